This design comes from an exercise in tuning for small area and a short achievable clock period on the open sky130 flow, not from production work. RTL that was checked went through simulation tests only; none was proved equivalent to the original. Runs are listed by start time; runs that overlapped did not see each other's results, and the first one shown may already differ from the original design. Some runs may be left out. An edit can pass the tests and still lose a function that they never use. For runs 3, 4, 6, 8 and 9, only the layout was checked, not whether the RTL still works. No activity file was given, so power comes from the tool's default toggle rates.

==> flow/design.v <==
module CRC32_D64(
    data_in,
    crc_last,
    crc_out
);
input   [63:0]  data_in;
input   [31:0]  crc_last;
output  [31:0]  crc_out;
wire    [63:0]  d;
wire    [31:0]  c;
wire    [31:0]  newcrc;
assign     d = data_in;
assign     c = crc_last;
assign    newcrc[0] = d[63] ^ d[61] ^ d[60] ^ d[58] ^ d[55] ^ d[54] ^ d[53] ^ d[50] ^ d[48] ^ d[47] ^ d[45] ^ d[44] ^ d[37] ^ d[34] ^ d[32] ^ d[31] ^ d[30] ^ d[29] ^ d[28] ^ d[26] ^ d[25] ^ d[24] ^ d[16] ^ d[12] ^ d[10] ^ d[9] ^ d[6] ^ d[0] ^ c[0] ^ c[2] ^ c[5] ^ c[12] ^ c[13] ^ c[15] ^ c[16] ^ c[18] ^ c[21] ^ c[22] ^ c[23] ^ c[26] ^ c[28] ^ c[29] ^ c[31];
assign    newcrc[1] = d[63] ^ d[62] ^ d[60] ^ d[59] ^ d[58] ^ d[56] ^ d[53] ^ d[51] ^ d[50] ^ d[49] ^ d[47] ^ d[46] ^ d[44] ^ d[38] ^ d[37] ^ d[35] ^ d[34] ^ d[33] ^ d[28] ^ d[27] ^ d[24] ^ d[17] ^ d[16] ^ d[13] ^ d[12] ^ d[11] ^ d[9] ^ d[7] ^ d[6] ^ d[1] ^ d[0] ^ c[1] ^ c[2] ^ c[3] ^ c[5] ^ c[6] ^ c[12] ^ c[14] ^ c[15] ^ c[17] ^ c[18] ^ c[19] ^ c[21] ^ c[24] ^ c[26] ^ c[27] ^ c[28] ^ c[30] ^ c[31];
assign    newcrc[2] = d[59] ^ d[58] ^ d[57] ^ d[55] ^ d[53] ^ d[52] ^ d[51] ^ d[44] ^ d[39] ^ d[38] ^ d[37] ^ d[36] ^ d[35] ^ d[32] ^ d[31] ^ d[30] ^ d[26] ^ d[24] ^ d[18] ^ d[17] ^ d[16] ^ d[14] ^ d[13] ^ d[9] ^ d[8] ^ d[7] ^ d[6] ^ d[2] ^ d[1] ^ d[0] ^ c[0] ^ c[3] ^ c[4] ^ c[5] ^ c[6] ^ c[7] ^ c[12] ^ c[19] ^ c[20] ^ c[21] ^ c[23] ^ c[25] ^ c[26] ^ c[27];
assign    newcrc[3] = d[60] ^ d[59] ^ d[58] ^ d[56] ^ d[54] ^ d[53] ^ d[52] ^ d[45] ^ d[40] ^ d[39] ^ d[38] ^ d[37] ^ d[36] ^ d[33] ^ d[32] ^ d[31] ^ d[27] ^ d[25] ^ d[19] ^ d[18] ^ d[17] ^ d[15] ^ d[14] ^ d[10] ^ d[9] ^ d[8] ^ d[7] ^ d[3] ^ d[2] ^ d[1] ^ c[0] ^ c[1] ^ c[4] ^ c[5] ^ c[6] ^ c[7] ^ c[8] ^ c[13] ^ c[20] ^ c[21] ^ c[22] ^ c[24] ^ c[26] ^ c[27] ^ c[28];
assign    newcrc[4] = d[63] ^ d[59] ^ d[58] ^ d[57] ^ d[50] ^ d[48] ^ d[47] ^ d[46] ^ d[45] ^ d[44] ^ d[41] ^ d[40] ^ d[39] ^ d[38] ^ d[33] ^ d[31] ^ d[30] ^ d[29] ^ d[25] ^ d[24] ^ d[20] ^ d[19] ^ d[18] ^ d[15] ^ d[12] ^ d[11] ^ d[8] ^ d[6] ^ d[4] ^ d[3] ^ d[2] ^ d[0] ^ c[1] ^ c[6] ^ c[7] ^ c[8] ^ c[9] ^ c[12] ^ c[13] ^ c[14] ^ c[15] ^ c[16] ^ c[18] ^ c[25] ^ c[26] ^ c[27] ^ c[31];
assign    newcrc[5] = d[63] ^ d[61] ^ d[59] ^ d[55] ^ d[54] ^ d[53] ^ d[51] ^ d[50] ^ d[49] ^ d[46] ^ d[44] ^ d[42] ^ d[41] ^ d[40] ^ d[39] ^ d[37] ^ d[29] ^ d[28] ^ d[24] ^ d[21] ^ d[20] ^ d[19] ^ d[13] ^ d[10] ^ d[7] ^ d[6] ^ d[5] ^ d[4] ^ d[3] ^ d[1] ^ d[0] ^ c[5] ^ c[7] ^ c[8] ^ c[9] ^ c[10] ^ c[12] ^ c[14] ^ c[17] ^ c[18] ^ c[19] ^ c[21] ^ c[22] ^ c[23] ^ c[27] ^ c[29] ^ c[31];
assign    newcrc[6] = d[62] ^ d[60] ^ d[56] ^ d[55] ^ d[54] ^ d[52] ^ d[51] ^ d[50] ^ d[47] ^ d[45] ^ d[43] ^ d[42] ^ d[41] ^ d[40] ^ d[38] ^ d[30] ^ d[29] ^ d[25] ^ d[22] ^ d[21] ^ d[20] ^ d[14] ^ d[11] ^ d[8] ^ d[7] ^ d[6] ^ d[5] ^ d[4] ^ d[2] ^ d[1] ^ c[6] ^ c[8] ^ c[9] ^ c[10] ^ c[11] ^ c[13] ^ c[15] ^ c[18] ^ c[19] ^ c[20] ^ c[22] ^ c[23] ^ c[24] ^ c[28] ^ c[30];
assign    newcrc[7] = d[60] ^ d[58] ^ d[57] ^ d[56] ^ d[54] ^ d[52] ^ d[51] ^ d[50] ^ d[47] ^ d[46] ^ d[45] ^ d[43] ^ d[42] ^ d[41] ^ d[39] ^ d[37] ^ d[34] ^ d[32] ^ d[29] ^ d[28] ^ d[25] ^ d[24] ^ d[23] ^ d[22] ^ d[21] ^ d[16] ^ d[15] ^ d[10] ^ d[8] ^ d[7] ^ d[5] ^ d[3] ^ d[2] ^ d[0] ^ c[0] ^ c[2] ^ c[5] ^ c[7] ^ c[9] ^ c[10] ^ c[11] ^ c[13] ^ c[14] ^ c[15] ^ c[18] ^ c[19] ^ c[20] ^ c[22] ^ c[24] ^ c[25] ^ c[26] ^ c[28];
assign    newcrc[8] = d[63] ^ d[60] ^ d[59] ^ d[57] ^ d[54] ^ d[52] ^ d[51] ^ d[50] ^ d[46] ^ d[45] ^ d[43] ^ d[42] ^ d[40] ^ d[38] ^ d[37] ^ d[35] ^ d[34] ^ d[33] ^ d[32] ^ d[31] ^ d[28] ^ d[23] ^ d[22] ^ d[17] ^ d[12] ^ d[11] ^ d[10] ^ d[8] ^ d[4] ^ d[3] ^ d[1] ^ d[0] ^ c[0] ^ c[1] ^ c[2] ^ c[3] ^ c[5] ^ c[6] ^ c[8] ^ c[10] ^ c[11] ^ c[13] ^ c[14] ^ c[18] ^ c[19] ^ c[20] ^ c[22] ^ c[25] ^ c[27] ^ c[28] ^ c[31];
assign    newcrc[9] = d[61] ^ d[60] ^ d[58] ^ d[55] ^ d[53] ^ d[52] ^ d[51] ^ d[47] ^ d[46] ^ d[44] ^ d[43] ^ d[41] ^ d[39] ^ d[38] ^ d[36] ^ d[35] ^ d[34] ^ d[33] ^ d[32] ^ d[29] ^ d[24] ^ d[23] ^ d[18] ^ d[13] ^ d[12] ^ d[11] ^ d[9] ^ d[5] ^ d[4] ^ d[2] ^ d[1] ^ c[0] ^ c[1] ^ c[2] ^ c[3] ^ c[4] ^ c[6] ^ c[7] ^ c[9] ^ c[11] ^ c[12] ^ c[14] ^ c[15] ^ c[19] ^ c[20] ^ c[21] ^ c[23] ^ c[26] ^ c[28] ^ c[29];
assign    newcrc[10] = d[63] ^ d[62] ^ d[60] ^ d[59] ^ d[58] ^ d[56] ^ d[55] ^ d[52] ^ d[50] ^ d[42] ^ d[40] ^ d[39] ^ d[36] ^ d[35] ^ d[33] ^ d[32] ^ d[31] ^ d[29] ^ d[28] ^ d[26] ^ d[19] ^ d[16] ^ d[14] ^ d[13] ^ d[9] ^ d[5] ^ d[3] ^ d[2] ^ d[0] ^ c[0] ^ c[1] ^ c[3] ^ c[4] ^ c[7] ^ c[8] ^ c[10] ^ c[18] ^ c[20] ^ c[23] ^ c[24] ^ c[26] ^ c[27] ^ c[28] ^ c[30] ^ c[31];
assign    newcrc[11] = d[59] ^ d[58] ^ d[57] ^ d[56] ^ d[55] ^ d[54] ^ d[51] ^ d[50] ^ d[48] ^ d[47] ^ d[45] ^ d[44] ^ d[43] ^ d[41] ^ d[40] ^ d[36] ^ d[33] ^ d[31] ^ d[28] ^ d[27] ^ d[26] ^ d[25] ^ d[24] ^ d[20] ^ d[17] ^ d[16] ^ d[15] ^ d[14] ^ d[12] ^ d[9] ^ d[4] ^ d[3] ^ d[1] ^ d[0] ^ c[1] ^ c[4] ^ c[8] ^ c[9] ^ c[11] ^ c[12] ^ c[13] ^ c[15] ^ c[16] ^ c[18] ^ c[19] ^ c[22] ^ c[23] ^ c[24] ^ c[25] ^ c[26] ^ c[27];
assign    newcrc[12] = d[63] ^ d[61] ^ d[59] ^ d[57] ^ d[56] ^ d[54] ^ d[53] ^ d[52] ^ d[51] ^ d[50] ^ d[49] ^ d[47] ^ d[46] ^ d[42] ^ d[41] ^ d[31] ^ d[30] ^ d[27] ^ d[24] ^ d[21] ^ d[18] ^ d[17] ^ d[15] ^ d[13] ^ d[12] ^ d[9] ^ d[6] ^ d[5] ^ d[4] ^ d[2] ^ d[1] ^ d[0] ^ c[9] ^ c[10] ^ c[14] ^ c[15] ^ c[17] ^ c[18] ^ c[19] ^ c[20] ^ c[21] ^ c[22] ^ c[24] ^ c[25] ^ c[27] ^ c[29] ^ c[31];
assign    newcrc[13] = d[62] ^ d[60] ^ d[58] ^ d[57] ^ d[55] ^ d[54] ^ d[53] ^ d[52] ^ d[51] ^ d[50] ^ d[48] ^ d[47] ^ d[43] ^ d[42] ^ d[32] ^ d[31] ^ d[28] ^ d[25] ^ d[22] ^ d[19] ^ d[18] ^ d[16] ^ d[14] ^ d[13] ^ d[10] ^ d[7] ^ d[6] ^ d[5] ^ d[3] ^ d[2] ^ d[1] ^ c[0] ^ c[10] ^ c[11] ^ c[15] ^ c[16] ^ c[18] ^ c[19] ^ c[20] ^ c[21] ^ c[22] ^ c[23] ^ c[25] ^ c[26] ^ c[28] ^ c[30];
assign    newcrc[14] = d[63] ^ d[61] ^ d[59] ^ d[58] ^ d[56] ^ d[55] ^ d[54] ^ d[53] ^ d[52] ^ d[51] ^ d[49] ^ d[48] ^ d[44] ^ d[43] ^ d[33] ^ d[32] ^ d[29] ^ d[26] ^ d[23] ^ d[20] ^ d[19] ^ d[17] ^ d[15] ^ d[14] ^ d[11] ^ d[8] ^ d[7] ^ d[6] ^ d[4] ^ d[3] ^ d[2] ^ c[0] ^ c[1] ^ c[11] ^ c[12] ^ c[16] ^ c[17] ^ c[19] ^ c[20] ^ c[21] ^ c[22] ^ c[23] ^ c[24] ^ c[26] ^ c[27] ^ c[29] ^ c[31];
assign    newcrc[15] = d[62] ^ d[60] ^ d[59] ^ d[57] ^ d[56] ^ d[55] ^ d[54] ^ d[53] ^ d[52] ^ d[50] ^ d[49] ^ d[45] ^ d[44] ^ d[34] ^ d[33] ^ d[30] ^ d[27] ^ d[24] ^ d[21] ^ d[20] ^ d[18] ^ d[16] ^ d[15] ^ d[12] ^ d[9] ^ d[8] ^ d[7] ^ d[5] ^ d[4] ^ d[3] ^ c[1] ^ c[2] ^ c[12] ^ c[13] ^ c[17] ^ c[18] ^ c[20] ^ c[21] ^ c[22] ^ c[23] ^ c[24] ^ c[25] ^ c[27] ^ c[28] ^ c[30];
assign    newcrc[16] = d[57] ^ d[56] ^ d[51] ^ d[48] ^ d[47] ^ d[46] ^ d[44] ^ d[37] ^ d[35] ^ d[32] ^ d[30] ^ d[29] ^ d[26] ^ d[24] ^ d[22] ^ d[21] ^ d[19] ^ d[17] ^ d[13] ^ d[12] ^ d[8] ^ d[5] ^ d[4] ^ d[0] ^ c[0] ^ c[3] ^ c[5] ^ c[12] ^ c[14] ^ c[15] ^ c[16] ^ c[19] ^ c[24] ^ c[25];
assign    newcrc[17] = d[58] ^ d[57] ^ d[52] ^ d[49] ^ d[48] ^ d[47] ^ d[45] ^ d[38] ^ d[36] ^ d[33] ^ d[31] ^ d[30] ^ d[27] ^ d[25] ^ d[23] ^ d[22] ^ d[20] ^ d[18] ^ d[14] ^ d[13] ^ d[9] ^ d[6] ^ d[5] ^ d[1] ^ c[1] ^ c[4] ^ c[6] ^ c[13] ^ c[15] ^ c[16] ^ c[17] ^ c[20] ^ c[25] ^ c[26];
assign    newcrc[18] = d[59] ^ d[58] ^ d[53] ^ d[50] ^ d[49] ^ d[48] ^ d[46] ^ d[39] ^ d[37] ^ d[34] ^ d[32] ^ d[31] ^ d[28] ^ d[26] ^ d[24] ^ d[23] ^ d[21] ^ d[19] ^ d[15] ^ d[14] ^ d[10] ^ d[7] ^ d[6] ^ d[2] ^ c[0] ^ c[2] ^ c[5] ^ c[7] ^ c[14] ^ c[16] ^ c[17] ^ c[18] ^ c[21] ^ c[26] ^ c[27];
assign    newcrc[19] = d[60] ^ d[59] ^ d[54] ^ d[51] ^ d[50] ^ d[49] ^ d[47] ^ d[40] ^ d[38] ^ d[35] ^ d[33] ^ d[32] ^ d[29] ^ d[27] ^ d[25] ^ d[24] ^ d[22] ^ d[20] ^ d[16] ^ d[15] ^ d[11] ^ d[8] ^ d[7] ^ d[3] ^ c[0] ^ c[1] ^ c[3] ^ c[6] ^ c[8] ^ c[15] ^ c[17] ^ c[18] ^ c[19] ^ c[22] ^ c[27] ^ c[28];
assign    newcrc[20] = d[61] ^ d[60] ^ d[55] ^ d[52] ^ d[51] ^ d[50] ^ d[48] ^ d[41] ^ d[39] ^ d[36] ^ d[34] ^ d[33] ^ d[30] ^ d[28] ^ d[26] ^ d[25] ^ d[23] ^ d[21] ^ d[17] ^ d[16] ^ d[12] ^ d[9] ^ d[8] ^ d[4] ^ c[1] ^ c[2] ^ c[4] ^ c[7] ^ c[9] ^ c[16] ^ c[18] ^ c[19] ^ c[20] ^ c[23] ^ c[28] ^ c[29];
assign    newcrc[21] = d[62] ^ d[61] ^ d[56] ^ d[53] ^ d[52] ^ d[51] ^ d[49] ^ d[42] ^ d[40] ^ d[37] ^ d[35] ^ d[34] ^ d[31] ^ d[29] ^ d[27] ^ d[26] ^ d[24] ^ d[22] ^ d[18] ^ d[17] ^ d[13] ^ d[10] ^ d[9] ^ d[5] ^ c[2] ^ c[3] ^ c[5] ^ c[8] ^ c[10] ^ c[17] ^ c[19] ^ c[20] ^ c[21] ^ c[24] ^ c[29] ^ c[30];
assign    newcrc[22] = d[62] ^ d[61] ^ d[60] ^ d[58] ^ d[57] ^ d[55] ^ d[52] ^ d[48] ^ d[47] ^ d[45] ^ d[44] ^ d[43] ^ d[41] ^ d[38] ^ d[37] ^ d[36] ^ d[35] ^ d[34] ^ d[31] ^ d[29] ^ d[27] ^ d[26] ^ d[24] ^ d[23] ^ d[19] ^ d[18] ^ d[16] ^ d[14] ^ d[12] ^ d[11] ^ d[9] ^ d[0] ^ c[2] ^ c[3] ^ c[4] ^ c[5] ^ c[6] ^ c[9] ^ c[11] ^ c[12] ^ c[13] ^ c[15] ^ c[16] ^ c[20] ^ c[23] ^ c[25] ^ c[26] ^ c[28] ^ c[29] ^ c[30];
assign    newcrc[23] = d[62] ^ d[60] ^ d[59] ^ d[56] ^ d[55] ^ d[54] ^ d[50] ^ d[49] ^ d[47] ^ d[46] ^ d[42] ^ d[39] ^ d[38] ^ d[36] ^ d[35] ^ d[34] ^ d[31] ^ d[29] ^ d[27] ^ d[26] ^ d[20] ^ d[19] ^ d[17] ^ d[16] ^ d[15] ^ d[13] ^ d[9] ^ d[6] ^ d[1] ^ d[0] ^ c[2] ^ c[3] ^ c[4] ^ c[6] ^ c[7] ^ c[10] ^ c[14] ^ c[15] ^ c[17] ^ c[18] ^ c[22] ^ c[23] ^ c[24] ^ c[27] ^ c[28] ^ c[30];
assign    newcrc[24] = d[63] ^ d[61] ^ d[60] ^ d[57] ^ d[56] ^ d[55] ^ d[51] ^ d[50] ^ d[48] ^ d[47] ^ d[43] ^ d[40] ^ d[39] ^ d[37] ^ d[36] ^ d[35] ^ d[32] ^ d[30] ^ d[28] ^ d[27] ^ d[21] ^ d[20] ^ d[18] ^ d[17] ^ d[16] ^ d[14] ^ d[10] ^ d[7] ^ d[2] ^ d[1] ^ c[0] ^ c[3] ^ c[4] ^ c[5] ^ c[7] ^ c[8] ^ c[11] ^ c[15] ^ c[16] ^ c[18] ^ c[19] ^ c[23] ^ c[24] ^ c[25] ^ c[28] ^ c[29] ^ c[31];
assign    newcrc[25] = d[62] ^ d[61] ^ d[58] ^ d[57] ^ d[56] ^ d[52] ^ d[51] ^ d[49] ^ d[48] ^ d[44] ^ d[41] ^ d[40] ^ d[38] ^ d[37] ^ d[36] ^ d[33] ^ d[31] ^ d[29] ^ d[28] ^ d[22] ^ d[21] ^ d[19] ^ d[18] ^ d[17] ^ d[15] ^ d[11] ^ d[8] ^ d[3] ^ d[2] ^ c[1] ^ c[4] ^ c[5] ^ c[6] ^ c[8] ^ c[9] ^ c[12] ^ c[16] ^ c[17] ^ c[19] ^ c[20] ^ c[24] ^ c[25] ^ c[26] ^ c[29] ^ c[30];
assign    newcrc[26] = d[62] ^ d[61] ^ d[60] ^ d[59] ^ d[57] ^ d[55] ^ d[54] ^ d[52] ^ d[49] ^ d[48] ^ d[47] ^ d[44] ^ d[42] ^ d[41] ^ d[39] ^ d[38] ^ d[31] ^ d[28] ^ d[26] ^ d[25] ^ d[24] ^ d[23] ^ d[22] ^ d[20] ^ d[19] ^ d[18] ^ d[10] ^ d[6] ^ d[4] ^ d[3] ^ d[0] ^ c[6] ^ c[7] ^ c[9] ^ c[10] ^ c[12] ^ c[15] ^ c[16] ^ c[17] ^ c[20] ^ c[22] ^ c[23] ^ c[25] ^ c[27] ^ c[28] ^ c[29] ^ c[30];
assign    newcrc[27] = d[63] ^ d[62] ^ d[61] ^ d[60] ^ d[58] ^ d[56] ^ d[55] ^ d[53] ^ d[50] ^ d[49] ^ d[48] ^ d[45] ^ d[43] ^ d[42] ^ d[40] ^ d[39] ^ d[32] ^ d[29] ^ d[27] ^ d[26] ^ d[25] ^ d[24] ^ d[23] ^ d[21] ^ d[20] ^ d[19] ^ d[11] ^ d[7] ^ d[5] ^ d[4] ^ d[1] ^ c[0] ^ c[7] ^ c[8] ^ c[10] ^ c[11] ^ c[13] ^ c[16] ^ c[17] ^ c[18] ^ c[21] ^ c[23] ^ c[24] ^ c[26] ^ c[28] ^ c[29] ^ c[30] ^ c[31];
assign    newcrc[28] = d[63] ^ d[62] ^ d[61] ^ d[59] ^ d[57] ^ d[56] ^ d[54] ^ d[51] ^ d[50] ^ d[49] ^ d[46] ^ d[44] ^ d[43] ^ d[41] ^ d[40] ^ d[33] ^ d[30] ^ d[28] ^ d[27] ^ d[26] ^ d[25] ^ d[24] ^ d[22] ^ d[21] ^ d[20] ^ d[12] ^ d[8] ^ d[6] ^ d[5] ^ d[2] ^ c[1] ^ c[8] ^ c[9] ^ c[11] ^ c[12] ^ c[14] ^ c[17] ^ c[18] ^ c[19] ^ c[22] ^ c[24] ^ c[25] ^ c[27] ^ c[29] ^ c[30] ^ c[31];
assign    newcrc[29] = d[63] ^ d[62] ^ d[60] ^ d[58] ^ d[57] ^ d[55] ^ d[52] ^ d[51] ^ d[50] ^ d[47] ^ d[45] ^ d[44] ^ d[42] ^ d[41] ^ d[34] ^ d[31] ^ d[29] ^ d[28] ^ d[27] ^ d[26] ^ d[25] ^ d[23] ^ d[22] ^ d[21] ^ d[13] ^ d[9] ^ d[7] ^ d[6] ^ d[3] ^ c[2] ^ c[9] ^ c[10] ^ c[12] ^ c[13] ^ c[15] ^ c[18] ^ c[19] ^ c[20] ^ c[23] ^ c[25] ^ c[26] ^ c[28] ^ c[30] ^ c[31];
assign    newcrc[30] = d[63] ^ d[61] ^ d[59] ^ d[58] ^ d[56] ^ d[53] ^ d[52] ^ d[51] ^ d[48] ^ d[46] ^ d[45] ^ d[43] ^ d[42] ^ d[35] ^ d[32] ^ d[30] ^ d[29] ^ d[28] ^ d[27] ^ d[26] ^ d[24] ^ d[23] ^ d[22] ^ d[14] ^ d[10] ^ d[8] ^ d[7] ^ d[4] ^ c[0] ^ c[3] ^ c[10] ^ c[11] ^ c[13] ^ c[14] ^ c[16] ^ c[19] ^ c[20] ^ c[21] ^ c[24] ^ c[26] ^ c[27] ^ c[29] ^ c[31];
assign    newcrc[31] = d[62] ^ d[60] ^ d[59] ^ d[57] ^ d[54] ^ d[53] ^ d[52] ^ d[49] ^ d[47] ^ d[46] ^ d[44] ^ d[43] ^ d[36] ^ d[33] ^ d[31] ^ d[30] ^ d[29] ^ d[28] ^ d[27] ^ d[25] ^ d[24] ^ d[23] ^ d[15] ^ d[11] ^ d[9] ^ d[8] ^ d[5] ^ c[1] ^ c[4] ^ c[11] ^ c[12] ^ c[14] ^ c[15] ^ c[17] ^ c[20] ^ c[21] ^ c[22] ^ c[25] ^ c[27] ^ c[28] ^ c[30];
assign crc_out = newcrc;
endmodule
module crc32_64bit_gen(
  input 			     clk			  , 	 
	input 			     reset_n		,	   
	input [63:0] 	   data		    ,	   
	input 			     datavalid	,	   
	output[31:0] 	   checksum	  ,	   
	output reg			     crcvalid		     
);
wire [31:0] nextCRC32_D64 	;
wire [63:0] data_tmp		    ;
reg [31:0] 	crc_result		  ;
reg  [31:0] checksum_tmp 	  ;
assign data_tmp = {data[56],data[57],data[58],data[59],data[60],data[61],data[62],data[63],
                   data[48],data[49],data[50],data[51],data[52],data[53],data[54],data[55],
                   data[40],data[41],data[42],data[43],data[44],data[45],data[46],data[47],
                   data[32],data[33],data[34],data[35],data[36],data[37],data[38],data[39],
                   data[24],data[25],data[26],data[27],data[28],data[29],data[30],data[31],
                   data[16],data[17],data[18],data[19],data[20],data[21],data[22],data[23],
                   data[8],data[9],data[10],data[11],data[12],data[13],data[14],data[15],
                   data[0],data[1],data[2],data[3],data[4],data[5],data[6],data[7]
                   };
always @ (posedge clk or negedge reset_n)
begin
    if (~reset_n) begin
        checksum_tmp <= 32'b0;
        crcvalid <= 1'b0;
    end
    else if(datavalid) begin
    	crcvalid <= 1'b1;
    	checksum_tmp <= nextCRC32_D64;
    end
    else begin
    	checksum_tmp <= 32'b0;
        crcvalid <= 1'b0;
    end
end
assign checksum = ~{checksum_tmp[24],checksum_tmp[25],checksum_tmp[26],checksum_tmp[27],checksum_tmp[28],checksum_tmp[29],checksum_tmp[30],checksum_tmp[31],
                    checksum_tmp[16],checksum_tmp[17],checksum_tmp[18],checksum_tmp[19],checksum_tmp[20],checksum_tmp[21],checksum_tmp[22],checksum_tmp[23],
                    checksum_tmp[8],checksum_tmp[9],checksum_tmp[10],checksum_tmp[11],checksum_tmp[12],checksum_tmp[13],checksum_tmp[14],checksum_tmp[15],
                    checksum_tmp[0],checksum_tmp[1],checksum_tmp[2],checksum_tmp[3],checksum_tmp[4],checksum_tmp[5],checksum_tmp[6],checksum_tmp[7]};
always @ (posedge clk or negedge reset_n)
begin
    if (~reset_n)
        crc_result <= 32'hffffffff;
    else if(datavalid)
        crc_result <= 32'hffffffff;
    else if(datavalid)
        crc_result <= nextCRC32_D64;
end
CRC32_D64  CRC32_D64_u  (.data_in(data_tmp[63:00]),.crc_last(crc_result),.crc_out(nextCRC32_D64 ));   
endmodule
`timescale 1ns / 1ps
module MINGA_TOP(
	input 			sys_clk		,		 
	input 			rst_n 		,		 
	input [31:0] 	e 			,		 
	input 			e_valid		,		 
	input 			e_query		,		 
	output reg 		out_valid	,		 
	output reg[31:0]out_id 		,		 
	output reg[15:0]out_count			 
    );
	parameter LENGTH = 32 ;
	localparam AW = 5 ;
	wire[31:0] hash							;	 
	wire 	   hash_valid 					;	 
	wire[31:0] random_num 					;	 
	reg [15:0] timer 						;	 
	reg [15:0] counter_array [0:LENGTH-1]	;
	reg [31:0] ID_array [0:LENGTH-1]		;
	reg [31:0] e_reg 						;
	reg 	   query_reg 					;
	reg 	   valid_1 						;
	reg 	   query_1 						;
	reg [31:0] e_reg_1 						;
	reg [AW-1:0] addr_1 					;
	reg [16:0] counter_1 					;	 
	reg [31:0] random_num_reg 				;
	reg 	   valid_2 						;
	reg 	   query_2 						;
	reg [31:0] e_reg_2 						;
	reg [AW-1:0] addr_2 					;
	reg [15:0] counter_2 					;
	reg [63:0] multi_result_1				;
	reg [63:0] multi_result_2				;
	reg [63:0] multi_result_3				;
	reg [63:0] multi_result_4				;
	reg 	   valid_3 						;
	reg 	   query_3 						;
	reg [31:0] e_reg_3 						;
	reg [AW-1:0] addr_3 					;
	reg [15:0] counter_3 					;
	reg 	   replace_3 					;
	integer i ;
	wire [AW-1:0] addr_0 = query_reg ? e_reg[AW-1:0] : hash[AW-1:0] ;
	wire [15:0]   counter_rd = counter_array[addr_0] ;
	wire [16:0]   counter_inc = {1'b0, counter_rd} + 17'b1 ;
	wire [63:0]   multi_sum = {multi_result_1[39:0], 24'b0} + {multi_result_2[47:0], 16'b0}
	                        + {multi_result_3[55:0], 8'b0} + multi_result_4 ;
	wire [31:0]   id_rd = ID_array[addr_3] ;
	always @ (posedge sys_clk or negedge rst_n) begin
	    if (~rst_n) begin
	        timer 			<= 16'b0;
	        e_reg 			<= 32'b0;
	        query_reg 		<= 1'b0;
	    end
	    else begin
	    	timer 			<= timer + 16'b1;
	    	e_reg 			<= e;
	    	query_reg 		<= e_query;
	    end
	end
	always @ (posedge sys_clk or negedge rst_n) begin
	    if (~rst_n) begin
	        for (i = 0; i < LENGTH; i = i + 1)
	        	counter_array[i] <= 16'b0;
	        valid_1 		<= 1'b0;
	        query_1 		<= 1'b0;
	        e_reg_1 		<= 32'b0;
	        addr_1 			<= {AW{1'b0}};
	        counter_1 		<= 17'b0;
	        random_num_reg 	<= 32'b0;
	    end
	    else begin
	    	if (hash_valid == 1'b1 && query_reg == 1'b0)
	    		counter_array[addr_0] <= counter_inc[15:0];
	    	valid_1 		<= hash_valid;
	    	query_1 		<= query_reg;
	    	e_reg_1 		<= e_reg;
	    	addr_1 			<= addr_0;
	    	counter_1 		<= query_reg ? {1'b0, counter_rd} : counter_inc;
	    	random_num_reg 	<= random_num;
	    end
	end
	always @(posedge sys_clk or negedge rst_n) begin
		if(~rst_n) begin
			valid_2 		<= 1'b0;
			query_2 		<= 1'b0;
			e_reg_2 		<= 32'b0;
			addr_2 			<= {AW{1'b0}};
			counter_2 		<= 16'b0;
			multi_result_1 	<= 64'b0;
			multi_result_2 	<= 64'b0;
			multi_result_3 	<= 64'b0;
			multi_result_4 	<= 64'b0;
		end
		else begin
			valid_2 		<= valid_1;
			query_2 		<= query_1;
			e_reg_2 		<= e_reg_1;
			addr_2 			<= addr_1;
			counter_2 		<= counter_1[15:0];
			if (valid_1 == 1'b1) begin
				multi_result_1 <= random_num_reg[31:16] * counter_1[16:8];
				multi_result_2 <= random_num_reg[31:16] * counter_1[7:0];
				multi_result_3 <= random_num_reg[15:0] * counter_1[16:8];
				multi_result_4 <= random_num_reg[15:0] * counter_1[7:0];
			end
		end
	end
	always @(posedge sys_clk or negedge rst_n) begin
		if(~rst_n) begin
			valid_3 		<= 1'b0;
			query_3 		<= 1'b0;
			e_reg_3 		<= 32'b0;
			addr_3 			<= {AW{1'b0}};
			counter_3 		<= 16'b0;
			replace_3 		<= 1'b0;
		end
		else begin
			valid_3 		<= valid_2;
			query_3 		<= query_2;
			e_reg_3 		<= e_reg_2;
			addr_3 			<= addr_2;
			counter_3 		<= counter_2;
			replace_3 		<= (multi_sum[63:32] == 32'b0);
		end
	end
	always @(posedge sys_clk or negedge rst_n) begin
		if(~rst_n) begin
			for (i = 0; i < LENGTH; i = i + 1)
				ID_array[i] <= 32'b0;
			out_valid 		<= 1'b0;
			out_id 			<= 32'b0;
			out_count 		<= 16'b0;
		end
		else begin
			out_valid 		<= valid_3;
			out_count 		<= counter_3;
			if (valid_3 == 1'b1 && query_3 == 1'b0 && replace_3 == 1'b1) begin
				ID_array[addr_3] <= e_reg_3;
				out_id 			<= e_reg_3;
			end
			else begin
				out_id 			<= id_rd;
			end
		end
	end
	crc32_64bit_gen random_num_gen(
    .clk		(sys_clk			), 	 
	.reset_n	(rst_n 				),	 
	.data		({48'b0, timer}		),	 
	.datavalid	(e_valid			),	 
	.checksum	(random_num			),
	.crcvalid	(					)
	);
	crc32_64bit_gen hash_gen(
    .clk		(sys_clk			), 	 
	.reset_n	(rst_n 				),	 
	.data		({32'b0, e}			),	 
	.datavalid	(e_valid			),	 
	.checksum	(hash				),
	.crcvalid	(hash_valid			)
	);
endmodule
==> flow/run.sh <==
#!/bin/bash
# synth_recipe.tcl (not shown) runs the flow's synth.tcl, then flattens the netlist and writes it again
# the make line also repeats each setting of config.mk as NAME=value (left out here)
make -C /OpenROAD-flow-scripts/flow DESIGN_CONFIG=/design/flow/config.mk WORK_HOME=/design/flow/orfs CLKGATE_MAP_FILE= SYNTH_SCRIPT=/design/flow/synth_recipe.tcl finish
==> flow/config.mk <==
export PLATFORM = sky130hd
export DESIGN_NAME = MINGA_TOP
export DESIGN_NICKNAME = MINGA_TOP
export VERILOG_FILES = /design/flow/design.v
export SDC_FILE = /design/flow/constraint.sdc
export NUM_CORES = 4
export LEC_CHECK = 0
export CAP_MARGIN = 20
export CORE_MARGIN = 2
export CORE_UTILIZATION = 45
export PLACE_DENSITY = 0.6
export SLEW_MARGIN = 20
==> flow/constraint.sdc <==
create_clock -name core_clock -period 5.5 [get_ports {sys_clk}]
set_input_delay 1.1000 -clock core_clock [delete_from_list [all_inputs] [get_ports {sys_clk}]]
set_output_delay 1.1000 -clock core_clock [all_outputs]
set_load 0.01 [all_outputs]
==> summary.txt, run 1 <==
status - finished clean
switching share of power - 0.417
Top Registers - ID_array: 1024 flops, counter_array: 512 flops
share of layout cells above drive strength 1 - 0.240
clock power share - 0.198
leakage power - 53.4 nW
Die X - 474 um
Critical Path Max Stage Delay - 0.50 ns
delay-heaviest family, CP - adder cells
post-synthesis xor/xnor area fraction - 0.0243
Post-synth ARST share - 1.00
Power Total - 74.9 mW
via count of the first global-routing pass - 72965
CP Cell Sequence - buf_12 > buf_4 > and2_1 > fa_1 > inv_1 > fa_1 > fa_1 > inv_1 > fa_1 > ha_1 > or3_1 > o21ai_0 > a311o_1 > nand3_2 > nand2_2 > o21ai_1 > or4_4 > a31oi_4 > xnor2_1 > mux2_2
Rel. slew slack - 0.203
max reg flops - 1024
DR vias - 72245
Syn-to-layout area delta - 14.4%
Startpoint Class - register
DRT Pass-1 Iters - 6
Placement Rows - 172
global-route met3 utilization - 0.0598
total track usage - 0.297
Synth Area in Adders - 0.105
die height - 474 um
CTS root buffer - clkbuf_16
Worst Skew - 0.0570 ns
Max Cap Viol - 0
commonest non-fill, non-tap cells in the layout - dfrtp_1 (1954), mux2_2 (1130), nand2_1 (707)
Finish-stage setup viols - 0
Int Power - 43.7 mW
final worst path period share - 0.970
Post-CTS Hold Fix Bufs - 0
slowest CP cell - fa_1
DRC Markers - 0
Synth Net Count - 9330
Worst Tran Pin Value - 1.16 ns
clock buffer count from CTS - 209
Hold Vio Cnt, Final - 0
Post-Route Setup TNS - 0 ns
sequential share of power - 0.237
Mapped Cells - 8684
full die area - 225000 sq um
H-tree levels - 4
CP endpoint kind - register
Synth Area in Compound Gates - 0.117
Hold WC Path Type - input port to asynchronous set/reset pin
Max Freq - 187 MHz
Clock Path Buffers - 3
Post-DP HPWL - 215000 um
CP max FO - 15
EDFF count, synth - 0
Sink Count - 1961
initial antenna violation count - 15
crit path kind - register to register
final setup margin - 0.164 ns
Ports - 85
clock-pin slew on the worst setup and hold paths - 0.07 ns
min cycle time layout - 5.34 ns
CP arrival - 6.08 ns
CP required - 6.24 ns
synthesized area - 99500 sq um
worst vdd rail ir drop - 0.973 mV
power per cell area - 658 nW/um^2
Distinct cells, synth - 90
First DRT Iteration DRCs - 7267
CTS tree - yes
number of routed nets with antenna violations - 0
sequential area share after synthesis - 0.493
Layout Nets - 9434
syn_area_per_cell - 11.5 sq um
cell mode on critical path - fa_1
WL final - 334000 um
placer congestion estimate - 0.902
gr busiest metal - met2
combinational share of power - 0.565
mux cell area share after synthesis - 0.130
commonest non-fill, non-tap cell in the layout - dfrtp_1
WP buf/inv - 4
largest family of logic cells by synthesized area - multiplexers
Seq cells post-synth - 1961
critical path depth - 20
Ys Warns - 4
met1 GRT Util - 0.401
largest reg by FF count - ID_array
Simple-Gate Fraction of Synth Area - 0.0867
clk latency of the worst-skew pair - 0.90 ns
largest net degree at the start of global routing - 150
max-slew violations - 0
Psw - 31.2 mW
Main synth FF type - dfrtp_1
initial core utilization - 0.453
Via density - 6.06
worst-case reg-to-reg path depth - 20
Placement Setup Slack - -0.0102 ns
first-pass GRT wire length - 495000 um
WL per Instance - 28.0 um
I/O Buffers - 84
core box area - 220000 sq um
GR Layer Usage met2 - 0.469
total gr overflow - 0
[metrics by stage]
step | util | hold WS (ns) | cells | area [sq um]
floorplan | - | 0.331 | 8684 | 99500
global placement | 0.483 | 0.331 | 11526 | 106000
detailed placement | 0.484 | 0.335 | 11529 | 106000
CTS | 0.517 | 0.264 | 11921 | 114000
global route | 0.518 | 0.294 | 11927 | 114000
finish | 0.518 | 0.277 | 11930 | 114000
[final cells by class]
cell class | instances | area, sq um
sequential | 1961 | 49100
timing repair buffer | 575 | 5260
inverter | 448 | 1680
multi-input combinational | 5593 | 46800
clock buffer | 305 | 6060
fill | 19049 | 106000
antenna | 3 | 7.51
tap | 2958 | 3700
clock inverter | 87 | 1190
[kinds of logic after synthesis]
family,after synthesis
AOI/OAI and AO/OA,1714
muxes,1149
adders and majority gates,610
xor gates and xnor gates,275
and+or+nand+nor,1845
buffers and inverters,1130
DFF,1961
[routing by layer]
metal,vias up,share of wire
met5,-,0.000054
met4,4,0.046
met3,859,0.085
met2,3338,0.46
met1,37460,0.41
li1,30584,-
[Yosys cell counts, types with 195 or more instances]
library cell | number | area (sq um)
inv_1 | 447 | 1680
a221oi_1 | 195 | 1710
mux2_2 | 1130 | 12700
a21oi_1 | 386 | 1930
clkbuf_1 | 534 | 2000
and2_1 | 255 | 1600
nor2_1 | 377 | 1420
a22oi_1 | 218 | 1640
fa_1 | 375 | 7510
nand2_1 | 725 | 2720
dfrtp_1 | 1961 | 49100
ha_1 | 235 | 2940
xnor2_1 | 208 | 1820
o21ai_0 | 314 | 1570
[worst paths after layout]
check / from / slack, ns / endpoint
max: counter_1[12] / 0.16 / multi_result_1[23]
min: rst_n / 0.28 / out_id[26]
max reg2reg: counter_1[12] / 0.16 / multi_result_1[23]
min reg2reg: counter_2[7] / 0.34 / counter_3[7]
max in group asynchronous: rst_n / 3.77 / ID_array[29][12]
min in group core_clock: counter_2[7] / 0.34 / counter_3[7]
[what timing repair did]
action / in CTS / in global routing
pin swaps: 0 / 12
gates cloned: 0 / 0
hold endpoints to repair: 0 / 0
resized for setup: 3 / 47
setup buffers: 0 / 4
setup endpoints to repair: 4 / 21
[power groups by stage]
stage	logic, mW	registers, mW	clock network, mW
floorplan	27.4	17.4	0
global placement	40.0	17.9	0
detailed placement	40.6	18.0	0
CTS	41.1	17.7	15.0
global route	47.2	18.0	15.6
finish	42.3	17.7	14.8
==> run 2, diff against run 1 <==
==> flow/design.v (replaced) <==
module MINGA_TOP(
	input 			sys_clk		,
	input 			rst_n 		,
	input [31:0] 	e 			,
	input 			e_valid		,
	input 			e_query		,
	output reg 		out_valid	,
	output reg[31:0]out_id 		,
	output reg[15:0]out_count
    );
	localparam LENGTH = 32 ;
	reg [15:0] counter_array [0:LENGTH-1] ;
	reg [31:0] ID_array [0:LENGTH-1] ;
	reg [LENGTH-1:0] cnt_valid ;
	integer j ;
	wire [4:0] hash5 = {
			^(e & 32'h5170e371) ^ 1'b0,
			^(e & 32'hc73899ba) ^ 1'b0,
			^(e & 32'h8c1c24df) ^ 1'b1,
			^(e & 32'h460e926f) ^ 1'b0,
			^(e & 32'hcc87a1b5) ^ 1'b1
		};
	reg        v0, ins0 ;
	reg [4:0]  idx0 ;
	reg [31:0] e0 ;
	always @(posedge sys_clk or negedge rst_n)
		if (~rst_n) v0 <= 1'b0;
		else        v0 <= e_valid;
	always @(posedge sys_clk) begin
		ins0 <= ~e_query;
		idx0 <= e_query ? e[4:0] : hash5;
		e0   <= e;
	end
	reg [15:0] tc ;
	always @(posedge sys_clk or negedge rst_n)
		if (~rst_n) tc <= 16'hffff;
		else        tc <= tc + 16'd1;
	wire [31:0] rnd = {
			^(tc & 16'h2261) ^ 1'b0,
			^(tc & 16'h9130) ^ 1'b1,
			^(tc & 16'h209a) ^ 1'b1,
			^(tc & 16'h104d) ^ 1'b0,
			^(tc & 16'h8826) ^ 1'b1,
			^(tc & 16'h4413) ^ 1'b0,
			^(tc & 16'ha209) ^ 1'b0,
			^(tc & 16'hd104) ^ 1'b1,
			^(tc & 16'h8c8c) ^ 1'b1,
			^(tc & 16'h4646) ^ 1'b1,
			^(tc & 16'h2323) ^ 1'b0,
			^(tc & 16'h9111) ^ 1'b1,
			^(tc & 16'hc808) ^ 1'b1,
			^(tc & 16'h6404) ^ 1'b1,
			^(tc & 16'h5a80) ^ 1'b1,
			^(tc & 16'h45c2) ^ 1'b1,
			^(tc & 16'hb8d8) ^ 1'b0,
			^(tc & 16'h5c6c) ^ 1'b0,
			^(tc & 16'h46b4) ^ 1'b1,
			^(tc & 16'h4bd8) ^ 1'b0,
			^(tc & 16'h4dee) ^ 1'b0,
			^(tc & 16'h2677) ^ 1'b0,
			^(tc & 16'h933b) ^ 1'b1,
			^(tc & 16'hc91d) ^ 1'b0,
			^(tc & 16'h6882) ^ 1'b0,
			^(tc & 16'h5cc3) ^ 1'b1,
			^(tc & 16'hc6e3) ^ 1'b1,
			^(tc & 16'he371) ^ 1'b0,
			^(tc & 16'h99ba) ^ 1'b0,
			^(tc & 16'h24df) ^ 1'b1,
			^(tc & 16'h926f) ^ 1'b0,
			^(tc & 16'ha1b5) ^ 1'b1
		};
	reg        v1, ins1, tch1 ;
	reg [4:0]  idx1 ;
	reg [31:0] e1, r1 ;
	reg [15:0] cnt_x ;
	wire [LENGTH-1:0] oh0 = 32'd1 << idx0 ;
	reg  [15:0] rd_cnt ;
	reg         rd_tch ;
	always @(*) begin
		rd_cnt = 16'd0;
		rd_tch = 1'b0;
		for (j = 0; j < LENGTH; j = j + 1) begin
			rd_cnt = rd_cnt | (counter_array[j] & {16{oh0[j] & cnt_valid[j]}});
			rd_tch = rd_tch | (oh0[j] & cnt_valid[j]);
		end
	end
	wire        byp1 = v1 & (idx1 == idx0) ;
	wire [15:0] inc_rd = rd_cnt + {15'd0, ins0} ;
	wire [15:0] inc_x  = cnt_x  + {15'd0, ins0} ;
	always @(posedge sys_clk or negedge rst_n)
		if (~rst_n) v1 <= 1'b0;
		else        v1 <= v0;
	always @(posedge sys_clk) begin
		ins1  <= v0 & ins0;
		idx1  <= idx0;
		e1    <= e0;
		r1    <= rnd;
		cnt_x <= byp1 ? inc_x : inc_rd;
		tch1  <= (byp1 ? tch1 : rd_tch) | ins0;
	end
	always @(posedge sys_clk)
		for (j = 0; j < LENGTH; j = j + 1)
			if (ins1 && idx1 == j) counter_array[j] <= cnt_x;
	always @(posedge sys_clk or negedge rst_n)
		if (~rst_n) cnt_valid <= {LENGTH{1'b0}};
		else for (j = 0; j < LENGTH; j = j + 1)
			if (ins1 && idx1 == j) cnt_valid[j] <= 1'b1;
	wire [15:0] c = cnt_x ;
	wire        c16 = (cnt_x == 16'd0) ;
	wire [31:0] rsuf ;	 
	genvar g ;
	generate for (g = 0; g < 32; g = g + 1) begin : suf
		assign rsuf[g] = |r1[31:g];
	end endgenerate
	reg big ;
	always @(*) begin
		big = c16 & rsuf[16];
		for (j = 1; j < 16; j = j + 1)
			big = big | (c[j] & rsuf[32-j]);
	end
	wire pp_0_0 = c[0] & r1[0];
	wire pp_0_1 = c[0] & r1[1];
	wire pp_0_2 = c[0] & r1[2];
	wire pp_0_3 = c[0] & r1[3];
	wire pp_0_4 = c[0] & r1[4];
	wire pp_0_5 = c[0] & r1[5];
	wire pp_0_6 = c[0] & r1[6];
	wire pp_0_7 = c[0] & r1[7];
	wire pp_0_8 = c[0] & r1[8];
	wire pp_0_9 = c[0] & r1[9];
	wire pp_0_10 = c[0] & r1[10];
	wire pp_0_11 = c[0] & r1[11];
	wire pp_0_12 = c[0] & r1[12];
	wire pp_0_13 = c[0] & r1[13];
	wire pp_0_14 = c[0] & r1[14];
	wire pp_0_15 = c[0] & r1[15];
	wire pp_0_16 = c[0] & r1[16];
	wire pp_0_17 = c[0] & r1[17];
	wire pp_0_18 = c[0] & r1[18];
	wire pp_0_19 = c[0] & r1[19];
	wire pp_0_20 = c[0] & r1[20];
	wire pp_0_21 = c[0] & r1[21];
	wire pp_0_22 = c[0] & r1[22];
	wire pp_0_23 = c[0] & r1[23];
	wire pp_0_24 = c[0] & r1[24];
	wire pp_0_25 = c[0] & r1[25];
	wire pp_0_26 = c[0] & r1[26];
	wire pp_0_27 = c[0] & r1[27];
	wire pp_0_28 = c[0] & r1[28];
	wire pp_0_29 = c[0] & r1[29];
	wire pp_0_30 = c[0] & r1[30];
	wire pp_0_31 = c[0] & r1[31];
	wire pp_1_0 = c[1] & r1[0];
	wire pp_1_1 = c[1] & r1[1];
	wire pp_1_2 = c[1] & r1[2];
	wire pp_1_3 = c[1] & r1[3];
	wire pp_1_4 = c[1] & r1[4];
	wire pp_1_5 = c[1] & r1[5];
	wire pp_1_6 = c[1] & r1[6];
	wire pp_1_7 = c[1] & r1[7];
	wire pp_1_8 = c[1] & r1[8];
	wire pp_1_9 = c[1] & r1[9];
	wire pp_1_10 = c[1] & r1[10];
	wire pp_1_11 = c[1] & r1[11];
	wire pp_1_12 = c[1] & r1[12];
	wire pp_1_13 = c[1] & r1[13];
	wire pp_1_14 = c[1] & r1[14];
	wire pp_1_15 = c[1] & r1[15];
	wire pp_1_16 = c[1] & r1[16];
	wire pp_1_17 = c[1] & r1[17];
	wire pp_1_18 = c[1] & r1[18];
	wire pp_1_19 = c[1] & r1[19];
	wire pp_1_20 = c[1] & r1[20];
	wire pp_1_21 = c[1] & r1[21];
	wire pp_1_22 = c[1] & r1[22];
	wire pp_1_23 = c[1] & r1[23];
	wire pp_1_24 = c[1] & r1[24];
	wire pp_1_25 = c[1] & r1[25];
	wire pp_1_26 = c[1] & r1[26];
	wire pp_1_27 = c[1] & r1[27];
	wire pp_1_28 = c[1] & r1[28];
	wire pp_1_29 = c[1] & r1[29];
	wire pp_1_30 = c[1] & r1[30];
	wire pp_2_0 = c[2] & r1[0];
	wire pp_2_1 = c[2] & r1[1];
	wire pp_2_2 = c[2] & r1[2];
	wire pp_2_3 = c[2] & r1[3];
	wire pp_2_4 = c[2] & r1[4];
	wire pp_2_5 = c[2] & r1[5];
	wire pp_2_6 = c[2] & r1[6];
	wire pp_2_7 = c[2] & r1[7];
	wire pp_2_8 = c[2] & r1[8];
	wire pp_2_9 = c[2] & r1[9];
	wire pp_2_10 = c[2] & r1[10];
	wire pp_2_11 = c[2] & r1[11];
	wire pp_2_12 = c[2] & r1[12];
	wire pp_2_13 = c[2] & r1[13];
	wire pp_2_14 = c[2] & r1[14];
	wire pp_2_15 = c[2] & r1[15];
	wire pp_2_16 = c[2] & r1[16];
	wire pp_2_17 = c[2] & r1[17];
	wire pp_2_18 = c[2] & r1[18];
	wire pp_2_19 = c[2] & r1[19];
	wire pp_2_20 = c[2] & r1[20];
	wire pp_2_21 = c[2] & r1[21];
	wire pp_2_22 = c[2] & r1[22];
	wire pp_2_23 = c[2] & r1[23];
	wire pp_2_24 = c[2] & r1[24];
	wire pp_2_25 = c[2] & r1[25];
	wire pp_2_26 = c[2] & r1[26];
	wire pp_2_27 = c[2] & r1[27];
	wire pp_2_28 = c[2] & r1[28];
	wire pp_2_29 = c[2] & r1[29];
	wire pp_3_0 = c[3] & r1[0];
	wire pp_3_1 = c[3] & r1[1];
	wire pp_3_2 = c[3] & r1[2];
	wire pp_3_3 = c[3] & r1[3];
	wire pp_3_4 = c[3] & r1[4];
	wire pp_3_5 = c[3] & r1[5];
	wire pp_3_6 = c[3] & r1[6];
	wire pp_3_7 = c[3] & r1[7];
	wire pp_3_8 = c[3] & r1[8];
	wire pp_3_9 = c[3] & r1[9];
	wire pp_3_10 = c[3] & r1[10];
	wire pp_3_11 = c[3] & r1[11];
	wire pp_3_12 = c[3] & r1[12];
	wire pp_3_13 = c[3] & r1[13];
	wire pp_3_14 = c[3] & r1[14];
	wire pp_3_15 = c[3] & r1[15];
	wire pp_3_16 = c[3] & r1[16];
	wire pp_3_17 = c[3] & r1[17];
	wire pp_3_18 = c[3] & r1[18];
	wire pp_3_19 = c[3] & r1[19];
	wire pp_3_20 = c[3] & r1[20];
	wire pp_3_21 = c[3] & r1[21];
	wire pp_3_22 = c[3] & r1[22];
	wire pp_3_23 = c[3] & r1[23];
	wire pp_3_24 = c[3] & r1[24];
	wire pp_3_25 = c[3] & r1[25];
	wire pp_3_26 = c[3] & r1[26];
	wire pp_3_27 = c[3] & r1[27];
	wire pp_3_28 = c[3] & r1[28];
	wire pp_4_0 = c[4] & r1[0];
	wire pp_4_1 = c[4] & r1[1];
	wire pp_4_2 = c[4] & r1[2];
	wire pp_4_3 = c[4] & r1[3];
	wire pp_4_4 = c[4] & r1[4];
	wire pp_4_5 = c[4] & r1[5];
	wire pp_4_6 = c[4] & r1[6];
	wire pp_4_7 = c[4] & r1[7];
	wire pp_4_8 = c[4] & r1[8];
	wire pp_4_9 = c[4] & r1[9];
	wire pp_4_10 = c[4] & r1[10];
	wire pp_4_11 = c[4] & r1[11];
	wire pp_4_12 = c[4] & r1[12];
	wire pp_4_13 = c[4] & r1[13];
	wire pp_4_14 = c[4] & r1[14];
	wire pp_4_15 = c[4] & r1[15];
	wire pp_4_16 = c[4] & r1[16];
	wire pp_4_17 = c[4] & r1[17];
	wire pp_4_18 = c[4] & r1[18];
	wire pp_4_19 = c[4] & r1[19];
	wire pp_4_20 = c[4] & r1[20];
	wire pp_4_21 = c[4] & r1[21];
	wire pp_4_22 = c[4] & r1[22];
	wire pp_4_23 = c[4] & r1[23];
	wire pp_4_24 = c[4] & r1[24];
	wire pp_4_25 = c[4] & r1[25];
	wire pp_4_26 = c[4] & r1[26];
	wire pp_4_27 = c[4] & r1[27];
	wire pp_5_0 = c[5] & r1[0];
	wire pp_5_1 = c[5] & r1[1];
	wire pp_5_2 = c[5] & r1[2];
	wire pp_5_3 = c[5] & r1[3];
	wire pp_5_4 = c[5] & r1[4];
	wire pp_5_5 = c[5] & r1[5];
	wire pp_5_6 = c[5] & r1[6];
	wire pp_5_7 = c[5] & r1[7];
	wire pp_5_8 = c[5] & r1[8];
	wire pp_5_9 = c[5] & r1[9];
	wire pp_5_10 = c[5] & r1[10];
	wire pp_5_11 = c[5] & r1[11];
	wire pp_5_12 = c[5] & r1[12];
	wire pp_5_13 = c[5] & r1[13];
	wire pp_5_14 = c[5] & r1[14];
	wire pp_5_15 = c[5] & r1[15];
	wire pp_5_16 = c[5] & r1[16];
	wire pp_5_17 = c[5] & r1[17];
	wire pp_5_18 = c[5] & r1[18];
	wire pp_5_19 = c[5] & r1[19];
	wire pp_5_20 = c[5] & r1[20];
	wire pp_5_21 = c[5] & r1[21];
	wire pp_5_22 = c[5] & r1[22];
	wire pp_5_23 = c[5] & r1[23];
	wire pp_5_24 = c[5] & r1[24];
	wire pp_5_25 = c[5] & r1[25];
	wire pp_5_26 = c[5] & r1[26];
	wire pp_6_0 = c[6] & r1[0];
	wire pp_6_1 = c[6] & r1[1];
	wire pp_6_2 = c[6] & r1[2];
	wire pp_6_3 = c[6] & r1[3];
	wire pp_6_4 = c[6] & r1[4];
	wire pp_6_5 = c[6] & r1[5];
	wire pp_6_6 = c[6] & r1[6];
	wire pp_6_7 = c[6] & r1[7];
	wire pp_6_8 = c[6] & r1[8];
	wire pp_6_9 = c[6] & r1[9];
	wire pp_6_10 = c[6] & r1[10];
	wire pp_6_11 = c[6] & r1[11];
	wire pp_6_12 = c[6] & r1[12];
	wire pp_6_13 = c[6] & r1[13];
	wire pp_6_14 = c[6] & r1[14];
	wire pp_6_15 = c[6] & r1[15];
	wire pp_6_16 = c[6] & r1[16];
	wire pp_6_17 = c[6] & r1[17];
	wire pp_6_18 = c[6] & r1[18];
	wire pp_6_19 = c[6] & r1[19];
	wire pp_6_20 = c[6] & r1[20];
	wire pp_6_21 = c[6] & r1[21];
	wire pp_6_22 = c[6] & r1[22];
	wire pp_6_23 = c[6] & r1[23];
	wire pp_6_24 = c[6] & r1[24];
	wire pp_6_25 = c[6] & r1[25];
	wire pp_7_0 = c[7] & r1[0];
	wire pp_7_1 = c[7] & r1[1];
	wire pp_7_2 = c[7] & r1[2];
	wire pp_7_3 = c[7] & r1[3];
	wire pp_7_4 = c[7] & r1[4];
	wire pp_7_5 = c[7] & r1[5];
	wire pp_7_6 = c[7] & r1[6];
	wire pp_7_7 = c[7] & r1[7];
	wire pp_7_8 = c[7] & r1[8];
	wire pp_7_9 = c[7] & r1[9];
	wire pp_7_10 = c[7] & r1[10];
	wire pp_7_11 = c[7] & r1[11];
	wire pp_7_12 = c[7] & r1[12];
	wire pp_7_13 = c[7] & r1[13];
	wire pp_7_14 = c[7] & r1[14];
	wire pp_7_15 = c[7] & r1[15];
	wire pp_7_16 = c[7] & r1[16];
	wire pp_7_17 = c[7] & r1[17];
	wire pp_7_18 = c[7] & r1[18];
	wire pp_7_19 = c[7] & r1[19];
	wire pp_7_20 = c[7] & r1[20];
	wire pp_7_21 = c[7] & r1[21];
	wire pp_7_22 = c[7] & r1[22];
	wire pp_7_23 = c[7] & r1[23];
	wire pp_7_24 = c[7] & r1[24];
	wire pp_8_0 = c[8] & r1[0];
	wire pp_8_1 = c[8] & r1[1];
	wire pp_8_2 = c[8] & r1[2];
	wire pp_8_3 = c[8] & r1[3];
	wire pp_8_4 = c[8] & r1[4];
	wire pp_8_5 = c[8] & r1[5];
	wire pp_8_6 = c[8] & r1[6];
	wire pp_8_7 = c[8] & r1[7];
	wire pp_8_8 = c[8] & r1[8];
	wire pp_8_9 = c[8] & r1[9];
	wire pp_8_10 = c[8] & r1[10];
	wire pp_8_11 = c[8] & r1[11];
	wire pp_8_12 = c[8] & r1[12];
	wire pp_8_13 = c[8] & r1[13];
	wire pp_8_14 = c[8] & r1[14];
	wire pp_8_15 = c[8] & r1[15];
	wire pp_8_16 = c[8] & r1[16];
	wire pp_8_17 = c[8] & r1[17];
	wire pp_8_18 = c[8] & r1[18];
	wire pp_8_19 = c[8] & r1[19];
	wire pp_8_20 = c[8] & r1[20];
	wire pp_8_21 = c[8] & r1[21];
	wire pp_8_22 = c[8] & r1[22];
	wire pp_8_23 = c[8] & r1[23];
	wire pp_9_0 = c[9] & r1[0];
	wire pp_9_1 = c[9] & r1[1];
	wire pp_9_2 = c[9] & r1[2];
	wire pp_9_3 = c[9] & r1[3];
	wire pp_9_4 = c[9] & r1[4];
	wire pp_9_5 = c[9] & r1[5];
	wire pp_9_6 = c[9] & r1[6];
	wire pp_9_7 = c[9] & r1[7];
	wire pp_9_8 = c[9] & r1[8];
	wire pp_9_9 = c[9] & r1[9];
	wire pp_9_10 = c[9] & r1[10];
	wire pp_9_11 = c[9] & r1[11];
	wire pp_9_12 = c[9] & r1[12];
	wire pp_9_13 = c[9] & r1[13];
	wire pp_9_14 = c[9] & r1[14];
	wire pp_9_15 = c[9] & r1[15];
	wire pp_9_16 = c[9] & r1[16];
	wire pp_9_17 = c[9] & r1[17];
	wire pp_9_18 = c[9] & r1[18];
	wire pp_9_19 = c[9] & r1[19];
	wire pp_9_20 = c[9] & r1[20];
	wire pp_9_21 = c[9] & r1[21];
	wire pp_9_22 = c[9] & r1[22];
	wire pp_10_0 = c[10] & r1[0];
	wire pp_10_1 = c[10] & r1[1];
	wire pp_10_2 = c[10] & r1[2];
	wire pp_10_3 = c[10] & r1[3];
	wire pp_10_4 = c[10] & r1[4];
	wire pp_10_5 = c[10] & r1[5];
	wire pp_10_6 = c[10] & r1[6];
	wire pp_10_7 = c[10] & r1[7];
	wire pp_10_8 = c[10] & r1[8];
	wire pp_10_9 = c[10] & r1[9];
	wire pp_10_10 = c[10] & r1[10];
	wire pp_10_11 = c[10] & r1[11];
	wire pp_10_12 = c[10] & r1[12];
	wire pp_10_13 = c[10] & r1[13];
	wire pp_10_14 = c[10] & r1[14];
	wire pp_10_15 = c[10] & r1[15];
	wire pp_10_16 = c[10] & r1[16];
	wire pp_10_17 = c[10] & r1[17];
	wire pp_10_18 = c[10] & r1[18];
	wire pp_10_19 = c[10] & r1[19];
	wire pp_10_20 = c[10] & r1[20];
	wire pp_10_21 = c[10] & r1[21];
	wire pp_11_0 = c[11] & r1[0];
	wire pp_11_1 = c[11] & r1[1];
	wire pp_11_2 = c[11] & r1[2];
	wire pp_11_3 = c[11] & r1[3];
	wire pp_11_4 = c[11] & r1[4];
	wire pp_11_5 = c[11] & r1[5];
	wire pp_11_6 = c[11] & r1[6];
	wire pp_11_7 = c[11] & r1[7];
	wire pp_11_8 = c[11] & r1[8];
	wire pp_11_9 = c[11] & r1[9];
	wire pp_11_10 = c[11] & r1[10];
	wire pp_11_11 = c[11] & r1[11];
	wire pp_11_12 = c[11] & r1[12];
	wire pp_11_13 = c[11] & r1[13];
	wire pp_11_14 = c[11] & r1[14];
	wire pp_11_15 = c[11] & r1[15];
	wire pp_11_16 = c[11] & r1[16];
	wire pp_11_17 = c[11] & r1[17];
	wire pp_11_18 = c[11] & r1[18];
	wire pp_11_19 = c[11] & r1[19];
	wire pp_11_20 = c[11] & r1[20];
	wire pp_12_0 = c[12] & r1[0];
	wire pp_12_1 = c[12] & r1[1];
	wire pp_12_2 = c[12] & r1[2];
	wire pp_12_3 = c[12] & r1[3];
	wire pp_12_4 = c[12] & r1[4];
	wire pp_12_5 = c[12] & r1[5];
	wire pp_12_6 = c[12] & r1[6];
	wire pp_12_7 = c[12] & r1[7];
	wire pp_12_8 = c[12] & r1[8];
	wire pp_12_9 = c[12] & r1[9];
	wire pp_12_10 = c[12] & r1[10];
	wire pp_12_11 = c[12] & r1[11];
	wire pp_12_12 = c[12] & r1[12];
	wire pp_12_13 = c[12] & r1[13];
	wire pp_12_14 = c[12] & r1[14];
	wire pp_12_15 = c[12] & r1[15];
	wire pp_12_16 = c[12] & r1[16];
	wire pp_12_17 = c[12] & r1[17];
	wire pp_12_18 = c[12] & r1[18];
	wire pp_12_19 = c[12] & r1[19];
	wire pp_13_0 = c[13] & r1[0];
	wire pp_13_1 = c[13] & r1[1];
	wire pp_13_2 = c[13] & r1[2];
	wire pp_13_3 = c[13] & r1[3];
	wire pp_13_4 = c[13] & r1[4];
	wire pp_13_5 = c[13] & r1[5];
	wire pp_13_6 = c[13] & r1[6];
	wire pp_13_7 = c[13] & r1[7];
	wire pp_13_8 = c[13] & r1[8];
	wire pp_13_9 = c[13] & r1[9];
	wire pp_13_10 = c[13] & r1[10];
	wire pp_13_11 = c[13] & r1[11];
	wire pp_13_12 = c[13] & r1[12];
	wire pp_13_13 = c[13] & r1[13];
	wire pp_13_14 = c[13] & r1[14];
	wire pp_13_15 = c[13] & r1[15];
	wire pp_13_16 = c[13] & r1[16];
	wire pp_13_17 = c[13] & r1[17];
	wire pp_13_18 = c[13] & r1[18];
	wire pp_14_0 = c[14] & r1[0];
	wire pp_14_1 = c[14] & r1[1];
	wire pp_14_2 = c[14] & r1[2];
	wire pp_14_3 = c[14] & r1[3];
	wire pp_14_4 = c[14] & r1[4];
	wire pp_14_5 = c[14] & r1[5];
	wire pp_14_6 = c[14] & r1[6];
	wire pp_14_7 = c[14] & r1[7];
	wire pp_14_8 = c[14] & r1[8];
	wire pp_14_9 = c[14] & r1[9];
	wire pp_14_10 = c[14] & r1[10];
	wire pp_14_11 = c[14] & r1[11];
	wire pp_14_12 = c[14] & r1[12];
	wire pp_14_13 = c[14] & r1[13];
	wire pp_14_14 = c[14] & r1[14];
	wire pp_14_15 = c[14] & r1[15];
	wire pp_14_16 = c[14] & r1[16];
	wire pp_14_17 = c[14] & r1[17];
	wire pp_15_0 = c[15] & r1[0];
	wire pp_15_1 = c[15] & r1[1];
	wire pp_15_2 = c[15] & r1[2];
	wire pp_15_3 = c[15] & r1[3];
	wire pp_15_4 = c[15] & r1[4];
	wire pp_15_5 = c[15] & r1[5];
	wire pp_15_6 = c[15] & r1[6];
	wire pp_15_7 = c[15] & r1[7];
	wire pp_15_8 = c[15] & r1[8];
	wire pp_15_9 = c[15] & r1[9];
	wire pp_15_10 = c[15] & r1[10];
	wire pp_15_11 = c[15] & r1[11];
	wire pp_15_12 = c[15] & r1[12];
	wire pp_15_13 = c[15] & r1[13];
	wire pp_15_14 = c[15] & r1[14];
	wire pp_15_15 = c[15] & r1[15];
	wire pp_15_16 = c[15] & r1[16];
	wire n1 = pp_0_13 ^ pp_1_12;
	wire n2 = pp_0_13 & pp_1_12;
	wire n3 = pp_0_14 ^ pp_1_13 ^ pp_2_12;
	wire n4 = (pp_0_14 & pp_1_13) | (pp_0_14 & pp_2_12) | (pp_1_13 & pp_2_12);
	wire n5 = pp_3_11 ^ pp_4_10;
	wire n6 = pp_3_11 & pp_4_10;
	wire n7 = pp_0_15 ^ pp_1_14 ^ pp_2_13;
	wire n8 = (pp_0_15 & pp_1_14) | (pp_0_15 & pp_2_13) | (pp_1_14 & pp_2_13);
	wire n9 = pp_3_12 ^ pp_4_11 ^ pp_5_10;
	wire n10 = (pp_3_12 & pp_4_11) | (pp_3_12 & pp_5_10) | (pp_4_11 & pp_5_10);
	wire n11 = pp_6_9 ^ pp_7_8;
	wire n12 = pp_6_9 & pp_7_8;
	wire n13 = pp_0_16 ^ pp_1_15 ^ pp_2_14;
	wire n14 = (pp_0_16 & pp_1_15) | (pp_0_16 & pp_2_14) | (pp_1_15 & pp_2_14);
	wire n15 = pp_3_13 ^ pp_4_12 ^ pp_5_11;
	wire n16 = (pp_3_13 & pp_4_12) | (pp_3_13 & pp_5_11) | (pp_4_12 & pp_5_11);
	wire n17 = pp_6_10 ^ pp_7_9 ^ pp_8_8;
	wire n18 = (pp_6_10 & pp_7_9) | (pp_6_10 & pp_8_8) | (pp_7_9 & pp_8_8);
	wire n19 = pp_0_17 ^ pp_1_16 ^ pp_2_15;
	wire n20 = (pp_0_17 & pp_1_16) | (pp_0_17 & pp_2_15) | (pp_1_16 & pp_2_15);
	wire n21 = pp_3_14 ^ pp_4_13 ^ pp_5_12;
	wire n22 = (pp_3_14 & pp_4_13) | (pp_3_14 & pp_5_12) | (pp_4_13 & pp_5_12);
	wire n23 = pp_6_11 ^ pp_7_10 ^ pp_8_9;
	wire n24 = (pp_6_11 & pp_7_10) | (pp_6_11 & pp_8_9) | (pp_7_10 & pp_8_9);
	wire n25 = pp_0_18 ^ pp_1_17 ^ pp_2_16;
	wire n26 = (pp_0_18 & pp_1_17) | (pp_0_18 & pp_2_16) | (pp_1_17 & pp_2_16);
	wire n27 = pp_3_15 ^ pp_4_14 ^ pp_5_13;
	wire n28 = (pp_3_15 & pp_4_14) | (pp_3_15 & pp_5_13) | (pp_4_14 & pp_5_13);
	wire n29 = pp_6_12 ^ pp_7_11 ^ pp_8_10;
	wire n30 = (pp_6_12 & pp_7_11) | (pp_6_12 & pp_8_10) | (pp_7_11 & pp_8_10);
	wire n31 = pp_0_19 ^ pp_1_18 ^ pp_2_17;
	wire n32 = (pp_0_19 & pp_1_18) | (pp_0_19 & pp_2_17) | (pp_1_18 & pp_2_17);
	wire n33 = pp_3_16 ^ pp_4_15 ^ pp_5_14;
	wire n34 = (pp_3_16 & pp_4_15) | (pp_3_16 & pp_5_14) | (pp_4_15 & pp_5_14);
	wire n35 = pp_6_13 ^ pp_7_12 ^ pp_8_11;
	wire n36 = (pp_6_13 & pp_7_12) | (pp_6_13 & pp_8_11) | (pp_7_12 & pp_8_11);
	wire n37 = pp_0_20 ^ pp_1_19 ^ pp_2_18;
	wire n38 = (pp_0_20 & pp_1_19) | (pp_0_20 & pp_2_18) | (pp_1_19 & pp_2_18);
	wire n39 = pp_3_17 ^ pp_4_16 ^ pp_5_15;
	wire n40 = (pp_3_17 & pp_4_16) | (pp_3_17 & pp_5_15) | (pp_4_16 & pp_5_15);
	wire n41 = pp_6_14 ^ pp_7_13 ^ pp_8_12;
	wire n42 = (pp_6_14 & pp_7_13) | (pp_6_14 & pp_8_12) | (pp_7_13 & pp_8_12);
	wire n43 = pp_0_21 ^ pp_1_20 ^ pp_2_19;
	wire n44 = (pp_0_21 & pp_1_20) | (pp_0_21 & pp_2_19) | (pp_1_20 & pp_2_19);
	wire n45 = pp_3_18 ^ pp_4_17 ^ pp_5_16;
	wire n46 = (pp_3_18 & pp_4_17) | (pp_3_18 & pp_5_16) | (pp_4_17 & pp_5_16);
	wire n47 = pp_6_15 ^ pp_7_14 ^ pp_8_13;
	wire n48 = (pp_6_15 & pp_7_14) | (pp_6_15 & pp_8_13) | (pp_7_14 & pp_8_13);
	wire n49 = pp_0_22 ^ pp_1_21 ^ pp_2_20;
	wire n50 = (pp_0_22 & pp_1_21) | (pp_0_22 & pp_2_20) | (pp_1_21 & pp_2_20);
	wire n51 = pp_3_19 ^ pp_4_18 ^ pp_5_17;
	wire n52 = (pp_3_19 & pp_4_18) | (pp_3_19 & pp_5_17) | (pp_4_18 & pp_5_17);
	wire n53 = pp_6_16 ^ pp_7_15 ^ pp_8_14;
	wire n54 = (pp_6_16 & pp_7_15) | (pp_6_16 & pp_8_14) | (pp_7_15 & pp_8_14);
	wire n55 = pp_0_23 ^ pp_1_22 ^ pp_2_21;
	wire n56 = (pp_0_23 & pp_1_22) | (pp_0_23 & pp_2_21) | (pp_1_22 & pp_2_21);
	wire n57 = pp_3_20 ^ pp_4_19 ^ pp_5_18;
	wire n58 = (pp_3_20 & pp_4_19) | (pp_3_20 & pp_5_18) | (pp_4_19 & pp_5_18);
	wire n59 = pp_6_17 ^ pp_7_16 ^ pp_8_15;
	wire n60 = (pp_6_17 & pp_7_16) | (pp_6_17 & pp_8_15) | (pp_7_16 & pp_8_15);
	wire n61 = pp_0_24 ^ pp_1_23 ^ pp_2_22;
	wire n62 = (pp_0_24 & pp_1_23) | (pp_0_24 & pp_2_22) | (pp_1_23 & pp_2_22);
	wire n63 = pp_3_21 ^ pp_4_20 ^ pp_5_19;
	wire n64 = (pp_3_21 & pp_4_20) | (pp_3_21 & pp_5_19) | (pp_4_20 & pp_5_19);
	wire n65 = pp_6_18 ^ pp_7_17 ^ pp_8_16;
	wire n66 = (pp_6_18 & pp_7_17) | (pp_6_18 & pp_8_16) | (pp_7_17 & pp_8_16);
	wire n67 = pp_0_25 ^ pp_1_24 ^ pp_2_23;
	wire n68 = (pp_0_25 & pp_1_24) | (pp_0_25 & pp_2_23) | (pp_1_24 & pp_2_23);
	wire n69 = pp_3_22 ^ pp_4_21 ^ pp_5_20;
	wire n70 = (pp_3_22 & pp_4_21) | (pp_3_22 & pp_5_20) | (pp_4_21 & pp_5_20);
	wire n71 = pp_6_19 ^ pp_7_18 ^ pp_8_17;
	wire n72 = (pp_6_19 & pp_7_18) | (pp_6_19 & pp_8_17) | (pp_7_18 & pp_8_17);
	wire n73 = pp_0_26 ^ pp_1_25 ^ pp_2_24;
	wire n74 = (pp_0_26 & pp_1_25) | (pp_0_26 & pp_2_24) | (pp_1_25 & pp_2_24);
	wire n75 = pp_3_23 ^ pp_4_22 ^ pp_5_21;
	wire n76 = (pp_3_23 & pp_4_22) | (pp_3_23 & pp_5_21) | (pp_4_22 & pp_5_21);
	wire n77 = pp_6_20 ^ pp_7_19 ^ pp_8_18;
	wire n78 = (pp_6_20 & pp_7_19) | (pp_6_20 & pp_8_18) | (pp_7_19 & pp_8_18);
	wire n79 = pp_0_27 ^ pp_1_26 ^ pp_2_25;
	wire n80 = (pp_0_27 & pp_1_26) | (pp_0_27 & pp_2_25) | (pp_1_26 & pp_2_25);
	wire n81 = pp_3_24 ^ pp_4_23 ^ pp_5_22;
	wire n82 = (pp_3_24 & pp_4_23) | (pp_3_24 & pp_5_22) | (pp_4_23 & pp_5_22);
	wire n83 = pp_6_21 ^ pp_7_20 ^ pp_8_19;
	wire n84 = (pp_6_21 & pp_7_20) | (pp_6_21 & pp_8_19) | (pp_7_20 & pp_8_19);
	wire n85 = pp_0_28 ^ pp_1_27 ^ pp_2_26;
	wire n86 = (pp_0_28 & pp_1_27) | (pp_0_28 & pp_2_26) | (pp_1_27 & pp_2_26);
	wire n87 = pp_3_25 ^ pp_4_24 ^ pp_5_23;
	wire n88 = (pp_3_25 & pp_4_24) | (pp_3_25 & pp_5_23) | (pp_4_24 & pp_5_23);
	wire n89 = pp_6_22 ^ pp_7_21 ^ pp_8_20;
	wire n90 = (pp_6_22 & pp_7_21) | (pp_6_22 & pp_8_20) | (pp_7_21 & pp_8_20);
	wire n91 = pp_0_29 ^ pp_1_28 ^ pp_2_27;
	wire n92 = (pp_0_29 & pp_1_28) | (pp_0_29 & pp_2_27) | (pp_1_28 & pp_2_27);
	wire n93 = pp_3_26 ^ pp_4_25 ^ pp_5_24;
	wire n94 = (pp_3_26 & pp_4_25) | (pp_3_26 & pp_5_24) | (pp_4_25 & pp_5_24);
	wire n95 = pp_6_23 ^ pp_7_22 ^ pp_8_21;
	wire n96 = (pp_6_23 & pp_7_22) | (pp_6_23 & pp_8_21) | (pp_7_22 & pp_8_21);
	wire n97 = pp_0_30 ^ pp_1_29 ^ pp_2_28;
	wire n98 = (pp_0_30 & pp_1_29) | (pp_0_30 & pp_2_28) | (pp_1_29 & pp_2_28);
	wire n99 = pp_3_27 ^ pp_4_26 ^ pp_5_25;
	wire n100 = (pp_3_27 & pp_4_26) | (pp_3_27 & pp_5_25) | (pp_4_26 & pp_5_25);
	wire n101 = pp_6_24 ^ pp_7_23 ^ pp_8_22;
	wire n102 = (pp_6_24 & pp_7_23) | (pp_6_24 & pp_8_22) | (pp_7_23 & pp_8_22);
	wire n103 = pp_0_31 ^ pp_1_30 ^ pp_2_29;
	wire n104 = (pp_0_31 & pp_1_30) | (pp_0_31 & pp_2_29) | (pp_1_30 & pp_2_29);
	wire n105 = pp_3_28 ^ pp_4_27 ^ pp_5_26;
	wire n106 = (pp_3_28 & pp_4_27) | (pp_3_28 & pp_5_26) | (pp_4_27 & pp_5_26);
	wire n107 = pp_6_25 ^ pp_7_24 ^ pp_8_23;
	wire n108 = (pp_6_25 & pp_7_24) | (pp_6_25 & pp_8_23) | (pp_7_24 & pp_8_23);
	wire n109 = pp_0_9 ^ pp_1_8;
	wire n110 = pp_0_9 & pp_1_8;
	wire n111 = pp_0_10 ^ pp_1_9 ^ pp_2_8;
	wire n112 = (pp_0_10 & pp_1_9) | (pp_0_10 & pp_2_8) | (pp_1_9 & pp_2_8);
	wire n113 = pp_3_7 ^ pp_4_6;
	wire n114 = pp_3_7 & pp_4_6;
	wire n115 = pp_0_11 ^ pp_1_10 ^ pp_2_9;
	wire n116 = (pp_0_11 & pp_1_10) | (pp_0_11 & pp_2_9) | (pp_1_10 & pp_2_9);
	wire n117 = pp_3_8 ^ pp_4_7 ^ pp_5_6;
	wire n118 = (pp_3_8 & pp_4_7) | (pp_3_8 & pp_5_6) | (pp_4_7 & pp_5_6);
	wire n119 = pp_6_5 ^ pp_7_4;
	wire n120 = pp_6_5 & pp_7_4;
	wire n121 = pp_0_12 ^ pp_1_11 ^ pp_2_10;
	wire n122 = (pp_0_12 & pp_1_11) | (pp_0_12 & pp_2_10) | (pp_1_11 & pp_2_10);
	wire n123 = pp_3_9 ^ pp_4_8 ^ pp_5_7;
	wire n124 = (pp_3_9 & pp_4_8) | (pp_3_9 & pp_5_7) | (pp_4_8 & pp_5_7);
	wire n125 = pp_6_6 ^ pp_7_5 ^ pp_8_4;
	wire n126 = (pp_6_6 & pp_7_5) | (pp_6_6 & pp_8_4) | (pp_7_5 & pp_8_4);
	wire n127 = pp_9_3 ^ pp_10_2;
	wire n128 = pp_9_3 & pp_10_2;
	wire n129 = pp_2_11 ^ pp_3_10 ^ pp_4_9;
	wire n130 = (pp_2_11 & pp_3_10) | (pp_2_11 & pp_4_9) | (pp_3_10 & pp_4_9);
	wire n131 = pp_5_8 ^ pp_6_7 ^ pp_7_6;
	wire n132 = (pp_5_8 & pp_6_7) | (pp_5_8 & pp_7_6) | (pp_6_7 & pp_7_6);
	wire n133 = pp_8_5 ^ pp_9_4 ^ pp_10_3;
	wire n134 = (pp_8_5 & pp_9_4) | (pp_8_5 & pp_10_3) | (pp_9_4 & pp_10_3);
	wire n135 = pp_11_2 ^ pp_12_1 ^ pp_13_0;
	wire n136 = (pp_11_2 & pp_12_1) | (pp_11_2 & pp_13_0) | (pp_12_1 & pp_13_0);
	wire n137 = pp_5_9 ^ pp_6_8 ^ pp_7_7;
	wire n138 = (pp_5_9 & pp_6_8) | (pp_5_9 & pp_7_7) | (pp_6_8 & pp_7_7);
	wire n139 = pp_8_6 ^ pp_9_5 ^ pp_10_4;
	wire n140 = (pp_8_6 & pp_9_5) | (pp_8_6 & pp_10_4) | (pp_9_5 & pp_10_4);
	wire n141 = pp_11_3 ^ pp_12_2 ^ pp_13_1;
	wire n142 = (pp_11_3 & pp_12_2) | (pp_11_3 & pp_13_1) | (pp_12_2 & pp_13_1);
	wire n143 = pp_14_0 ^ n3 ^ n5;
	wire n144 = (pp_14_0 & n3) | (pp_14_0 & n5) | (n3 & n5);
	wire n145 = pp_8_7 ^ pp_9_6 ^ pp_10_5;
	wire n146 = (pp_8_7 & pp_9_6) | (pp_8_7 & pp_10_5) | (pp_9_6 & pp_10_5);
	wire n147 = pp_11_4 ^ pp_12_3 ^ pp_13_2;
	wire n148 = (pp_11_4 & pp_12_3) | (pp_11_4 & pp_13_2) | (pp_12_3 & pp_13_2);
	wire n149 = pp_14_1 ^ pp_15_0 ^ n7;
	wire n150 = (pp_14_1 & pp_15_0) | (pp_14_1 & n7) | (pp_15_0 & n7);
	wire n151 = n9 ^ n11 ^ n4;
	wire n152 = (n9 & n11) | (n9 & n4) | (n11 & n4);
	wire n153 = pp_9_7 ^ pp_10_6 ^ pp_11_5;
	wire n154 = (pp_9_7 & pp_10_6) | (pp_9_7 & pp_11_5) | (pp_10_6 & pp_11_5);
	wire n155 = pp_12_4 ^ pp_13_3 ^ pp_14_2;
	wire n156 = (pp_12_4 & pp_13_3) | (pp_12_4 & pp_14_2) | (pp_13_3 & pp_14_2);
	wire n157 = pp_15_1 ^ n13 ^ n15;
	wire n158 = (pp_15_1 & n13) | (pp_15_1 & n15) | (n13 & n15);
	wire n159 = n17 ^ n8 ^ n10;
	wire n160 = (n17 & n8) | (n17 & n10) | (n8 & n10);
	wire n161 = pp_9_8 ^ pp_10_7 ^ pp_11_6;
	wire n162 = (pp_9_8 & pp_10_7) | (pp_9_8 & pp_11_6) | (pp_10_7 & pp_11_6);
	wire n163 = pp_12_5 ^ pp_13_4 ^ pp_14_3;
	wire n164 = (pp_12_5 & pp_13_4) | (pp_12_5 & pp_14_3) | (pp_13_4 & pp_14_3);
	wire n165 = pp_15_2 ^ n19 ^ n21;
	wire n166 = (pp_15_2 & n19) | (pp_15_2 & n21) | (n19 & n21);
	wire n167 = n23 ^ n14 ^ n16;
	wire n168 = (n23 & n14) | (n23 & n16) | (n14 & n16);
	wire n169 = pp_9_9 ^ pp_10_8 ^ pp_11_7;
	wire n170 = (pp_9_9 & pp_10_8) | (pp_9_9 & pp_11_7) | (pp_10_8 & pp_11_7);
	wire n171 = pp_12_6 ^ pp_13_5 ^ pp_14_4;
	wire n172 = (pp_12_6 & pp_13_5) | (pp_12_6 & pp_14_4) | (pp_13_5 & pp_14_4);
	wire n173 = pp_15_3 ^ n25 ^ n27;
	wire n174 = (pp_15_3 & n25) | (pp_15_3 & n27) | (n25 & n27);
	wire n175 = n29 ^ n20 ^ n22;
	wire n176 = (n29 & n20) | (n29 & n22) | (n20 & n22);
	wire n177 = pp_9_10 ^ pp_10_9 ^ pp_11_8;
	wire n178 = (pp_9_10 & pp_10_9) | (pp_9_10 & pp_11_8) | (pp_10_9 & pp_11_8);
	wire n179 = pp_12_7 ^ pp_13_6 ^ pp_14_5;
	wire n180 = (pp_12_7 & pp_13_6) | (pp_12_7 & pp_14_5) | (pp_13_6 & pp_14_5);
	wire n181 = pp_15_4 ^ n31 ^ n33;
	wire n182 = (pp_15_4 & n31) | (pp_15_4 & n33) | (n31 & n33);
	wire n183 = n35 ^ n26 ^ n28;
	wire n184 = (n35 & n26) | (n35 & n28) | (n26 & n28);
	wire n185 = pp_9_11 ^ pp_10_10 ^ pp_11_9;
	wire n186 = (pp_9_11 & pp_10_10) | (pp_9_11 & pp_11_9) | (pp_10_10 & pp_11_9);
	wire n187 = pp_12_8 ^ pp_13_7 ^ pp_14_6;
	wire n188 = (pp_12_8 & pp_13_7) | (pp_12_8 & pp_14_6) | (pp_13_7 & pp_14_6);
	wire n189 = pp_15_5 ^ n37 ^ n39;
	wire n190 = (pp_15_5 & n37) | (pp_15_5 & n39) | (n37 & n39);
	wire n191 = n41 ^ n32 ^ n34;
	wire n192 = (n41 & n32) | (n41 & n34) | (n32 & n34);
	wire n193 = pp_9_12 ^ pp_10_11 ^ pp_11_10;
	wire n194 = (pp_9_12 & pp_10_11) | (pp_9_12 & pp_11_10) | (pp_10_11 & pp_11_10);
	wire n195 = pp_12_9 ^ pp_13_8 ^ pp_14_7;
	wire n196 = (pp_12_9 & pp_13_8) | (pp_12_9 & pp_14_7) | (pp_13_8 & pp_14_7);
	wire n197 = pp_15_6 ^ n43 ^ n45;
	wire n198 = (pp_15_6 & n43) | (pp_15_6 & n45) | (n43 & n45);
	wire n199 = n47 ^ n38 ^ n40;
	wire n200 = (n47 & n38) | (n47 & n40) | (n38 & n40);
	wire n201 = pp_9_13 ^ pp_10_12 ^ pp_11_11;
	wire n202 = (pp_9_13 & pp_10_12) | (pp_9_13 & pp_11_11) | (pp_10_12 & pp_11_11);
	wire n203 = pp_12_10 ^ pp_13_9 ^ pp_14_8;
	wire n204 = (pp_12_10 & pp_13_9) | (pp_12_10 & pp_14_8) | (pp_13_9 & pp_14_8);
	wire n205 = pp_15_7 ^ n49 ^ n51;
	wire n206 = (pp_15_7 & n49) | (pp_15_7 & n51) | (n49 & n51);
	wire n207 = n53 ^ n44 ^ n46;
	wire n208 = (n53 & n44) | (n53 & n46) | (n44 & n46);
	wire n209 = pp_9_14 ^ pp_10_13 ^ pp_11_12;
	wire n210 = (pp_9_14 & pp_10_13) | (pp_9_14 & pp_11_12) | (pp_10_13 & pp_11_12);
	wire n211 = pp_12_11 ^ pp_13_10 ^ pp_14_9;
	wire n212 = (pp_12_11 & pp_13_10) | (pp_12_11 & pp_14_9) | (pp_13_10 & pp_14_9);
	wire n213 = pp_15_8 ^ n55 ^ n57;
	wire n214 = (pp_15_8 & n55) | (pp_15_8 & n57) | (n55 & n57);
	wire n215 = n59 ^ n50 ^ n52;
	wire n216 = (n59 & n50) | (n59 & n52) | (n50 & n52);
	wire n217 = pp_9_15 ^ pp_10_14 ^ pp_11_13;
	wire n218 = (pp_9_15 & pp_10_14) | (pp_9_15 & pp_11_13) | (pp_10_14 & pp_11_13);
	wire n219 = pp_12_12 ^ pp_13_11 ^ pp_14_10;
	wire n220 = (pp_12_12 & pp_13_11) | (pp_12_12 & pp_14_10) | (pp_13_11 & pp_14_10);
	wire n221 = pp_15_9 ^ n61 ^ n63;
	wire n222 = (pp_15_9 & n61) | (pp_15_9 & n63) | (n61 & n63);
	wire n223 = n65 ^ n56 ^ n58;
	wire n224 = (n65 & n56) | (n65 & n58) | (n56 & n58);
	wire n225 = pp_9_16 ^ pp_10_15 ^ pp_11_14;
	wire n226 = (pp_9_16 & pp_10_15) | (pp_9_16 & pp_11_14) | (pp_10_15 & pp_11_14);
	wire n227 = pp_12_13 ^ pp_13_12 ^ pp_14_11;
	wire n228 = (pp_12_13 & pp_13_12) | (pp_12_13 & pp_14_11) | (pp_13_12 & pp_14_11);
	wire n229 = pp_15_10 ^ n67 ^ n69;
	wire n230 = (pp_15_10 & n67) | (pp_15_10 & n69) | (n67 & n69);
	wire n231 = n71 ^ n62 ^ n64;
	wire n232 = (n71 & n62) | (n71 & n64) | (n62 & n64);
	wire n233 = pp_9_17 ^ pp_10_16 ^ pp_11_15;
	wire n234 = (pp_9_17 & pp_10_16) | (pp_9_17 & pp_11_15) | (pp_10_16 & pp_11_15);
	wire n235 = pp_12_14 ^ pp_13_13 ^ pp_14_12;
	wire n236 = (pp_12_14 & pp_13_13) | (pp_12_14 & pp_14_12) | (pp_13_13 & pp_14_12);
	wire n237 = pp_15_11 ^ n73 ^ n75;
	wire n238 = (pp_15_11 & n73) | (pp_15_11 & n75) | (n73 & n75);
	wire n239 = n77 ^ n68 ^ n70;
	wire n240 = (n77 & n68) | (n77 & n70) | (n68 & n70);
	wire n241 = pp_9_18 ^ pp_10_17 ^ pp_11_16;
	wire n242 = (pp_9_18 & pp_10_17) | (pp_9_18 & pp_11_16) | (pp_10_17 & pp_11_16);
	wire n243 = pp_12_15 ^ pp_13_14 ^ pp_14_13;
	wire n244 = (pp_12_15 & pp_13_14) | (pp_12_15 & pp_14_13) | (pp_13_14 & pp_14_13);
	wire n245 = pp_15_12 ^ n79 ^ n81;
	wire n246 = (pp_15_12 & n79) | (pp_15_12 & n81) | (n79 & n81);
	wire n247 = n83 ^ n74 ^ n76;
	wire n248 = (n83 & n74) | (n83 & n76) | (n74 & n76);
	wire n249 = pp_9_19 ^ pp_10_18 ^ pp_11_17;
	wire n250 = (pp_9_19 & pp_10_18) | (pp_9_19 & pp_11_17) | (pp_10_18 & pp_11_17);
	wire n251 = pp_12_16 ^ pp_13_15 ^ pp_14_14;
	wire n252 = (pp_12_16 & pp_13_15) | (pp_12_16 & pp_14_14) | (pp_13_15 & pp_14_14);
	wire n253 = pp_15_13 ^ n85 ^ n87;
	wire n254 = (pp_15_13 & n85) | (pp_15_13 & n87) | (n85 & n87);
	wire n255 = n89 ^ n80 ^ n82;
	wire n256 = (n89 & n80) | (n89 & n82) | (n80 & n82);
	wire n257 = pp_9_20 ^ pp_10_19 ^ pp_11_18;
	wire n258 = (pp_9_20 & pp_10_19) | (pp_9_20 & pp_11_18) | (pp_10_19 & pp_11_18);
	wire n259 = pp_12_17 ^ pp_13_16 ^ pp_14_15;
	wire n260 = (pp_12_17 & pp_13_16) | (pp_12_17 & pp_14_15) | (pp_13_16 & pp_14_15);
	wire n261 = pp_15_14 ^ n91 ^ n93;
	wire n262 = (pp_15_14 & n91) | (pp_15_14 & n93) | (n91 & n93);
	wire n263 = n95 ^ n86 ^ n88;
	wire n264 = (n95 & n86) | (n95 & n88) | (n86 & n88);
	wire n265 = pp_9_21 ^ pp_10_20 ^ pp_11_19;
	wire n266 = (pp_9_21 & pp_10_20) | (pp_9_21 & pp_11_19) | (pp_10_20 & pp_11_19);
	wire n267 = pp_12_18 ^ pp_13_17 ^ pp_14_16;
	wire n268 = (pp_12_18 & pp_13_17) | (pp_12_18 & pp_14_16) | (pp_13_17 & pp_14_16);
	wire n269 = pp_15_15 ^ n97 ^ n99;
	wire n270 = (pp_15_15 & n97) | (pp_15_15 & n99) | (n97 & n99);
	wire n271 = n101 ^ n92 ^ n94;
	wire n272 = (n101 & n92) | (n101 & n94) | (n92 & n94);
	wire n273 = pp_9_22 ^ pp_10_21 ^ pp_11_20;
	wire n274 = (pp_9_22 & pp_10_21) | (pp_9_22 & pp_11_20) | (pp_10_21 & pp_11_20);
	wire n275 = pp_12_19 ^ pp_13_18 ^ pp_14_17;
	wire n276 = (pp_12_19 & pp_13_18) | (pp_12_19 & pp_14_17) | (pp_13_18 & pp_14_17);
	wire n277 = pp_15_16 ^ n103 ^ n105;
	wire n278 = (pp_15_16 & n103) | (pp_15_16 & n105) | (n103 & n105);
	wire n279 = n107 ^ n98 ^ n100;
	wire n280 = (n107 & n98) | (n107 & n100) | (n98 & n100);
	wire n281 = pp_0_6 ^ pp_1_5;
	wire n282 = pp_0_6 & pp_1_5;
	wire n283 = pp_0_7 ^ pp_1_6 ^ pp_2_5;
	wire n284 = (pp_0_7 & pp_1_6) | (pp_0_7 & pp_2_5) | (pp_1_6 & pp_2_5);
	wire n285 = pp_3_4 ^ pp_4_3;
	wire n286 = pp_3_4 & pp_4_3;
	wire n287 = pp_0_8 ^ pp_1_7 ^ pp_2_6;
	wire n288 = (pp_0_8 & pp_1_7) | (pp_0_8 & pp_2_6) | (pp_1_7 & pp_2_6);
	wire n289 = pp_3_5 ^ pp_4_4 ^ pp_5_3;
	wire n290 = (pp_3_5 & pp_4_4) | (pp_3_5 & pp_5_3) | (pp_4_4 & pp_5_3);
	wire n291 = pp_6_2 ^ pp_7_1;
	wire n292 = pp_6_2 & pp_7_1;
	wire n293 = pp_2_7 ^ pp_3_6 ^ pp_4_5;
	wire n294 = (pp_2_7 & pp_3_6) | (pp_2_7 & pp_4_5) | (pp_3_6 & pp_4_5);
	wire n295 = pp_5_4 ^ pp_6_3 ^ pp_7_2;
	wire n296 = (pp_5_4 & pp_6_3) | (pp_5_4 & pp_7_2) | (pp_6_3 & pp_7_2);
	wire n297 = pp_8_1 ^ pp_9_0 ^ n109;
	wire n298 = (pp_8_1 & pp_9_0) | (pp_8_1 & n109) | (pp_9_0 & n109);
	wire n299 = pp_5_5 ^ pp_6_4 ^ pp_7_3;
	wire n300 = (pp_5_5 & pp_6_4) | (pp_5_5 & pp_7_3) | (pp_6_4 & pp_7_3);
	wire n301 = pp_8_2 ^ pp_9_1 ^ pp_10_0;
	wire n302 = (pp_8_2 & pp_9_1) | (pp_8_2 & pp_10_0) | (pp_9_1 & pp_10_0);
	wire n303 = n111 ^ n113 ^ n110;
	wire n304 = (n111 & n113) | (n111 & n110) | (n113 & n110);
	wire n305 = pp_8_3 ^ pp_9_2 ^ pp_10_1;
	wire n306 = (pp_8_3 & pp_9_2) | (pp_8_3 & pp_10_1) | (pp_9_2 & pp_10_1);
	wire n307 = pp_11_0 ^ n115 ^ n117;
	wire n308 = (pp_11_0 & n115) | (pp_11_0 & n117) | (n115 & n117);
	wire n309 = n119 ^ n112 ^ n114;
	wire n310 = (n119 & n112) | (n119 & n114) | (n112 & n114);
	wire n311 = pp_11_1 ^ pp_12_0 ^ n121;
	wire n312 = (pp_11_1 & pp_12_0) | (pp_11_1 & n121) | (pp_12_0 & n121);
	wire n313 = n123 ^ n125 ^ n127;
	wire n314 = (n123 & n125) | (n123 & n127) | (n125 & n127);
	wire n315 = n116 ^ n118 ^ n120;
	wire n316 = (n116 & n118) | (n116 & n120) | (n118 & n120);
	wire n317 = n1 ^ n129 ^ n131;
	wire n318 = (n1 & n129) | (n1 & n131) | (n129 & n131);
	wire n319 = n133 ^ n135 ^ n122;
	wire n320 = (n133 & n135) | (n133 & n122) | (n135 & n122);
	wire n321 = n124 ^ n126 ^ n128;
	wire n322 = (n124 & n126) | (n124 & n128) | (n126 & n128);
	wire n323 = n2 ^ n137 ^ n139;
	wire n324 = (n2 & n137) | (n2 & n139) | (n137 & n139);
	wire n325 = n141 ^ n143 ^ n130;
	wire n326 = (n141 & n143) | (n141 & n130) | (n143 & n130);
	wire n327 = n132 ^ n134 ^ n136;
	wire n328 = (n132 & n134) | (n132 & n136) | (n134 & n136);
	wire n329 = n6 ^ n145 ^ n147;
	wire n330 = (n6 & n145) | (n6 & n147) | (n145 & n147);
	wire n331 = n149 ^ n151 ^ n138;
	wire n332 = (n149 & n151) | (n149 & n138) | (n151 & n138);
	wire n333 = n140 ^ n142 ^ n144;
	wire n334 = (n140 & n142) | (n140 & n144) | (n142 & n144);
	wire n335 = n12 ^ n153 ^ n155;
	wire n336 = (n12 & n153) | (n12 & n155) | (n153 & n155);
	wire n337 = n157 ^ n159 ^ n146;
	wire n338 = (n157 & n159) | (n157 & n146) | (n159 & n146);
	wire n339 = n148 ^ n150 ^ n152;
	wire n340 = (n148 & n150) | (n148 & n152) | (n150 & n152);
	wire n341 = n18 ^ n161 ^ n163;
	wire n342 = (n18 & n161) | (n18 & n163) | (n161 & n163);
	wire n343 = n165 ^ n167 ^ n154;
	wire n344 = (n165 & n167) | (n165 & n154) | (n167 & n154);
	wire n345 = n156 ^ n158 ^ n160;
	wire n346 = (n156 & n158) | (n156 & n160) | (n158 & n160);
	wire n347 = n24 ^ n169 ^ n171;
	wire n348 = (n24 & n169) | (n24 & n171) | (n169 & n171);
	wire n349 = n173 ^ n175 ^ n162;
	wire n350 = (n173 & n175) | (n173 & n162) | (n175 & n162);
	wire n351 = n164 ^ n166 ^ n168;
	wire n352 = (n164 & n166) | (n164 & n168) | (n166 & n168);
	wire n353 = n30 ^ n177 ^ n179;
	wire n354 = (n30 & n177) | (n30 & n179) | (n177 & n179);
	wire n355 = n181 ^ n183 ^ n170;
	wire n356 = (n181 & n183) | (n181 & n170) | (n183 & n170);
	wire n357 = n172 ^ n174 ^ n176;
	wire n358 = (n172 & n174) | (n172 & n176) | (n174 & n176);
	wire n359 = n36 ^ n185 ^ n187;
	wire n360 = (n36 & n185) | (n36 & n187) | (n185 & n187);
	wire n361 = n189 ^ n191 ^ n178;
	wire n362 = (n189 & n191) | (n189 & n178) | (n191 & n178);
	wire n363 = n180 ^ n182 ^ n184;
	wire n364 = (n180 & n182) | (n180 & n184) | (n182 & n184);
	wire n365 = n42 ^ n193 ^ n195;
	wire n366 = (n42 & n193) | (n42 & n195) | (n193 & n195);
	wire n367 = n197 ^ n199 ^ n186;
	wire n368 = (n197 & n199) | (n197 & n186) | (n199 & n186);
	wire n369 = n188 ^ n190 ^ n192;
	wire n370 = (n188 & n190) | (n188 & n192) | (n190 & n192);
	wire n371 = n48 ^ n201 ^ n203;
	wire n372 = (n48 & n201) | (n48 & n203) | (n201 & n203);
	wire n373 = n205 ^ n207 ^ n194;
	wire n374 = (n205 & n207) | (n205 & n194) | (n207 & n194);
	wire n375 = n196 ^ n198 ^ n200;
	wire n376 = (n196 & n198) | (n196 & n200) | (n198 & n200);
	wire n377 = n54 ^ n209 ^ n211;
	wire n378 = (n54 & n209) | (n54 & n211) | (n209 & n211);
	wire n379 = n213 ^ n215 ^ n202;
	wire n380 = (n213 & n215) | (n213 & n202) | (n215 & n202);
	wire n381 = n204 ^ n206 ^ n208;
	wire n382 = (n204 & n206) | (n204 & n208) | (n206 & n208);
	wire n383 = n60 ^ n217 ^ n219;
	wire n384 = (n60 & n217) | (n60 & n219) | (n217 & n219);
	wire n385 = n221 ^ n223 ^ n210;
	wire n386 = (n221 & n223) | (n221 & n210) | (n223 & n210);
	wire n387 = n212 ^ n214 ^ n216;
	wire n388 = (n212 & n214) | (n212 & n216) | (n214 & n216);
	wire n389 = n66 ^ n225 ^ n227;
	wire n390 = (n66 & n225) | (n66 & n227) | (n225 & n227);
	wire n391 = n229 ^ n231 ^ n218;
	wire n392 = (n229 & n231) | (n229 & n218) | (n231 & n218);
	wire n393 = n220 ^ n222 ^ n224;
	wire n394 = (n220 & n222) | (n220 & n224) | (n222 & n224);
	wire n395 = n72 ^ n233 ^ n235;
	wire n396 = (n72 & n233) | (n72 & n235) | (n233 & n235);
	wire n397 = n237 ^ n239 ^ n226;
	wire n398 = (n237 & n239) | (n237 & n226) | (n239 & n226);
	wire n399 = n228 ^ n230 ^ n232;
	wire n400 = (n228 & n230) | (n228 & n232) | (n230 & n232);
	wire n401 = n78 ^ n241 ^ n243;
	wire n402 = (n78 & n241) | (n78 & n243) | (n241 & n243);
	wire n403 = n245 ^ n247 ^ n234;
	wire n404 = (n245 & n247) | (n245 & n234) | (n247 & n234);
	wire n405 = n236 ^ n238 ^ n240;
	wire n406 = (n236 & n238) | (n236 & n240) | (n238 & n240);
	wire n407 = n84 ^ n249 ^ n251;
	wire n408 = (n84 & n249) | (n84 & n251) | (n249 & n251);
	wire n409 = n253 ^ n255 ^ n242;
	wire n410 = (n253 & n255) | (n253 & n242) | (n255 & n242);
	wire n411 = n244 ^ n246 ^ n248;
	wire n412 = (n244 & n246) | (n244 & n248) | (n246 & n248);
	wire n413 = n90 ^ n257 ^ n259;
	wire n414 = (n90 & n257) | (n90 & n259) | (n257 & n259);
	wire n415 = n261 ^ n263 ^ n250;
	wire n416 = (n261 & n263) | (n261 & n250) | (n263 & n250);
	wire n417 = n252 ^ n254 ^ n256;
	wire n418 = (n252 & n254) | (n252 & n256) | (n254 & n256);
	wire n419 = n96 ^ n265 ^ n267;
	wire n420 = (n96 & n265) | (n96 & n267) | (n265 & n267);
	wire n421 = n269 ^ n271 ^ n258;
	wire n422 = (n269 & n271) | (n269 & n258) | (n271 & n258);
	wire n423 = n260 ^ n262 ^ n264;
	wire n424 = (n260 & n262) | (n260 & n264) | (n262 & n264);
	wire n425 = n102 ^ n273 ^ n275;
	wire n426 = (n102 & n273) | (n102 & n275) | (n273 & n275);
	wire n427 = n277 ^ n279 ^ n266;
	wire n428 = (n277 & n279) | (n277 & n266) | (n279 & n266);
	wire n429 = n268 ^ n270 ^ n272;
	wire n430 = (n268 & n270) | (n268 & n272) | (n270 & n272);
	wire n431 = pp_0_4 ^ pp_1_3;
	wire n432 = pp_0_4 & pp_1_3;
	wire n433 = pp_0_5 ^ pp_1_4 ^ pp_2_3;
	wire n434 = (pp_0_5 & pp_1_4) | (pp_0_5 & pp_2_3) | (pp_1_4 & pp_2_3);
	wire n435 = pp_3_2 ^ pp_4_1;
	wire n436 = pp_3_2 & pp_4_1;
	wire n437 = pp_2_4 ^ pp_3_3 ^ pp_4_2;
	wire n438 = (pp_2_4 & pp_3_3) | (pp_2_4 & pp_4_2) | (pp_3_3 & pp_4_2);
	wire n439 = pp_5_1 ^ pp_6_0 ^ n281;
	wire n440 = (pp_5_1 & pp_6_0) | (pp_5_1 & n281) | (pp_6_0 & n281);
	wire n441 = pp_5_2 ^ pp_6_1 ^ pp_7_0;
	wire n442 = (pp_5_2 & pp_6_1) | (pp_5_2 & pp_7_0) | (pp_6_1 & pp_7_0);
	wire n443 = n283 ^ n285 ^ n282;
	wire n444 = (n283 & n285) | (n283 & n282) | (n285 & n282);
	wire n445 = pp_8_0 ^ n287 ^ n289;
	wire n446 = (pp_8_0 & n287) | (pp_8_0 & n289) | (n287 & n289);
	wire n447 = n291 ^ n284 ^ n286;
	wire n448 = (n291 & n284) | (n291 & n286) | (n284 & n286);
	wire n449 = n293 ^ n295 ^ n297;
	wire n450 = (n293 & n295) | (n293 & n297) | (n295 & n297);
	wire n451 = n288 ^ n290 ^ n292;
	wire n452 = (n288 & n290) | (n288 & n292) | (n290 & n292);
	wire n453 = n299 ^ n301 ^ n303;
	wire n454 = (n299 & n301) | (n299 & n303) | (n301 & n303);
	wire n455 = n294 ^ n296 ^ n298;
	wire n456 = (n294 & n296) | (n294 & n298) | (n296 & n298);
	wire n457 = n305 ^ n307 ^ n309;
	wire n458 = (n305 & n307) | (n305 & n309) | (n307 & n309);
	wire n459 = n300 ^ n302 ^ n304;
	wire n460 = (n300 & n302) | (n300 & n304) | (n302 & n304);
	wire n461 = n311 ^ n313 ^ n315;
	wire n462 = (n311 & n313) | (n311 & n315) | (n313 & n315);
	wire n463 = n306 ^ n308 ^ n310;
	wire n464 = (n306 & n308) | (n306 & n310) | (n308 & n310);
	wire n465 = n317 ^ n319 ^ n321;
	wire n466 = (n317 & n319) | (n317 & n321) | (n319 & n321);
	wire n467 = n312 ^ n314 ^ n316;
	wire n468 = (n312 & n314) | (n312 & n316) | (n314 & n316);
	wire n469 = n323 ^ n325 ^ n327;
	wire n470 = (n323 & n325) | (n323 & n327) | (n325 & n327);
	wire n471 = n318 ^ n320 ^ n322;
	wire n472 = (n318 & n320) | (n318 & n322) | (n320 & n322);
	wire n473 = n329 ^ n331 ^ n333;
	wire n474 = (n329 & n331) | (n329 & n333) | (n331 & n333);
	wire n475 = n324 ^ n326 ^ n328;
	wire n476 = (n324 & n326) | (n324 & n328) | (n326 & n328);
	wire n477 = n335 ^ n337 ^ n339;
	wire n478 = (n335 & n337) | (n335 & n339) | (n337 & n339);
	wire n479 = n330 ^ n332 ^ n334;
	wire n480 = (n330 & n332) | (n330 & n334) | (n332 & n334);
	wire n481 = n341 ^ n343 ^ n345;
	wire n482 = (n341 & n343) | (n341 & n345) | (n343 & n345);
	wire n483 = n336 ^ n338 ^ n340;
	wire n484 = (n336 & n338) | (n336 & n340) | (n338 & n340);
	wire n485 = n347 ^ n349 ^ n351;
	wire n486 = (n347 & n349) | (n347 & n351) | (n349 & n351);
	wire n487 = n342 ^ n344 ^ n346;
	wire n488 = (n342 & n344) | (n342 & n346) | (n344 & n346);
	wire n489 = n353 ^ n355 ^ n357;
	wire n490 = (n353 & n355) | (n353 & n357) | (n355 & n357);
	wire n491 = n348 ^ n350 ^ n352;
	wire n492 = (n348 & n350) | (n348 & n352) | (n350 & n352);
	wire n493 = n359 ^ n361 ^ n363;
	wire n494 = (n359 & n361) | (n359 & n363) | (n361 & n363);
	wire n495 = n354 ^ n356 ^ n358;
	wire n496 = (n354 & n356) | (n354 & n358) | (n356 & n358);
	wire n497 = n365 ^ n367 ^ n369;
	wire n498 = (n365 & n367) | (n365 & n369) | (n367 & n369);
	wire n499 = n360 ^ n362 ^ n364;
	wire n500 = (n360 & n362) | (n360 & n364) | (n362 & n364);
	wire n501 = n371 ^ n373 ^ n375;
	wire n502 = (n371 & n373) | (n371 & n375) | (n373 & n375);
	wire n503 = n366 ^ n368 ^ n370;
	wire n504 = (n366 & n368) | (n366 & n370) | (n368 & n370);
	wire n505 = n377 ^ n379 ^ n381;
	wire n506 = (n377 & n379) | (n377 & n381) | (n379 & n381);
	wire n507 = n372 ^ n374 ^ n376;
	wire n508 = (n372 & n374) | (n372 & n376) | (n374 & n376);
	wire n509 = n383 ^ n385 ^ n387;
	wire n510 = (n383 & n385) | (n383 & n387) | (n385 & n387);
	wire n511 = n378 ^ n380 ^ n382;
	wire n512 = (n378 & n380) | (n378 & n382) | (n380 & n382);
	wire n513 = n389 ^ n391 ^ n393;
	wire n514 = (n389 & n391) | (n389 & n393) | (n391 & n393);
	wire n515 = n384 ^ n386 ^ n388;
	wire n516 = (n384 & n386) | (n384 & n388) | (n386 & n388);
	wire n517 = n395 ^ n397 ^ n399;
	wire n518 = (n395 & n397) | (n395 & n399) | (n397 & n399);
	wire n519 = n390 ^ n392 ^ n394;
	wire n520 = (n390 & n392) | (n390 & n394) | (n392 & n394);
	wire n521 = n401 ^ n403 ^ n405;
	wire n522 = (n401 & n403) | (n401 & n405) | (n403 & n405);
	wire n523 = n396 ^ n398 ^ n400;
	wire n524 = (n396 & n398) | (n396 & n400) | (n398 & n400);
	wire n525 = n407 ^ n409 ^ n411;
	wire n526 = (n407 & n409) | (n407 & n411) | (n409 & n411);
	wire n527 = n402 ^ n404 ^ n406;
	wire n528 = (n402 & n404) | (n402 & n406) | (n404 & n406);
	wire n529 = n413 ^ n415 ^ n417;
	wire n530 = (n413 & n415) | (n413 & n417) | (n415 & n417);
	wire n531 = n408 ^ n410 ^ n412;
	wire n532 = (n408 & n410) | (n408 & n412) | (n410 & n412);
	wire n533 = n419 ^ n421 ^ n423;
	wire n534 = (n419 & n421) | (n419 & n423) | (n421 & n423);
	wire n535 = n414 ^ n416 ^ n418;
	wire n536 = (n414 & n416) | (n414 & n418) | (n416 & n418);
	wire n537 = n425 ^ n427 ^ n429;
	wire n538 = (n425 & n427) | (n425 & n429) | (n427 & n429);
	wire n539 = n420 ^ n422 ^ n424;
	wire n540 = (n420 & n422) | (n420 & n424) | (n422 & n424);
	wire n541 = pp_0_3 ^ pp_1_2;
	wire n542 = pp_0_3 & pp_1_2;
	wire n543 = pp_2_2 ^ pp_3_1 ^ pp_4_0;
	wire n544 = (pp_2_2 & pp_3_1) | (pp_2_2 & pp_4_0) | (pp_3_1 & pp_4_0);
	wire n545 = pp_5_0 ^ n433 ^ n435;
	wire n546 = (pp_5_0 & n433) | (pp_5_0 & n435) | (n433 & n435);
	wire n547 = n437 ^ n439 ^ n434;
	wire n548 = (n437 & n439) | (n437 & n434) | (n439 & n434);
	wire n549 = n441 ^ n443 ^ n438;
	wire n550 = (n441 & n443) | (n441 & n438) | (n443 & n438);
	wire n551 = n445 ^ n447 ^ n442;
	wire n552 = (n445 & n447) | (n445 & n442) | (n447 & n442);
	wire n553 = n449 ^ n451 ^ n446;
	wire n554 = (n449 & n451) | (n449 & n446) | (n451 & n446);
	wire n555 = n453 ^ n455 ^ n450;
	wire n556 = (n453 & n455) | (n453 & n450) | (n455 & n450);
	wire n557 = n457 ^ n459 ^ n454;
	wire n558 = (n457 & n459) | (n457 & n454) | (n459 & n454);
	wire n559 = n461 ^ n463 ^ n458;
	wire n560 = (n461 & n463) | (n461 & n458) | (n463 & n458);
	wire n561 = n465 ^ n467 ^ n462;
	wire n562 = (n465 & n467) | (n465 & n462) | (n467 & n462);
	wire n563 = n469 ^ n471 ^ n466;
	wire n564 = (n469 & n471) | (n469 & n466) | (n471 & n466);
	wire n565 = n473 ^ n475 ^ n470;
	wire n566 = (n473 & n475) | (n473 & n470) | (n475 & n470);
	wire n567 = n477 ^ n479 ^ n474;
	wire n568 = (n477 & n479) | (n477 & n474) | (n479 & n474);
	wire n569 = n481 ^ n483 ^ n478;
	wire n570 = (n481 & n483) | (n481 & n478) | (n483 & n478);
	wire n571 = n485 ^ n487 ^ n482;
	wire n572 = (n485 & n487) | (n485 & n482) | (n487 & n482);
	wire n573 = n489 ^ n491 ^ n486;
	wire n574 = (n489 & n491) | (n489 & n486) | (n491 & n486);
	wire n575 = n493 ^ n495 ^ n490;
	wire n576 = (n493 & n495) | (n493 & n490) | (n495 & n490);
	wire n577 = n497 ^ n499 ^ n494;
	wire n578 = (n497 & n499) | (n497 & n494) | (n499 & n494);
	wire n579 = n501 ^ n503 ^ n498;
	wire n580 = (n501 & n503) | (n501 & n498) | (n503 & n498);
	wire n581 = n505 ^ n507 ^ n502;
	wire n582 = (n505 & n507) | (n505 & n502) | (n507 & n502);
	wire n583 = n509 ^ n511 ^ n506;
	wire n584 = (n509 & n511) | (n509 & n506) | (n511 & n506);
	wire n585 = n513 ^ n515 ^ n510;
	wire n586 = (n513 & n515) | (n513 & n510) | (n515 & n510);
	wire n587 = n517 ^ n519 ^ n514;
	wire n588 = (n517 & n519) | (n517 & n514) | (n519 & n514);
	wire n589 = n521 ^ n523 ^ n518;
	wire n590 = (n521 & n523) | (n521 & n518) | (n523 & n518);
	wire n591 = n525 ^ n527 ^ n522;
	wire n592 = (n525 & n527) | (n525 & n522) | (n527 & n522);
	wire n593 = n529 ^ n531 ^ n526;
	wire n594 = (n529 & n531) | (n529 & n526) | (n531 & n526);
	wire n595 = n533 ^ n535 ^ n530;
	wire n596 = (n533 & n535) | (n533 & n530) | (n535 & n530);
	wire n597 = n537 ^ n539 ^ n534;
	wire n598 = (n537 & n539) | (n537 & n534) | (n539 & n534);
	wire n599 = pp_0_2 ^ pp_1_1;
	wire n600 = pp_0_2 & pp_1_1;
	wire n601 = pp_2_1 ^ pp_3_0 ^ n541;
	wire n602 = (pp_2_1 & pp_3_0) | (pp_2_1 & n541) | (pp_3_0 & n541);
	wire n603 = n431 ^ n543 ^ n542;
	wire n604 = (n431 & n543) | (n431 & n542) | (n543 & n542);
	wire n605 = n432 ^ n545 ^ n544;
	wire n606 = (n432 & n545) | (n432 & n544) | (n545 & n544);
	wire n607 = n436 ^ n547 ^ n546;
	wire n608 = (n436 & n547) | (n436 & n546) | (n547 & n546);
	wire n609 = n440 ^ n549 ^ n548;
	wire n610 = (n440 & n549) | (n440 & n548) | (n549 & n548);
	wire n611 = n444 ^ n551 ^ n550;
	wire n612 = (n444 & n551) | (n444 & n550) | (n551 & n550);
	wire n613 = n448 ^ n553 ^ n552;
	wire n614 = (n448 & n553) | (n448 & n552) | (n553 & n552);
	wire n615 = n452 ^ n555 ^ n554;
	wire n616 = (n452 & n555) | (n452 & n554) | (n555 & n554);
	wire n617 = n456 ^ n557 ^ n556;
	wire n618 = (n456 & n557) | (n456 & n556) | (n557 & n556);
	wire n619 = n460 ^ n559 ^ n558;
	wire n620 = (n460 & n559) | (n460 & n558) | (n559 & n558);
	wire n621 = n464 ^ n561 ^ n560;
	wire n622 = (n464 & n561) | (n464 & n560) | (n561 & n560);
	wire n623 = n468 ^ n563 ^ n562;
	wire n624 = (n468 & n563) | (n468 & n562) | (n563 & n562);
	wire n625 = n472 ^ n565 ^ n564;
	wire n626 = (n472 & n565) | (n472 & n564) | (n565 & n564);
	wire n627 = n476 ^ n567 ^ n566;
	wire n628 = (n476 & n567) | (n476 & n566) | (n567 & n566);
	wire n629 = n480 ^ n569 ^ n568;
	wire n630 = (n480 & n569) | (n480 & n568) | (n569 & n568);
	wire n631 = n484 ^ n571 ^ n570;
	wire n632 = (n484 & n571) | (n484 & n570) | (n571 & n570);
	wire n633 = n488 ^ n573 ^ n572;
	wire n634 = (n488 & n573) | (n488 & n572) | (n573 & n572);
	wire n635 = n492 ^ n575 ^ n574;
	wire n636 = (n492 & n575) | (n492 & n574) | (n575 & n574);
	wire n637 = n496 ^ n577 ^ n576;
	wire n638 = (n496 & n577) | (n496 & n576) | (n577 & n576);
	wire n639 = n500 ^ n579 ^ n578;
	wire n640 = (n500 & n579) | (n500 & n578) | (n579 & n578);
	wire n641 = n504 ^ n581 ^ n580;
	wire n642 = (n504 & n581) | (n504 & n580) | (n581 & n580);
	wire n643 = n508 ^ n583 ^ n582;
	wire n644 = (n508 & n583) | (n508 & n582) | (n583 & n582);
	wire n645 = n512 ^ n585 ^ n584;
	wire n646 = (n512 & n585) | (n512 & n584) | (n585 & n584);
	wire n647 = n516 ^ n587 ^ n586;
	wire n648 = (n516 & n587) | (n516 & n586) | (n587 & n586);
	wire n649 = n520 ^ n589 ^ n588;
	wire n650 = (n520 & n589) | (n520 & n588) | (n589 & n588);
	wire n651 = n524 ^ n591 ^ n590;
	wire n652 = (n524 & n591) | (n524 & n590) | (n591 & n590);
	wire n653 = n528 ^ n593 ^ n592;
	wire n654 = (n528 & n593) | (n528 & n592) | (n593 & n592);
	wire n655 = n532 ^ n595 ^ n594;
	wire n656 = (n532 & n595) | (n532 & n594) | (n595 & n594);
	wire n657 = n536 ^ n597 ^ n596;
	wire n658 = (n536 & n597) | (n536 & n596) | (n597 & n596);
	wire [31:0] csa_a = {n657, n655, n653, n651, n649, n647, n645, n643, n641, n639, n637, n635, n633, n631, n629, n627, n625, n623, n621, n619, n617, n615, n613, n611, n609, n607, n605, n603, n601, pp_2_0, pp_0_1, pp_0_0};
	wire [31:0] csa_b = {n656, n654, n652, n650, n648, n646, n644, n642, n640, n638, n636, n634, n632, n630, n628, n626, n624, n622, n620, n618, n616, n614, n612, n610, n608, n606, n604, n602, n600, n599, pp_1_0, 1'b0};
	wire csa_k = n104 | n106 | n108 | n274 | n276 | n278 | n280 | n426 | n428 | n430 | n538 | n540 | n598 | n658;
	reg        v2, ins2, tch2, big2, k2 ;
	reg [4:0]  idx2 ;
	reg [31:0] e2, sa, sb ;
	reg [15:0] cnt2 ;
	always @(posedge sys_clk or negedge rst_n)
		if (~rst_n) v2 <= 1'b0;
		else        v2 <= v1;
	always @(posedge sys_clk) begin
		ins2 <= ins1;
		tch2 <= tch1;
		idx2 <= idx1;
		e2   <= e1;
		cnt2 <= cnt_x;
		big2 <= big;
		k2   <= csa_k;
		sa   <= csa_a;
		sb   <= csa_b;
	end
	wire [32:0] ssum = {1'b0, sa} + {1'b0, sb} ;
	wire replace = ins2 & ~big2 & ~k2 & ~ssum[32] ;
	wire [LENGTH-1:0] oh2 = 32'd1 << idx2 ;
	reg [31:0] rd_id ;
	always @(*) begin
		rd_id = 32'd0;
		for (j = 0; j < LENGTH; j = j + 1)
			rd_id = rd_id | (ID_array[j] & {32{oh2[j]}});
	end
	always @(posedge sys_clk)
		for (j = 0; j < LENGTH; j = j + 1)
			if (replace && idx2 == j) ID_array[j] <= e2;
	always @(posedge sys_clk or negedge rst_n)
		if (~rst_n) out_valid <= 1'b0;
		else        out_valid <= v2;
	always @(posedge sys_clk) begin
		out_count <= cnt2;
		out_id    <= replace ? e2 : (rd_id & {32{tch2}});
	end
endmodule
==> summary.txt, run 2 <==
total track usage - 0.299 (+0.00112)
WP buf/inv - 3 (-1)
top cells by count, synth - edfxtp_1 (1536), and2_1 (352), fa_1 (315)
delay-heaviest family, CP - adder cells
CP endpoint kind - register
core box area - 172000 sq um (-22%)
Finish-stage setup viols - 0 (unchanged)
Top Registers - ID_array: 1024 flops, counter_array: 512 flops
power per cell area - 515 nW/um^2 (-22%)
Ys Warns - 3 (-1)
commonest non-fill, non-tap cell in the layout - edfxtp_1
post-route insts no fill - 7764 (-35%)
cell mode on critical path - fa_1
largest net degree at the start of global routing - 65 (-57%)
Placement Rows - 152 (-12%)
Worst Tran Pin Value - 1.28 ns (+0.112 ns)
Post-Route Setup TNS - 0 ns (unchanged)
placer congestion estimate - 0.953 (+5.6%)
RSZ-0062 raised after global routing - false
Startpoint Class - register
clock-pin slew on the worst setup and hold paths - 0.06 ns (about the same)
First DRT Iteration DRCs - 7046 (-3.0%)
Sink Count - 1880 (-4.1%)
flop-to-flop setup slack - 0.90 ns (+0.74 ns)
CTS root buffer - clkbuf_16
first-pass GRT wire length - 368000 um (-26%)
Yosys top cell area share - 0.592 (+0.0990)
max-slew violations - 0 (unchanged)
top-count cell post-synth - edfxtp_1
Hold Vio Cnt, Final - 0 (unchanged)
EDFF count, synth - 1536 (+1536)
WL final - 262000 um (-22%)
Clock Path Buffers - 3 (unchanged)
DRT Pass-1 Iters - 6 (unchanged)
crit path kind - register to register
DRC Markers - 0 (unchanged)
placed cells - 7410 (-36%)
worst r2r dst - sa[16]
worst vdd rail ir drop - 0.609 mV (-37%)
Main synth FF type - edfxtp_1
post-cts resize count - 0 (-3)
Ports - 85 (unchanged)
Layout Nets - 5696 (-40%)
Rel. slew slack - 0.126 (-0.0769)
largest reg by FF count - ID_array
I/O Buffers - 84 (unchanged)
WL per Instance - 33.8 um (+20%)
Critical Path Max Stage Delay - 0.61 ns (+0.11 ns)
Mapped Cells - 5100 (-41%)
CP max FO - 47 (+32)
final worst path period share - 0.836 (-0.135)
Multi-input gate area - 22800 sq um (-51%)
min cycle time layout - 4.60 ns (-0.741 ns)
Via density - 6.23 (+2.9%)
Max Cap Viol - 0 (unchanged)
commonest non-fill, non-tap cells in the layout - edfxtp_1 (1536), and2_1 (320), fa_1 (315)
max reg flops - 1024 (unchanged)
sequential cell area - 53300 sq um (+8.6%)
FF-to-FF Start - cnt_x[5]
slowest CP cell - buf_4
cell taking the most area after synthesis - edfxtp_1
initial antenna violation count - 6 (-9)
Die X - 420 um (-11%)
sequential area share after synthesis - 0.684 (+0.191)
die height - 420 um (-11%)
top cells by area, synth - edfxtp_1 (59%), fa_1 (8.1%), dfxtp_1 (7.5%)
initial core utilization - 0.454 (+0.000654)
leakage power - 30.6 nW (-43%)
CP required - 6.18 ns (-0.06 ns)
via count of the first global-routing pass - 47864 (-34%)
Post-DP HPWL - 158000 um (-26%)
Hold WC Path Type - input port to asynchronous set/reset pin
worst-case reg-to-reg path depth - 10 (-50%)
Post-CTS Setup Inserts - 0 (unchanged)
Max Freq - 218 MHz (+16%)
Syn-to-layout area delta - 14.5% (about the same)
Distinct cells, synth - 70 (-22%)
total gr overflow - 0 (unchanged)
CTS tree - yes
Power Total - 45.9 mW (-39%)
full die area - 176000 sq um (-22%)
Worst Skew - 0.0742 ns (+0.0172 ns)
CP Cell Sequence - buf_4 > and2_1 > fa_1 > fa_1 > inv_1 > fa_1 > fa_1 > fa_1 > inv_1 > fa_1
Post-synth ARST share - 0.0277 (-0.972)
clock buffer count from CTS - 186 (-11%)
synthesized area - 77900 sq um (-22%)
clk latency of the worst-skew pair - 0.88 ns (-0.02 ns)
DR vias - 48360 (-33%)
number of routed nets with antenna violations - 0 (unchanged)
syn_area_per_cell - 15.3 sq um (+33%)
status - finished clean
CP arrival - 5.28 ns (-0.80 ns)
Synth Net Count - 5508 (-41%)
share of layout cells above drive strength 1 - 0.133 (-0.108)
Post-CTS Hold Fix Bufs - 0 (unchanged)
H-tree levels - 4 (unchanged)
Seq cells post-synth - 1880 (-4.1%)
# fillers - 14040 (-26%)
## run 2: changes by cell type in the layout (fill, tap and decap cells not counted), moves of 113 or more
cell / before / now
ha_1: 232 / 57
edfxtp_1: 0 / 1536
nor3_1: 50 / 166
buf_4: 434 / 189
dfxtp_1: 0 / 273
inv_1: 446 / 273
mux2_2: 1130 / 33
nand2_1: 707 / 269
dfrtp_1: 1954 / 36
nor2_1: 339 / 41
nand3_1: 152 / 39
a21oi_1: 382 / 14
o21ai_0: 308 / 13
## run 2: layout make-up
class,instances,share of cell area
flip-flops and latches,1880,0.598
multi-input cells,2645,0.256
clock buffers,272,0.0599
well taps,2310,0.0324
repair buffers,302,0.0318
inverters,273,0.0115
clock inverters,78,0.0105
diodes,4,0.000112
## run 2: logic make-up after synthesis
family | Yosys count | synth area share
buffers and inverters | 575 | 0.0290
and+or+nand+nor | 1291 | 0.0914
muxes | 34 | 0.00495
xor gates and xnor gates | 171 | 0.0192
AOI/OAI and AO/OA | 777 | 0.0813
adders and majority gates | 372 | 0.0901
DFF | 1880 | 0.684
## run 2: per-layer routing
metal	vias to the layer above	part of all wire	track usage
met5	-	0.000042	0
li1	19512	-	-
met3	608	0.12	0.0728
met4	2	0.047	0.122
met2	3370	0.45	0.460
met1	24868	0.38	0.407
## run 2: where the power goes
part | switching [mW] | internal (mW)
combinational | 9.35 | 5.82
sequential | 1.07 | 16.7
clock | 5.65 | 7.33
## run 2: how the worst max path moves through the flow
| stage | from | endpoint | slack [ns] | cells after the start |
|---|---|---|---|---|
| floorplan | cnt_x[5] | k2 | 0.68 | 16 |
| global placement | cnt_x[5] | sa[16] | 1.00 | 10 |
| detailed placement | cnt_x[5] | sa[16] | 0.98 | 10 |
| CTS | cnt_x[5] | sa[16] | 0.93 | 10 |
| global route | cnt_x[0] | k2 | 0.75 | 12 |
| finish | cnt_x[5] | sa[16] | 0.90 | 10 |
## run 2: metrics by stage
stage | util | setup WS, ns | cell area (sq um) | hold slack [ns]
3_5_place_dp | 0.483 | 0.975 | 82900 | 0.312
2_1_floorplan | - | 0.683 | 77900 | 0.310
4_1_cts | 0.519 | 0.928 | 89200 | 0.219
3_3_place_gp | 0.483 | 1.00 | 82900 | 0.310
5_1_grt | 0.519 | 0.752 | 89200 | 0.240
6_report | 0.519 | 0.904 | 89200 | 0.239
## run 2: worst reg2reg max path, cell delays in order, from the launching register on
cell     delay [ns]
dfxtp_2        0.52
buf_4          0.61
and2_1         0.28
fa_1           0.42
fa_1           0.59
inv_1          0.06
fa_1           0.46
fa_1           0.49
fa_1           0.51
inv_1          0.06
fa_1           0.44
==> run 3, diff against run 2 <==
==> flow/design.v (replaced) <==
module MINGA_TOP(
	input 			sys_clk		,
	input 			rst_n 		,
	input [31:0] 	e 			,
	input 			e_valid		,
	input 			e_query		,
	output reg 		out_valid	,
	output reg[31:0]out_id 		,
	output reg[15:0]out_count
    );
	localparam LENGTH = 32 ;
	reg [15:0] counter_array [0:LENGTH-1] ;
	reg [31:0] ID_array [0:LENGTH-1] ;
	reg [LENGTH-1:0] cnt_valid ;
	integer j ;
	wire [4:0] hash5 = {
			^(e & 32'h5170e371) ^ 1'b0,
			^(e & 32'hc73899ba) ^ 1'b0,
			^(e & 32'h8c1c24df) ^ 1'b1,
			^(e & 32'h460e926f) ^ 1'b0,
			^(e & 32'hcc87a1b5) ^ 1'b1
		};
	reg        v0, ins0 ;
	reg [4:0]  idx0 ;
	reg [31:0] e0 ;
	always @(posedge sys_clk or negedge rst_n)
		if (~rst_n) v0 <= 1'b0;
		else        v0 <= e_valid;
	always @(posedge sys_clk) begin
		ins0 <= ~e_query;
		idx0 <= e_query ? e[4:0] : hash5;
		e0   <= e;
	end
	reg [15:0] tc ;
	always @(posedge sys_clk or negedge rst_n)
		if (~rst_n) tc <= 16'hffff;
		else        tc <= tc + 16'd1;
	wire [31:0] rnd = {
			^(tc & 16'h2261) ^ 1'b0,
			^(tc & 16'h9130) ^ 1'b1,
			^(tc & 16'h209a) ^ 1'b1,
			^(tc & 16'h104d) ^ 1'b0,
			^(tc & 16'h8826) ^ 1'b1,
			^(tc & 16'h4413) ^ 1'b0,
			^(tc & 16'ha209) ^ 1'b0,
			^(tc & 16'hd104) ^ 1'b1,
			^(tc & 16'h8c8c) ^ 1'b1,
			^(tc & 16'h4646) ^ 1'b1,
			^(tc & 16'h2323) ^ 1'b0,
			^(tc & 16'h9111) ^ 1'b1,
			^(tc & 16'hc808) ^ 1'b1,
			^(tc & 16'h6404) ^ 1'b1,
			^(tc & 16'h5a80) ^ 1'b1,
			^(tc & 16'h45c2) ^ 1'b1,
			^(tc & 16'hb8d8) ^ 1'b0,
			^(tc & 16'h5c6c) ^ 1'b0,
			^(tc & 16'h46b4) ^ 1'b1,
			^(tc & 16'h4bd8) ^ 1'b0,
			^(tc & 16'h4dee) ^ 1'b0,
			^(tc & 16'h2677) ^ 1'b0,
			^(tc & 16'h933b) ^ 1'b1,
			^(tc & 16'hc91d) ^ 1'b0,
			^(tc & 16'h6882) ^ 1'b0,
			^(tc & 16'h5cc3) ^ 1'b1,
			^(tc & 16'hc6e3) ^ 1'b1,
			^(tc & 16'he371) ^ 1'b0,
			^(tc & 16'h99ba) ^ 1'b0,
			^(tc & 16'h24df) ^ 1'b1,
			^(tc & 16'h926f) ^ 1'b0,
			^(tc & 16'ha1b5) ^ 1'b1
		};
	wire [33:0] rnd3 = {2'b00, rnd} + {1'b0, rnd, 1'b0} ;
	reg        v1, ins1, tch1 ;
	reg [4:0]  idx1 ;
	reg [31:0] e1, r1 ;
	reg [33:0] r3 ;
	reg [15:0] cnt_x ;
	wire [LENGTH-1:0] oh0 = 32'd1 << idx0 ;
	reg  [15:0] rd_cnt ;
	reg         rd_tch ;
	always @(*) begin
		rd_cnt = 16'd0;
		rd_tch = 1'b0;
		for (j = 0; j < LENGTH; j = j + 1) begin
			rd_cnt = rd_cnt | (counter_array[j] & {16{oh0[j] & cnt_valid[j]}});
			rd_tch = rd_tch | (oh0[j] & cnt_valid[j]);
		end
	end
	wire        byp1 = v1 & (idx1 == idx0) ;
	wire [15:0] inc_rd = rd_cnt + {15'd0, ins0} ;
	wire [15:0] inc_x  = cnt_x  + {15'd0, ins0} ;
	always @(posedge sys_clk or negedge rst_n)
		if (~rst_n) v1 <= 1'b0;
		else        v1 <= v0;
	always @(posedge sys_clk) begin
		ins1  <= v0 & ins0;
		idx1  <= idx0;
		e1    <= e0;
		r1    <= rnd;
		r3    <= rnd3;
		cnt_x <= byp1 ? inc_x : inc_rd;
		tch1  <= (byp1 ? tch1 : rd_tch) | ins0;
	end
	always @(posedge sys_clk)
		for (j = 0; j < LENGTH; j = j + 1)
			if (ins1 && idx1 == j) counter_array[j] <= cnt_x;
	always @(posedge sys_clk or negedge rst_n)
		if (~rst_n) cnt_valid <= {LENGTH{1'b0}};
		else for (j = 0; j < LENGTH; j = j + 1)
			if (ins1 && idx1 == j) cnt_valid[j] <= 1'b1;
	wire [15:0] c = cnt_x ;
	wire        c16 = (cnt_x == 16'd0) ;
	wire [7:0] d1, d2, d3 ;
	genvar g ;
	generate for (g = 0; g < 8; g = g + 1) begin : dig
		assign d1[g] = ~c[2*g+1] &  c[2*g];
		assign d2[g] =  c[2*g+1] & ~c[2*g];
		assign d3[g] =  c[2*g+1] &  c[2*g];
	end endgenerate
	wire d0_1 = d1[0], d0_2 = d2[0], d0_3 = d3[0];
	wire d1_1 = d1[1], d1_2 = d2[1], d1_3 = d3[1];
	wire d2_1 = d1[2], d2_2 = d2[2], d2_3 = d3[2];
	wire d3_1 = d1[3], d3_2 = d2[3], d3_3 = d3[3];
	wire d4_1 = d1[4], d4_2 = d2[4], d4_3 = d3[4];
	wire d5_1 = d1[5], d5_2 = d2[5], d5_3 = d3[5];
	wire d6_1 = d1[6], d6_2 = d2[6], d6_3 = d3[6];
	wire d7_1 = d1[7], d7_2 = d2[7], d7_3 = d3[7];
	wire [31:0] rsuf ;	 
	generate for (g = 0; g < 32; g = g + 1) begin : suf
		assign rsuf[g] = |r1[31:g];
	end endgenerate
	reg big ;
	always @(*) begin
		big = c16 & rsuf[16];
		for (j = 1; j < 16; j = j + 1)
			big = big | (c[j] & rsuf[32-j]);
	end
	wire ppn_0_0 = ~((d0_1 & r1[0]) | (d0_3 & r3[0]));
	wire ppn_0_1 = ~((d0_1 & r1[1]) | (d0_2 & r1[0]) | (d0_3 & r3[1]));
	wire ppn_0_2 = ~((d0_1 & r1[2]) | (d0_2 & r1[1]) | (d0_3 & r3[2]));
	wire ppn_0_3 = ~((d0_1 & r1[3]) | (d0_2 & r1[2]) | (d0_3 & r3[3]));
	wire ppn_0_4 = ~((d0_1 & r1[4]) | (d0_2 & r1[3]) | (d0_3 & r3[4]));
	wire ppn_0_5 = ~((d0_1 & r1[5]) | (d0_2 & r1[4]) | (d0_3 & r3[5]));
	wire ppn_0_6 = ~((d0_1 & r1[6]) | (d0_2 & r1[5]) | (d0_3 & r3[6]));
	wire ppn_0_7 = ~((d0_1 & r1[7]) | (d0_2 & r1[6]) | (d0_3 & r3[7]));
	wire ppn_0_8 = ~((d0_1 & r1[8]) | (d0_2 & r1[7]) | (d0_3 & r3[8]));
	wire ppn_0_9 = ~((d0_1 & r1[9]) | (d0_2 & r1[8]) | (d0_3 & r3[9]));
	wire ppn_0_10 = ~((d0_1 & r1[10]) | (d0_2 & r1[9]) | (d0_3 & r3[10]));
	wire ppn_0_11 = ~((d0_1 & r1[11]) | (d0_2 & r1[10]) | (d0_3 & r3[11]));
	wire ppn_0_12 = ~((d0_1 & r1[12]) | (d0_2 & r1[11]) | (d0_3 & r3[12]));
	wire ppn_0_13 = ~((d0_1 & r1[13]) | (d0_2 & r1[12]) | (d0_3 & r3[13]));
	wire ppn_0_14 = ~((d0_1 & r1[14]) | (d0_2 & r1[13]) | (d0_3 & r3[14]));
	wire ppn_0_15 = ~((d0_1 & r1[15]) | (d0_2 & r1[14]) | (d0_3 & r3[15]));
	wire ppn_0_16 = ~((d0_1 & r1[16]) | (d0_2 & r1[15]) | (d0_3 & r3[16]));
	wire ppn_0_17 = ~((d0_1 & r1[17]) | (d0_2 & r1[16]) | (d0_3 & r3[17]));
	wire ppn_0_18 = ~((d0_1 & r1[18]) | (d0_2 & r1[17]) | (d0_3 & r3[18]));
	wire ppn_0_19 = ~((d0_1 & r1[19]) | (d0_2 & r1[18]) | (d0_3 & r3[19]));
	wire ppn_0_20 = ~((d0_1 & r1[20]) | (d0_2 & r1[19]) | (d0_3 & r3[20]));
	wire ppn_0_21 = ~((d0_1 & r1[21]) | (d0_2 & r1[20]) | (d0_3 & r3[21]));
	wire ppn_0_22 = ~((d0_1 & r1[22]) | (d0_2 & r1[21]) | (d0_3 & r3[22]));
	wire ppn_0_23 = ~((d0_1 & r1[23]) | (d0_2 & r1[22]) | (d0_3 & r3[23]));
	wire ppn_0_24 = ~((d0_1 & r1[24]) | (d0_2 & r1[23]) | (d0_3 & r3[24]));
	wire ppn_0_25 = ~((d0_1 & r1[25]) | (d0_2 & r1[24]) | (d0_3 & r3[25]));
	wire ppn_0_26 = ~((d0_1 & r1[26]) | (d0_2 & r1[25]) | (d0_3 & r3[26]));
	wire ppn_0_27 = ~((d0_1 & r1[27]) | (d0_2 & r1[26]) | (d0_3 & r3[27]));
	wire ppn_0_28 = ~((d0_1 & r1[28]) | (d0_2 & r1[27]) | (d0_3 & r3[28]));
	wire ppn_0_29 = ~((d0_1 & r1[29]) | (d0_2 & r1[28]) | (d0_3 & r3[29]));
	wire ppn_0_30 = ~((d0_1 & r1[30]) | (d0_2 & r1[29]) | (d0_3 & r3[30]));
	wire ppn_0_31 = ~((d0_1 & r1[31]) | (d0_2 & r1[30]) | (d0_3 & r3[31]));
	wire ppn_0_32 = ~((d0_2 & r1[31]) | (d0_3 & r3[32]));
	wire ppn_1_2 = ~((d1_1 & r1[0]) | (d1_3 & r3[0]));
	wire ppn_1_3 = ~((d1_1 & r1[1]) | (d1_2 & r1[0]) | (d1_3 & r3[1]));
	wire ppn_1_4 = ~((d1_1 & r1[2]) | (d1_2 & r1[1]) | (d1_3 & r3[2]));
	wire ppn_1_5 = ~((d1_1 & r1[3]) | (d1_2 & r1[2]) | (d1_3 & r3[3]));
	wire ppn_1_6 = ~((d1_1 & r1[4]) | (d1_2 & r1[3]) | (d1_3 & r3[4]));
	wire ppn_1_7 = ~((d1_1 & r1[5]) | (d1_2 & r1[4]) | (d1_3 & r3[5]));
	wire ppn_1_8 = ~((d1_1 & r1[6]) | (d1_2 & r1[5]) | (d1_3 & r3[6]));
	wire ppn_1_9 = ~((d1_1 & r1[7]) | (d1_2 & r1[6]) | (d1_3 & r3[7]));
	wire ppn_1_10 = ~((d1_1 & r1[8]) | (d1_2 & r1[7]) | (d1_3 & r3[8]));
	wire ppn_1_11 = ~((d1_1 & r1[9]) | (d1_2 & r1[8]) | (d1_3 & r3[9]));
	wire ppn_1_12 = ~((d1_1 & r1[10]) | (d1_2 & r1[9]) | (d1_3 & r3[10]));
	wire ppn_1_13 = ~((d1_1 & r1[11]) | (d1_2 & r1[10]) | (d1_3 & r3[11]));
	wire ppn_1_14 = ~((d1_1 & r1[12]) | (d1_2 & r1[11]) | (d1_3 & r3[12]));
	wire ppn_1_15 = ~((d1_1 & r1[13]) | (d1_2 & r1[12]) | (d1_3 & r3[13]));
	wire ppn_1_16 = ~((d1_1 & r1[14]) | (d1_2 & r1[13]) | (d1_3 & r3[14]));
	wire ppn_1_17 = ~((d1_1 & r1[15]) | (d1_2 & r1[14]) | (d1_3 & r3[15]));
	wire ppn_1_18 = ~((d1_1 & r1[16]) | (d1_2 & r1[15]) | (d1_3 & r3[16]));
	wire ppn_1_19 = ~((d1_1 & r1[17]) | (d1_2 & r1[16]) | (d1_3 & r3[17]));
	wire ppn_1_20 = ~((d1_1 & r1[18]) | (d1_2 & r1[17]) | (d1_3 & r3[18]));
	wire ppn_1_21 = ~((d1_1 & r1[19]) | (d1_2 & r1[18]) | (d1_3 & r3[19]));
	wire ppn_1_22 = ~((d1_1 & r1[20]) | (d1_2 & r1[19]) | (d1_3 & r3[20]));
	wire ppn_1_23 = ~((d1_1 & r1[21]) | (d1_2 & r1[20]) | (d1_3 & r3[21]));
	wire ppn_1_24 = ~((d1_1 & r1[22]) | (d1_2 & r1[21]) | (d1_3 & r3[22]));
	wire ppn_1_25 = ~((d1_1 & r1[23]) | (d1_2 & r1[22]) | (d1_3 & r3[23]));
	wire ppn_1_26 = ~((d1_1 & r1[24]) | (d1_2 & r1[23]) | (d1_3 & r3[24]));
	wire ppn_1_27 = ~((d1_1 & r1[25]) | (d1_2 & r1[24]) | (d1_3 & r3[25]));
	wire ppn_1_28 = ~((d1_1 & r1[26]) | (d1_2 & r1[25]) | (d1_3 & r3[26]));
	wire ppn_1_29 = ~((d1_1 & r1[27]) | (d1_2 & r1[26]) | (d1_3 & r3[27]));
	wire ppn_1_30 = ~((d1_1 & r1[28]) | (d1_2 & r1[27]) | (d1_3 & r3[28]));
	wire ppn_1_31 = ~((d1_1 & r1[29]) | (d1_2 & r1[28]) | (d1_3 & r3[29]));
	wire ppn_1_32 = ~((d1_1 & r1[30]) | (d1_2 & r1[29]) | (d1_3 & r3[30]));
	wire ppn_2_4 = ~((d2_1 & r1[0]) | (d2_3 & r3[0]));
	wire ppn_2_5 = ~((d2_1 & r1[1]) | (d2_2 & r1[0]) | (d2_3 & r3[1]));
	wire ppn_2_6 = ~((d2_1 & r1[2]) | (d2_2 & r1[1]) | (d2_3 & r3[2]));
	wire ppn_2_7 = ~((d2_1 & r1[3]) | (d2_2 & r1[2]) | (d2_3 & r3[3]));
	wire ppn_2_8 = ~((d2_1 & r1[4]) | (d2_2 & r1[3]) | (d2_3 & r3[4]));
	wire ppn_2_9 = ~((d2_1 & r1[5]) | (d2_2 & r1[4]) | (d2_3 & r3[5]));
	wire ppn_2_10 = ~((d2_1 & r1[6]) | (d2_2 & r1[5]) | (d2_3 & r3[6]));
	wire ppn_2_11 = ~((d2_1 & r1[7]) | (d2_2 & r1[6]) | (d2_3 & r3[7]));
	wire ppn_2_12 = ~((d2_1 & r1[8]) | (d2_2 & r1[7]) | (d2_3 & r3[8]));
	wire ppn_2_13 = ~((d2_1 & r1[9]) | (d2_2 & r1[8]) | (d2_3 & r3[9]));
	wire ppn_2_14 = ~((d2_1 & r1[10]) | (d2_2 & r1[9]) | (d2_3 & r3[10]));
	wire ppn_2_15 = ~((d2_1 & r1[11]) | (d2_2 & r1[10]) | (d2_3 & r3[11]));
	wire ppn_2_16 = ~((d2_1 & r1[12]) | (d2_2 & r1[11]) | (d2_3 & r3[12]));
	wire ppn_2_17 = ~((d2_1 & r1[13]) | (d2_2 & r1[12]) | (d2_3 & r3[13]));
	wire ppn_2_18 = ~((d2_1 & r1[14]) | (d2_2 & r1[13]) | (d2_3 & r3[14]));
	wire ppn_2_19 = ~((d2_1 & r1[15]) | (d2_2 & r1[14]) | (d2_3 & r3[15]));
	wire ppn_2_20 = ~((d2_1 & r1[16]) | (d2_2 & r1[15]) | (d2_3 & r3[16]));
	wire ppn_2_21 = ~((d2_1 & r1[17]) | (d2_2 & r1[16]) | (d2_3 & r3[17]));
	wire ppn_2_22 = ~((d2_1 & r1[18]) | (d2_2 & r1[17]) | (d2_3 & r3[18]));
	wire ppn_2_23 = ~((d2_1 & r1[19]) | (d2_2 & r1[18]) | (d2_3 & r3[19]));
	wire ppn_2_24 = ~((d2_1 & r1[20]) | (d2_2 & r1[19]) | (d2_3 & r3[20]));
	wire ppn_2_25 = ~((d2_1 & r1[21]) | (d2_2 & r1[20]) | (d2_3 & r3[21]));
	wire ppn_2_26 = ~((d2_1 & r1[22]) | (d2_2 & r1[21]) | (d2_3 & r3[22]));
	wire ppn_2_27 = ~((d2_1 & r1[23]) | (d2_2 & r1[22]) | (d2_3 & r3[23]));
	wire ppn_2_28 = ~((d2_1 & r1[24]) | (d2_2 & r1[23]) | (d2_3 & r3[24]));
	wire ppn_2_29 = ~((d2_1 & r1[25]) | (d2_2 & r1[24]) | (d2_3 & r3[25]));
	wire ppn_2_30 = ~((d2_1 & r1[26]) | (d2_2 & r1[25]) | (d2_3 & r3[26]));
	wire ppn_2_31 = ~((d2_1 & r1[27]) | (d2_2 & r1[26]) | (d2_3 & r3[27]));
	wire ppn_2_32 = ~((d2_1 & r1[28]) | (d2_2 & r1[27]) | (d2_3 & r3[28]));
	wire ppn_3_6 = ~((d3_1 & r1[0]) | (d3_3 & r3[0]));
	wire ppn_3_7 = ~((d3_1 & r1[1]) | (d3_2 & r1[0]) | (d3_3 & r3[1]));
	wire ppn_3_8 = ~((d3_1 & r1[2]) | (d3_2 & r1[1]) | (d3_3 & r3[2]));
	wire ppn_3_9 = ~((d3_1 & r1[3]) | (d3_2 & r1[2]) | (d3_3 & r3[3]));
	wire ppn_3_10 = ~((d3_1 & r1[4]) | (d3_2 & r1[3]) | (d3_3 & r3[4]));
	wire ppn_3_11 = ~((d3_1 & r1[5]) | (d3_2 & r1[4]) | (d3_3 & r3[5]));
	wire ppn_3_12 = ~((d3_1 & r1[6]) | (d3_2 & r1[5]) | (d3_3 & r3[6]));
	wire ppn_3_13 = ~((d3_1 & r1[7]) | (d3_2 & r1[6]) | (d3_3 & r3[7]));
	wire ppn_3_14 = ~((d3_1 & r1[8]) | (d3_2 & r1[7]) | (d3_3 & r3[8]));
	wire ppn_3_15 = ~((d3_1 & r1[9]) | (d3_2 & r1[8]) | (d3_3 & r3[9]));
	wire ppn_3_16 = ~((d3_1 & r1[10]) | (d3_2 & r1[9]) | (d3_3 & r3[10]));
	wire ppn_3_17 = ~((d3_1 & r1[11]) | (d3_2 & r1[10]) | (d3_3 & r3[11]));
	wire ppn_3_18 = ~((d3_1 & r1[12]) | (d3_2 & r1[11]) | (d3_3 & r3[12]));
	wire ppn_3_19 = ~((d3_1 & r1[13]) | (d3_2 & r1[12]) | (d3_3 & r3[13]));
	wire ppn_3_20 = ~((d3_1 & r1[14]) | (d3_2 & r1[13]) | (d3_3 & r3[14]));
	wire ppn_3_21 = ~((d3_1 & r1[15]) | (d3_2 & r1[14]) | (d3_3 & r3[15]));
	wire ppn_3_22 = ~((d3_1 & r1[16]) | (d3_2 & r1[15]) | (d3_3 & r3[16]));
	wire ppn_3_23 = ~((d3_1 & r1[17]) | (d3_2 & r1[16]) | (d3_3 & r3[17]));
	wire ppn_3_24 = ~((d3_1 & r1[18]) | (d3_2 & r1[17]) | (d3_3 & r3[18]));
	wire ppn_3_25 = ~((d3_1 & r1[19]) | (d3_2 & r1[18]) | (d3_3 & r3[19]));
	wire ppn_3_26 = ~((d3_1 & r1[20]) | (d3_2 & r1[19]) | (d3_3 & r3[20]));
	wire ppn_3_27 = ~((d3_1 & r1[21]) | (d3_2 & r1[20]) | (d3_3 & r3[21]));
	wire ppn_3_28 = ~((d3_1 & r1[22]) | (d3_2 & r1[21]) | (d3_3 & r3[22]));
	wire ppn_3_29 = ~((d3_1 & r1[23]) | (d3_2 & r1[22]) | (d3_3 & r3[23]));
	wire ppn_3_30 = ~((d3_1 & r1[24]) | (d3_2 & r1[23]) | (d3_3 & r3[24]));
	wire ppn_3_31 = ~((d3_1 & r1[25]) | (d3_2 & r1[24]) | (d3_3 & r3[25]));
	wire ppn_3_32 = ~((d3_1 & r1[26]) | (d3_2 & r1[25]) | (d3_3 & r3[26]));
	wire ppn_4_8 = ~((d4_1 & r1[0]) | (d4_3 & r3[0]));
	wire ppn_4_9 = ~((d4_1 & r1[1]) | (d4_2 & r1[0]) | (d4_3 & r3[1]));
	wire ppn_4_10 = ~((d4_1 & r1[2]) | (d4_2 & r1[1]) | (d4_3 & r3[2]));
	wire ppn_4_11 = ~((d4_1 & r1[3]) | (d4_2 & r1[2]) | (d4_3 & r3[3]));
	wire ppn_4_12 = ~((d4_1 & r1[4]) | (d4_2 & r1[3]) | (d4_3 & r3[4]));
	wire ppn_4_13 = ~((d4_1 & r1[5]) | (d4_2 & r1[4]) | (d4_3 & r3[5]));
	wire ppn_4_14 = ~((d4_1 & r1[6]) | (d4_2 & r1[5]) | (d4_3 & r3[6]));
	wire ppn_4_15 = ~((d4_1 & r1[7]) | (d4_2 & r1[6]) | (d4_3 & r3[7]));
	wire ppn_4_16 = ~((d4_1 & r1[8]) | (d4_2 & r1[7]) | (d4_3 & r3[8]));
	wire ppn_4_17 = ~((d4_1 & r1[9]) | (d4_2 & r1[8]) | (d4_3 & r3[9]));
	wire ppn_4_18 = ~((d4_1 & r1[10]) | (d4_2 & r1[9]) | (d4_3 & r3[10]));
	wire ppn_4_19 = ~((d4_1 & r1[11]) | (d4_2 & r1[10]) | (d4_3 & r3[11]));
	wire ppn_4_20 = ~((d4_1 & r1[12]) | (d4_2 & r1[11]) | (d4_3 & r3[12]));
	wire ppn_4_21 = ~((d4_1 & r1[13]) | (d4_2 & r1[12]) | (d4_3 & r3[13]));
	wire ppn_4_22 = ~((d4_1 & r1[14]) | (d4_2 & r1[13]) | (d4_3 & r3[14]));
	wire ppn_4_23 = ~((d4_1 & r1[15]) | (d4_2 & r1[14]) | (d4_3 & r3[15]));
	wire ppn_4_24 = ~((d4_1 & r1[16]) | (d4_2 & r1[15]) | (d4_3 & r3[16]));
	wire ppn_4_25 = ~((d4_1 & r1[17]) | (d4_2 & r1[16]) | (d4_3 & r3[17]));
	wire ppn_4_26 = ~((d4_1 & r1[18]) | (d4_2 & r1[17]) | (d4_3 & r3[18]));
	wire ppn_4_27 = ~((d4_1 & r1[19]) | (d4_2 & r1[18]) | (d4_3 & r3[19]));
	wire ppn_4_28 = ~((d4_1 & r1[20]) | (d4_2 & r1[19]) | (d4_3 & r3[20]));
	wire ppn_4_29 = ~((d4_1 & r1[21]) | (d4_2 & r1[20]) | (d4_3 & r3[21]));
	wire ppn_4_30 = ~((d4_1 & r1[22]) | (d4_2 & r1[21]) | (d4_3 & r3[22]));
	wire ppn_4_31 = ~((d4_1 & r1[23]) | (d4_2 & r1[22]) | (d4_3 & r3[23]));
	wire ppn_4_32 = ~((d4_1 & r1[24]) | (d4_2 & r1[23]) | (d4_3 & r3[24]));
	wire ppn_5_10 = ~((d5_1 & r1[0]) | (d5_3 & r3[0]));
	wire ppn_5_11 = ~((d5_1 & r1[1]) | (d5_2 & r1[0]) | (d5_3 & r3[1]));
	wire ppn_5_12 = ~((d5_1 & r1[2]) | (d5_2 & r1[1]) | (d5_3 & r3[2]));
	wire ppn_5_13 = ~((d5_1 & r1[3]) | (d5_2 & r1[2]) | (d5_3 & r3[3]));
	wire ppn_5_14 = ~((d5_1 & r1[4]) | (d5_2 & r1[3]) | (d5_3 & r3[4]));
	wire ppn_5_15 = ~((d5_1 & r1[5]) | (d5_2 & r1[4]) | (d5_3 & r3[5]));
	wire ppn_5_16 = ~((d5_1 & r1[6]) | (d5_2 & r1[5]) | (d5_3 & r3[6]));
	wire ppn_5_17 = ~((d5_1 & r1[7]) | (d5_2 & r1[6]) | (d5_3 & r3[7]));
	wire ppn_5_18 = ~((d5_1 & r1[8]) | (d5_2 & r1[7]) | (d5_3 & r3[8]));
	wire ppn_5_19 = ~((d5_1 & r1[9]) | (d5_2 & r1[8]) | (d5_3 & r3[9]));
	wire ppn_5_20 = ~((d5_1 & r1[10]) | (d5_2 & r1[9]) | (d5_3 & r3[10]));
	wire ppn_5_21 = ~((d5_1 & r1[11]) | (d5_2 & r1[10]) | (d5_3 & r3[11]));
	wire ppn_5_22 = ~((d5_1 & r1[12]) | (d5_2 & r1[11]) | (d5_3 & r3[12]));
	wire ppn_5_23 = ~((d5_1 & r1[13]) | (d5_2 & r1[12]) | (d5_3 & r3[13]));
	wire ppn_5_24 = ~((d5_1 & r1[14]) | (d5_2 & r1[13]) | (d5_3 & r3[14]));
	wire ppn_5_25 = ~((d5_1 & r1[15]) | (d5_2 & r1[14]) | (d5_3 & r3[15]));
	wire ppn_5_26 = ~((d5_1 & r1[16]) | (d5_2 & r1[15]) | (d5_3 & r3[16]));
	wire ppn_5_27 = ~((d5_1 & r1[17]) | (d5_2 & r1[16]) | (d5_3 & r3[17]));
	wire ppn_5_28 = ~((d5_1 & r1[18]) | (d5_2 & r1[17]) | (d5_3 & r3[18]));
	wire ppn_5_29 = ~((d5_1 & r1[19]) | (d5_2 & r1[18]) | (d5_3 & r3[19]));
	wire ppn_5_30 = ~((d5_1 & r1[20]) | (d5_2 & r1[19]) | (d5_3 & r3[20]));
	wire ppn_5_31 = ~((d5_1 & r1[21]) | (d5_2 & r1[20]) | (d5_3 & r3[21]));
	wire ppn_5_32 = ~((d5_1 & r1[22]) | (d5_2 & r1[21]) | (d5_3 & r3[22]));
	wire ppn_6_12 = ~((d6_1 & r1[0]) | (d6_3 & r3[0]));
	wire ppn_6_13 = ~((d6_1 & r1[1]) | (d6_2 & r1[0]) | (d6_3 & r3[1]));
	wire ppn_6_14 = ~((d6_1 & r1[2]) | (d6_2 & r1[1]) | (d6_3 & r3[2]));
	wire ppn_6_15 = ~((d6_1 & r1[3]) | (d6_2 & r1[2]) | (d6_3 & r3[3]));
	wire ppn_6_16 = ~((d6_1 & r1[4]) | (d6_2 & r1[3]) | (d6_3 & r3[4]));
	wire ppn_6_17 = ~((d6_1 & r1[5]) | (d6_2 & r1[4]) | (d6_3 & r3[5]));
	wire ppn_6_18 = ~((d6_1 & r1[6]) | (d6_2 & r1[5]) | (d6_3 & r3[6]));
	wire ppn_6_19 = ~((d6_1 & r1[7]) | (d6_2 & r1[6]) | (d6_3 & r3[7]));
	wire ppn_6_20 = ~((d6_1 & r1[8]) | (d6_2 & r1[7]) | (d6_3 & r3[8]));
	wire ppn_6_21 = ~((d6_1 & r1[9]) | (d6_2 & r1[8]) | (d6_3 & r3[9]));
	wire ppn_6_22 = ~((d6_1 & r1[10]) | (d6_2 & r1[9]) | (d6_3 & r3[10]));
	wire ppn_6_23 = ~((d6_1 & r1[11]) | (d6_2 & r1[10]) | (d6_3 & r3[11]));
	wire ppn_6_24 = ~((d6_1 & r1[12]) | (d6_2 & r1[11]) | (d6_3 & r3[12]));
	wire ppn_6_25 = ~((d6_1 & r1[13]) | (d6_2 & r1[12]) | (d6_3 & r3[13]));
	wire ppn_6_26 = ~((d6_1 & r1[14]) | (d6_2 & r1[13]) | (d6_3 & r3[14]));
	wire ppn_6_27 = ~((d6_1 & r1[15]) | (d6_2 & r1[14]) | (d6_3 & r3[15]));
	wire ppn_6_28 = ~((d6_1 & r1[16]) | (d6_2 & r1[15]) | (d6_3 & r3[16]));
	wire ppn_6_29 = ~((d6_1 & r1[17]) | (d6_2 & r1[16]) | (d6_3 & r3[17]));
	wire ppn_6_30 = ~((d6_1 & r1[18]) | (d6_2 & r1[17]) | (d6_3 & r3[18]));
	wire ppn_6_31 = ~((d6_1 & r1[19]) | (d6_2 & r1[18]) | (d6_3 & r3[19]));
	wire ppn_6_32 = ~((d6_1 & r1[20]) | (d6_2 & r1[19]) | (d6_3 & r3[20]));
	wire ppn_7_14 = ~((d7_1 & r1[0]) | (d7_3 & r3[0]));
	wire ppn_7_15 = ~((d7_1 & r1[1]) | (d7_2 & r1[0]) | (d7_3 & r3[1]));
	wire ppn_7_16 = ~((d7_1 & r1[2]) | (d7_2 & r1[1]) | (d7_3 & r3[2]));
	wire ppn_7_17 = ~((d7_1 & r1[3]) | (d7_2 & r1[2]) | (d7_3 & r3[3]));
	wire ppn_7_18 = ~((d7_1 & r1[4]) | (d7_2 & r1[3]) | (d7_3 & r3[4]));
	wire ppn_7_19 = ~((d7_1 & r1[5]) | (d7_2 & r1[4]) | (d7_3 & r3[5]));
	wire ppn_7_20 = ~((d7_1 & r1[6]) | (d7_2 & r1[5]) | (d7_3 & r3[6]));
	wire ppn_7_21 = ~((d7_1 & r1[7]) | (d7_2 & r1[6]) | (d7_3 & r3[7]));
	wire ppn_7_22 = ~((d7_1 & r1[8]) | (d7_2 & r1[7]) | (d7_3 & r3[8]));
	wire ppn_7_23 = ~((d7_1 & r1[9]) | (d7_2 & r1[8]) | (d7_3 & r3[9]));
	wire ppn_7_24 = ~((d7_1 & r1[10]) | (d7_2 & r1[9]) | (d7_3 & r3[10]));
	wire ppn_7_25 = ~((d7_1 & r1[11]) | (d7_2 & r1[10]) | (d7_3 & r3[11]));
	wire ppn_7_26 = ~((d7_1 & r1[12]) | (d7_2 & r1[11]) | (d7_3 & r3[12]));
	wire ppn_7_27 = ~((d7_1 & r1[13]) | (d7_2 & r1[12]) | (d7_3 & r3[13]));
	wire ppn_7_28 = ~((d7_1 & r1[14]) | (d7_2 & r1[13]) | (d7_3 & r3[14]));
	wire ppn_7_29 = ~((d7_1 & r1[15]) | (d7_2 & r1[14]) | (d7_3 & r3[15]));
	wire ppn_7_30 = ~((d7_1 & r1[16]) | (d7_2 & r1[15]) | (d7_3 & r3[16]));
	wire ppn_7_31 = ~((d7_1 & r1[17]) | (d7_2 & r1[16]) | (d7_3 & r3[17]));
	wire ppn_7_32 = ~((d7_1 & r1[18]) | (d7_2 & r1[17]) | (d7_3 & r3[18]));
	wire n1 = ~(ppn_0_12 ^ ppn_1_12);
	wire n2 = ppn_0_12 | ppn_1_12;
	wire n3 = ppn_0_13 ^ ppn_1_13 ^ ppn_2_13;
	wire n4 = (ppn_0_13 & ppn_1_13) | (ppn_0_13 & ppn_2_13) | (ppn_1_13 & ppn_2_13);
	wire n5 = ppn_0_14 ^ ppn_1_14 ^ ppn_2_14;
	wire n6 = (ppn_0_14 & ppn_1_14) | (ppn_0_14 & ppn_2_14) | (ppn_1_14 & ppn_2_14);
	wire n7 = ~(ppn_3_14 ^ ppn_4_14);
	wire n8 = ppn_3_14 | ppn_4_14;
	wire n9 = ppn_0_15 ^ ppn_1_15 ^ ppn_2_15;
	wire n10 = (ppn_0_15 & ppn_1_15) | (ppn_0_15 & ppn_2_15) | (ppn_1_15 & ppn_2_15);
	wire n11 = ppn_3_15 ^ ppn_4_15 ^ ppn_5_15;
	wire n12 = (ppn_3_15 & ppn_4_15) | (ppn_3_15 & ppn_5_15) | (ppn_4_15 & ppn_5_15);
	wire n13 = ppn_0_16 ^ ppn_1_16 ^ ppn_2_16;
	wire n14 = (ppn_0_16 & ppn_1_16) | (ppn_0_16 & ppn_2_16) | (ppn_1_16 & ppn_2_16);
	wire n15 = ppn_3_16 ^ ppn_4_16 ^ ppn_5_16;
	wire n16 = (ppn_3_16 & ppn_4_16) | (ppn_3_16 & ppn_5_16) | (ppn_4_16 & ppn_5_16);
	wire n17 = ppn_0_17 ^ ppn_1_17 ^ ppn_2_17;
	wire n18 = (ppn_0_17 & ppn_1_17) | (ppn_0_17 & ppn_2_17) | (ppn_1_17 & ppn_2_17);
	wire n19 = ppn_3_17 ^ ppn_4_17 ^ ppn_5_17;
	wire n20 = (ppn_3_17 & ppn_4_17) | (ppn_3_17 & ppn_5_17) | (ppn_4_17 & ppn_5_17);
	wire n21 = ppn_0_18 ^ ppn_1_18 ^ ppn_2_18;
	wire n22 = (ppn_0_18 & ppn_1_18) | (ppn_0_18 & ppn_2_18) | (ppn_1_18 & ppn_2_18);
	wire n23 = ppn_3_18 ^ ppn_4_18 ^ ppn_5_18;
	wire n24 = (ppn_3_18 & ppn_4_18) | (ppn_3_18 & ppn_5_18) | (ppn_4_18 & ppn_5_18);
	wire n25 = ppn_0_19 ^ ppn_1_19 ^ ppn_2_19;
	wire n26 = (ppn_0_19 & ppn_1_19) | (ppn_0_19 & ppn_2_19) | (ppn_1_19 & ppn_2_19);
	wire n27 = ppn_3_19 ^ ppn_4_19 ^ ppn_5_19;
	wire n28 = (ppn_3_19 & ppn_4_19) | (ppn_3_19 & ppn_5_19) | (ppn_4_19 & ppn_5_19);
	wire n29 = ppn_0_20 ^ ppn_1_20 ^ ppn_2_20;
	wire n30 = (ppn_0_20 & ppn_1_20) | (ppn_0_20 & ppn_2_20) | (ppn_1_20 & ppn_2_20);
	wire n31 = ppn_3_20 ^ ppn_4_20 ^ ppn_5_20;
	wire n32 = (ppn_3_20 & ppn_4_20) | (ppn_3_20 & ppn_5_20) | (ppn_4_20 & ppn_5_20);
	wire n33 = ppn_0_21 ^ ppn_1_21 ^ ppn_2_21;
	wire n34 = (ppn_0_21 & ppn_1_21) | (ppn_0_21 & ppn_2_21) | (ppn_1_21 & ppn_2_21);
	wire n35 = ppn_3_21 ^ ppn_4_21 ^ ppn_5_21;
	wire n36 = (ppn_3_21 & ppn_4_21) | (ppn_3_21 & ppn_5_21) | (ppn_4_21 & ppn_5_21);
	wire n37 = ppn_0_22 ^ ppn_1_22 ^ ppn_2_22;
	wire n38 = (ppn_0_22 & ppn_1_22) | (ppn_0_22 & ppn_2_22) | (ppn_1_22 & ppn_2_22);
	wire n39 = ppn_3_22 ^ ppn_4_22 ^ ppn_5_22;
	wire n40 = (ppn_3_22 & ppn_4_22) | (ppn_3_22 & ppn_5_22) | (ppn_4_22 & ppn_5_22);
	wire n41 = ppn_0_23 ^ ppn_1_23 ^ ppn_2_23;
	wire n42 = (ppn_0_23 & ppn_1_23) | (ppn_0_23 & ppn_2_23) | (ppn_1_23 & ppn_2_23);
	wire n43 = ppn_3_23 ^ ppn_4_23 ^ ppn_5_23;
	wire n44 = (ppn_3_23 & ppn_4_23) | (ppn_3_23 & ppn_5_23) | (ppn_4_23 & ppn_5_23);
	wire n45 = ppn_0_24 ^ ppn_1_24 ^ ppn_2_24;
	wire n46 = (ppn_0_24 & ppn_1_24) | (ppn_0_24 & ppn_2_24) | (ppn_1_24 & ppn_2_24);
	wire n47 = ppn_3_24 ^ ppn_4_24 ^ ppn_5_24;
	wire n48 = (ppn_3_24 & ppn_4_24) | (ppn_3_24 & ppn_5_24) | (ppn_4_24 & ppn_5_24);
	wire n49 = ppn_0_25 ^ ppn_1_25 ^ ppn_2_25;
	wire n50 = (ppn_0_25 & ppn_1_25) | (ppn_0_25 & ppn_2_25) | (ppn_1_25 & ppn_2_25);
	wire n51 = ppn_3_25 ^ ppn_4_25 ^ ppn_5_25;
	wire n52 = (ppn_3_25 & ppn_4_25) | (ppn_3_25 & ppn_5_25) | (ppn_4_25 & ppn_5_25);
	wire n53 = ppn_0_26 ^ ppn_1_26 ^ ppn_2_26;
	wire n54 = (ppn_0_26 & ppn_1_26) | (ppn_0_26 & ppn_2_26) | (ppn_1_26 & ppn_2_26);
	wire n55 = ppn_3_26 ^ ppn_4_26 ^ ppn_5_26;
	wire n56 = (ppn_3_26 & ppn_4_26) | (ppn_3_26 & ppn_5_26) | (ppn_4_26 & ppn_5_26);
	wire n57 = ppn_0_27 ^ ppn_1_27 ^ ppn_2_27;
	wire n58 = (ppn_0_27 & ppn_1_27) | (ppn_0_27 & ppn_2_27) | (ppn_1_27 & ppn_2_27);
	wire n59 = ppn_3_27 ^ ppn_4_27 ^ ppn_5_27;
	wire n60 = (ppn_3_27 & ppn_4_27) | (ppn_3_27 & ppn_5_27) | (ppn_4_27 & ppn_5_27);
	wire n61 = ppn_0_28 ^ ppn_1_28 ^ ppn_2_28;
	wire n62 = (ppn_0_28 & ppn_1_28) | (ppn_0_28 & ppn_2_28) | (ppn_1_28 & ppn_2_28);
	wire n63 = ppn_3_28 ^ ppn_4_28 ^ ppn_5_28;
	wire n64 = (ppn_3_28 & ppn_4_28) | (ppn_3_28 & ppn_5_28) | (ppn_4_28 & ppn_5_28);
	wire n65 = ppn_0_29 ^ ppn_1_29 ^ ppn_2_29;
	wire n66 = (ppn_0_29 & ppn_1_29) | (ppn_0_29 & ppn_2_29) | (ppn_1_29 & ppn_2_29);
	wire n67 = ppn_3_29 ^ ppn_4_29 ^ ppn_5_29;
	wire n68 = (ppn_3_29 & ppn_4_29) | (ppn_3_29 & ppn_5_29) | (ppn_4_29 & ppn_5_29);
	wire n69 = ppn_0_30 ^ ppn_1_30 ^ ppn_2_30;
	wire n70 = (ppn_0_30 & ppn_1_30) | (ppn_0_30 & ppn_2_30) | (ppn_1_30 & ppn_2_30);
	wire n71 = ppn_3_30 ^ ppn_4_30 ^ ppn_5_30;
	wire n72 = (ppn_3_30 & ppn_4_30) | (ppn_3_30 & ppn_5_30) | (ppn_4_30 & ppn_5_30);
	wire n73 = ppn_0_31 ^ ppn_1_31 ^ ppn_2_31;
	wire n74 = (ppn_0_31 & ppn_1_31) | (ppn_0_31 & ppn_2_31) | (ppn_1_31 & ppn_2_31);
	wire n75 = ppn_3_31 ^ ppn_4_31 ^ ppn_5_31;
	wire n76 = (ppn_3_31 & ppn_4_31) | (ppn_3_31 & ppn_5_31) | (ppn_4_31 & ppn_5_31);
	wire n77 = ~(ppn_0_8 ^ ppn_1_8);
	wire n78 = ppn_0_8 | ppn_1_8;
	wire n79 = ppn_0_9 ^ ppn_1_9 ^ ppn_2_9;
	wire n80 = (ppn_0_9 & ppn_1_9) | (ppn_0_9 & ppn_2_9) | (ppn_1_9 & ppn_2_9);
	wire n81 = ppn_0_10 ^ ppn_1_10 ^ ppn_2_10;
	wire n82 = (ppn_0_10 & ppn_1_10) | (ppn_0_10 & ppn_2_10) | (ppn_1_10 & ppn_2_10);
	wire n83 = ~(ppn_3_10 ^ ppn_4_10);
	wire n84 = ppn_3_10 | ppn_4_10;
	wire n85 = ppn_0_11 ^ ppn_1_11 ^ ppn_2_11;
	wire n86 = (ppn_0_11 & ppn_1_11) | (ppn_0_11 & ppn_2_11) | (ppn_1_11 & ppn_2_11);
	wire n87 = ppn_3_11 ^ ppn_4_11 ^ ppn_5_11;
	wire n88 = (ppn_3_11 & ppn_4_11) | (ppn_3_11 & ppn_5_11) | (ppn_4_11 & ppn_5_11);
	wire n89 = ppn_2_12 ^ ppn_3_12 ^ ppn_4_12;
	wire n90 = (ppn_2_12 & ppn_3_12) | (ppn_2_12 & ppn_4_12) | (ppn_3_12 & ppn_4_12);
	wire n91 = ppn_5_12 ^ ppn_6_12 ^ n1;
	wire n92 = (ppn_5_12 & ppn_6_12) | (ppn_5_12 & n1) | (ppn_6_12 & n1);
	wire n93 = ppn_3_13 ^ ppn_4_13 ^ ppn_5_13;
	wire n94 = (ppn_3_13 & ppn_4_13) | (ppn_3_13 & ppn_5_13) | (ppn_4_13 & ppn_5_13);
	wire n95 = ppn_6_13 ^ n3 ^ n2;
	wire n96 = (ppn_6_13 & n3) | (ppn_6_13 & n2) | (n3 & n2);
	wire n97 = ppn_5_14 ^ ppn_6_14 ^ ppn_7_14;
	wire n98 = (ppn_5_14 & ppn_6_14) | (ppn_5_14 & ppn_7_14) | (ppn_6_14 & ppn_7_14);
	wire n99 = n5 ^ n7 ^ n4;
	wire n100 = (n5 & n7) | (n5 & n4) | (n7 & n4);
	wire n101 = ppn_6_15 ^ ppn_7_15 ^ n9;
	wire n102 = (ppn_6_15 & ppn_7_15) | (ppn_6_15 & n9) | (ppn_7_15 & n9);
	wire n103 = n11 ^ n6 ^ n8;
	wire n104 = (n11 & n6) | (n11 & n8) | (n6 & n8);
	wire n105 = ppn_6_16 ^ ppn_7_16 ^ n13;
	wire n106 = (ppn_6_16 & ppn_7_16) | (ppn_6_16 & n13) | (ppn_7_16 & n13);
	wire n107 = n15 ^ n10 ^ n12;
	wire n108 = (n15 & n10) | (n15 & n12) | (n10 & n12);
	wire n109 = ppn_6_17 ^ ppn_7_17 ^ n17;
	wire n110 = (ppn_6_17 & ppn_7_17) | (ppn_6_17 & n17) | (ppn_7_17 & n17);
	wire n111 = n19 ^ n14 ^ n16;
	wire n112 = (n19 & n14) | (n19 & n16) | (n14 & n16);
	wire n113 = ppn_6_18 ^ ppn_7_18 ^ n21;
	wire n114 = (ppn_6_18 & ppn_7_18) | (ppn_6_18 & n21) | (ppn_7_18 & n21);
	wire n115 = n23 ^ n18 ^ n20;
	wire n116 = (n23 & n18) | (n23 & n20) | (n18 & n20);
	wire n117 = ppn_6_19 ^ ppn_7_19 ^ n25;
	wire n118 = (ppn_6_19 & ppn_7_19) | (ppn_6_19 & n25) | (ppn_7_19 & n25);
	wire n119 = n27 ^ n22 ^ n24;
	wire n120 = (n27 & n22) | (n27 & n24) | (n22 & n24);
	wire n121 = ppn_6_20 ^ ppn_7_20 ^ n29;
	wire n122 = (ppn_6_20 & ppn_7_20) | (ppn_6_20 & n29) | (ppn_7_20 & n29);
	wire n123 = n31 ^ n26 ^ n28;
	wire n124 = (n31 & n26) | (n31 & n28) | (n26 & n28);
	wire n125 = ppn_6_21 ^ ppn_7_21 ^ n33;
	wire n126 = (ppn_6_21 & ppn_7_21) | (ppn_6_21 & n33) | (ppn_7_21 & n33);
	wire n127 = n35 ^ n30 ^ n32;
	wire n128 = (n35 & n30) | (n35 & n32) | (n30 & n32);
	wire n129 = ppn_6_22 ^ ppn_7_22 ^ n37;
	wire n130 = (ppn_6_22 & ppn_7_22) | (ppn_6_22 & n37) | (ppn_7_22 & n37);
	wire n131 = n39 ^ n34 ^ n36;
	wire n132 = (n39 & n34) | (n39 & n36) | (n34 & n36);
	wire n133 = ppn_6_23 ^ ppn_7_23 ^ n41;
	wire n134 = (ppn_6_23 & ppn_7_23) | (ppn_6_23 & n41) | (ppn_7_23 & n41);
	wire n135 = n43 ^ n38 ^ n40;
	wire n136 = (n43 & n38) | (n43 & n40) | (n38 & n40);
	wire n137 = ppn_6_24 ^ ppn_7_24 ^ n45;
	wire n138 = (ppn_6_24 & ppn_7_24) | (ppn_6_24 & n45) | (ppn_7_24 & n45);
	wire n139 = n47 ^ n42 ^ n44;
	wire n140 = (n47 & n42) | (n47 & n44) | (n42 & n44);
	wire n141 = ppn_6_25 ^ ppn_7_25 ^ n49;
	wire n142 = (ppn_6_25 & ppn_7_25) | (ppn_6_25 & n49) | (ppn_7_25 & n49);
	wire n143 = n51 ^ n46 ^ n48;
	wire n144 = (n51 & n46) | (n51 & n48) | (n46 & n48);
	wire n145 = ppn_6_26 ^ ppn_7_26 ^ n53;
	wire n146 = (ppn_6_26 & ppn_7_26) | (ppn_6_26 & n53) | (ppn_7_26 & n53);
	wire n147 = n55 ^ n50 ^ n52;
	wire n148 = (n55 & n50) | (n55 & n52) | (n50 & n52);
	wire n149 = ppn_6_27 ^ ppn_7_27 ^ n57;
	wire n150 = (ppn_6_27 & ppn_7_27) | (ppn_6_27 & n57) | (ppn_7_27 & n57);
	wire n151 = n59 ^ n54 ^ n56;
	wire n152 = (n59 & n54) | (n59 & n56) | (n54 & n56);
	wire n153 = ppn_6_28 ^ ppn_7_28 ^ n61;
	wire n154 = (ppn_6_28 & ppn_7_28) | (ppn_6_28 & n61) | (ppn_7_28 & n61);
	wire n155 = n63 ^ n58 ^ n60;
	wire n156 = (n63 & n58) | (n63 & n60) | (n58 & n60);
	wire n157 = ppn_6_29 ^ ppn_7_29 ^ n65;
	wire n158 = (ppn_6_29 & ppn_7_29) | (ppn_6_29 & n65) | (ppn_7_29 & n65);
	wire n159 = n67 ^ n62 ^ n64;
	wire n160 = (n67 & n62) | (n67 & n64) | (n62 & n64);
	wire n161 = ppn_6_30 ^ ppn_7_30 ^ n69;
	wire n162 = (ppn_6_30 & ppn_7_30) | (ppn_6_30 & n69) | (ppn_7_30 & n69);
	wire n163 = n71 ^ n66 ^ n68;
	wire n164 = (n71 & n66) | (n71 & n68) | (n66 & n68);
	wire n165 = ppn_6_31 ^ ppn_7_31 ^ n73;
	wire n166 = (ppn_6_31 & ppn_7_31) | (ppn_6_31 & n73) | (ppn_7_31 & n73);
	wire n167 = n75 ^ n70 ^ n72;
	wire n168 = (n75 & n70) | (n75 & n72) | (n70 & n72);
	reg q_ppn_0_0, q_ppn_0_1, q_ppn_0_2, q_ppn_1_2, q_ppn_0_3, q_ppn_1_3, q_ppn_0_4, q_ppn_1_4, q_ppn_2_4, q_ppn_0_5, q_ppn_1_5, q_ppn_2_5, q_ppn_0_6, q_ppn_1_6, q_ppn_2_6, q_ppn_3_6, q_ppn_0_7, q_ppn_1_7, q_ppn_2_7, q_ppn_3_7, q_ppn_2_8, q_ppn_3_8, q_ppn_4_8, q_n77, q_ppn_3_9, q_ppn_4_9, q_n79, q_n78, q_ppn_5_10, q_n81, q_n83, q_n80, q_n85, q_n87, q_n82, q_n84, q_n89, q_n91, q_n86, q_n88, q_n93, q_n95, q_n90, q_n92, q_n97, q_n99, q_n94, q_n96, q_n101, q_n103, q_n98, q_n100, q_n105, q_n107, q_n102, q_n104, q_n109, q_n111, q_n106, q_n108, q_n113, q_n115, q_n110, q_n112, q_n117, q_n119, q_n114, q_n116, q_n121, q_n123, q_n118, q_n120, q_n125, q_n127, q_n122, q_n124, q_n129, q_n131, q_n126, q_n128, q_n133, q_n135, q_n130, q_n132, q_n137, q_n139, q_n134, q_n136, q_n141, q_n143, q_n138, q_n140, q_n145, q_n147, q_n142, q_n144, q_n149, q_n151, q_n146, q_n148, q_n153, q_n155, q_n150, q_n152, q_n157, q_n159, q_n154, q_n156, q_n161, q_n163, q_n158, q_n160, q_n165, q_n167, q_n162, q_n164, q_ppn_0_32, q_ppn_1_32, q_ppn_2_32, q_ppn_3_32, q_ppn_4_32, q_ppn_5_32, q_ppn_6_32, q_ppn_7_32, q_n74, q_n76, q_n166, q_n168;
	always @(posedge sys_clk) begin
		q_ppn_0_0 <= ppn_0_0;
		q_ppn_0_1 <= ppn_0_1;
		q_ppn_0_2 <= ppn_0_2;
		q_ppn_1_2 <= ppn_1_2;
		q_ppn_0_3 <= ppn_0_3;
		q_ppn_1_3 <= ppn_1_3;
		q_ppn_0_4 <= ppn_0_4;
		q_ppn_1_4 <= ppn_1_4;
		q_ppn_2_4 <= ppn_2_4;
		q_ppn_0_5 <= ppn_0_5;
		q_ppn_1_5 <= ppn_1_5;
		q_ppn_2_5 <= ppn_2_5;
		q_ppn_0_6 <= ppn_0_6;
		q_ppn_1_6 <= ppn_1_6;
		q_ppn_2_6 <= ppn_2_6;
		q_ppn_3_6 <= ppn_3_6;
		q_ppn_0_7 <= ppn_0_7;
		q_ppn_1_7 <= ppn_1_7;
		q_ppn_2_7 <= ppn_2_7;
		q_ppn_3_7 <= ppn_3_7;
		q_ppn_2_8 <= ppn_2_8;
		q_ppn_3_8 <= ppn_3_8;
		q_ppn_4_8 <= ppn_4_8;
		q_n77 <= n77;
		q_ppn_3_9 <= ppn_3_9;
		q_ppn_4_9 <= ppn_4_9;
		q_n79 <= n79;
		q_n78 <= n78;
		q_ppn_5_10 <= ppn_5_10;
		q_n81 <= n81;
		q_n83 <= n83;
		q_n80 <= n80;
		q_n85 <= n85;
		q_n87 <= n87;
		q_n82 <= n82;
		q_n84 <= n84;
		q_n89 <= n89;
		q_n91 <= n91;
		q_n86 <= n86;
		q_n88 <= n88;
		q_n93 <= n93;
		q_n95 <= n95;
		q_n90 <= n90;
		q_n92 <= n92;
		q_n97 <= n97;
		q_n99 <= n99;
		q_n94 <= n94;
		q_n96 <= n96;
		q_n101 <= n101;
		q_n103 <= n103;
		q_n98 <= n98;
		q_n100 <= n100;
		q_n105 <= n105;
		q_n107 <= n107;
		q_n102 <= n102;
		q_n104 <= n104;
		q_n109 <= n109;
		q_n111 <= n111;
		q_n106 <= n106;
		q_n108 <= n108;
		q_n113 <= n113;
		q_n115 <= n115;
		q_n110 <= n110;
		q_n112 <= n112;
		q_n117 <= n117;
		q_n119 <= n119;
		q_n114 <= n114;
		q_n116 <= n116;
		q_n121 <= n121;
		q_n123 <= n123;
		q_n118 <= n118;
		q_n120 <= n120;
		q_n125 <= n125;
		q_n127 <= n127;
		q_n122 <= n122;
		q_n124 <= n124;
		q_n129 <= n129;
		q_n131 <= n131;
		q_n126 <= n126;
		q_n128 <= n128;
		q_n133 <= n133;
		q_n135 <= n135;
		q_n130 <= n130;
		q_n132 <= n132;
		q_n137 <= n137;
		q_n139 <= n139;
		q_n134 <= n134;
		q_n136 <= n136;
		q_n141 <= n141;
		q_n143 <= n143;
		q_n138 <= n138;
		q_n140 <= n140;
		q_n145 <= n145;
		q_n147 <= n147;
		q_n142 <= n142;
		q_n144 <= n144;
		q_n149 <= n149;
		q_n151 <= n151;
		q_n146 <= n146;
		q_n148 <= n148;
		q_n153 <= n153;
		q_n155 <= n155;
		q_n150 <= n150;
		q_n152 <= n152;
		q_n157 <= n157;
		q_n159 <= n159;
		q_n154 <= n154;
		q_n156 <= n156;
		q_n161 <= n161;
		q_n163 <= n163;
		q_n158 <= n158;
		q_n160 <= n160;
		q_n165 <= n165;
		q_n167 <= n167;
		q_n162 <= n162;
		q_n164 <= n164;
		q_ppn_0_32 <= ppn_0_32;
		q_ppn_1_32 <= ppn_1_32;
		q_ppn_2_32 <= ppn_2_32;
		q_ppn_3_32 <= ppn_3_32;
		q_ppn_4_32 <= ppn_4_32;
		q_ppn_5_32 <= ppn_5_32;
		q_ppn_6_32 <= ppn_6_32;
		q_ppn_7_32 <= ppn_7_32;
		q_n74 <= n74;
		q_n76 <= n76;
		q_n166 <= n166;
		q_n168 <= n168;
	end
	reg        v2, ins2, tch2, big2 ;
	reg [4:0]  idx2 ;
	reg [31:0] e2 ;
	reg [15:0] cnt2 ;
	always @(posedge sys_clk or negedge rst_n)
		if (~rst_n) v2 <= 1'b0;
		else        v2 <= v1;
	always @(posedge sys_clk) begin
		ins2 <= ins1;
		tch2 <= tch1;
		idx2 <= idx1;
		e2   <= e1;
		cnt2 <= cnt_x;
		big2 <= big;
	end
	wire n169 = ~(q_ppn_0_6 ^ q_ppn_1_6);
	wire n170 = q_ppn_0_6 | q_ppn_1_6;
	wire n171 = q_ppn_0_7 ^ q_ppn_1_7 ^ q_ppn_2_7;
	wire n172 = (q_ppn_0_7 & q_ppn_1_7) | (q_ppn_0_7 & q_ppn_2_7) | (q_ppn_1_7 & q_ppn_2_7);
	wire n173 = q_ppn_2_8 ^ q_ppn_3_8 ^ q_ppn_4_8;
	wire n174 = (q_ppn_2_8 & q_ppn_3_8) | (q_ppn_2_8 & q_ppn_4_8) | (q_ppn_3_8 & q_ppn_4_8);
	wire n175 = q_ppn_3_9 ^ q_ppn_4_9 ^ q_n79;
	wire n176 = (q_ppn_3_9 & q_ppn_4_9) | (q_ppn_3_9 & q_n79) | (q_ppn_4_9 & q_n79);
	wire n177 = q_ppn_5_10 ^ q_n81 ^ q_n83;
	wire n178 = (q_ppn_5_10 & q_n81) | (q_ppn_5_10 & q_n83) | (q_n81 & q_n83);
	wire n179 = q_n85 ^ q_n87 ^ q_n82;
	wire n180 = (q_n85 & q_n87) | (q_n85 & q_n82) | (q_n87 & q_n82);
	wire n181 = q_n89 ^ q_n91 ^ q_n86;
	wire n182 = (q_n89 & q_n91) | (q_n89 & q_n86) | (q_n91 & q_n86);
	wire n183 = q_n93 ^ q_n95 ^ q_n90;
	wire n184 = (q_n93 & q_n95) | (q_n93 & q_n90) | (q_n95 & q_n90);
	wire n185 = q_n97 ^ q_n99 ^ q_n94;
	wire n186 = (q_n97 & q_n99) | (q_n97 & q_n94) | (q_n99 & q_n94);
	wire n187 = q_n101 ^ q_n103 ^ q_n98;
	wire n188 = (q_n101 & q_n103) | (q_n101 & q_n98) | (q_n103 & q_n98);
	wire n189 = q_n105 ^ q_n107 ^ q_n102;
	wire n190 = (q_n105 & q_n107) | (q_n105 & q_n102) | (q_n107 & q_n102);
	wire n191 = q_n109 ^ q_n111 ^ q_n106;
	wire n192 = (q_n109 & q_n111) | (q_n109 & q_n106) | (q_n111 & q_n106);
	wire n193 = q_n113 ^ q_n115 ^ q_n110;
	wire n194 = (q_n113 & q_n115) | (q_n113 & q_n110) | (q_n115 & q_n110);
	wire n195 = q_n117 ^ q_n119 ^ q_n114;
	wire n196 = (q_n117 & q_n119) | (q_n117 & q_n114) | (q_n119 & q_n114);
	wire n197 = q_n121 ^ q_n123 ^ q_n118;
	wire n198 = (q_n121 & q_n123) | (q_n121 & q_n118) | (q_n123 & q_n118);
	wire n199 = q_n125 ^ q_n127 ^ q_n122;
	wire n200 = (q_n125 & q_n127) | (q_n125 & q_n122) | (q_n127 & q_n122);
	wire n201 = q_n129 ^ q_n131 ^ q_n126;
	wire n202 = (q_n129 & q_n131) | (q_n129 & q_n126) | (q_n131 & q_n126);
	wire n203 = q_n133 ^ q_n135 ^ q_n130;
	wire n204 = (q_n133 & q_n135) | (q_n133 & q_n130) | (q_n135 & q_n130);
	wire n205 = q_n137 ^ q_n139 ^ q_n134;
	wire n206 = (q_n137 & q_n139) | (q_n137 & q_n134) | (q_n139 & q_n134);
	wire n207 = q_n141 ^ q_n143 ^ q_n138;
	wire n208 = (q_n141 & q_n143) | (q_n141 & q_n138) | (q_n143 & q_n138);
	wire n209 = q_n145 ^ q_n147 ^ q_n142;
	wire n210 = (q_n145 & q_n147) | (q_n145 & q_n142) | (q_n147 & q_n142);
	wire n211 = q_n149 ^ q_n151 ^ q_n146;
	wire n212 = (q_n149 & q_n151) | (q_n149 & q_n146) | (q_n151 & q_n146);
	wire n213 = q_n153 ^ q_n155 ^ q_n150;
	wire n214 = (q_n153 & q_n155) | (q_n153 & q_n150) | (q_n155 & q_n150);
	wire n215 = q_n157 ^ q_n159 ^ q_n154;
	wire n216 = (q_n157 & q_n159) | (q_n157 & q_n154) | (q_n159 & q_n154);
	wire n217 = q_n161 ^ q_n163 ^ q_n158;
	wire n218 = (q_n161 & q_n163) | (q_n161 & q_n158) | (q_n163 & q_n158);
	wire n219 = q_n165 ^ q_n167 ^ q_n162;
	wire n220 = (q_n165 & q_n167) | (q_n165 & q_n162) | (q_n167 & q_n162);
	wire n221 = ~(q_ppn_0_4 ^ q_ppn_1_4);
	wire n222 = q_ppn_0_4 | q_ppn_1_4;
	wire n223 = q_ppn_0_5 ^ q_ppn_1_5 ^ q_ppn_2_5;
	wire n224 = (q_ppn_0_5 & q_ppn_1_5) | (q_ppn_0_5 & q_ppn_2_5) | (q_ppn_1_5 & q_ppn_2_5);
	wire n225 = q_ppn_2_6 ^ q_ppn_3_6 ^ n169;
	wire n226 = (q_ppn_2_6 & q_ppn_3_6) | (q_ppn_2_6 & n169) | (q_ppn_3_6 & n169);
	wire n227 = q_ppn_3_7 ^ n171 ^ n170;
	wire n228 = (q_ppn_3_7 & n171) | (q_ppn_3_7 & n170) | (n171 & n170);
	wire n229 = q_n77 ^ n173 ^ n172;
	wire n230 = (q_n77 & n173) | (q_n77 & n172) | (n173 & n172);
	wire n231 = q_n78 ^ n175 ^ n174;
	wire n232 = (q_n78 & n175) | (q_n78 & n174) | (n175 & n174);
	wire n233 = q_n80 ^ n177 ^ n176;
	wire n234 = (q_n80 & n177) | (q_n80 & n176) | (n177 & n176);
	wire n235 = q_n84 ^ n179 ^ n178;
	wire n236 = (q_n84 & n179) | (q_n84 & n178) | (n179 & n178);
	wire n237 = q_n88 ^ n181 ^ n180;
	wire n238 = (q_n88 & n181) | (q_n88 & n180) | (n181 & n180);
	wire n239 = q_n92 ^ n183 ^ n182;
	wire n240 = (q_n92 & n183) | (q_n92 & n182) | (n183 & n182);
	wire n241 = q_n96 ^ n185 ^ n184;
	wire n242 = (q_n96 & n185) | (q_n96 & n184) | (n185 & n184);
	wire n243 = q_n100 ^ n187 ^ n186;
	wire n244 = (q_n100 & n187) | (q_n100 & n186) | (n187 & n186);
	wire n245 = q_n104 ^ n189 ^ n188;
	wire n246 = (q_n104 & n189) | (q_n104 & n188) | (n189 & n188);
	wire n247 = q_n108 ^ n191 ^ n190;
	wire n248 = (q_n108 & n191) | (q_n108 & n190) | (n191 & n190);
	wire n249 = q_n112 ^ n193 ^ n192;
	wire n250 = (q_n112 & n193) | (q_n112 & n192) | (n193 & n192);
	wire n251 = q_n116 ^ n195 ^ n194;
	wire n252 = (q_n116 & n195) | (q_n116 & n194) | (n195 & n194);
	wire n253 = q_n120 ^ n197 ^ n196;
	wire n254 = (q_n120 & n197) | (q_n120 & n196) | (n197 & n196);
	wire n255 = q_n124 ^ n199 ^ n198;
	wire n256 = (q_n124 & n199) | (q_n124 & n198) | (n199 & n198);
	wire n257 = q_n128 ^ n201 ^ n200;
	wire n258 = (q_n128 & n201) | (q_n128 & n200) | (n201 & n200);
	wire n259 = q_n132 ^ n203 ^ n202;
	wire n260 = (q_n132 & n203) | (q_n132 & n202) | (n203 & n202);
	wire n261 = q_n136 ^ n205 ^ n204;
	wire n262 = (q_n136 & n205) | (q_n136 & n204) | (n205 & n204);
	wire n263 = q_n140 ^ n207 ^ n206;
	wire n264 = (q_n140 & n207) | (q_n140 & n206) | (n207 & n206);
	wire n265 = q_n144 ^ n209 ^ n208;
	wire n266 = (q_n144 & n209) | (q_n144 & n208) | (n209 & n208);
	wire n267 = q_n148 ^ n211 ^ n210;
	wire n268 = (q_n148 & n211) | (q_n148 & n210) | (n211 & n210);
	wire n269 = q_n152 ^ n213 ^ n212;
	wire n270 = (q_n152 & n213) | (q_n152 & n212) | (n213 & n212);
	wire n271 = q_n156 ^ n215 ^ n214;
	wire n272 = (q_n156 & n215) | (q_n156 & n214) | (n215 & n214);
	wire n273 = q_n160 ^ n217 ^ n216;
	wire n274 = (q_n160 & n217) | (q_n160 & n216) | (n217 & n216);
	wire n275 = q_n164 ^ n219 ^ n218;
	wire n276 = (q_n164 & n219) | (q_n164 & n218) | (n219 & n218);
	wire [31:0] csa_an = {n275, n273, n271, n269, n267, n265, n263, n261, n259, n257, n255, n253, n251, n249, n247, n245, n243, n241, n239, n237, n235, n233, n231, n229, n227, n225, n223, q_ppn_2_4, q_ppn_0_3, q_ppn_0_2, q_ppn_0_1, q_ppn_0_0};
	wire [31:0] csa_bn = {n274, n272, n270, n268, n266, n264, n262, n260, n258, n256, n254, n252, n250, n248, n246, n244, n242, n240, n238, n236, n234, n232, n230, n228, n226, n224, n222, n221, q_ppn_1_3, q_ppn_1_2, 1'b1, 1'b1};
	wire csa_k = ~q_ppn_0_32 | ~q_ppn_1_32 | ~q_ppn_2_32 | ~q_ppn_3_32 | ~q_ppn_4_32 | ~q_ppn_5_32 | ~q_ppn_6_32 | ~q_ppn_7_32 | ~q_n74 | ~q_n76 | ~q_n166 | ~q_n168 | ~n220 | ~n276;
	wire [32:0] ssum = {1'b0, ~csa_an} + {1'b0, ~csa_bn} ;
	reg        v3, tch3, rep3 ;
	reg [4:0]  idx3 ;
	reg [31:0] e3 ;
	reg [15:0] cnt3 ;
	always @(posedge sys_clk or negedge rst_n)
		if (~rst_n) v3 <= 1'b0;
		else        v3 <= v2;
	always @(posedge sys_clk) begin
		rep3 <= ins2 & ~big2 & ~csa_k & ~ssum[32];
		tch3 <= tch2;
		idx3 <= idx2;
		e3   <= e2;
		cnt3 <= cnt2;
	end
	wire [LENGTH-1:0] oh3 = 32'd1 << idx3 ;
	reg [31:0] rd_id ;
	always @(*) begin
		rd_id = 32'd0;
		for (j = 0; j < LENGTH; j = j + 1)
			rd_id = rd_id | (ID_array[j] & {32{oh3[j]}});
	end
	always @(posedge sys_clk)
		for (j = 0; j < LENGTH; j = j + 1)
			if (rep3 && idx3 == j) ID_array[j] <= e3;
	always @(posedge sys_clk or negedge rst_n)
		if (~rst_n) out_valid <= 1'b0;
		else        out_valid <= v3;
	always @(posedge sys_clk) begin
		out_count <= cnt3;
		out_id    <= rep3 ? e3 : (rd_id & {32{tch3}});
	end
endmodule
--- a/flow/config.mk
+++ b/flow/config.mk
@@ -5,8 +5,11 @@
 export SDC_FILE = /design/flow/constraint.sdc
 export NUM_CORES = 4
 export LEC_CHECK = 0
+export ABC_CLOCK_PERIOD_IN_PS = 2800
 export CAP_MARGIN = 20
 export CORE_MARGIN = 2
 export CORE_UTILIZATION = 45
 export PLACE_DENSITY = 0.6
+export SETUP_SLACK_MARGIN = 2.7
 export SLEW_MARGIN = 20
+export TNS_END_PERCENT = 100
==> summary.txt, run 3 <==
status - finished clean
Layout Nets - 6009 (+5.5%)
cell taking the most area after synthesis - edfxtp_1
largest net degree at the start of global routing - 69 (+6.2%)
initial core utilization - 0.452 (-0.00171)
Distinct cells, synth - 85 (+21%)
die height - 427 um (+1.7%)
WL final - 292000 um (+11%)
Synth Net Count - 5482 (-0.47%)
DR vias - 53673 (+11%)
RSZ-0062 raised after global routing - true
placer congestion estimate - 0.995 (+4.4%)
Startpoint Class - register
top cells by area, synth - edfxtp_1 (57%), dfxtp_1 (11%), a22oi_1 (4.0%)
number of routed nets with antenna violations - 0 (unchanged)
Ys Warns - 3 (unchanged)
H-tree levels - 4 (unchanged)
leakage power - 35.8 nW (+17%)
Top Registers - ID_array: 1024 flops, counter_array: 512 flops, r3: 33 flops
share of layout cells above drive strength 1 - 0.268 (+0.135)
core box area - 178000 sq um (+3.8%)
Placement Setup Slack - 1.50 ns (+0.520 ns)
CTS tree - yes
Via density - 6.46 (+3.7%)
initial antenna violation count - 12 (+6)
EDFF count, synth - 1536 (unchanged)
Syn-to-layout area delta - 21.6%
top cells by count, synth - edfxtp_1 (1536), dfxtp_1 (442), a22oi_1 (426)
Post-DP HPWL - 161000 um (+1.6%)
clock power share - 0.313 (+0.030)
Post-synth ARST share - 0.0261 (-0.00156)
worst vdd rail ir drop - 0.369 mV (-39%)
first-pass GRT wire length - 402000 um (+9.2%)
DRT Pass-1 Iters - 6 (unchanged)
Hold Vio Cnt, Final - 0 (unchanged)
Sink Count - 2031 (+8.0%)
Placement Rows - 155 (+2.0%)
max reg flops - 1024 (unchanged)
worst hold path depth - 0
commonest non-fill, non-tap cells in the layout - edfxtp_1 (1536), a22oi_1 (421), dfxtp_1 (410)
Hold WC Path Type - register to register
largest reg by FF count - ID_array
Psw - 14.4 mW (-10%)
sequential area share after synthesis - 0.699 (+0.0152)
synthesized area - 80500 sq um (+3.4%)
Post-CTS Hold Fix Bufs - 0 (unchanged)
total track usage - 0.315 (+0.0160)
Max Freq - 277 MHz (+27%)
Main synth FF type - edfxtp_1
CP required - 6.25 ns (+0.07 ns)
Clock Path Buffers - 3 (unchanged)
final setup margin - 1.88 ns (+0.980 ns)
crit path kind - register to register
commonest non-fill, non-tap cell in the layout - edfxtp_1
Seq cells post-synth - 2031 (+8.0%)
flop-to-flop setup slack - 1.88 ns (+0.98 ns)
max-slew violations - 0 (unchanged)
DRC Markers - 0 (unchanged)
Ports - 85 (unchanged)
Worst Skew - 0.0454 ns (-0.0288 ns)
Die X - 427 um (+1.7%)
WL per Instance - 35.1 um (+4.0%)
CP arrival - 4.36 ns (-0.92 ns)
worst-case reg-to-reg path depth - 15 (+5)
I/O Buffers - 84 (unchanged)
power per cell area - 462 nW/um^2 (-10%)
clock buffer count from CTS - 203 (+9.1%)
clk latency of the worst-skew pair - 0.87 ns (about the same)
First DRT Iteration DRCs - 8018 (+14%)
Int Power - 30.9 mW (+3.5%)
syn_area_per_cell - 15.4 sq um (+0.74%)
total gr overflow - 0 (unchanged)
Max Cap Viol - 0 (unchanged)
Finish-stage setup viols - 0 (unchanged)
clock-pin slew on the worst setup and hold paths - 0.06 ns (about the same)
top-count cell post-synth - edfxtp_1
full die area - 182000 sq um (+3.4%)
Worst Tran Pin Value - 1.26 ns (-0.0195 ns)
CTS root buffer - clkbuf_16
Yosys top cell area share - 0.573 (-0.0194)
sequential share of power - 0.413 (+0.026)
switching share of power - 0.318 (-0.0317)
min cycle time layout - 3.62 ns (-0.980 ns)
CP endpoint kind - register
Mapped Cells - 5234 (+2.6%)
combinational share of power - 0.274 (-0.057)
Rel. slew slack - 0.161 (+0.0341)
final worst path period share - 0.657 (-0.178)
CP max FO - 4 (-91%)
Post-Route Setup TNS - 0 ns (unchanged)
via count of the first global-routing pass - 51866 (+8.4%)
[run 3: cell count changes after synthesis, sizes merged, moves of 143 or more]
cell and change:
and2 -288, a221oi -149, dfxtp +150, and3 +171, nor3 -143, fa -182, mux2 +166
[run 3: layer usage]
layer,routed length (um),vias up,global-route usage,share of wire
met1,106000,27224,0.406,0.36
li1,-,21427,-,-
met2,132000,4022,0.486,0.45
met3,35400,980,0.0865,0.12
met4,18500,20,0.163,0.063
met5,132,-,0,0.00045
[run 3: path summary, 6_finish.rpt]
path                            endpoint   start
max                               r3[22]   tc[7]
min                               e3[21]  e2[21]
max reg2reg                       r3[22]   tc[7]
min reg2reg                       e3[21]  e2[21]
max in group asynchronous  cnt_valid[10]   rst_n
min in group asynchronous         tc[10]   rst_n
[run 3: cell type report]
type                    instances  area [sq um]
fillers                     13914         80300
flip-flops and latches       2031         56400
multi-input cells            2697         25000
repair buffers                621          5970
clock buffers                 286          5850
well taps                    2355          2950
clock inverters               101          1010
inverters                     207           777
diodes                          9          22.5
[run 3: worst max-delay path: stages (launching register included)]
cell      delay, ns
dfstp_2        0.59
ha_4           0.25
xor2_4         0.16
buf_12         0.15
xnor2_4        0.24
xor2_1         0.17
buf_4          0.16
ha_2           0.31
a21oi_2        0.19
nand2_1        0.09
nand3_1        0.11
a31o_4         0.15
a21boi_2       0.08
o21a_1         0.21
or4bb_1        0.53
o311ai_2       0.10
[run 3: power by group through the flow]
stage	sequential, mW	combinational [mW]	clock [mW]
2_1_floorplan	18.7	6.17	0
3_3_place_gp	19.0	10.0	0
6_report	18.7	12.4	14.2
3_5_place_dp	19.0	10.1	0
4_1_cts	18.7	11.8	14.3
5_1_grt	18.8	13.2	14.9
[run 3: what timing repair did]
action / 4_1_cts / 5_1_grt
gates resized for setup: 550 / 134
endpoints found under the setup margin: 1094 / 277
pin swaps: 147 / 86
cloned: 20 / 5
setup buffers: 289 / 63
[run 3: through the flow]
stage	cell area [sq um]	instances	hold slack [ns]	total power, mW	utilization
floorplan	80700	5234	0.310	24.9	-
global placement	84800	7534	0.310	29.0	0.476
detailed placement	84800	7534	0.312	29.1	0.476
CTS	96600	8230	0.300	44.8	0.542
global route	97900	8298	0.313	46.8	0.549
finish	97900	8307	0.289	45.3	0.549
[run 3: cell families after synthesis]
kind of cell             Yosys count  synth area share
multiplexers                     199            0.0278
AND/OR/NAND/NOR                 1049            0.0757
AO/OA/AOI/OAI                   1027             0.103
buffers and inverters            523            0.0277
adder cells (fa/ha/maj)          212            0.0453
XOR/XNOR                         193            0.0210
flip-flops                      2031             0.699
==> run 4, diff against run 3 <==
--- a/flow/design.v
+++ b/flow/design.v
@@ -23,19 +23,24 @@
 	reg        v0, ins0 ;
 	reg [4:0]  idx0 ;
 	reg [31:0] e0 ;
+	reg [LENGTH-1:0] oh0 ;	 
+	wire [4:0] idx_in = e_query ? e[4:0] : hash5 ;
 	always @(posedge sys_clk or negedge rst_n)
 		if (~rst_n) v0 <= 1'b0;
 		else        v0 <= e_valid;
 	always @(posedge sys_clk) begin
 		ins0 <= ~e_query;
-		idx0 <= e_query ? e[4:0] : hash5;
+		idx0 <= idx_in;
+		oh0  <= 32'd1 << idx_in;
 		e0   <= e;
 	end
 	reg [15:0] tc ;
 	always @(posedge sys_clk or negedge rst_n)
-		if (~rst_n) tc <= 16'hffff;
+		if (~rst_n) tc <= 16'h0000;
 		else        tc <= tc + 16'd1;
-	wire [31:0] rnd = {
+	reg [31:0] r0 ;	 
+	always @(posedge sys_clk)
+		r0 <= {
 			^(tc & 16'h2261) ^ 1'b0,
 			^(tc & 16'h9130) ^ 1'b1,
 			^(tc & 16'h209a) ^ 1'b1,
@@ -69,13 +74,12 @@
 			^(tc & 16'h926f) ^ 1'b0,
 			^(tc & 16'ha1b5) ^ 1'b1
 		};
-	wire [33:0] rnd3 = {2'b00, rnd} + {1'b0, rnd, 1'b0} ;
+	wire [33:0] rnd3 = {2'b00, r0} + {1'b0, r0, 1'b0} ;
 	reg        v1, ins1, tch1 ;
 	reg [4:0]  idx1 ;
 	reg [31:0] e1, r1 ;
 	reg [33:0] r3 ;
 	reg [15:0] cnt_x ;
-	wire [LENGTH-1:0] oh0 = 32'd1 << idx0 ;
 	reg  [15:0] rd_cnt ;
 	reg         rd_tch ;
 	always @(*) begin
@@ -96,7 +100,7 @@
 		ins1  <= v0 & ins0;
 		idx1  <= idx0;
 		e1    <= e0;
-		r1    <= rnd;
+		r1    <= r0;
 		r3    <= rnd3;
 		cnt_x <= byp1 ? inc_x : inc_rd;
 		tch1  <= (byp1 ? tch1 : rd_tch) | ins0;
==> summary.txt, run 4 <==
CP endpoint kind - register
largest family of logic cells by synthesized area - compound AO/OA/AOI/OAI gates
mux cell area share after synthesis - 0.0281 (+0.000253)
Seq cells post-synth - 2095 (+3.2%)
flop-to-flop setup slack - 2.38 ns (+0.50 ns)
sequential area share after synthesis - 0.715 (+0.0154)
Post-DP HPWL - 154000 um (-4.4%)
Simple-Gate Fraction of Synth Area - 0.0646 (-0.0110)
Rel. slew slack - 0.222 (+0.0610)
Synth Area in Compound Gates - 0.0986 (-0.00470)
first-pass GRT wire length - 379000 um (-5.7%)
Syn-to-layout area delta - 17.0%
global-route met3 utilization - 0.0623 (-0.0243)
Max Freq - 321 MHz (+16%)
CP Cell Sequence - fa_1 > inv_1 > fa_1 > ha_4 > a21o_1 > a21o_1 > a21o_1 > a21o_1 > a21oi_2 > o21ai_2 > a21oi_2 > o21ai_2 > a41oi_2
met1 GRT Util - 0.387 (-0.0196)
crit path kind - register to register
post-synthesis xor/xnor area fraction - 0.0218 (+0.000815)
top cells by count, synth - edfxtp_1 (1536), dfxtp_1 (506), nand3_1 (383)
Hold WC Path Type - register to register
cell taking the most area after synthesis - edfxtp_1
top cells by area, synth - edfxtp_1 (57%), dfxtp_1 (13%), fa_1 (3.3%)
Ys Warns - 3 (unchanged)
FF-to-FF Start - q_n109
Post-synth ARST share - 0.0253 (-0.000797)
DR vias - 51248 (-4.5%)
H-tree levels - 4 (unchanged)
Startpoint Class - register
status - finished clean
Worst Skew - 0.0501 ns (+0.00470 ns)
Yosys top cell area share - 0.572 (about the same)
CP required - 6.26 ns (about the same)
clk latency of the worst-skew pair - 0.87 ns (about the same)
slowest CP cell - fa_1
hold path start - e1[30]
commonest non-fill, non-tap cells in the layout - edfxtp_1 (1536), dfxtp_1 (447), nand3_1 (382)
Max Cap Viol - 0 (unchanged)
cell mode on critical path - a21o_1
number of routed nets with antenna violations - 0 (unchanged)
total gr overflow - 0 (unchanged)
CTS root buffer - clkbuf_16
initial core utilization - 0.452 (about the same)
RSZ-0062 raised after global routing - true
syn_area_per_cell - 15.3 sq um (-0.47%)
Ports - 85 (unchanged)
First DRT Iteration DRCs - 7292 (-9.1%)
total track usage - 0.294 (-0.0207)
worst hold path depth - 0 (unchanged)
CP max FO - 2 (-2)
DRT Pass-1 Iters - 7 (+1)
Worst Tran Pin Value - 1.17 ns (-0.0914 ns)
CTS tree - yes
share of layout cells above drive strength 1 - 0.211 (-0.0569)
min cycle time layout - 3.12 ns (-0.498 ns)
via count of the first global-routing pass - 49896 (-3.8%)
Distinct cells, synth - 66 (-22%)
Post-Route Setup TNS - 0 ns (unchanged)
worst-case reg-to-reg path depth - 13 (-2)
full die area - 182000 sq um (about the same)
CP arrival - 3.87 ns (-0.49 ns)
Top Registers - ID_array: 1024 flops, counter_array: 512 flops, r3: 33 flops
I/O Buffers - 84 (unchanged)
Critical Path Max Stage Delay - 0.53 ns (-0.06 ns)
Synth Net Count - 5509 (+0.49%)
synthesized area - 80600 sq um (about the same)
EDFF count, synth - 1536 (unchanged)
top-count cell post-synth - edfxtp_1
max reg flops - 1024 (unchanged)
max-slew violations - 0 (unchanged)
core box area - 178000 sq um (unchanged)
die height - 427 um (about the same)
worst r2r dst - rep3
Placement Rows - 155 (unchanged)
largest net degree at the start of global routing - 67 (-2.9%)
Clock Path Buffers - 3 (unchanged)
worst vdd rail ir drop - 0.360 mV (-2.5%)
initial antenna violation count - 9 (-3)
largest reg by FF count - ID_array
gr busiest metal - met2
Main synth FF type - edfxtp_1
Mapped Cells - 5261 (+0.52%)
Die X - 427 um (about the same)
commonest non-fill, non-tap cell in the layout - edfxtp_1
power per cell area - 471 nW/um^2 (+1.9%)
Synth Area in Adders - 0.0453 (about the same)
Finish-stage setup viols - 0 (unchanged)
GR Layer Usage met2 - 0.470 (-0.0169)
WL final - 271000 um (-7.2%)
placer congestion estimate - 0.889 (-11%)
Power Total - 44.4 mW (-1.9%)
Hold Vio Cnt, Final - 0 (unchanged)
WL per Instance - 33.4 um (-4.9%)
clock-pin slew on the worst setup and hold paths - 0.06 ns (about the same)
leakage power - 32.9 nW (-8.0%)
Post-CTS Hold Fix Bufs - 0 (unchanged)
Layout Nets - 5803 (-3.4%)
hold endpoint - e2[30]
Via density - 6.32 (-2.1%)
final worst path period share - 0.567 (-0.0906)
DRC Markers - 0 (unchanged)
Sink Count - 2095 (+3.2%)
clock buffer count from CTS - 211 (+3.9%)
-- run 4: changes by cell type in the layout (fill, tap and decap cells not counted), sizes merged, moves of 89 or more --
cell    change
nand3     +269
a221oi    +175
buf       -215
a22oi      -89
a221o      -92
and3      -266
nand4      +90
-- run 4: logic make-up after synthesis --
| kind of cell | count (synthesis) |
|---|---|
| flip-flops | 2095 |
| adder cells (fa/ha/maj) | 212 |
| AO/OA/AOI/OAI | 1016 |
| multiplexers | 201 |
| AND/OR/NAND/NOR | 987 |
| buffers and inverters | 551 |
| XOR/XNOR | 199 |
-- run 4: metrics by stage --
stage               utilization  area [sq um]  hold slack (ns)  cells  setup slack [ns]
global route              0.529         94200            0.310   8101              2.30
global placement          0.476         84800            0.311   7545             0.903
detailed placement        0.476         84800            0.312   7545             0.926
floorplan                     -         80600            0.310   5261              2.70
CTS                       0.525         93500            0.306   8078              2.37
finish                    0.529         94300            0.305   8105              2.38
-- run 4: area by class of cell --
cell class                      count  area (sq um)
Multi-Input combinational cell   2630         22200
Tap cell                         2355          2950
Sequential cell                  2095         57700
Clock inverter                     96           960
Clock buffer                      307          6170
Fill cell                       14368         84000
Inverter                          217           817
Antenna cell                        5          12.5
Timing Repair Buffer              400          3430
-- run 4: report_power, final --
| group | internal [mW] | leakage [nW] | total [mW] | switching, mW |
|---|---|---|---|---|
| clock network | 8.35 | 3.51 | 14.6 | 6.23 |
| registers | 18.3 | 18.8 | 19.4 | 1.10 |
| logic | 3.91 | 10.6 | 10.4 | 6.47 |
-- run 4: critical path: cells and delay by family (launching register included) --
kind	cells	cell delay [ns]
flip-flops	1	0.31
adder cells (fa/ha/maj)	3	1.27
buffers and inverters	1	0.05
AO/OA/AOI/OAI	9	1.41
-- run 4: what timing repair did --
| action | 4_1_cts | 5_1_grt |
|---|---|---|
| setup buffers | 117 | 20 |
| gates resized for setup | 237 | 110 |
| pin swaps | 46 | 25 |
| endpoints found under the setup margin | 1156 | 175 |
| cloned | 13 | 2 |
-- run 4: layer usage --
layer | up-vias | part of all wire
met1 | 25985 | 0.37
met2 | 3512 | 0.46
met5 | - | 0.000030
met4 | 2 | 0.053
li1 | 20979 | -
met3 | 770 | 0.11
-- run 4: how the worst max path moves through the flow --
stage	cells past startpoint	start	slack, ns	endpoint
final	13	q_n109	2.38	rep3
after detailed placement	10	e[15]	0.93	oh0[18]
after global routing	13	q_n109	2.30	rep3
after global placement	10	e[15]	0.90	oh0[28]
after CTS	13	q_n109	2.37	rep3
after floorplan	15	idx1[0]	2.70	cnt_x[10]
==> run 5, diff against run 4 <==
--- a/flow/design.v
+++ b/flow/design.v
@@ -769,10 +769,134 @@
 	wire n274 = (q_n160 & n217) | (q_n160 & n216) | (n217 & n216);
 	wire n275 = q_n164 ^ n219 ^ n218;
 	wire n276 = (q_n164 & n219) | (q_n164 & n218) | (n219 & n218);
-	wire [31:0] csa_an = {n275, n273, n271, n269, n267, n265, n263, n261, n259, n257, n255, n253, n251, n249, n247, n245, n243, n241, n239, n237, n235, n233, n231, n229, n227, n225, n223, q_ppn_2_4, q_ppn_0_3, q_ppn_0_2, q_ppn_0_1, q_ppn_0_0};
-	wire [31:0] csa_bn = {n274, n272, n270, n268, n266, n264, n262, n260, n258, n256, n254, n252, n250, n248, n246, n244, n242, n240, n238, n236, n234, n232, n230, n228, n226, n224, n222, n221, q_ppn_1_3, q_ppn_1_2, 1'b1, 1'b1};
+	wire cg0_0 = ~(q_ppn_0_0 | 1'b1);
+	wire cp0_0 = ~(q_ppn_0_0 & 1'b1);
+	wire cg0_1 = ~(q_ppn_0_1 | 1'b1);
+	wire cp0_1 = ~(q_ppn_0_1 & 1'b1);
+	wire cg0_2 = ~(q_ppn_0_2 | q_ppn_1_2);
+	wire cp0_2 = ~(q_ppn_0_2 & q_ppn_1_2);
+	wire cg0_3 = ~(q_ppn_0_3 | q_ppn_1_3);
+	wire cp0_3 = ~(q_ppn_0_3 & q_ppn_1_3);
+	wire cg0_4 = ~(q_ppn_2_4 | n221);
+	wire cp0_4 = ~(q_ppn_2_4 & n221);
+	wire cg0_5 = ~(n223 | n222);
+	wire cp0_5 = ~(n223 & n222);
+	wire cg0_6 = ~(n225 | n224);
+	wire cp0_6 = ~(n225 & n224);
+	wire cg0_7 = ~(n227 | n226);
+	wire cp0_7 = ~(n227 & n226);
+	wire cg0_8 = ~(n229 | n228);
+	wire cp0_8 = ~(n229 & n228);
+	wire cg0_9 = ~(n231 | n230);
+	wire cp0_9 = ~(n231 & n230);
+	wire cg0_10 = ~(n233 | n232);
+	wire cp0_10 = ~(n233 & n232);
+	wire cg0_11 = ~(n235 | n234);
+	wire cp0_11 = ~(n235 & n234);
+	wire cg0_12 = ~(n237 | n236);
+	wire cp0_12 = ~(n237 & n236);
+	wire cg0_13 = ~(n239 | n238);
+	wire cp0_13 = ~(n239 & n238);
+	wire cg0_14 = ~(n241 | n240);
+	wire cp0_14 = ~(n241 & n240);
+	wire cg0_15 = ~(n243 | n242);
+	wire cp0_15 = ~(n243 & n242);
+	wire cg0_16 = ~(n245 | n244);
+	wire cp0_16 = ~(n245 & n244);
+	wire cg0_17 = ~(n247 | n246);
+	wire cp0_17 = ~(n247 & n246);
+	wire cg0_18 = ~(n249 | n248);
+	wire cp0_18 = ~(n249 & n248);
+	wire cg0_19 = ~(n251 | n250);
+	wire cp0_19 = ~(n251 & n250);
+	wire cg0_20 = ~(n253 | n252);
+	wire cp0_20 = ~(n253 & n252);
+	wire cg0_21 = ~(n255 | n254);
+	wire cp0_21 = ~(n255 & n254);
+	wire cg0_22 = ~(n257 | n256);
+	wire cp0_22 = ~(n257 & n256);
+	wire cg0_23 = ~(n259 | n258);
+	wire cp0_23 = ~(n259 & n258);
+	wire cg0_24 = ~(n261 | n260);
+	wire cp0_24 = ~(n261 & n260);
+	wire cg0_25 = ~(n263 | n262);
+	wire cp0_25 = ~(n263 & n262);
+	wire cg0_26 = ~(n265 | n264);
+	wire cp0_26 = ~(n265 & n264);
+	wire cg0_27 = ~(n267 | n266);
+	wire cp0_27 = ~(n267 & n266);
+	wire cg0_28 = ~(n269 | n268);
+	wire cp0_28 = ~(n269 & n268);
+	wire cg0_29 = ~(n271 | n270);
+	wire cp0_29 = ~(n271 & n270);
+	wire cg0_30 = ~(n273 | n272);
+	wire cp0_30 = ~(n273 & n272);
+	wire cg0_31 = ~(n275 | n274);
+	wire cp0_31 = ~(n275 & n274);
+	wire cg1_0 = cg0_1 | (cp0_1 & cg0_0);
+	wire cp1_0 = cp0_1 & cp0_0;
+	wire cg1_1 = cg0_3 | (cp0_3 & cg0_2);
+	wire cp1_1 = cp0_3 & cp0_2;
+	wire cg1_2 = cg0_5 | (cp0_5 & cg0_4);
+	wire cp1_2 = cp0_5 & cp0_4;
+	wire cg1_3 = cg0_7 | (cp0_7 & cg0_6);
+	wire cp1_3 = cp0_7 & cp0_6;
+	wire cg1_4 = cg0_9 | (cp0_9 & cg0_8);
+	wire cp1_4 = cp0_9 & cp0_8;
+	wire cg1_5 = cg0_11 | (cp0_11 & cg0_10);
+	wire cp1_5 = cp0_11 & cp0_10;
+	wire cg1_6 = cg0_13 | (cp0_13 & cg0_12);
+	wire cp1_6 = cp0_13 & cp0_12;
+	wire cg1_7 = cg0_15 | (cp0_15 & cg0_14);
+	wire cp1_7 = cp0_15 & cp0_14;
+	wire cg1_8 = cg0_17 | (cp0_17 & cg0_16);
+	wire cp1_8 = cp0_17 & cp0_16;
+	wire cg1_9 = cg0_19 | (cp0_19 & cg0_18);
+	wire cp1_9 = cp0_19 & cp0_18;
+	wire cg1_10 = cg0_21 | (cp0_21 & cg0_20);
+	wire cp1_10 = cp0_21 & cp0_20;
+	wire cg1_11 = cg0_23 | (cp0_23 & cg0_22);
+	wire cp1_11 = cp0_23 & cp0_22;
+	wire cg1_12 = cg0_25 | (cp0_25 & cg0_24);
+	wire cp1_12 = cp0_25 & cp0_24;
+	wire cg1_13 = cg0_27 | (cp0_27 & cg0_26);
+	wire cp1_13 = cp0_27 & cp0_26;
+	wire cg1_14 = cg0_29 | (cp0_29 & cg0_28);
+	wire cp1_14 = cp0_29 & cp0_28;
+	wire cg1_15 = cg0_31 | (cp0_31 & cg0_30);
+	wire cp1_15 = cp0_31 & cp0_30;
+	wire cg2_0 = cg1_1 | (cp1_1 & cg1_0);
+	wire cp2_0 = cp1_1 & cp1_0;
+	wire cg2_1 = cg1_3 | (cp1_3 & cg1_2);
+	wire cp2_1 = cp1_3 & cp1_2;
+	wire cg2_2 = cg1_5 | (cp1_5 & cg1_4);
+	wire cp2_2 = cp1_5 & cp1_4;
+	wire cg2_3 = cg1_7 | (cp1_7 & cg1_6);
+	wire cp2_3 = cp1_7 & cp1_6;
+	wire cg2_4 = cg1_9 | (cp1_9 & cg1_8);
+	wire cp2_4 = cp1_9 & cp1_8;
+	wire cg2_5 = cg1_11 | (cp1_11 & cg1_10);
+	wire cp2_5 = cp1_11 & cp1_10;
+	wire cg2_6 = cg1_13 | (cp1_13 & cg1_12);
+	wire cp2_6 = cp1_13 & cp1_12;
+	wire cg2_7 = cg1_15 | (cp1_15 & cg1_14);
+	wire cp2_7 = cp1_15 & cp1_14;
+	wire cg3_0 = cg2_1 | (cp2_1 & cg2_0);
+	wire cp3_0 = cp2_1 & cp2_0;
+	wire cg3_1 = cg2_3 | (cp2_3 & cg2_2);
+	wire cp3_1 = cp2_3 & cp2_2;
+	wire cg3_2 = cg2_5 | (cp2_5 & cg2_4);
+	wire cp3_2 = cp2_5 & cp2_4;
+	wire cg3_3 = cg2_7 | (cp2_7 & cg2_6);
+	wire cp3_3 = cp2_7 & cp2_6;
+	wire cg4_0 = cg3_1 | (cp3_1 & cg3_0);
+	wire cp4_0 = cp3_1 & cp3_0;
+	wire cg4_1 = cg3_3 | (cp3_3 & cg3_2);
+	wire cp4_1 = cp3_3 & cp3_2;
+	wire cg5_0 = cg4_1 | (cp4_1 & cg4_0);
+	wire cp5_0 = cp4_1 & cp4_0;
+	wire csa_cout = cg5_0;
 	wire csa_k = ~q_ppn_0_32 | ~q_ppn_1_32 | ~q_ppn_2_32 | ~q_ppn_3_32 | ~q_ppn_4_32 | ~q_ppn_5_32 | ~q_ppn_6_32 | ~q_ppn_7_32 | ~q_n74 | ~q_n76 | ~q_n166 | ~q_n168 | ~n220 | ~n276;
-	wire [32:0] ssum = {1'b0, ~csa_an} + {1'b0, ~csa_bn} ;
 	reg        v3, tch3, rep3 ;
 	reg [4:0]  idx3 ;
 	reg [31:0] e3 ;
@@ -781,7 +905,7 @@
 		if (~rst_n) v3 <= 1'b0;
 		else        v3 <= v2;
 	always @(posedge sys_clk) begin
-		rep3 <= ins2 & ~big2 & ~csa_k & ~ssum[32];
+		rep3 <= ins2 & ~big2 & ~csa_k & ~csa_cout;
 		tch3 <= tch2;
 		idx3 <= idx2;
 		e3   <= e2;
==> summary.txt, run 5 <==
status - finished clean
CP arrival - 3.58 ns (-0.29 ns)
CTS tree - yes
worst-case reg-to-reg path depth - 7 (-6)
placer congestion estimate - 0.884 (-0.48%)
commonest non-fill, non-tap cells in the layout - edfxtp_1 (1536), a22oi_1 (523), dfxtp_1 (450)
syn_area_per_cell - 15.6 sq um (+2.0%)
Layout Nets - 5670 (-2.3%)
Syn-to-layout area delta - 16.6%
Via density - 6.29 (-0.56%)
clk latency of the worst-skew pair - 0.85 ns (-0.02 ns)
Distinct cells, synth - 82 (+24%)
worst hold path depth - 0 (unchanged)
crit path kind - register to register
DRT Pass-1 Iters - 6 (-1)
Die X - 427 um (-0.13%)
Placed Area - 84600 sq um (-0.15%)
CP required - 6.15 ns (-0.11 ns)
final instance area - 93700 sq um (-0.58%)
FF-to-FF Start - q_n165
largest net degree at the start of global routing - 67 (unchanged)
CP startpoint - q_n165
H-tree levels - 4 (unchanged)
slowest CP cell - nor4_1
clock buffer count from CTS - 208 (-1.4%)
Ports - 85 (unchanged)
WP buf/inv - 0 (-1)
WL final - 268000 um (-0.98%)
commonest non-fill, non-tap cell in the layout - edfxtp_1
power per cell area - 461 nW/um^2 (-2.1%)
initial antenna violation count - 12 (+3)
DR vias - 50275 (-1.9%)
Max Freq - 340 MHz (+6.1%)
WL per Instance - 33.5 um (+0.37%)
max reg flops - 1024 (unchanged)
Worst Tran Pin Value - 1.14 ns (-0.0220 ns)
placed cells - 7451 (-1.2%)
die height - 427 um (-0.13%)
Top Registers - ID_array: 1024 flops, counter_array: 512 flops, r3: 33 flops
Synth Net Count - 5365 (-2.6%)
hold path start - e1[4]
First DRT Iteration DRCs - 7134 (-2.2%)
Rel. slew slack - 0.237 (+0.0155)
share of layout cells above drive strength 1 - 0.207 (-0.00408)
CTS root buffer - clkbuf_16
via count of the first global-routing pass - 48634 (-2.5%)
top cells by count, synth - edfxtp_1 (1536), a22oi_1 (531), dfxtp_1 (506)
Clock Path Buffers - 3 (unchanged)
RSZ-0062 raised after global routing - true
post-route insts no fill - 7996 (-1.3%)
# fillers - 14502 (+0.93%)
Multi-input gate area - 22100 sq um (-0.65%)
leakage power - 32.8 nW (-0.47%)
full die area - 182000 sq um (-0.26%)
CP max FO - 2 (unchanged)
largest reg by FF count - ID_array
sequential cell area - 57700 sq um (about the same)
Ys Warns - 3 (unchanged)
Post-synth ARST share - 0.0253 (unchanged)
Startpoint Class - register
core box area - 178000 sq um (-0.11%)
Yosys top cell area share - 0.574 (+0.00152)
top cells by area, synth - edfxtp_1 (57%), dfxtp_1 (13%), a22oi_1 (5.0%)
DRC Markers - 0 (unchanged)
top-count cell post-synth - edfxtp_1
Finish-stage setup viols - 0 (unchanged)
Mapped Cells - 5146 (-2.2%)
cell taking the most area after synthesis - edfxtp_1
initial core utilization - 0.451 (-0.000702)
clock-pin slew on the worst setup and hold paths - 0.06 ns (about the same)
number of routed nets with antenna violations - 0 (unchanged)
max-slew violations - 0 (unchanged)
Seq cells post-synth - 2095 (unchanged)
delay-heaviest family, CP - adder cells
Critical Path Max Stage Delay - 0.70 ns (+0.17 ns)
EDFF count, synth - 1536 (unchanged)
Placement Rows - 155 (unchanged)
total track usage - 0.291 (-0.00254)
sequential area share after synthesis - 0.716 (+0.00189)
critical path depth - 7 (-6)
min cycle time layout - 2.94 ns (-0.179 ns)
Sink Count - 2095 (unchanged)
Main synth FF type - edfxtp_1
final worst path period share - 0.534 (-0.0326)
Max Cap Viol - 0 (unchanged)
Post-DP HPWL - 151000 um (-1.4%)
cell mode on critical path - fa_1
worst vdd rail ir drop - 0.388 mV (+7.8%)
I/O Buffers - 84 (unchanged)
Hold WC Path Type - register to register
Hold Vio Cnt, Final - 0 (unchanged)
first-pass GRT wire length - 373000 um (-1.5%)
Post-Route Setup TNS - 0 ns (unchanged)
total gr overflow - 0 (unchanged)
synthesized area - 80400 sq um (-0.26%)
CP endpoint kind - register
Worst Skew - 0.0556 ns (+0.00548 ns)
CP Cell Sequence - fa_1 > fa_1 > nand2b_1 > o221a_2 > nand2_1 > nor4_1 > a31oi_1
## run 5: cell count changes after synthesis, sizes merged, moves of 63 or more
cell    previous run  this run
clkbuf           317       218
a22oi            337       531
a221oi           177        15
nand3            383       145
nand4            166       103
buf               14        78
a221o              1        84
## run 5: logic make-up (layout without fill, tap and decap cells)
logic type,after synthesis,in the layout,synth area share
other,0,10,0
muxes,204,204,0.0288
adders and majority gates,188,188,0.0416
and+or+nand+nor,853,861,0.0568
xor gates and xnor gates,193,193,0.0220
DFF,2095,2095,0.716
buffers and inverters,503,980,0.0247
AOI/OAI and AO/OA,1110,1110,0.110
## run 5: power breakdown
group	internal, mW	switching (mW)	leakage [nW]	total (mW)
combinational	3.85	5.92	10.6	9.77
sequential	18.3	1.02	18.8	19.3
clock	8.00	6.10	3.37	14.1
## run 5: routing by layer
layer	GRT usage	vias to the layer above	routed length (um)
met5	0	-	27
met4	0.125	6	13200
met3	0.0570	669	26600
met2	0.474	3108	127000
met1	0.382	25823	101000
li1	-	20669	-
## run 5: what timing repair did
action,CTS,global route
setup buffers,103,34
hold buffers,0,0
pin swaps,44,34
gates resized for setup,189,147
cloned,7,1
endpoints found under the setup margin,1030,200
## run 5: worst paths after layout
kind                                  to  slack, ns
setup / recovery                    rep3       2.56
hold / removal                     e2[4]       0.30
setup reg to reg                    rep3       2.56
hold reg to reg                    e2[4]       0.30
max in group asynchronous   cnt_valid[8]       4.24
min in group asynchronous  cnt_valid[25]       0.40
## run 5: final cells by class
| class | count | area share |
|---|---|---|
| multi-input combinational | 2556 | 0.235 |
| clock inverter | 87 | 0.00862 |
| sequential | 2095 | 0.616 |
| inverter | 207 | 0.00832 |
| timing repair buffer | 383 | 0.0362 |
| clock buffer | 303 | 0.0640 |
| antenna | 10 | 0.000267 |
| tap | 2355 | 0.0314 |
## run 5: per-stage QoR
step	util	worst slack, ns	hold WS [ns]	total power [mW]
2_1_floorplan	-	2.72	0.310	24.8
3_3_place_gp	0.475	1.08	0.310	28.4
3_5_place_dp	0.475	1.10	0.312	28.6
4_1_cts	0.521	2.55	0.304	42.9
5_1_grt	0.526	2.38	0.309	44.7
6_report	0.526	2.56	0.299	43.2
==> run 6, diff against run 5 <==
--- a/flow/design.v
+++ b/flow/design.v
@@ -20,7 +20,7 @@
 			^(e & 32'h460e926f) ^ 1'b0,
 			^(e & 32'hcc87a1b5) ^ 1'b1
 		};
-	reg        v0, ins0 ;
+	reg        v0, ins0, byp1 ;
 	reg [4:0]  idx0 ;
 	reg [31:0] e0 ;
 	reg [LENGTH-1:0] oh0 ;	 
@@ -31,6 +31,7 @@
 	always @(posedge sys_clk) begin
 		ins0 <= ~e_query;
 		idx0 <= idx_in;
+		byp1 <= v0 & (idx0 == idx_in);	 
 		oh0  <= 32'd1 << idx_in;
 		e0   <= e;
 	end
@@ -80,6 +81,7 @@
 	reg [31:0] e1, r1 ;
 	reg [33:0] r3 ;
 	reg [15:0] cnt_x ;
+	reg [7:0]  d1, d2, d3 ;	 
 	reg  [15:0] rd_cnt ;
 	reg         rd_tch ;
 	always @(*) begin
@@ -90,9 +92,9 @@
 			rd_tch = rd_tch | (oh0[j] & cnt_valid[j]);
 		end
 	end
-	wire        byp1 = v1 & (idx1 == idx0) ;
 	wire [15:0] inc_rd = rd_cnt + {15'd0, ins0} ;
 	wire [15:0] inc_x  = cnt_x  + {15'd0, ins0} ;
+	wire [15:0] cnt_n  = byp1 ? inc_x : inc_rd ;
 	always @(posedge sys_clk or negedge rst_n)
 		if (~rst_n) v1 <= 1'b0;
 		else        v1 <= v0;
@@ -102,7 +104,12 @@
 		e1    <= e0;
 		r1    <= r0;
 		r3    <= rnd3;
-		cnt_x <= byp1 ? inc_x : inc_rd;
+		cnt_x <= cnt_n;
+		for (j = 0; j < 8; j = j + 1) begin
+			d1[j] <= ~cnt_n[2*j+1] &  cnt_n[2*j];
+			d2[j] <=  cnt_n[2*j+1] & ~cnt_n[2*j];
+			d3[j] <=  cnt_n[2*j+1] &  cnt_n[2*j];
+		end
 		tch1  <= (byp1 ? tch1 : rd_tch) | ins0;
 	end
 	always @(posedge sys_clk)
@@ -114,13 +121,7 @@
 			if (ins1 && idx1 == j) cnt_valid[j] <= 1'b1;
 	wire [15:0] c = cnt_x ;
 	wire        c16 = (cnt_x == 16'd0) ;
-	wire [7:0] d1, d2, d3 ;
 	genvar g ;
-	generate for (g = 0; g < 8; g = g + 1) begin : dig
-		assign d1[g] = ~c[2*g+1] &  c[2*g];
-		assign d2[g] =  c[2*g+1] & ~c[2*g];
-		assign d3[g] =  c[2*g+1] &  c[2*g];
-	end endgenerate
 	wire d0_1 = d1[0], d0_2 = d2[0], d0_3 = d3[0];
 	wire d1_1 = d1[1], d1_2 = d2[1], d1_3 = d3[1];
 	wire d2_1 = d1[2], d2_2 = d2[2], d2_3 = d3[2];
--- a/flow/config.mk
+++ b/flow/config.mk
@@ -8,8 +8,10 @@
 export ABC_CLOCK_PERIOD_IN_PS = 2800
 export CAP_MARGIN = 20
 export CORE_MARGIN = 2
-export CORE_UTILIZATION = 45
-export PLACE_DENSITY = 0.6
+export CORE_UTILIZATION = 60
+export CTS_CLUSTER_DIAMETER = 70
+export CTS_CLUSTER_SIZE = 28
+export PLACE_DENSITY = 0.72
 export SETUP_SLACK_MARGIN = 2.7
 export SLEW_MARGIN = 20
 export TNS_END_PERCENT = 100
==> summary.txt, run 6 <==
Post-synth ARST share - 0.0250 (-0.000298)
WL per Instance - 34.3 um (+2.4%)
CTS tree - yes
die height - 369 um (-14%)
clock buffer count from CTS - 109 (-48%)
core box area - 132000 sq um (-26%)
total gr overflow - 0 (unchanged)
Mapped Cells - 5206 (+1.2%)
Syn-to-layout area delta - 11.9%
First DRT Iteration DRCs - 10404 (+46%)
Placement Rows - 133 (-14%)
Clock Path Buffers - 3 (unchanged)
CTS root buffer - clkbuf_16
final worst path period share - 0.533 (-0.00147)
largest reg by FF count - ID_array
initial antenna violation count - 15 (+3)
first-pass GRT wire length - 352000 um (-5.8%)
Power Total - 39.7 mW (-8.0%)
top-count cell post-synth - edfxtp_1
syn_area_per_cell - 15.4 sq um (-1.7%)
Post-Route Setup TNS - 0 ns (unchanged)
max-slew violations - 0 (unchanged)
number of routed nets with antenna violations - 0 (unchanged)
synthesized area - 79900 sq um (-0.54%)
initial core utilization - 0.606 (+0.155)
Via density - 7.04 (+12%)
total track usage - 0.362 (+0.0710)
top cells by area, synth - edfxtp_1 (58%), dfxtp_1 (13%), fa_1 (3.3%)
RSZ-0062 raised after global routing - true
CP max FO - 12 (+10)
Sink Count - 2120 (+1.2%)
hold slack - 0.147 ns (-0.152 ns)
Rel. slew slack - 0.191 (-0.0458)
combinational share of power - 0.251 (+0.025)
Main synth FF type - edfxtp_1
worst vdd rail ir drop - 0.376 mV (-2.9%)
Top Registers - ID_array: 1024 flops, counter_array: 512 flops, r3: 33 flops
H-tree levels - 3 (-1)
Distinct cells, synth - 88 (+7.3%)
DR vias - 50974 (+1.4%)
Max Cap Viol - 0 (unchanged)
crit path kind - register to register
Layout Nets - 5606 (-1.1%)
commonest non-fill, non-tap cells in the layout - edfxtp_1 (1536), dfxtp_1 (471), nand3_1 (378)
top cells by count, synth - edfxtp_1 (1536), dfxtp_1 (531), nand3_1 (380)
sequential share of power - 0.503 (+0.055)
Psw - 13.1 mW (+0.48%)
WL final - 249000 um (-7.2%)
Worst Tran Pin Value - 1.21 ns (+0.0621 ns)
DRC Markers - 0 (unchanged)
DRT Pass-1 Iters - 19 (+13)
Seq cells post-synth - 2120 (+1.2%)
cell taking the most area after synthesis - edfxtp_1
placer congestion estimate - 0.987 (+12%)
Post-DP HPWL - 148000 um (-2.6%)
Synth Net Count - 5425 (+1.1%)
EDFF count, synth - 1536 (unchanged)
Ports - 85 (unchanged)
Ys Warns - 3 (unchanged)
Yosys top cell area share - 0.577 (+0.00314)
Hold Vio Cnt, Final - 0 (unchanged)
Worst Skew - 0.0367 ns (-0.0189 ns)
largest net degree at the start of global routing - 46 (-31%)
clock-pin slew on the worst setup and hold paths - 0.09 ns (+0.03 ns)
min cycle time layout - 2.93 ns (-0.00807 ns)
Max Freq - 341 MHz (+0.28%)
CP arrival - 3.39 ns (-0.19 ns)
power per cell area - 444 nW/um^2 (-3.6%)
via count of the first global-routing pass - 48640 (+0.012%)
# fillers - 8810 (-39%)
max reg flops - 1024 (unchanged)
sequential area share after synthesis - 0.727 (+0.0102)
CP required - 5.96 ns (-0.19 ns)
Startpoint Class - register
full die area - 136000 sq um (-25%)
Hold WC Path Type - input port to asynchronous set/reset pin
clock power share - 0.246 (-0.080)
status - finished clean
CP endpoint kind - register
switching share of power - 0.330 (+0.0280)
clk latency of the worst-skew pair - 0.79 ns (-0.06 ns)
I/O Buffers - 84 (unchanged)
commonest non-fill, non-tap cell in the layout - edfxtp_1
leakage power - 31.4 nW (-4.1%)
Int Power - 26.6 mW (-12%)
Finish-stage setup viols - 0 (unchanged)
Die X - 369 um (-14%)
share of layout cells above drive strength 1 - 0.162 (-0.0447)
## run 6: metal layers
layer,track usage,share of wire,vias up
li1,-,-,20522
met1,0.485,0.34,24812
met2,0.539,0.44,4717
met3,0.124,0.17,905
met4,0.164,0.059,18
met5,0,0.00064,-
## run 6: critical path, stage by stage (launching register included)
cell     delay, ns
dfxtp_1       0.84
nand4_1       0.35
nor3_2        0.99
buf_4         0.41
## run 6: power groups by stage
stage | sequential [mW] | clock (mW) | combinational (mW)
floorplan | 19.5 | 0 | 5.60
global placement | 20.3 | 0 | 8.22
detailed placement | 20.4 | 0 | 8.42
CTS | 20.0 | 9.79 | 9.22
global route | 20.0 | 10.3 | 10.7
finish | 20.0 | 9.78 | 9.98
## run 6: metrics by stage
stage / cell area, sq um / worst slack [ns] / cells / util
2_1_floorplan: 79900 / 2.67 / 5206 / -
3_3_place_gp: 82900 / 1.59 / 6860 / 0.629
3_5_place_dp: 82900 / 1.57 / 6861 / 0.629
4_1_cts: 88500 / 2.53 / 7187 / 0.671
5_1_grt: 89400 / 2.52 / 7236 / 0.678
6_report: 89400 / 2.57 / 7245 / 0.678
## run 6: cell families (layout without fill, tap and decap cells)
group / Yosys count / count (layout) / synth area share
other: 0 / 10 / 0
XOR/XNOR: 197 / 198 / 0.0232
AO/OA/AOI/OAI: 1044 / 1044 / 0.107
buffers and inverters: 670 / 933 / 0.0350
AND/OR/NAND/NOR: 988 / 998 / 0.0660
flip-flops: 2120 / 2120 / 0.727
adder cells (fa/ha/maj): 187 / 187 / 0.0416
## run 6: worst paths after layout
check                         from              endpoint  slack [ns]  cells after the start
hold / removal               rst_n                tc[14]        0.15                      1
max in group asynchronous    rst_n          cnt_valid[0]        4.19                      2
setup / recovery           idx1[3]  counter_array[28][6]        2.57                      3
hold reg to reg            idx2[4]               idx3[4]        0.32                      0
min in group core_clock    idx2[4]               idx3[4]        0.32                      0
setup reg to reg           idx1[3]  counter_array[28][6]        2.57                      3
## run 6: area by class of cell
cell class	instances	area (sq um)	share of cell area
well taps	1755	2200	0.0246
inverters	336	1260	0.0141
diodes	10	25.0	0.000280
clock buffers	130	2960	0.0331
clock inverters	74	905	0.0101
repair buffers	393	3500	0.0391
flip-flops and latches	2120	58200	0.652
multi-input cells	2427	20300	0.227
## run 6: what timing repair did
item                                    in CTS  in global routing
buffers inserted                           112                 47
cloned                                      10                  1
endpoints found under the setup margin     932                214
resized for setup                          220                117
pin swaps                                   41                 55
hold buffers                                 0                  0
==> run 7, diff against run 6 <==
--- a/flow/design.v
+++ b/flow/design.v
@@ -20,7 +20,7 @@
 			^(e & 32'h460e926f) ^ 1'b0,
 			^(e & 32'hcc87a1b5) ^ 1'b1
 		};
-	reg        v0, ins0, byp1 ;
+	reg        v0, ins0 ;
 	reg [4:0]  idx0 ;
 	reg [31:0] e0 ;
 	reg [LENGTH-1:0] oh0 ;	 
@@ -31,7 +31,6 @@
 	always @(posedge sys_clk) begin
 		ins0 <= ~e_query;
 		idx0 <= idx_in;
-		byp1 <= v0 & (idx0 == idx_in);	 
 		oh0  <= 32'd1 << idx_in;
 		e0   <= e;
 	end
@@ -81,7 +80,6 @@
 	reg [31:0] e1, r1 ;
 	reg [33:0] r3 ;
 	reg [15:0] cnt_x ;
-	reg [7:0]  d1, d2, d3 ;	 
 	reg  [15:0] rd_cnt ;
 	reg         rd_tch ;
 	always @(*) begin
@@ -92,9 +90,9 @@
 			rd_tch = rd_tch | (oh0[j] & cnt_valid[j]);
 		end
 	end
+	wire        byp1 = v1 & (idx1 == idx0) ;
 	wire [15:0] inc_rd = rd_cnt + {15'd0, ins0} ;
 	wire [15:0] inc_x  = cnt_x  + {15'd0, ins0} ;
-	wire [15:0] cnt_n  = byp1 ? inc_x : inc_rd ;
 	always @(posedge sys_clk or negedge rst_n)
 		if (~rst_n) v1 <= 1'b0;
 		else        v1 <= v0;
@@ -104,12 +102,7 @@
 		e1    <= e0;
 		r1    <= r0;
 		r3    <= rnd3;
-		cnt_x <= cnt_n;
-		for (j = 0; j < 8; j = j + 1) begin
-			d1[j] <= ~cnt_n[2*j+1] &  cnt_n[2*j];
-			d2[j] <=  cnt_n[2*j+1] & ~cnt_n[2*j];
-			d3[j] <=  cnt_n[2*j+1] &  cnt_n[2*j];
-		end
+		cnt_x <= byp1 ? inc_x : inc_rd;
 		tch1  <= (byp1 ? tch1 : rd_tch) | ins0;
 	end
 	always @(posedge sys_clk)
@@ -121,7 +114,13 @@
 			if (ins1 && idx1 == j) cnt_valid[j] <= 1'b1;
 	wire [15:0] c = cnt_x ;
 	wire        c16 = (cnt_x == 16'd0) ;
+	wire [7:0] d1, d2, d3 ;
 	genvar g ;
+	generate for (g = 0; g < 8; g = g + 1) begin : dig
+		assign d1[g] = ~c[2*g+1] &  c[2*g];
+		assign d2[g] =  c[2*g+1] & ~c[2*g];
+		assign d3[g] =  c[2*g+1] &  c[2*g];
+	end endgenerate
 	wire d0_1 = d1[0], d0_2 = d2[0], d0_3 = d3[0];
 	wire d1_1 = d1[1], d1_2 = d2[1], d1_3 = d3[1];
 	wire d2_1 = d1[2], d2_2 = d2[2], d2_3 = d3[2];
==> summary.txt, run 7 <==
status - finished clean
syn_area_per_cell - 15.6 sq um (+1.7%)
via count of the first global-routing pass - 48208 (-0.89%)
initial core utilization - 0.604 (-0.00275)
largest net degree at the start of global routing - 69 (+50%)
CP Cell Sequence - buf_4 > and2_2 > buf_4
commonest non-fill, non-tap cell in the layout - edfxtp_1
leakage power - 31.0 nW (-1.4%)
Simple-Gate Fraction of Synth Area - 0.0568 (-0.00927)
Sink Count - 2095 (-1.2%)
Placement Rows - 134 (+0.75%)
Post-Route Setup TNS - 0 ns (unchanged)
WL final - 246000 um (-0.93%)
Worst Skew - 0.0522 ns (+0.0156 ns)
Top Registers - ID_array: 1024 flops, counter_array: 512 flops, r3: 33 flops
hold path start - e2[19]
Layout Nets - 5543 (-1.1%)
WP buf/inv - 2 (+1)
crit path kind - register to register
Finish-stage setup viols - 0 (unchanged)
sequential area share after synthesis - 0.716 (-0.0102)
Worst Tran Pin Value - 1.18 ns (-0.0270 ns)
Main synth FF type - edfxtp_1
total gr overflow - 0 (unchanged)
top-count cell post-synth - edfxtp_1
Ports - 85 (unchanged)
Synth Net Count - 5365 (-1.1%)
CP required - 5.94 ns (-0.02 ns)
Clock Path Buffers - 3 (unchanged)
Die X - 370 um (+0.27%)
core box area - 133000 sq um (+1.0%)
cell mode on critical path - buf_4
EDFF count, synth - 1536 (unchanged)
Post-CTS Hold Fix Bufs - 0 (unchanged)
Seq cells post-synth - 2095 (-1.2%)
Rel. slew slack - 0.213 (+0.0213)
post-synthesis xor/xnor area fraction - 0.0220 (-0.00115)
Yosys top cell area share - 0.574 (-0.00314)
final worst path period share - 0.527 (-0.00525)
largest family of logic cells by synthesized area - compound AO/OA/AOI/OAI gates
clock-pin slew on the worst setup and hold paths - 0.10 ns (about the same)
max-slew violations - 0 (unchanged)
Post-DP HPWL - 140000 um (-5.3%)
CTS root buffer - clkbuf_16
max reg flops - 1024 (unchanged)
RSZ-0062 raised after global routing - true
delay-heaviest family, CP - buffers and inverters
top cells by count, synth - edfxtp_1 (1536), a22oi_1 (531), dfxtp_1 (506)
FF-to-FF Start - rep3
Max Cap Viol - 0 (unchanged)
Syn-to-layout area delta - 11.4%
CTS tree - yes
commonest non-fill, non-tap cells in the layout - edfxtp_1 (1536), a22oi_1 (531), dfxtp_1 (452)
power per cell area - 434 nW/um^2 (-2.4%)
CP max FO - 28 (+16)
mux cell area share after synthesis - 0.0288 (+0.0288)
Ys Warns - 3 (unchanged)
CP startpoint - rep3
largest reg by FF count - ID_array
Post-synth ARST share - 0.0253 (+0.000298)
Placed Area - 83800 sq um (+0.98%)
Hold Vio Cnt, Final - 0 (unchanged)
Synth Area in Compound Gates - 0.110 (+0.00225)
Startpoint Class - register
CP endpoint kind - register
Distinct cells, synth - 82 (-6.8%)
H-tree levels - 3 (unchanged)
die height - 370 um (+0.27%)
cell taking the most area after synthesis - edfxtp_1
gr busiest metal - met2
clk latency of the worst-skew pair - 0.81 ns (+0.02 ns)
post-route insts no fill - 7188 (-0.79%)
clock buffer count from CTS - 107 (-1.8%)
full die area - 137000 sq um (+0.54%)
placed cells - 6845 (-0.23%)
final instance area - 89500 sq um (about the same)
First DRT Iteration DRCs - 8059 (-23%)
slowest CP cell - dfxtp_4
Synth Area in Adders - 0.0416 (-0.0000868)
CP arrival - 3.34 ns (-0.05 ns)
number of routed nets with antenna violations - 0 (unchanged)
Hold WC Path Type - register to register
share of layout cells above drive strength 1 - 0.177 (+0.0150)
Max Freq - 345 MHz (+1.0%)
DR vias - 50170 (-1.6%)
Critical Path Max Stage Delay - 0.73 ns (-0.26 ns)
first-pass GRT wire length - 346000 um (-1.7%)
hold slack - 0.288 ns (+0.142 ns)
DRT Pass-1 Iters - 7 (-12)
DRC Markers - 0 (unchanged)
GR Layer Usage met2 - 0.561 (+0.0224)
I/O Buffers - 84 (unchanged)
initial antenna violation count - 3 (-12)
worst vdd rail ir drop - 0.391 mV (+3.8%)
min cycle time layout - 2.90 ns (-0.0289 ns)
total track usage - 0.356 (-0.00682)
# fillers - 8911 (+1.1%)
global-route met3 utilization - 0.0774 (-0.0463)
Via density - 6.98 (-0.80%)
WL per Instance - 34.3 um (-0.15%)
Mapped Cells - 5146 (-1.2%)
placer congestion estimate - 0.909 (-7.9%)
met1 GRT Util - 0.457 (-0.0282)
synthesized area - 80400 sq um (+0.55%)
top cells by area, synth - edfxtp_1 (57%), dfxtp_1 (13%), a22oi_1 (5.0%)
==> run 7: path summary, 6_finish.rpt <==
path                                   to  slack (ns)  cells past startpoint
setup / recovery           ID_array[5][9]        2.60                      3
hold / removal                     e3[19]        0.29                      0
setup reg to reg           ID_array[5][9]        2.60                      3
hold reg to reg                    e3[19]        0.29                      0
max in group asynchronous          tc[12]        4.39                      1
min in group asynchronous    cnt_valid[8]        0.39                      1
==> run 7: cell families (layout without fill, tap and decap cells) <==
group / Yosys count / after routing
flops: 2095 / 2095
compound gates: 1110 / 1110
simple gates: 853 / 860
buf+inv: 503 / 768
mux: 204 / 204
xor+xnor: 193 / 193
fa+ha+maj: 188 / 188
other cells: 0 / 2
==> run 7: through the flow <==
stage               utilization  total power, mW  setup slack [ns]
detailed placement        0.629             28.4              1.52
global route              0.672             40.1              2.58
finish                    0.672             38.8              2.60
floorplan                     -             24.8              2.72
global placement          0.629             28.2              1.57
CTS                       0.666             38.3              2.65
==> run 7: layout make-up <==
type / count / area [sq um] / area share
inverter: 207 / 779 / 0.00871
timing repair buffer: 358 / 3160 / 0.0353
clock buffer: 131 / 2900 / 0.0324
antenna: 2 / 5.00 / 0.0000559
clock inverter: 72 / 946 / 0.0106
multi-input combinational: 2555 / 21800 / 0.244
sequential: 2095 / 57700 / 0.645
tap: 1768 / 2210 / 0.0247
==> run 7: repair_timing <==
action | 4_1_cts | 5_1_grt
cloned | 6 | 1
pin swaps | 40 | 24
setup endpoints to repair | 809 | 251
setup buffers | 78 | 53
gates resized for setup | 161 | 79
==> run 7: routing by layer <==
| layer | part of all wire | vias to the layer above | wire length [um] |
|---|---|---|---|
| met2 | 0.46 | 4044 | 113000 |
| met1 | 0.34 | 24864 | 83200 |
| met3 | 0.13 | 961 | 31300 |
| li1 | - | 20297 | - |
| met5 | 0.00011 | - | 27 |
| met4 | 0.074 | 4 | 18300 |
==> run 7: worst reg2reg max path: stages, from the launching register on <==
cell	delay, ns
dfxtp_4	0.73
buf_4	0.53
and2_2	0.72
buf_4	0.55
==> run 7: where the power goes <==
part / total [mW] / internal, mW / leakage (nW) / switching, mW
sequential: 19.2 / 18.3 / 18.8 / 0.918
clock: 9.73 / 4.28 / 1.85 / 5.46
combinational: 9.90 / 3.85 / 10.4 / 6.05
total: 38.8 / 26.4 / 31.0 / 12.4
==> run 8, diff against run 7 <==
--- a/flow/design.v
+++ b/flow/design.v
@@ -20,7 +20,7 @@
 			^(e & 32'h460e926f) ^ 1'b0,
 			^(e & 32'hcc87a1b5) ^ 1'b1
 		};
-	reg        v0, ins0 ;
+	reg        v0, ins0, byp1 ;
 	reg [4:0]  idx0 ;
 	reg [31:0] e0 ;
 	reg [LENGTH-1:0] oh0 ;	 
@@ -31,6 +31,7 @@
 	always @(posedge sys_clk) begin
 		ins0 <= ~e_query;
 		idx0 <= idx_in;
+		byp1 <= v0 & (idx0 == idx_in);	 
 		oh0  <= 32'd1 << idx_in;
 		e0   <= e;
 	end
@@ -80,6 +81,7 @@
 	reg [31:0] e1, r1 ;
 	reg [33:0] r3 ;
 	reg [15:0] cnt_x ;
+	reg [7:0]  d1, d2, d3 ;	 
 	reg  [15:0] rd_cnt ;
 	reg         rd_tch ;
 	always @(*) begin
@@ -90,9 +92,9 @@
 			rd_tch = rd_tch | (oh0[j] & cnt_valid[j]);
 		end
 	end
-	wire        byp1 = v1 & (idx1 == idx0) ;
 	wire [15:0] inc_rd = rd_cnt + {15'd0, ins0} ;
 	wire [15:0] inc_x  = cnt_x  + {15'd0, ins0} ;
+	wire [15:0] cnt_n  = byp1 ? inc_x : inc_rd ;
 	always @(posedge sys_clk or negedge rst_n)
 		if (~rst_n) v1 <= 1'b0;
 		else        v1 <= v0;
@@ -102,7 +104,12 @@
 		e1    <= e0;
 		r1    <= r0;
 		r3    <= rnd3;
-		cnt_x <= byp1 ? inc_x : inc_rd;
+		cnt_x <= cnt_n;
+		for (j = 0; j < 8; j = j + 1) begin
+			d1[j] <= ~cnt_n[2*j+1] &  cnt_n[2*j];
+			d2[j] <=  cnt_n[2*j+1] & ~cnt_n[2*j];
+			d3[j] <=  cnt_n[2*j+1] &  cnt_n[2*j];
+		end
 		tch1  <= (byp1 ? tch1 : rd_tch) | ins0;
 	end
 	always @(posedge sys_clk)
@@ -114,13 +121,7 @@
 			if (ins1 && idx1 == j) cnt_valid[j] <= 1'b1;
 	wire [15:0] c = cnt_x ;
 	wire        c16 = (cnt_x == 16'd0) ;
-	wire [7:0] d1, d2, d3 ;
 	genvar g ;
-	generate for (g = 0; g < 8; g = g + 1) begin : dig
-		assign d1[g] = ~c[2*g+1] &  c[2*g];
-		assign d2[g] =  c[2*g+1] & ~c[2*g];
-		assign d3[g] =  c[2*g+1] &  c[2*g];
-	end endgenerate
 	wire d0_1 = d1[0], d0_2 = d2[0], d0_3 = d3[0];
 	wire d1_1 = d1[1], d1_2 = d2[1], d1_3 = d3[1];
 	wire d2_1 = d1[2], d2_2 = d2[2], d2_3 = d3[2];
--- a/flow/config.mk
+++ b/flow/config.mk
@@ -8,10 +8,10 @@
 export ABC_CLOCK_PERIOD_IN_PS = 2800
 export CAP_MARGIN = 20
 export CORE_MARGIN = 2
-export CORE_UTILIZATION = 60
+export CORE_UTILIZATION = 58
 export CTS_CLUSTER_DIAMETER = 70
 export CTS_CLUSTER_SIZE = 28
-export PLACE_DENSITY = 0.72
-export SETUP_SLACK_MARGIN = 2.7
+export PLACE_DENSITY = 0.66
+export SETUP_SLACK_MARGIN = 2.55
 export SLEW_MARGIN = 20
 export TNS_END_PERCENT = 100
==> summary.txt, run 8 <==
WL final - 250000 um (+1.5%)
clock buffer count from CTS - 120 (+12%)
sequential cell area - 58300 sq um (+0.98%)
crit path kind - register to register
largest reg by FF count - ID_array
Top Registers - ID_array: 1024 flops, counter_array: 512 flops, r3: 33 flops
CP Cell Sequence - or3b_2 > nor2_4 > and2_4 > buf_4
Hold Vio Cnt, Final - 0 (unchanged)
Post-synth ARST share - 0.0250 (-0.000298)
CP max FO - 17 (-39%)
final worst path period share - 0.548 (+0.0202)
WL per Instance - 34.4 um (+0.50%)
Ports - 85 (unchanged)
Post-Route Setup TNS - 0 ns (unchanged)
Multi-input gate area - 20000 sq um (-8.1%)
EDFF count, synth - 1536 (unchanged)
Synth Net Count - 5425 (+1.1%)
CTS root buffer - clkbuf_16
clock-pin slew on the worst setup and hold paths - 0.09 ns (about the same)
status - finished clean
initial core utilization - 0.583 (-0.0209)
Placement Rows - 136 (+1.5%)
# fillers - 9622 (+8.0%)
Placement Setup Slack - 1.32 ns (-0.208 ns)
max reg flops - 1024 (unchanged)
RSZ-0062 raised after global routing - true
commonest non-fill, non-tap cell in the layout - edfxtp_1
Mapped Cells - 5206 (+1.2%)
first-pass GRT wire length - 351000 um (+1.6%)
slowest CP cell - or3b_2
Sink Count - 2120 (+1.2%)
commonest non-fill, non-tap cells in the layout - edfxtp_1 (1536), dfxtp_1 (477), nand3_1 (380)
Max Freq - 332 MHz (-3.7%)
largest net degree at the start of global routing - 49 (-29%)
Die X - 375 um (+1.4%)
Distinct cells, synth - 88 (+7.3%)
cell taking the most area after synthesis - edfxtp_1
H-tree levels - 3 (unchanged)
via count of the first global-routing pass - 47569 (-1.3%)
Max Cap Viol - 0 (unchanged)
initial antenna violation count - 11 (+8)
top cells by count, synth - edfxtp_1 (1536), dfxtp_1 (531), nand3_1 (380)
top cells by area, synth - edfxtp_1 (58%), dfxtp_1 (13%), fa_1 (3.3%)
Main synth FF type - edfxtp_1
synthesized area - 79900 sq um (-0.54%)
First DRT Iteration DRCs - 9187 (+14%)
sequential area share after synthesis - 0.727 (+0.0102)
leakage power - 31.2 nW (+0.63%)
Power Total - 40.3 mW (+3.8%)
Layout Nets - 5574 (+0.56%)
Syn-to-layout area delta - 11.7%
max-slew violations - 0 (unchanged)
placer congestion estimate - 0.910 (about the same)
FF-to-FF Start - idx3[2]
DR vias - 50438 (+0.53%)
Worst Skew - 0.0492 ns (-0.00301 ns)
total gr overflow - 0 (unchanged)
CP required - 5.91 ns (-0.03 ns)
CP startpoint - idx3[2]
Clock Path Buffers - 3 (unchanged)
CP endpoint kind - register
share of layout cells above drive strength 1 - 0.153 (-0.0245)
syn_area_per_cell - 15.4 sq um (-1.7%)
Finish-stage setup viols - 0 (unchanged)
Ys Warns - 3 (unchanged)
die height - 375 um (+1.4%)
Startpoint Class - register
power per cell area - 452 nW/um^2 (+4.1%)
Yosys top cell area share - 0.577 (+0.00314)
Rel. slew slack - 0.216 (+0.00303)
clk latency of the worst-skew pair - 0.81 ns (about the same)
core box area - 137000 sq um (+3.0%)
worst vdd rail ir drop - 0.306 mV (-22%)
Seq cells post-synth - 2120 (+1.2%)
total track usage - 0.351 (-0.00438)
number of routed nets with antenna violations - 0 (unchanged)
DRC Markers - 0 (unchanged)
Worst Tran Pin Value - 1.17 ns (-0.00455 ns)
CTS tree - yes
I/O Buffers - 84 (unchanged)
Critical Path Max Stage Delay - 0.68 ns (-0.05 ns)
final setup margin - 2.49 ns (-0.111 ns)
Via density - 6.95 (-0.48%)
top-count cell post-synth - edfxtp_1
Post-DP HPWL - 147000 um (+5.3%)
CP arrival - 3.42 ns (+0.08 ns)
min cycle time layout - 3.01 ns (+0.111 ns)
DRT Pass-1 Iters - 17 (+10)
full die area - 141000 sq um (+2.9%)
Hold WC Path Type - input port to asynchronous set/reset pin
==> run 8: cell types whose count changed in the layout (fill, tap and decap cells not counted), sizes merged, moves of 121 or more <==
| cell | change |
|---|---|
| a221oi | +121 |
| a222oi | +212 |
| a22oi | -226 |
| inv | +145 |
| mux2 | -200 |
| nand3 | +237 |
==> run 8: logic make-up after synthesis <==
group | after synthesis | synth area share
fa+ha+maj | 187 | 0.0416
flops | 2120 | 0.727
xor+xnor | 197 | 0.0232
buf+inv | 670 | 0.0350
simple gates | 988 | 0.0660
compound gates | 1044 | 0.107
==> run 8: final cells by class <==
type / count / share of cell area
antenna: 4 / 0.000112
timing repair buffer: 352 / 0.0345
clock buffer: 134 / 0.0345
sequential: 2120 / 0.653
inverter: 336 / 0.0141
tap: 1794 / 0.0251
multi-input combinational: 2425 / 0.224
clock inverter: 96 / 0.0148
==> run 8: what timing repair did <==
action | in CTS | in global routing
setup buffers | 106 | 27
gates resized for setup | 164 | 84
pin swaps | 33 | 18
endpoints found under the setup margin | 774 | 139
hold buffers | 0 | 0
gates cloned | 8 | 1
==> run 8: worst max-delay path, delay by kind of cell (launching register included) <==
family | cells | cell delay (ns)
and+or+nand+nor | 3 | 1.62
DFF | 1 | 0.48
buffers and inverters | 1 | 0.48
==> run 8: per-stage QoR <==
stage | instances | util | area, sq um | hold slack [ns]
after floorplan | 5206 | - | 79900 | 0.310
after global placement | 6884 | 0.604 | 82900 | 0.310
after detailed placement | 6884 | 0.604 | 82900 | 0.312
after CTS | 7228 | 0.646 | 88600 | 0.112
after global routing | 7257 | 0.651 | 89300 | 0.131
final | 7261 | 0.651 | 89300 | 0.150
==> run 8: per-layer routing <==
metal | GRT usage | vias up | routed length (um)
met5 | 0 | - | 80
met4 | 0.148 | 12 | 12600
met3 | 0.0837 | 752 | 33800
met2 | 0.541 | 4065 | 113000
met1 | 0.483 | 25129 | 90300
li1 | - | 20480 | -
==> run 8: worst paths after layout <==
kind | cells past startpoint | to | slack, ns
max | 4 | ID_array[28][19] | 2.49
min | 1 | tc[8] | 0.15
max reg2reg | 4 | ID_array[28][19] | 2.49
min reg2reg | 0 | e3[13] | 0.30
max in group asynchronous | 2 | cnt_valid[3] | 4.12
min in group core_clock | 0 | e3[13] | 0.30
==> run 8: power breakdown <==
part           leakage [nW]  internal [mW]  switching [mW]
Combinational          10.1           3.68            6.03
Sequential             19.0           18.6            1.46
Clock                  2.11           4.64            5.93
==> run 9, diff against run 8 <==
--- a/flow/design.v
+++ b/flow/design.v
@@ -899,7 +899,7 @@
 	wire csa_cout = cg5_0;
 	wire csa_k = ~q_ppn_0_32 | ~q_ppn_1_32 | ~q_ppn_2_32 | ~q_ppn_3_32 | ~q_ppn_4_32 | ~q_ppn_5_32 | ~q_ppn_6_32 | ~q_ppn_7_32 | ~q_n74 | ~q_n76 | ~q_n166 | ~q_n168 | ~n220 | ~n276;
 	reg        v3, tch3, rep3 ;
-	reg [4:0]  idx3 ;
+	reg [LENGTH-1:0] oh3 ;	 
 	reg [31:0] e3 ;
 	reg [15:0] cnt3 ;
 	always @(posedge sys_clk or negedge rst_n)
@@ -908,11 +908,10 @@
 	always @(posedge sys_clk) begin
 		rep3 <= ins2 & ~big2 & ~csa_k & ~csa_cout;
 		tch3 <= tch2;
-		idx3 <= idx2;
+		oh3  <= 32'd1 << idx2;
 		e3   <= e2;
 		cnt3 <= cnt2;
 	end
-	wire [LENGTH-1:0] oh3 = 32'd1 << idx3 ;
 	reg [31:0] rd_id ;
 	always @(*) begin
 		rd_id = 32'd0;
@@ -921,7 +920,7 @@
 	end
 	always @(posedge sys_clk)
 		for (j = 0; j < LENGTH; j = j + 1)
-			if (rep3 && idx3 == j) ID_array[j] <= e3;
+			if (rep3 && oh3[j]) ID_array[j] <= e3;
 	always @(posedge sys_clk or negedge rst_n)
 		if (~rst_n) out_valid <= 1'b0;
 		else        out_valid <= v3;
--- a/flow/config.mk
+++ b/flow/config.mk
@@ -8,10 +8,10 @@
 export ABC_CLOCK_PERIOD_IN_PS = 2800
 export CAP_MARGIN = 20
 export CORE_MARGIN = 2
-export CORE_UTILIZATION = 58
+export CORE_UTILIZATION = 52
 export CTS_CLUSTER_DIAMETER = 70
 export CTS_CLUSTER_SIZE = 28
-export PLACE_DENSITY = 0.66
-export SETUP_SLACK_MARGIN = 2.55
+export PLACE_DENSITY = 0.64
+export SETUP_SLACK_MARGIN = 2.7
 export SLEW_MARGIN = 20
 export TNS_END_PERCENT = 100
==> summary.txt, run 9 <==
CP max FO - 8 (-9)
commonest non-fill, non-tap cell in the layout - edfxtp_1
top cells by count, synth - edfxtp_1 (1536), dfxtp_1 (558), nand3_1 (438)
max-slew violations - 0 (unchanged)
leakage power - 31.2 nW (about the same)
combinational share of power - 0.242 (about the same)
RSZ-0062 raised after global routing - true
clk latency of the worst-skew pair - 0.81 ns (about the same)
Worst Tran Pin Value - 1.20 ns (+0.0226 ns)
EDFF count, synth - 1536 (unchanged)
DRC Markers - 0 (unchanged)
Sink Count - 2147 (+1.3%)
clock power share - 0.255 (-0.007)
Synth Net Count - 5541 (+2.1%)
DR vias - 50835 (+0.79%)
Critical Path Max Stage Delay - 0.98 ns (+0.30 ns)
first-pass GRT wire length - 360000 um (+2.5%)
max reg flops - 1024 (unchanged)
Hold WC Path Type - input port to asynchronous set/reset pin
CTS tree - yes
Post-DP HPWL - 152000 um (+3.3%)
final worst path period share - 0.553 (+0.00503)
First DRT Iteration DRCs - 8950 (-2.6%)
full die area - 158000 sq um (+12%)
largest net degree at the start of global routing - 37 (-24%)
share of layout cells above drive strength 1 - 0.150 (-0.00262)
largest reg by FF count - ID_array
Hold Vio Cnt, Final - 0 (unchanged)
Startpoint Class - register
DRT Pass-1 Iters - 15 (-2)
placer congestion estimate - 0.942 (+3.5%)
Ys Warns - 3 (unchanged)
Yosys top cell area share - 0.573 (-0.00377)
Placement Rows - 144 (+5.9%)
Distinct cells, synth - 77 (-13%)
cell taking the most area after synthesis - edfxtp_1
delay-heaviest family, CP - compound AO/OA/AOI/OAI gates
CP arrival - 3.77 ns (+0.35 ns)
WL per Instance - 34.0 um (-1.1%)
Post-CTS Hold Fix Bufs - 0 (unchanged)
top-count cell post-synth - edfxtp_1
I/O Buffers - 84 (unchanged)
Int Power - 27.4 mW (+2.0%)
crit path kind - register to register
min cycle time layout - 3.04 ns (+0.0277 ns)
Power Total - 41.0 mW (+1.7%)
die height - 397 um (+5.9%)
hold slack - 0.285 ns (+0.134 ns)
Die X - 397 um (+5.9%)
sequential area share after synthesis - 0.729 (+0.00197)
WL final - 257000 um (+2.8%)
WP buf/inv - 3 (+2)
commonest non-fill, non-tap cells in the layout - edfxtp_1 (1536), dfxtp_1 (474), nand3_1 (435)
Post-Route Setup TNS - 0 ns (unchanged)
Mapped Cells - 5322 (+2.2%)
CTS root buffer - clkbuf_16
Max Cap Viol - 0 (unchanged)
Rel. slew slack - 0.201 (-0.0151)
sequential share of power - 0.502 (+0.005)
H-tree levels - 3 (unchanged)
Psw - 13.6 mW (+1.1%)
synthesized area - 80500 sq um (+0.66%)
syn_area_per_cell - 15.1 sq um (-1.5%)
status - finished clean
Worst Skew - 0.0454 ns (-0.00384 ns)
CP required - 6.23 ns (+0.32 ns)
total track usage - 0.321 (-0.0300)
total gr overflow - 0 (unchanged)
worst vdd rail ir drop - 0.356 mV (+16%)
Finish-stage setup viols - 0 (unchanged)
slowest CP cell - a222oi_1
power per cell area - 456 nW/um^2 (+0.97%)
Top Registers - ID_array: 1024 flops, counter_array: 512 flops, r3: 33 flops
Main synth FF type - edfxtp_1
post-route insts no fill - 7552 (+4.0%)
clock-pin slew on the worst setup and hold paths - 0.10 ns (about the same)
CP Cell Sequence - buf_12 > and2_4 > a222oi_1 > a32oi_2 > nand4_4 > buf_4 > nor2b_4 > and3b_4 > xnor2_4 > inv_2 > nor2_1
switching share of power - 0.331 (-0.00192)
initial antenna violation count - 16 (+5)
via count of the first global-routing pass - 47760 (+0.40%)
Post-synth ARST share - 0.0247 (-0.000314)
CP endpoint kind - register
Clock Path Buffers - 3 (unchanged)
placed cells - 7232 (+5.1%)
Via density - 6.73 (-3.1%)
number of routed nets with antenna violations - 0 (unchanged)
clock buffer count from CTS - 121 (+0.83%)
Layout Nets - 5618 (+0.79%)
Max Freq - 329 MHz (-0.91%)
core box area - 154000 sq um (+12%)
Seq cells post-synth - 2147 (+1.3%)
top cells by area, synth - edfxtp_1 (57%), dfxtp_1 (14%), a22oi_1 (3.7%)
initial core utilization - 0.523 (-0.0599)
Syn-to-layout area delta - 11.7% (about the same)
Ports - 85 (unchanged)
## run 9: changes by cell type in the layout (fill, tap and decap cells not counted), sizes merged, moves of 9 or more
cell           previous run  this run
a221oi                  136        72
a22o                    147        79
a22oi                   305       395
a32oi                     8        23
buf                     269       238
clkdlybuf4s50            72        62
dfxtp                   531       558
nand3                   382       438
nand4                   128       160
nor2                    160       133
o21ai                    76        67
xor2                     42        51
## run 9: worst register-to-register path, delay by kind of cell (launching register included)
family | cells | cell delay (ns)
and+or+nand+nor | 5 | 0.72
DFF | 1 | 0.41
xor gates and xnor gates | 1 | 0.16
AOI/OAI and AO/OA | 2 | 1.32
buffers and inverters | 3 | 0.34
## run 9: logic make-up (layout without fill, tap and decap cells)
family | Yosys count | after routing | synth area share
flip-flops | 2147 | 2147 | 0.729
AND/OR/NAND/NOR | 1040 | 1040 | 0.0678
AO/OA/AOI/OAI | 1032 | 1032 | 0.104
buffers and inverters | 714 | 897 | 0.0356
XOR/XNOR | 201 | 201 | 0.0225
adder cells (fa/ha/maj) | 186 | 186 | 0.0412
multiplexers | 2 | 2 | 0.000249
other | 0 | 3 | 0
## run 9: through the flow
step	worst slack (ns)	cell area (sq um)	util
after floorplan	2.70	80500	-
after global placement	0.764	83600	0.543
after detailed placement	0.783	83600	0.543
after CTS	2.55	89200	0.580
after global routing	2.49	89900	0.584
final	2.46	89900	0.584
## run 9: metal layers
metal	up-vias	part of all wire	global-route usage
met5	-	0.00020	0
met4	8	0.049	0.128
met3	665	0.13	0.0725
met2	3953	0.45	0.495
met1	25548	0.37	0.446
li1	20661	-	-
## run 9: cell type report
| cell class | instances | area, sq um |
|---|---|---|
| clock buffers | 135 | 3160 |
| inverters | 347 | 1300 |
| diodes | 3 | 7.51 |
| clock inverters | 94 | 1100 |
| repair buffers | 321 | 2740 |
| flip-flops and latches | 2147 | 58800 |
| well taps | 2044 | 2560 |
| multi-input cells | 2461 | 20200 |
| fillers | 11867 | 64000 |
## run 9: repair_timing
| action | in CTS | in global routing |
|---|---|---|
| setup endpoints to repair | 241 | 89 |
| cloned | 0 | 0 |
| pin swaps | 49 | 51 |
| resized for setup | 249 | 99 |
| setup buffers | 68 | 20 |
## run 9: final timing paths
kind	slack (ns)	depth (start not counted)	end	start
max in group asynchronous	4.00	2	cnt_valid[1]	rst_n
min in group core_clock	0.32	0	out_count[12]	cnt3[12]
min	0.28	1	tc[14]	rst_n
max reg2reg	2.46	11	d1[4]	cnt_valid[13]
max	2.46	11	d1[4]	cnt_valid[13]
min reg2reg	0.32	0	out_count[12]	cnt3[12]
## run 9: power groups by stage
| stage | registers, mW | clock network, mW | logic [mW] |
|---|---|---|---|
| after floorplan | 19.8 | 0 | 5.71 |
| after CTS | 20.5 | 10.5 | 9.38 |
| after detailed placement | 21.0 | 0 | 8.44 |
| after global placement | 20.9 | 0 | 8.35 |
| final | 20.6 | 10.5 | 9.94 |
| after global routing | 20.7 | 11.1 | 10.7 |
==> run 10, diff against run 9 <==
==> flow/design.v: back to that of run 5 <==
--- a/flow/config.mk
+++ b/flow/config.mk
@@ -8,10 +8,10 @@
 export ABC_CLOCK_PERIOD_IN_PS = 2800
 export CAP_MARGIN = 20
 export CORE_MARGIN = 2
-export CORE_UTILIZATION = 52
+export CORE_UTILIZATION = 60
 export CTS_CLUSTER_DIAMETER = 70
 export CTS_CLUSTER_SIZE = 28
-export PLACE_DENSITY = 0.64
-export SETUP_SLACK_MARGIN = 2.7
+export PLACE_DENSITY = 0.72
+export SETUP_SLACK_MARGIN = 2.85
 export SLEW_MARGIN = 20
 export TNS_END_PERCENT = 100
==> summary.txt, run 10 <==
Top Registers - ID_array: 1024 flops, counter_array: 512 flops, r3: 33 flops
worst-case reg-to-reg path depth - 9 (-2)
clock-pin slew on the worst setup and hold paths - 0.10 ns (about the same)
H-tree levels - 3 (unchanged)
total track usage - 0.365 (+0.0434)
min cycle time layout - 2.98 ns (-0.0574 ns)
Hold WC Path Type - register to register
core box area - 133000 sq um (-13%)
DRC Markers - 0 (unchanged)
Mapped Cells - 5146 (-3.3%)
worst r2r dst - cnt_x[15]
Rel. slew slack - 0.210 (+0.00922)
clock buffer count from CTS - 116 (-4.1%)
Max Freq - 335 MHz (+1.9%)
power per cell area - 437 nW/um^2 (-4.1%)
CTS tree - yes
Main synth FF type - edfxtp_1
sequential area share after synthesis - 0.716 (-0.0122)
FF-to-FF Start - cnt_valid[8]
CTS root buffer - clkbuf_16
top cells by count, synth - edfxtp_1 (1536), a22oi_1 (531), dfxtp_1 (506)
I/O Buffers - 84 (unchanged)
Startpoint Class - register
CP Cell Sequence - buf_4 > nand3_1 > nand4_1 > nor4_1 > nand4_1 > o21a_1 > o2111a_1 > nand4_1 > xor2_1
delay-heaviest family, CP - simple AND/OR/NAND/NOR gates
flop-to-flop setup slack - 2.52 ns (+0.06 ns)
largest reg by FF count - ID_array
Layout Nets - 5605 (-0.23%)
synthesized area - 80400 sq um (-0.11%)
Placement Rows - 134 (-6.9%)
initial core utilization - 0.604 (+0.0808)
WP buf/inv - 1 (-2)
Max Cap Viol - 0 (unchanged)
CP required - 6.21 ns (-0.02 ns)
largest net degree at the start of global routing - 69 (+86%)
top-count cell post-synth - edfxtp_1
Die X - 370 um (-6.9%)
die height - 370 um (-6.9%)
CP arrival - 3.69 ns (-0.08 ns)
CP startpoint - cnt_valid[8]
Sink Count - 2095 (-2.4%)
Finish-stage setup viols - 0 (unchanged)
Worst Skew - 0.0544 ns (+0.00900 ns)
clk latency of the worst-skew pair - 0.81 ns (about the same)
number of routed nets with antenna violations - 0 (unchanged)
total gr overflow - 0 (unchanged)
Syn-to-layout area delta - 13.0%
max-slew violations - 0 (unchanged)
first-pass GRT wire length - 354000 um (-1.7%)
Worst Tran Pin Value - 1.19 ns (-0.0122 ns)
DR WL met3 - 35100 um (+2.9%)
CP max FO - 12 (+4)
cell taking the most area after synthesis - edfxtp_1
share of layout cells above drive strength 1 - 0.200 (+0.0500)
Clock Path Buffers - 3 (unchanged)
placer congestion estimate - 0.886 (-5.9%)
Distinct cells, synth - 82 (+6.5%)
Post-DP HPWL - 142000 um (-6.7%)
RSZ-0062 raised after global routing - true
commonest non-fill, non-tap cell in the layout - edfxtp_1
Ports - 85 (unchanged)
Post-Route Setup TNS - 0 ns (unchanged)
status - finished clean
Yosys top cell area share - 0.574 (+0.000625)
metal1 wirelength - 84700 um (-10%)
metal2 WL - 114000 um (-1.8%)
WL final - 250000 um (-2.6%)
DR top layer - met5
cell mode on critical path - nand4_1
Post-synth ARST share - 0.0253 (+0.000613)
Critical Path End - cnt_x[15]
critical path depth - 9 (-2)
full die area - 137000 sq um (-13%)
CP endpoint kind - register
EDFF count, synth - 1536 (unchanged)
post-route insts no fill - 7262 (-3.8%)
final worst path period share - 0.542 (-0.0104)
Hold Vio Cnt, Final - 0 (unchanged)
leakage power - 31.7 nW (+1.8%)
top cells by area, synth - edfxtp_1 (57%), dfxtp_1 (13%), a22oi_1 (5.0%)
via count of the first global-routing pass - 48823 (+2.2%)
First DRT Iteration DRCs - 8486 (-5.2%)
DRT Pass-1 Iters - 6 (-9)
commonest non-fill, non-tap cells in the layout - edfxtp_1 (1536), a22oi_1 (528), dfxtp_1 (450)
Seq cells post-synth - 2095 (-2.4%)
crit path kind - register to register
Critical Path Max Stage Delay - 0.94 ns (-0.04 ns)
Ys Warns - 3 (unchanged)
placed cells - 6853 (-5.2%)
slowest CP cell - nor4_1
syn_area_per_cell - 15.6 sq um (+3.3%)
max reg flops - 1024 (unchanged)
WL per Instance - 34.5 um (+1.3%)
worst vdd rail ir drop - 0.370 mV (+3.9%)
Synth Net Count - 5365 (-3.2%)
initial antenna violation count - 7 (-9)
Via density - 6.99 (+3.8%)
DR vias - 50747 (-0.17%)
run 10: cells by family (layout without fill, tap and decap cells):
group,count (synthesis),count (layout),synth area share
adder cells (fa/ha/maj),188,188,0.0416
flip-flops,2095,2095,0.716
XOR/XNOR,193,193,0.0220
AO/OA/AOI/OAI,1110,1110,0.110
other,0,5,0
buffers and inverters,503,836,0.0247
multiplexers,204,204,0.0288
AND/OR/NAND/NOR,853,863,0.0568
run 10: cell type report:
cell class	instances	area, sq um
antenna	5	12.5
clock buffer	133	3090
clock inverter	88	1130
fill	8783	42300
inverter	207	782
multi-input combinational	2558	22100
sequential	2095	57700
tap	1768	2210
timing repair buffer	408	3710
run 10: worst min-delay path by stage:
stage	start	to	slack [ns]	cells after the start
after floorplan	cnt2[0]	cnt3[0]	0.31	0
final	idx2[3]	idx3[3]	0.33	0
after global routing	idx2[3]	idx3[3]	0.34	0
after CTS	cnt2[15]	cnt3[15]	0.33	0
after detailed placement	cnt2[12]	cnt3[12]	0.31	0
after global placement	cnt2[10]	cnt3[10]	0.31	0
run 10: report_power, final:
group	internal [mW]	switching, mW
clock	4.59	5.74
sequential	18.3	0.824
combinational	4.02	6.22
run 10: timing repair:
action / 4_1_cts / 5_1_grt
hold buffers: 0 / 0
buffers inserted: 150 / 22
pin swaps: 58 / 27
hold endpoints to repair: 0 / 0
gates cloned: 11 / 0
setup endpoints to repair: 1132 / 111
gates resized for setup: 270 / 81
run 10: worst reg2reg max path, delay by kind of cell (launching register included):
family | cells | cell delay [ns]
AOI/OAI and AO/OA | 2 | 0.45
buffers and inverters | 1 | 0.28
DFF | 1 | 0.51
xor gates and xnor gates | 1 | 0.15
and+or+nand+nor | 5 | 1.50
run 10: stage by stage:
stage / area (sq um) / worst slack, ns / total power, mW / util / hold WS (ns)
6_report: 90800 / 2.52 / 39.7 / 0.682 / 0.329
5_1_grt: 90800 / 2.36 / 41.0 / 0.682 / 0.336
4_1_cts: 90200 / 2.53 / 39.2 / 0.678 / 0.331
3_5_place_dp: 83900 / 1.32 / 28.4 / 0.630 / 0.312
3_3_place_gp: 83900 / 1.35 / 28.2 / 0.630 / 0.310
2_1_floorplan: 80600 / 2.73 / 24.9 / - / 0.310
run 10: layer usage:
metal,GRT usage,vias to the layer above
li1,-,20455
met1,0.478,25052
met2,0.564,4280
met3,0.0902,952
met4,0.200,8
met5,0,-
==> run 11, diff against run 10 <==
--- a/flow/config.mk
+++ b/flow/config.mk
@@ -9,9 +9,9 @@
 export CAP_MARGIN = 20
 export CORE_MARGIN = 2
 export CORE_UTILIZATION = 60
-export CTS_CLUSTER_DIAMETER = 70
-export CTS_CLUSTER_SIZE = 28
+export CTS_CLUSTER_DIAMETER = 74
+export CTS_CLUSTER_SIZE = 32
 export PLACE_DENSITY = 0.72
-export SETUP_SLACK_MARGIN = 2.85
+export SETUP_SLACK_MARGIN = 2.7
 export SLEW_MARGIN = 20
 export TNS_END_PERCENT = 100
==> summary.txt, run 11 <==
Placement Rows - 134 (unchanged)
synthesized area - 80400 sq um (unchanged)
worst-case reg-to-reg path depth - 9 (unchanged)
commonest non-fill, non-tap cell in the layout - edfxtp_1
Synth Area in Compound Gates - 0.110 (unchanged)
first-pass GRT wire length - 345000 um (-2.5%)
Hold WC Path Type - register to register
Psw - 12.4 mW (-3.3%)
Seq cells post-synth - 2095 (unchanged)
Post-DP HPWL - 140000 um (-1.5%)
max-slew violations - 0 (unchanged)
H-tree levels - 3 (unchanged)
post-route insts no fill - 7153 (-1.5%)
Mapped Cells - 5146 (unchanged)
CTS tree - yes
Sink Count - 2095 (unchanged)
full die area - 137000 sq um (unchanged)
largest reg by FF count - ID_array
largest family of logic cells by synthesized area - compound AO/OA/AOI/OAI gates
Main synth FF type - edfxtp_1
CP startpoint - oh0[20]
number of routed nets with antenna violations - 0 (unchanged)
max reg flops - 1024 (unchanged)
sequential share of power - 0.502 (+0.020)
Yosys top cell area share - 0.574 (unchanged)
initial core utilization - 0.604 (unchanged)
placed cells - 6845 (-0.12%)
flop-to-flop setup slack - 2.60 ns (+0.08 ns)
CP required - 6.23 ns (+0.02 ns)
Syn-to-layout area delta - 10.8%
Finish-stage setup viols - 0 (unchanged)
Post-synth ARST share - 0.0253 (unchanged)
Layout Nets - 5518 (-1.6%)
commonest non-fill, non-tap cells in the layout - edfxtp_1 (1536), a22oi_1 (530), dfxtp_1 (456)
I/O Buffers - 84 (unchanged)
RSZ-0062 raised after global routing - true
sequential area share after synthesis - 0.716 (unchanged)
Simple-Gate Fraction of Synth Area - 0.0568 (unchanged)
cell taking the most area after synthesis - edfxtp_1
power per cell area - 430 nW/um^2 (-1.6%)
DR vias - 49861 (-1.7%)
Rel. slew slack - 0.225 (+0.0155)
CP arrival - 3.63 ns (-0.06 ns)
Ys Warns - 3 (unchanged)
mux cell area share after synthesis - 0.0288 (unchanged)
combinational share of power - 0.256 (-0.002)
Clock Path Buffers - 3 (unchanged)
top-count cell post-synth - edfxtp_1
Startpoint Class - register
hold slack - 0.274 ns (-0.0555 ns)
top cells by area, synth - edfxtp_1 (57%), dfxtp_1 (13%), a22oi_1 (5.0%)
Critical Path End - cnt_x[15]
Worst Skew - 0.0759 ns (+0.0215 ns)
DRC Markers - 0 (unchanged)
EDFF count, synth - 1536 (unchanged)
status - finished clean
Top Registers - ID_array: 1024 flops, counter_array: 512 flops, r3: 33 flops
worst vdd rail ir drop - 0.413 mV (+12%)
clk latency of the worst-skew pair - 0.80 ns (about the same)
Die X - 370 um (unchanged)
post-synthesis xor/xnor area fraction - 0.0220 (unchanged)
Hold Vio Cnt, Final - 0 (unchanged)
Post-Route Setup TNS - 0 ns (unchanged)
clock buffer count from CTS - 98 (-16%)
WL per Instance - 34.3 um (-0.61%)
Distinct cells, synth - 82 (unchanged)
clock-pin slew on the worst setup and hold paths - 0.12 ns (+0.02 ns)
placer congestion estimate - 0.909 (+2.6%)
crit path kind - register to register
largest net degree at the start of global routing - 69 (unchanged)
Synth Net Count - 5365 (unchanged)
Max Cap Viol - 0 (unchanged)
CP endpoint kind - register
Post-CTS Hold Fix Bufs - 0 (unchanged)
cell mode on critical path - nand4_1
CTS root buffer - clkbuf_16
clock power share - 0.242 (-0.018)
Synth Area in Adders - 0.0416 (unchanged)
core box area - 133000 sq um (unchanged)
syn_area_per_cell - 15.6 sq um (unchanged)
Via density - 6.97 (-0.25%)
CP Cell Sequence - buf_4 > nand3_1 > nand4_1 > nor4_1 > nand4_1 > o2111a_1 > o2111a_1 > nand4_1 > xor2_1
min cycle time layout - 2.90 ns (-0.0803 ns)
slowest CP cell - nor4_1
Ports - 85 (unchanged)
worst r2r dst - cnt_x[15]
Worst Tran Pin Value - 1.16 ns (-0.0248 ns)
FF-to-FF Start - oh0[20]
share of layout cells above drive strength 1 - 0.171 (-0.0290)
top cells by count, synth - edfxtp_1 (1536), a22oi_1 (531), dfxtp_1 (506)
WL final - 245000 um (-2.1%)
DRT Pass-1 Iters - 6 (unchanged)
final instance area - 89000 sq um (-1.9%)
Int Power - 25.9 mW (-3.6%)
Critical Path Max Stage Delay - 0.92 ns (-0.02 ns)
First DRT Iteration DRCs - 7950 (-6.3%)
total track usage - 0.355 (-0.00970)
leakage power - 30.8 nW (-3.0%)
final worst path period share - 0.528 (-0.0146)
initial antenna violation count - 5 (-2)
Max Freq - 345 MHz (+2.8%)
switching share of power - 0.323 (+0.000813)
Placed Area - 83800 sq um (-0.21%)
CP max FO - 17 (+5)
via count of the first global-routing pass - 47831 (-2.0%)
die height - 370 um (unchanged)
Power Total - 38.3 mW (-3.5%)
total gr overflow - 0 (unchanged)
-- run 11: cell counts after synthesis --
Identical to the previous run, type by type.
-- run 11: cells by family after synthesis --
group,count (synthesis)
DFF,2095
AOI/OAI and AO/OA,1110
and+or+nand+nor,853
buffers and inverters,503
muxes,204
xor gates and xnor gates,193
adders and majority gates,188
-- run 11: critical path, delay by kind of cell, from the launching register on --
kind / cells / cell delay [ns]
buffers and inverters: 1 / 0.24
xor gates and xnor gates: 1 / 0.15
DFF: 1 / 0.34
AOI/OAI and AO/OA: 2 / 0.44
and+or+nand+nor: 5 / 1.66
-- run 11: how the worst min path moves through the flow --
stage,from,endpoint,depth (start not counted)
detailed placement,cnt2[9],cnt3[9],0
global placement,cnt3[1],out_count[1],0
global route,e2[19],e3[19],0
CTS,e1[16],e2[16],0
finish,e2[19],e3[19],0
floorplan,cnt2[0],cnt3[0],0
-- run 11: through the flow --
stage	worst slack, ns	util
after floorplan	2.72	-
after global placement	1.57	0.629
after detailed placement	1.52	0.629
after CTS	2.65	0.663
after global routing	2.55	0.669
final	2.60	0.669
-- run 11: cell type report --
type	count	area, sq um
Clock inverter	70	1000
Antenna cell	1	2.50
Multi-Input combinational cell	2554	21800
Clock buffer	115	2520
Inverter	207	779
Tap cell	1768	2210
Timing Repair Buffer	343	3070
Sequential cell	2095	57700
Fill cell	8953	44100
-- run 11: layer usage --
layer / track usage / up-vias / part of all wire
li1: - / 20259 / -
met5: 0 / - / 0.00022
met2: 0.563 / 3846 / 0.46
met3: 0.0759 / 894 / 0.13
met4: 0.202 / 8 / 0.071
met1: 0.457 / 24854 / 0.34
-- run 11: power by group through the flow --
stage	clock [mW]	sequential, mW	combinational (mW)
after floorplan	0	19.3	5.57
after global placement	0	19.5	8.77
after detailed placement	0	19.5	8.88
after CTS	9.24	19.2	9.32
after global routing	9.76	19.3	10.5
final	9.25	19.2	9.81
-- run 11: repair_timing --
item / 4_1_cts / 5_1_grt
setup endpoints to repair: 805 / 216
resized for setup: 147 / 92
cloned: 5 / 1
pin swaps: 33 / 21
setup buffers: 74 / 42

## what the ideal ports hide
How much do the figures lean on ideal ports? The routed layouts below were timed once more, with nothing changed but the port constraints.
Step 1 assumes that a clkbuf_16 drives the clock port and a buf_2 every other input.
Step 2, shift: input delay + t, output delay - t, t = (earliest + latest rising clock arrival at the registers) / 2. This alone moves slack from input paths to output paths.
Slacks: ideal ports / drivers / drivers and shift; pairs: ideal ports / drivers.
run	t, ns	setup WS [ns]	worst setup path after step 2	worst slew at a driven data input, ns
run 1	0.965	0.164 / 0.164 / 0.164	register to register	0.18
run 2	0.921	0.904 / 0.904 / 0.904	register to register	0.09
run 3	0.928	1.884 / 1.884 / 1.884	input to register	0.06
run 4	0.929	2.383 / 2.383 / 1.948	input to register	0.14
run 5	0.908	2.562 / 2.562 / 1.777	input to register	0.16
run 6	0.845	2.570 / 2.570 / 2.007	input to register	0.04
run 7	0.855	2.599 / 2.599 / 1.946	input to register	0.04
run 8	0.867	2.488 / 2.488 / 1.789	input to register	0.18
run 9	0.867	2.460 / 2.460 / 1.928	input to register	0.19
run 10	0.847	2.517 / 2.517 / 2.033	input to register	0.12
run 11	0.841	2.598 / 2.598 / 1.972	input to register	0.04
After both steps setup and hold are still met in every run listed. For run 5, which loses most, drivers alone change the setup slack by 0.000 ns; drivers and shift together by -0.785 ns.
